Context: an optimization exercise on an open-source flow, tuned for small area, a short achievable clock period and few clock cycles per item. The choices shown serve that exercise and are no tape-out recipe. At most, simulation tests tie the RTL to the original design; equivalence was not proved. Runs are listed by start time; runs that overlapped did not see each other's results, and the first one shown may already differ from the original design. Not every run is shown, and edits may drop behaviour that the tests do not exercise. Function not checked in runs 5, 7 to 11, 17, 20 to 22 and 27: the RTL went through the layout flow alone.

$ cat flow/design.v
`timescale 1ns / 1ps
module BlockA(
	input a,
	input b,
	input c_in,
	output s,
	output g,
	output p
	);
assign s = a ^ b ^ c_in;
assign g = a & b;
assign p = a | b;
endmodule
module BlockB(
	input c_in,
	input G_ij,
	input G_jk,
	input P_ij,
	input P_jk,
	output c_pass,
	output c_out,
	output G_out,
	output P_out
	);
assign G_out = G_jk | (P_jk & G_ij);
assign P_out = P_jk & P_ij;
assign c_pass = c_in;
assign c_out = G_ij | (P_ij & c_in);
endmodule
`timescale 1ns / 1ps
module EightBitAdder(
    input [7:0] a,
    input [7:0] b,
	 input carry_in,
    output [7:0] s,
    output carry_out
    );
		wire c [0:14];
		wire g [0:14];
		wire p [0:14];
		assign c[14] = carry_in;
		assign carry_out = g[14]|(p[14]&carry_in);
		generate
		genvar i;
			for(i = 0; i<8; i = i+1)
			begin: Block_Generator
				BlockA A(
					.a(a[i]),
					.b(b[i]),
					.s(s[i]),
					.g(g[i]),
					.p(p[i]),
					.c_in(c[i])
					);
				if	(i < 7)
					BlockB B(
						.c_in(c[i+8]),
						.c_pass(c[2*i]),
						.c_out(c[2*i+1]),
						.G_ij(g[2*i]),
						.G_jk(g[2*i+1]),
						.G_out(g[i+8]),
						.P_ij(p[2*i]),
						.P_jk(p[2*i+1]),
						.P_out(p[i+8])
						);
			end
		endgenerate
endmodule
`timescale 1ns / 1ps
module AddSubCLA129Bits(
		input [128:0] a,
		input [128:0] b,
		input add_sub,
		output [128:0] s,
		output carry_out
		);
		wire c [0:254];
		wire g [0:254];
		wire p [0:254];
		wire b_add_sub [128:0];
		wire [1:0] g_con, p_con;
		wire c_con;
		assign carry_out = (g_con[1]|(p_con[1]&add_sub))^add_sub;
		generate
		genvar i;
			for(i = 0; i<129; i = i+1)
			begin: Block_Generator
				if (i < 128)
					BlockA A(
						.a(a[i]),
						.b(b_add_sub[i]),
						.s(s[i]),
						.g(g[i]),
						.p(p[i]),
						.c_in(c[i])
						);
				if	(i < 127)
					BlockB B(
						.c_in(c[i+128]),
						.c_pass(c[2*i]),
						.c_out(c[2*i+1]),
						.G_ij(g[2*i]),
						.G_jk(g[2*i+1]),
						.G_out(g[i+128]),
						.P_ij(p[2*i]),
						.P_jk(p[2*i+1]),
						.P_out(p[i+128])
						);
				assign b_add_sub[i] = b[i]^add_sub;
			end
		endgenerate
		BlockA LastBit_A(
			.a(a[128]),
			.b(b_add_sub[128]),
			.s(s[128]),
			.g(g_con[0]),
			.p(p_con[0]),
			.c_in(c_con)
			);
		BlockB B_08(
			.c_in(add_sub),
			.c_pass(c[254]),
			.c_out(c_con),
			.G_ij(g[254]),
			.G_jk(g_con[0]),
			.G_out(g_con[1]),
			.P_ij(p[254]),
			.P_jk(p_con[0]),
			.P_out(p_con[1])
			);
endmodule
`timescale 1ns / 1ps
module SequentialNonrestoringDivider128Bit(
    input [127:0] dividend_q,
    input [127:0] divisor_m,
    input clk,
	 input reset_n,
    output [127:0] quotient,
	 output [127:0] remainder,
	 output done
    );
	parameter [2:0] 	START = 3'b000,
							SHIFT = 3'b001,
							ACCUM = 3'b010,
							FIX_REMAINDER = 3'b011,
							DONE = 3'b100;
	reg [2:0] state;
	reg [7:0] count;
	reg [127:0] q_shift;
	reg [129:0] a_shift;
	reg add_sub_control;
	wire [129:0] add_sub_out;
	wire [7:0] count_plusone;
	EightBitAdder count_inc (
		.a(count),
		.b(8'b0),
		.carry_in(1'b1),
		.s(count_plusone),
		.carry_out()
		);
	wire add_sub_carry;
	AddSubCLA129Bits add_sub (
		.a(a_shift[128:0]), 
		.b({1'b0, divisor_m}), 
		.add_sub(add_sub_control), 
		.s(add_sub_out[128:0]), 
		.carry_out(add_sub_carry)
		);
	assign add_sub_out[129] = a_shift[129] ^ add_sub_carry;
	always @(posedge clk or negedge reset_n)
	begin
		if (!reset_n) 
			state <= START;
		else
		begin
			case (state)
				START: 			begin
									q_shift <= dividend_q;
									a_shift <= 130'h0;
									add_sub_control <= 1;
									count <= 8'h00;
									state <= SHIFT;
									end
				SHIFT: 			begin
									count <= count + 1;
									{a_shift, q_shift} <= {a_shift[128:0], q_shift, 1'b0};
									state <= ACCUM;
									end
				ACCUM:			begin
									a_shift <= add_sub_out[129:0];
									if (add_sub_out[129])
										begin
										add_sub_control <= 0;
										q_shift[0] <= 0;
										end
									else
										begin
										add_sub_control <= 1;
										q_shift[0] <= 1;
										end
									state <= (count == 8'b10000000)? FIX_REMAINDER : SHIFT;
									end
				FIX_REMAINDER:	begin
									if (a_shift[129])
										begin
										add_sub_control <= 0;
										a_shift <= add_sub_out[129:0];
										state <= FIX_REMAINDER;
										end
									else
										begin
										state <= DONE;
										end
									end
				DONE:				begin
									state <= DONE;
									end
			endcase
		end
	end
	assign done = state[2];
	assign quotient = q_shift;
	assign remainder = a_shift[127:0];
endmodule
$ cat flow/run.sh
#!/bin/bash
# synth_recipe.tcl (not shown) runs the flow's synth.tcl, then flattens the netlist and writes it again
# the make line also repeats each setting of config.mk as NAME=value (left out here)
make -C /OpenROAD-flow-scripts/flow DESIGN_CONFIG=/design/flow/config.mk WORK_HOME=/design/flow/orfs CLKGATE_MAP_FILE= SYNTH_SCRIPT=/design/flow/synth_recipe.tcl finish
$ cat flow/config.mk
export PLATFORM = sky130hd
export DESIGN_NAME = SequentialNonrestoringDivider128Bit
export DESIGN_NICKNAME = SequentialNonrestoringDivider128Bit
export VERILOG_FILES = /design/flow/design.v
export SDC_FILE = /design/flow/constraint.sdc
export NUM_CORES = 4
export LEC_CHECK = 0
export CAP_MARGIN = 20
export CORE_MARGIN = 2
export CORE_UTILIZATION = 40
export SLEW_MARGIN = 20
$ cat flow/constraint.sdc
create_clock -name core_clock -period 5.5 [get_ports {clk}]
set_input_delay 1.1000 -clock core_clock [delete_from_list [all_inputs] [get_ports {clk}]]
set_output_delay 1.1000 -clock core_clock [all_outputs]
set_load 0.01 [all_outputs]
==> results.txt, run 1 <==
Synth Flop Type=edfxtp_1; DRC=0; global-route wire length before repair=96900 µm; Die H=235 µm; fillers=4765; Final setup viols=0; Critical Path Start Type=input pin; FF-to-FF End=a_shift[127]; clk_skew=22.8 ps; Via density=4.80; min Tclk post-route=5180 ps; Max stage delay on crit path=500 ps; met1 Track Usage GR=0.268; worst path required time=5750 ps; asr flop ratio synth=0.0111; largest net degree at the start of global routing=128; Post-synth EDFFs=267; Min-Delay Path Class=reg -> reg; fmax=0.193 GHz; H-Tree Depth=2; gr usage total=0.222; clock latency (worst-skew pair)=550 ps; WHS Path Cells=2; Routed WL=62400 µm; Hold Fails Final Rpt=0; Initial DRT Pass Iterations=6; Die Area=0.0553 mm²; # nets final=3265; # hold bufs at CTS=0; Die Span X=235 µm; Reg area=0.00809 mm²; grt met3 use=0.0660; Mapped Nets=2832; Yosys warning count=3; input/output buffers=514; TritonCTS clock tree=done; clk sinks=270; Min-Delay Endpoint=q_shift[123]; status=timing/DRC/antenna clean; DPL Wire Length=46700 µm; Worst path slowest cell=clkdlybuf4s50_1; MaxCap Viol Count=0; Crit Path Max Fanout=4; initial drt markers=715; critical path cell sequence=clkdlybuf4s50_1, xor2_2, inv_1, ha_1, nor4_4, nand3_1, a21oi_2, nor4_2, buf_4, nor3_2, o211a_1, o211ai_2, o31a_1, o41ai_4, buf_4, o21a_1, nor2_1, fa_1, xor2_1, o22ai_1; CP top delay family=compound AO/OA/AOI/OAI gates; Core Region=0.0527 mm²; Post-Syn Area=0.0214 mm²; crit share post-route=0.941; CTS buffer count=36; post-synthesis sequential area ratio=0.379; worst r2r src=add_sub_control; area delta synth->final=31.0%; crit path capture type=register; Unique masters post-synth=59; Starting Density=0.406; max_slew headroom=0.281; # IOs=515; vias post-DR=16300; transition time of the tightest slew-check pin=1080 ps; CTS clk-pin slew, worst paths=60 ps; Final Wtd Congestion=0.879; vias in the first global route=17100; fin. max-slew vios=0; Cells after DPL=3333; Worst Setup Path Type=in -> reg; Synth Instances=2250; HP Start=q_shift[122]; CTS max path bufs=3; syn avg cell area=9.49 µm²; initial antenna violation count=4; Routed WL per cell=18.3 µm; worst reg2reg path depth=18; row cnt=84; most used routing layer=met2; CP most frequent cell=buf_4; WP depth=20; grt total ovfl=0; Reg2Reg Setup Slack=500 ps; Multi-input gate area=0.0108 mm²; RSZ-0062 raised after global routing=no; final non-filler cell total=3399; GR met2 Demand/Resource=0.383; crit path buf inv count=4; Yosys reg bits=270; layout cells sized above 1=0.0561; worst endpoint data arrival time=5430 ps; post-route ant nets=0; Root Buffer=clkbuf_16
## worst max-delay path by stage
stage | startpoint | end | slack (ps)
after detailed placement | divisor_m[10] | a_shift[127] | -300
after CTS | divisor_m[10] | a_shift[127] | 270
after global placement | divisor_m[10] | a_shift[127] | -240
final | divisor_m[10] | a_shift[127] | 320
after global routing | divisor_m[6] | a_shift[129] | 2
after floorplan | reset_n | count[0] | 310
## routing by layer
metal | routed length [µm] | up-vias
met1 | 25400 | 7782
met2 | 30700 | 431
met5 | 41 | -
li1 | - | 8036
met3 | 4900 | 74
met4 | 1330 | 6
## flip-flops by register name, summed over array words and instances (netlist names)
register         cells
a_shift            130
q_shift            128
count                8
state                3
add_sub_control      1
## kinds of logic (layout without fill, tap and decap cells)
logic type / Yosys count / in the layout / synth area share
mux: 4 / 4 / 0.00187
xor+xnor: 199 / 199 / 0.0816
compound gates: 304 / 304 / 0.0900
flops: 270 / 270 / 0.379
other cells: 0 / 3 / 0
buf+inv: 543 / 1001 / 0.118
fa+ha+maj: 324 / 324 / 0.212
simple gates: 606 / 606 / 0.118
## cell usage in the layout, fill, tap and decap left out, drive strengths merged, types with 5 or more instances in the layout
cell	Yosys	layout
a21boi	8	8
a21o	14	14
a21oi	72	72
a221oi	8	8
buf	144	84
clkbuf	59	46
clkdlybuf4s50	0	514
clkinv	1	15
edfxtp	267	267
fa	63	63
ha	261	261
inv	339	340
nand2	440	440
nand3	13	13
nor2	89	89
nor2b	7	7
nor3	6	6
nor4	25	25
o21a	5	5
o21ai	51	51
o21bai	20	20
o22ai	94	94
o31ai	13	13
or4	6	6
xnor2	47	47
xor2	152	152
## cells in the mapped netlist, drive strengths merged, types with 2 or more instances
library cell / instances / area (µm²)
a21boi: 8 / 60.1
a21o: 14 / 105
a21oi: 72 / 364
a221o: 3 / 30.0
a221oi: 8 / 70.1
and2: 4 / 25.0
and3: 2 / 12.5
buf: 144 / 1020
clkbuf: 59 / 221
dfrtp: 3 / 75.1
edfxtp: 267 / 8020
fa: 63 / 1260
ha: 261 / 3270
inv: 339 / 1270
mux2i: 4 / 40.0
nand2: 440 / 1650
nand2b: 4 / 25.0
nand3: 13 / 65.1
nor2: 89 / 334
nor2b: 7 / 43.8
nor3: 6 / 35.0
nor4: 25 / 205
o21a: 5 / 37.5
o21ai: 51 / 255
o21bai: 20 / 150
o221ai: 2 / 17.5
o22ai: 94 / 588
o31a: 3 / 26.3
o31ai: 13 / 97.6
or2: 4 / 25.0
or3: 2 / 12.5
or4: 6 / 45.0
xnor2: 47 / 412
xor2: 152 / 1330
## area by class of cell
class	count	share of cell area
clock inverter	17	0.00510
tap	688	0.0308
sequential	270	0.289
timing repair buffer	598	0.210
multi-input combinational	1437	0.386
clock buffer	46	0.0335
antenna	3	0.000268
inverter	340	0.0456
## per-stage QoR
stage,hold WS (ps),setup TNS [ps],setup WS (ps),area [µm²],util
finish,535,0,323,28000,0.531
global route,557,0,2.43,28000,0.531
CTS,539,0,271,28000,0.531
detailed placement,525,-1740,-303,26900,0.510
global placement,518,-1230,-240,26900,0.510
floorplan,570,0,309,21400,-
## timing repair
| action | 4_1_cts | 5_1_grt |
|---|---|---|
| gates resized for setup | 0 | 1 |
| setup buffers | 0 | 0 |
| endpoints found under the setup margin | 0 | 3 |
## worst reg2reg max path, stage by stage (launching register included)
cell and delay (ps):
edfxtp_1 450, buf_12 330, xor2_1 310, inv_1 120, ha_1 220, nor4_1 410
and2_1 230, nand3_1 140, nor2_1 250, o211a_1 240, o211ai_2 190, o31a_1 440
o41ai_4 400, buf_4 170, o21a_1 100, nor2_1 50, fa_1 400, xor2_1 180
o22ai_1 90
Testbench counts, summed over its fixed seeds: cycles 99,650, items 384.
Power of run 1 is not shown: the default activity estimate is doubtful for this run.
==> inputs of run 2 (changes only) <==
==> flow/design.v (replaced) <==
`timescale 1ns / 1ps
module SequentialNonrestoringDivider128Bit(
    input  [127:0] dividend_q,
    input  [127:0] divisor_m,
    input          clk,
    input          reset_n,
    output [127:0] quotient,
    output [127:0] remainder,
    output         done
    );
    reg [127:0] r;       
    reg [127:0] q;       
    reg [7:0]   cnt;     
    reg         skip;    
    wire [15:0] nz;
    wire [15:0] hi;
    genvar k;
    generate
        for (k = 0; k < 16; k = k + 1) begin : g_nz
            assign nz[k] = |divisor_m[8*k+7:8*k];
        end
        for (k = 0; k < 16; k = k + 1) begin : g_hi
            if (k == 15) begin : g_top
                assign hi[k] = 1'b0;
            end else begin : g_or
                assign hi[k] = |nz[15:k+1];
            end
        end
    endgenerate
    wire [128:0] diff = {r, q[127]} - {1'b0, divisor_m};
    wire         qbit = ~diff[128];
    always @(posedge clk or negedge reset_n) begin
        if (!reset_n)
            cnt <= 8'd0;
        else if (!cnt[7])
            cnt <= skip ? cnt + 8'd8 : cnt + 8'd1;
    end
    always @(posedge clk) begin
        if (!reset_n) begin
            r    <= 128'd0;
            q    <= dividend_q;
            skip <= hi[0];
        end else if (!cnt[7]) begin
            if (skip) begin
                {r, q} <= {r[119:0], q, 8'd0};
                skip   <= hi[cnt[6:3] + 4'd1];
            end else begin
                r    <= qbit ? diff[127:0] : {r[126:0], q[127]};
                q    <= {q[126:0], qbit};
                skip <= 1'b0;
            end
        end
    end
    assign done      = cnt[7];
    assign quotient  = q;
    assign remainder = r;
endmodule
==> run 2 against run 1 <==
First-iteration DRC count increased to 2.8 times the previous value. Register-to-register slack improved by 530 ps. Clock skew decreased by 6.4 ps. Still clean on timing, DRC and antenna. Area after synthesis increased by 7.3%.
==> results.txt, run 2 <==
row cnt=87 (+3.6%); Root Buffer=clkbuf_16; grt met3 use=0.0711 (+0.00503); Worst Setup Path Type=in -> reg; fin. max-slew vios=0 (unchanged); # nets final=3849 (+18%); GR met2 Demand/Resource=0.585 (+0.202); Unique masters post-synth=88 (+49%); transition time of the tightest slew-check pin=1140 ps (+59.1 ps); H-Tree Depth=2 (unchanged); max_slew headroom=0.241 (-0.0394); Synth Instances=3021 (+34%); Die H=243 µm (+3.5%); syn avg cell area=7.58 µm² (-20%); crit path capture type=register; CTS clk-pin slew, worst paths=60 ps (about the same); post-route ant nets=0 (unchanged); Min-Delay Endpoint=cnt[0]; area delta synth->final=31.6%; most frequent cell after synthesis=a21oi_1; CTS buffer count=35 (-2.8%); met1 Track Usage GR=0.415 (+0.147); grt total ovfl=0 (unchanged); worst r2r src=q[127]; # IOs=515 (unchanged); Starting Density=0.406 (about the same); Reg2Reg Setup Slack=1030 ps (+530 ps); vias in the first global route=24900 (+46%); post-CTS setup buffers=0 (unchanged); top cells by area, synth=edfxtp_1 17%, dfxtp_1 11%, a21oi_1 9.6%; worst endpoint data arrival time=5610 ps (+180 ps); Yosys warning count=1 (-2); clk_skew=16.4 ps (-6.41 ps); FF-to-FF End=r[9]; commonest cells in the netlist=440 x a21oi_1, 357 x nand2_1, 337 x nor2_1; Critical Path Start Type=input pin; Final Wtd Congestion=0.978 (+11%); Hold Fails Final Rpt=0 (unchanged); Mapped Nets=3410 (+20%); Largest regs=q x128, r x128, cnt x6; initial antenna violation count=4 (unchanged); Die Span X=243 µm (+3.5%); TritonCTS clock tree=done; Final setup viols=0 (unchanged); share of the synthesized area in the top cell type=0.169 (-0.206); gr usage total=0.342 (+0.120); Core Region=0.0565 mm² (+7.3%); RSZ-0062 raised after global routing=no; Hold Slack=510 ps (-25.0 ps); # hold bufs at CTS=0 (unchanged); initial drt markers=1983 (+180%); Post-synth EDFFs=129 (-52%); MaxCap Viol Count=0 (unchanged); clk sinks=265 (-1.9%); Initial DRT Pass Iterations=5 (-1); Routed WL=105000 µm (+69%); status=timing/DRC/antenna clean; crit share post-route=0.932 (-0.00952); CTS max path bufs=3 (unchanged); DRC=0 (unchanged); DPL Wire Length=82000 µm (+76%); post_cts resized=0 (unchanged); most common cell after layout, fill and taps aside=clkdlybuf4s50_1; commonest cells after routing, fill and taps aside=513 x clkdlybuf4s50_1, 440 x a21oi_1, 357 x nand2_1, 336 x nor2_1, 210 x o21ai_0; vias post-DR=25200 (+54%); area leader, netlist=edfxtp_1; HP Start=cnt[0]; fmax=0.195 GHz (+1.0%); min Tclk post-route=5120 ps (-52.4 ps); Post-Syn Area=0.0229 mm² (+7.3%); largest net degree at the start of global routing=102 (-20%); Via density=5.93 (+23%); Routed WL per cell=24.8 µm (+35%); Die Area=0.0592 mm² (+7.2%); Crit Path Max Fanout=15 (+11); input/output buffers=514 (unchanged); WHS Path Cells=1 (-1); worst reg2reg path depth=18 (unchanged); Yosys reg bits=265 (-1.9%); most used routing layer=met2; Synth Flop Type=edfxtp_1; worst path required time=5990 ps (+240 ps); post-synthesis sequential area ratio=0.290 (-0.0893); layout cells sized above 1=0.0577 (+0.00153); fillers=5470 (+15%); Min-Delay Path Class=reg -> reg; asr flop ratio synth=0.0302 (+0.0191); global-route wire length before repair=156000 µm (+61%); clock latency (worst-skew pair)=580 ps (+30 ps)
-- run 2: layout make-up --
| cell class | count | area (µm²) | area share |
|---|---|---|---|
| antenna | 3 | 7.51 | 0.000249 |
| clock inverter | 13 | 195 | 0.00647 |
| clock buffer | 50 | 1020 | 0.0339 |
| tap | 756 | 946 | 0.0314 |
| multi-input combinational | 2391 | 14800 | 0.492 |
| timing repair buffer | 599 | 5870 | 0.195 |
| sequential | 265 | 6640 | 0.220 |
| inverter | 168 | 633 | 0.0210 |
-- run 2: per-stage QoR --
| step | setup slack, ps | cell area (µm²) | setup TNS [ps] | utilization | instances |
|---|---|---|---|---|---|
| detailed placement | -123 | 28900 | -123 | 0.512 | 4179 |
| global route | 177 | 30200 | 0 | 0.534 | 4242 |
| CTS | 438 | 30200 | 0 | 0.534 | 4242 |
| global placement | -88.8 | 28900 | -88.8 | 0.512 | 4179 |
| finish | 376 | 30200 | 0 | 0.534 | 4245 |
| floorplan | 851 | 22900 | 0 | - | 3021 |
-- run 2: worst max-delay path, cell delays in order --
cell and delay, ps:
clkdlybuf4s50_1 520, inv_1 60, ha_1 430, a21oi_1 270
o21ai_1 170, a221oi_2 290, a21oi_1 130, or4_1 470
a21oi_1 250, nor3_1 110, buf_4 150, o31ai_4 350
buf_4 320, a21oi_1 90, o21ai_0 440, buf_4 200
nand2_1 50, a21oi_1 190
-- run 2: cell families (layout without fill, tap and decap cells) --
| family | Yosys count | in the layout | synth area share |
|---|---|---|---|
| adder cells (fa/ha/maj) | 131 | 131 | 0.0719 |
| XOR/XNOR | 124 | 124 | 0.0474 |
| flip-flops | 265 | 265 | 0.290 |
| buffers and inverters | 365 | 830 | 0.0630 |
| AND/OR/NAND/NOR | 961 | 961 | 0.185 |
| AO/OA/AOI/OAI | 999 | 999 | 0.266 |
| multiplexers | 176 | 176 | 0.0769 |
| other | 0 | 3 | 0 |
-- run 2: how the worst max path moves through the flow --
stage / start / endpoint / slack, ps / depth (start not counted)
global route: divisor_m[33] / r[9] / 180 / 18
detailed placement: divisor_m[33] / r[9] / -120 / 18
global placement: divisor_m[35] / r[9] / -90 / 18
floorplan: reset_n / q[0] / 850 / 5
finish: divisor_m[33] / r[9] / 380 / 18
CTS: divisor_m[33] / r[9] / 440 / 18
-- run 2: metal layers --
layer | vias to the layer above | share of wire
li1 | 11800 | -
met1 | 12000 | 0.40
met2 | 1144 | 0.48
met3 | 250 | 0.080
met4 | 8 | 0.047
met5 | - | 0.00042
Testbench counts for the RTL of run 2, summed over its fixed seeds: cycles 29,684, items 384.
Power of run 2 is not shown: the default activity estimate is doubtful for this run.
==> inputs of run 3 (changes only) <==
--- a/flow/config.mk
+++ b/flow/config.mk
@@ -5,7 +5,9 @@
 export SDC_FILE = /design/flow/constraint.sdc
 export NUM_CORES = 4
 export LEC_CHECK = 0
+export ABC_CLOCK_PERIOD_IN_PS = 2500
 export CAP_MARGIN = 20
 export CORE_MARGIN = 2
-export CORE_UTILIZATION = 40
+export CORE_UTILIZATION = 60
+export SETUP_SLACK_MARGIN = 2.5
 export SLEW_MARGIN = 20
==> run 3 against run 2 <==
Synthesized cell count did not move. Area after synthesis did not move. The run now fails in global routing (5_1_grt).
==> results.txt, run 3 <==
row cnt=71 (-18%); Post-Syn Area=0.0229 mm² (unchanged); clk sinks=265 (unchanged); Synth Instances=3021 (unchanged); CTS max path bufs=3 (unchanged); DPL Wire Length=74900 µm (-8.7%); share of the synthesized area in the top cell type=0.169 (unchanged); top cells by area, synth=edfxtp_1 17%, dfxtp_1 11%, a21oi_1 9.6%; post-synthesis sequential area ratio=0.290 (unchanged); H-Tree Depth=1 (-1); # hold bufs at CTS=0 (unchanged); input/output buffers=514 (unchanged); last step reached=global routing (5_1_grt); gr usage total=0.775; global-route wire length before repair=229000 µm; syn avg cell area=7.58 µm² (unchanged); Yosys reg bits=265 (unchanged); asr flop ratio synth=0.0302 (unchanged); Starting Density=0.608 (+0.203); Final Wtd Congestion=1.09 (+12%); Cells after DPL=3880 (-7.2%); area leader, netlist=edfxtp_1; most frequent cell after synthesis=a21oi_1; Post-synth EDFFs=129 (unchanged); Unique masters post-synth=88 (unchanged); # IOs=515 (unchanged); First Err=[ERROR GRT-0116] Global routing finished with congestion. Check the congestion regions in the DRC Viewer.; largest net degree at the start of global routing=231; Root Buffer=clkbuf_16; status=stopped before the end; vias in the first global route=35300; commonest cells in the netlist=440 x a21oi_1, 357 x nand2_1, 337 x nor2_1; Yosys warning count=1 (unchanged); CTS buffer count=31 (-11%); grt total ovfl=171; Mapped Nets=3410 (unchanged); Synth Flop Type=edfxtp_1; Die Span X=199 µm (-18%); Die H=199 µm (-18%)
## run 3: cell counts after synthesis
Identical to the previous run, type by type.
## run 3: per-layer routing
layer  GRT usage  overflow
met2       0.940        93
met5       0.439         1
met1       0.782         2
met3       0.637         5
met4       0.706        70
## run 3: how the worst max path moves through the flow
stage | start | endpoint | slack [ps] | cells past startpoint
global placement | divisor_m[42] | r[114] | 160 | 14
detailed placement | divisor_m[32] | r[114] | 250 | 16
CTS | divisor_m[0] | r[61] | 1690 | 17
floorplan | divisor_m[0] | r[112] | 1520 | 16
## run 3: cell families after synthesis
logic type	after synthesis	synth area share
xor gates and xnor gates	124	0.0474
muxes	176	0.0769
buffers and inverters	365	0.0630
adders and majority gates	131	0.0719
and+or+nand+nor	961	0.185
AOI/OAI and AO/OA	999	0.266
DFF	265	0.290
## run 3: stage by stage
stage	hold WS, ps	cell area, µm²	setup slack (ps)	utilization
CTS	433	35000	1690	0.928
detailed placement	510	28900	250	0.766
global placement	486	28900	156	0.766
floorplan	469	23800	1520	-
## run 3: repair_timing
action | in CTS
resized for setup | 776
cloned | 12
endpoints found under the setup margin | 243
pin swaps | 251
setup buffers | 253
hold endpoints to repair | 0
==> inputs of run 4 (changes only) <==
--- a/flow/config.mk
+++ b/flow/config.mk
@@ -9,5 +9,4 @@
 export CAP_MARGIN = 20
 export CORE_MARGIN = 2
 export CORE_UTILIZATION = 60
-export SETUP_SLACK_MARGIN = 2.5
 export SLEW_MARGIN = 20
==> run 4 against run 3 <==
Now clean on timing, DRC and antenna. Synthesized cell count unchanged. Area after synthesis unchanged.
==> results.txt, run 4 <==
status=timing/DRC/antenna clean; Min-Delay Path Class=reg -> reg; most used routing layer=met2; grt total ovfl=0; initial drt markers=3835; Yosys warning count=1 (unchanged); # hold bufs at CTS=0 (unchanged); Critical Path Start Type=input pin; WHS Path Cells=1; post-CTS setup buffers=0 (-100%); CTS buffer count=30 (-3.2%); DPL Wire Length=74500 µm (-0.57%); # nets final=3832; clk_skew=55.3 ps; crit path capture type=register; CTS clk-pin slew, worst paths=70 ps; mux cell area share after synthesis=0.0769 (unchanged); Die Span X=199 µm (unchanged); MaxCap Viol Count=0; area delta synth->final=29.0%; min Tclk post-route=5080 ps; Post-Syn Area=0.0229 mm² (unchanged); Core Region=0.0377 mm²; # IOs=515 (unchanged); area share of fa/ha/maj cells after synthesis=0.0719 (unchanged); commonest cells after routing, fill and taps aside=513 x clkdlybuf4s50_1, 440 x a21oi_1, 357 x nand2_1, 336 x nor2_1, 210 x o21ai_0; DRC=0; fin. max-slew vios=0; Die H=199 µm (unchanged); Largest regs=q x128, r x128, cnt x6; area leader, netlist=edfxtp_1; most frequent cell after synthesis=a21oi_1; post_cts resized=0 (-100%); TritonCTS clock tree=done; Crit Path Max Fanout=7; Routed WL=102000 µm; initial antenna violation count=10; Starting Density=0.608 (unchanged); most common cell after layout, fill and taps aside=clkdlybuf4s50_1; transition time of the tightest slew-check pin=1080 ps; Via density=6.81; met1 Track Usage GR=0.561; Hold Fails Final Rpt=0; share of the synthesized area in the top cell type=0.169 (unchanged); worst r2r src=r[5]; post-synthesis sequential area ratio=0.290 (unchanged); GR met2 Demand/Resource=0.771; max_slew headroom=0.282; layout cells sized above 1=0.0511; post-synthesis xor/xnor area fraction=0.0474 (unchanged); Post-synth EDFFs=129 (unchanged); clk sinks=265 (unchanged); pre-CTS setup slack=-27.3 ps (-277 ps); largest net degree at the start of global routing=171; gr usage total=0.492; HP Start=cnt[6]; Unique masters post-synth=88 (unchanged); H-Tree Depth=1 (unchanged); input/output buffers=514 (unchanged); commonest cells in the netlist=440 x a21oi_1, 357 x nand2_1, 337 x nor2_1; fin worst setup slack=416 ps; grt met3 use=0.144; crit share post-route=0.924; Root Buffer=clkbuf_16; syn avg cell area=7.58 µm² (unchanged); Routed WL per cell=25.6 µm; Initial DRT Pass Iterations=10; Worst Setup Path Type=in -> reg; row cnt=71 (unchanged); Yosys reg bits=265 (unchanged); fin util=0.785; post-route ant nets=0; vias post-DR=27100; Die Area=0.0398 mm²; vias in the first global route=26300; Final Wtd Congestion=1.11 (+1.4%); worst endpoint data arrival time=5590 ps; Mapped Nets=3410 (unchanged); CTS max path bufs=3 (unchanged); global-route wire length before repair=150000 µm; worst path required time=6010 ps; asr flop ratio synth=0.0302 (unchanged); Synth Flop Type=edfxtp_1; largest family of logic cells by synthesized area=compound AO/OA/AOI/OAI gates; Simple-Gate Fraction of Synth Area=0.185 (unchanged); fmax=0.197 GHz; RSZ-0062 raised after global routing=no; Synth Area in Compound Gates=0.266 (unchanged); clock latency (worst-skew pair)=630 ps; crit path launch=divisor_m[71]; worst reg2reg path depth=14; top cells by area, synth=edfxtp_1 17%, dfxtp_1 11%, a21oi_1 9.6%; Synth Instances=3021 (unchanged); Final setup viols=0
## run 4: cell counts after synthesis
No cell type changed its count.
## run 4: worst paths after layout
path                            slack, ps     end
worst max-delay path                  420  r[124]
worst min-delay path                  520  cnt[6]
worst max register to register       1080  r[121]
worst min register to register        520  cnt[6]
min in group asynchronous             580  cnt[6]
max in group asynchronous            4360  cnt[7]
## run 4: cell families (layout without fill, tap and decap cells)
logic type	Yosys count	in the layout
adder cells (fa/ha/maj)	131	131
flip-flops	265	265
XOR/XNOR	124	124
AO/OA/AOI/OAI	999	999
other	0	6
buffers and inverters	365	811
multiplexers	176	176
AND/OR/NAND/NOR	961	961
## run 4: critical path: stages
cell	delay (ps)
clkdlybuf4s50_1	480
inv_1	60
ha_1	410
nand4_1	190
nor4_1	580
buf_4	230
nand2_1	50
nor4_1	490
a21o_2	350
a21oi_2	150
o31a_1	370
o31ai_4	370
a21oi_2	150
o31ai_4	230
xor2_1	110
a22o_1	250
## run 4: layout make-up
cell class                      count  area (µm²)
Clock buffer                       51         910
Inverter                          168         633
Timing Repair Buffer              587        5780
Tap cell                          511         639
Antenna cell                        6        15.0
Fill cell                        2498        8110
Sequential cell                   265        6640
Clock inverter                      5        97.6
Multi-Input combinational cell   2391       14800
## run 4: per-stage QoR
step / hold slack (ps) / cells / setup TNS [ps] / area (µm²)
floorplan: 469 / 3021 / 0 / 22900
CTS: 521 / 3978 / 0 / 29500
detailed placement: 508 / 3922 / -27.3 / 28500
global route: 537 / 3979 / 0 / 29500
global placement: 485 / 3922 / -45.4 / 28500
finish: 519 / 3984 / 0 / 29600
## run 4: per-layer routing
layer | vias to the layer above | share of wire
met5 | - | 0.00068
met1 | 12400 | 0.34
li1 | 11700 | -
met3 | 732 | 0.12
met4 | 10 | 0.10
met2 | 2257 | 0.44
Power of run 4 is not shown: the default activity estimate is doubtful for this run.
==> inputs of run 5 (changes only) <==
--- a/flow/design.v
+++ b/flow/design.v
@@ -12,12 +12,13 @@
     reg [127:0] q;       
     reg [7:0]   cnt;     
     reg         skip;    
+    reg [127:0] d;       
     wire [15:0] nz;
     wire [15:0] hi;
     genvar k;
     generate
         for (k = 0; k < 16; k = k + 1) begin : g_nz
-            assign nz[k] = |divisor_m[8*k+7:8*k];
+            assign nz[k] = |d[8*k+7:8*k];
         end
         for (k = 0; k < 16; k = k + 1) begin : g_hi
             if (k == 15) begin : g_top
@@ -27,7 +28,7 @@
             end
         end
     endgenerate
-    wire [128:0] diff = {r, q[127]} - {1'b0, divisor_m};
+    wire [128:0] diff = {r, q[127]} - {1'b0, d};
     wire         qbit = ~diff[128];
     always @(posedge clk or negedge reset_n) begin
         if (!reset_n)
@@ -35,11 +36,13 @@
         else if (!cnt[7])
             cnt <= skip ? cnt + 8'd8 : cnt + 8'd1;
     end
+    always @(posedge clk)
+        d <= divisor_m;
     always @(posedge clk) begin
         if (!reset_n) begin
             r    <= 128'd0;
             q    <= dividend_q;
-            skip <= hi[0];
+            skip <= |divisor_m[127:8];
         end else if (!cnt[7]) begin
             if (skip) begin
                 {r, q} <= {r[119:0], q, 8'd0};
--- a/flow/config.mk
+++ b/flow/config.mk
@@ -8,5 +8,6 @@
 export ABC_CLOCK_PERIOD_IN_PS = 2500
 export CAP_MARGIN = 20
 export CORE_MARGIN = 2
-export CORE_UTILIZATION = 60
+export CORE_UTILIZATION = 40
+export SETUP_SLACK_MARGIN = 2.0
 export SLEW_MARGIN = 20
==> run 5 against run 4 <==
Design area is 20% higher. Count of clock-buffer cells in the layout increased by 23. Critical endpoint is now r[47]. Wire length grew 14%. Largest cell class unchanged. Setup slack better by 950 ps.
==> results.txt, run 5 <==
CTS clk-pin slew, worst paths=70 ps (about the same); Critical Path Start Type=register; crit share post-route=0.752 (-0.172); Routed WL=117000 µm (+14%); # nets final=3991 (+4.1%); worst r2r src=r[122]; most common cell after layout, fill and taps aside=clkdlybuf4s50_1; CTS max path bufs=3 (unchanged); TNS Setup=0 ps (unchanged); Post-Syn Area=0.0256 mm² (+12%); Yosys warning count=1 (unchanged); post-synthesis sequential area ratio=0.359 (+0.0693); global-route wire length before repair=169000 µm (+12%); # IOs=515 (unchanged); Routed WL per cell=26.0 µm (+1.4%); most frequent cell after synthesis=a21oi_1; Synth Instances=3113 (+3.0%); gr usage total=0.334 (-0.158); worst path required time=5980 ps (-30 ps); Final setup viols=0 (unchanged); HP Start=cnt[0]; RSZ-0062 raised after global routing=yes; crit path capture type=register; Worst Setup Path Type=reg -> reg; initial drt markers=2285 (-40%); post-route ant nets=0 (unchanged); commonest cells after routing, fill and taps aside=513 x clkdlybuf4s50_1, 361 x a21oi_1, 273 x nor2_1, 269 x nand2_1, 241 x dfxtp_1; row cnt=92 (+30%); fin. max-slew vios=0 (unchanged); initial antenna violation count=6 (-4); DRC=0 (unchanged); Die Span X=257 µm (+29%); Min-Delay Path Class=reg -> reg; fillers=5794 (+130%); WHS Path Cells=1 (unchanged); H-Tree Depth=2 (+1); Synth Flop Type=dfxtp_1; Reg2Reg Setup Slack=1360 ps (+280 ps); min Tclk post-route=4140 ps (-948 ps); Core Region=0.0632 mm² (+68%); Crit Path Max Fanout=6 (-1); input/output buffers=514 (unchanged); MaxCap Viol Count=0 (unchanged); asr flop ratio synth=0.0204 (-0.00983); Min-Delay Endpoint=cnt[0]; Initial DRT Pass Iterations=5 (-5); Root Buffer=clkbuf_16; DPL Wire Length=85000 µm (+14%); clk sinks=393 (+48%); Die H=257 µm (+29%); Final Wtd Congestion=1.03 (-7.3%); status=timing/DRC/antenna clean; worst reg2reg path depth=14 (unchanged); transition time of the tightest slew-check pin=1130 ps (+55.5 ps); Via density=5.93 (-13%); Multi-input gate area=0.0163 mm² (+10%); syn avg cell area=8.23 µm² (+8.5%); Hold Fails Final Rpt=0 (unchanged); vias in the first global route=26500 (+0.53%); fmax=0.242 GHz (+23%); layout cells sized above 1=0.125 (+0.0737); top cells by area, synth=dfxtp_1 20%, edfxtp_1 15%, a21oi_1 7.6%; Unique masters post-synth=77 (-13%); Yosys reg bits=393 (+48%); worst endpoint data arrival time=4620 ps (-970 ps); Largest regs=d x128, q x128, r x128; commonest cells in the netlist=389 x a21oi_1, 292 x nor2_1, 288 x nand2_1; Starting Density=0.406 (-0.203); Die Area=0.0661 mm² (+66%); FF-to-FF End=r[47]; CTS buffer count=45 (+50%); clock latency (worst-skew pair)=620 ps (about the same); max_slew headroom=0.245 (-0.0370); TritonCTS clock tree=done; area leader, netlist=dfxtp_1; clk_skew=26.0 ps (-29.3 ps); Reg area=0.00922 mm² (+39%); Mapped Nets=3502 (+2.7%); largest net degree at the start of global routing=238 (+39%); vias post-DR=26600 (-2.0%); area delta synth->final=38.9%; grt total ovfl=0 (unchanged); share of the synthesized area in the top cell type=0.200 (+0.0309); Post-synth EDFFs=129 (unchanged)
[run 5: cell families (layout without fill, tap and decap cells)]
kind of cell / after synthesis / after routing / synth area share
AOI/OAI and AO/OA: 947 / 947 / 0.227
xor gates and xnor gates: 124 / 124 / 0.0427
adders and majority gates: 131 / 131 / 0.0642
buffers and inverters: 378 / 903 / 0.0564
DFF: 393 / 393 / 0.359
muxes: 216 / 216 / 0.0864
other: 0 / 3 / 0
and+or+nand+nor: 924 / 924 / 0.165
[run 5: timing repair]
item                       4_1_cts  5_1_grt
gates cloned                    14        4
resized for setup              174      151
setup endpoints to repair      130      130
hold buffers                     0        0
pin swaps                       52       77
setup buffers                   34       19
[run 5: worst max-delay path, stage by stage (launching register included)]
cell	delay (ps)
dfxtp_1	410
ha_4	370
nand2_1	110
or3_4	400
or4_4	530
or4_4	460
o41ai_4	350
buf_4	190
xor2_4	180
buf_12	160
buf_12	130
clkbuf_16	160
mux2_4	300
mux2i_1	130
o21ai_1	90
[run 5: final cells by class]
class	count	area share
diodes	3	0.000211
clock buffers	74	0.0384
clock inverters	9	0.00281
inverters	175	0.0194
multi-input cells	2342	0.459
flip-flops and latches	393	0.259
well taps	846	0.0297
repair buffers	645	0.192
[run 5: how the worst max path moves through the flow]
stage | from | end | slack (ps) | depth (start not counted)
after floorplan | q[127] | r[51] | 1700 | 17
after global placement | r[26] | r[110] | 590 | 15
after detailed placement | r[0] | r[85] | 670 | 15
after CTS | q[127] | r[105] | 1240 | 19
after global routing | q[127] | r[17] | 1210 | 20
final | r[122] | r[47] | 1360 | 14
[run 5: routing by layer]
metal	part of all wire	vias up	GRT usage
met5	0.00010	-	0
met3	0.072	270	0.0652
met1	0.39	12800	0.392
li1	-	12300	-
met4	0.054	2	0.159
met2	0.49	1187	0.584
[run 5: through the flow]
stage                     utilization  instances  hold WS, ps  area (µm²)  setup slack [ps]
final                           0.563       4487          499       35600              1360
after global routing            0.563       4487          535       35600              1210
after CTS                       0.548       4461          502       34600              1240
after detailed placement        0.504       4330          490       31800               670
after global placement          0.504       4330          485       31800               592
after floorplan                     -       3113          469       26000              1700
Power of run 5 is not shown: the default activity estimate is doubtful for this run.
==> inputs of run 6 (changes only) <==
--- a/flow/design.v
+++ b/flow/design.v
@@ -12,13 +12,12 @@
     reg [127:0] q;       
     reg [7:0]   cnt;     
     reg         skip;    
-    reg [127:0] d;       
     wire [15:0] nz;
     wire [15:0] hi;
     genvar k;
     generate
         for (k = 0; k < 16; k = k + 1) begin : g_nz
-            assign nz[k] = |d[8*k+7:8*k];
+            assign nz[k] = |divisor_m[8*k+7:8*k];
         end
         for (k = 0; k < 16; k = k + 1) begin : g_hi
             if (k == 15) begin : g_top
@@ -28,7 +27,7 @@
             end
         end
     endgenerate
-    wire [128:0] diff = {r, q[127]} - {1'b0, d};
+    wire [128:0] diff = {r, q[127]} - {1'b0, divisor_m};
     wire         qbit = ~diff[128];
     always @(posedge clk or negedge reset_n) begin
         if (!reset_n)
@@ -36,13 +35,11 @@
         else if (!cnt[7])
             cnt <= skip ? cnt + 8'd8 : cnt + 8'd1;
     end
-    always @(posedge clk)
-        d <= divisor_m;
     always @(posedge clk) begin
         if (!reset_n) begin
             r    <= 128'd0;
             q    <= dividend_q;
-            skip <= |divisor_m[127:8];
+            skip <= hi[0];
         end else if (!cnt[7]) begin
             if (skip) begin
                 {r, q} <= {r[119:0], q, 8'd0};
==> run 6 against run 5 <==
Setup slack gained 62 ps. Global-route usage rose by 3.6 points. Wire length grew 0.24%. Via count up 4.1%. First-iteration DRC count grew 8.5%. Die area down 10%. Design area rose by 6.7%.
==> results.txt, run 6 <==
status=timing/DRC/antenna clean; max_slew headroom=0.265 (+0.0196); largest net degree at the start of global routing=113 (-53%); wire length on met2=55600 µm (-1.7%); Unique masters post-synth=88 (+14%); Top Layer Used=met5; Cells after DPL=4240 (-2.1%); layout cells sized above 1=0.325 (+0.201); Metal-1 WL=44500 µm (-1.7%); Routed WL per cell=25.4 µm (-2.1%); CP top delay family=compound AO/OA/AOI/OAI gates; most frequent cell after synthesis=a21oi_1; critical path cell sequence=buf_8, ha_4, fa_2, nand2b_4, a21o_1, a31oi_2, o41a_1, a21o_2, buf_6, a21o_4, a221oi_4, buf_4, o31ai_4, buf_6, buf_12, buf_12, buf_16, nand2_1, a21oi_1, a21oi_1, o21ai_0; # hold bufs at CTS=0 (unchanged); crit path buf inv count=7 (+3); global-route wire length before repair=170000 µm (+0.76%); Synth Flop Type=edfxtp_1; Via density=6.02 (+1.6%); CTS clk-pin slew, worst paths=60 ps (about the same); grt total ovfl=0 (unchanged); TNS Setup=0 ps (unchanged); vias in the first global route=27700 (+4.8%); Largest regs=q x128, r x128, cnt x6; fin. max-slew vios=0 (unchanged); MaxCap Viol Count=0 (unchanged); WHS Path Cells=1 (unchanged); Initial DRT Pass Iterations=6 (+1); clk_skew=24.7 ps (-1.21 ps); HP Start=cnt[0]; Mapped Nets=3410 (-2.6%); clock latency (worst-skew pair)=580 ps (-40 ps); fmax=0.245 GHz (+1.5%); worst path required time=5950 ps (-30 ps); crit path capture type=register; share of the synthesized area in the top cell type=0.169 (-0.0309); row cnt=87 (-5.4%); commonest cells in the netlist=440 x a21oi_1, 357 x nand2_1, 337 x nor2_1; FF-to-FF End=r[43]; fillers=4593 (-21%); input/output buffers=514 (unchanged); H-Tree Depth=2 (unchanged); Final Wtd Congestion=1.00 (-2.2%); commonest cells after routing, fill and taps aside=385 x clkdlybuf4s50_1, 322 x buf_4, 294 x a21oi_1, 279 x nor2_1, 279 x nand2_1; Multi-input gate area=0.0192 mm² (+18%); Min-Delay Path Class=reg -> reg; Min-Delay Endpoint=cnt[0]; post-route ant nets=0 (unchanged); Core Region=0.0565 mm² (-11%); Die H=243 µm (-5.4%); transition time of the tightest slew-check pin=1100 ps (-29.4 ps); most common cell after layout, fill and taps aside=clkdlybuf4s50_1; crit share post-route=0.741 (-0.0112); gr usage total=0.371 (+0.0362); CTS max path bufs=3 (unchanged); area delta synth->final=65.8%; Root Buffer=clkbuf_16; Post-Syn Area=0.0229 mm² (-11%); CTS buffer count=36 (-20%); min Tclk post-route=4070 ps (-61.5 ps); post-synthesis sequential area ratio=0.290 (-0.0693); Starting Density=0.406 (about the same); Worst path slowest cell=o41a_1; Max stage delay on crit path=440 ps (-90 ps); final non-filler cell total=4595 (+2.4%); RSZ-0062 raised after global routing=yes; Synth Instances=3021 (-3.0%); Die Span X=243 µm (-5.4%); Hold Fails Final Rpt=0 (unchanged); vias post-DR=27700 (+4.1%); syn avg cell area=7.58 µm² (-7.9%); Die Area=0.0592 mm² (-10%); Crit Path Max Fanout=8 (+2); # IOs=515 (unchanged); Worst Setup Path Type=in -> reg; Critical Path Start Type=input pin; clk sinks=265 (-33%); Post-synth EDFFs=129 (unchanged); Yosys warning count=1 (unchanged); DRC=0 (unchanged); Reg2Reg Setup Slack=1450 ps (+90 ps); top cells by area, synth=edfxtp_1 17%, dfxtp_1 11%, a21oi_1 9.6%; met3 routed WL=9650 µm (+15%); TritonCTS clock tree=done; Reg area=0.00664 mm² (-28%); DPL Wire Length=81800 µm (-3.8%); worst reg2reg path depth=21 (+7); asr flop ratio synth=0.0302 (+0.00983); Final setup viols=0 (unchanged); worst r2r src=q[127]; area leader, netlist=edfxtp_1; worst endpoint data arrival time=4530 ps (-90 ps); Yosys reg bits=265 (-33%); initial drt markers=2480 (+8.5%); # nets final=4199 (+5.2%); initial antenna violation count=9 (+3); Routed WL=117000 µm (+0.24%)
## run 6: cell type report
| type | count | share of cell area |
|---|---|---|
| Antenna cell | 3 | 0.000198 |
| Sequential cell | 265 | 0.175 |
| Clock inverter | 17 | 0.00583 |
| Clock buffer | 47 | 0.0259 |
| Multi-Input combinational cell | 2392 | 0.505 |
| Inverter | 168 | 0.0174 |
| Timing Repair Buffer | 947 | 0.246 |
| Tap cell | 756 | 0.0249 |
## run 6: worst max-delay path by stage
stage,start,to,slack (ps),depth (start not counted)
6_report,divisor_m[0],r[43],1430,21
5_1_grt,q[127],r[44],1350,20
4_1_cts,divisor_m[0],r[59],1490,21
3_5_place_dp,divisor_m[8],r[97],100,16
3_3_place_gp,divisor_m[8],r[97],90,16
2_1_floorplan,divisor_m[0],r[112],1520,16
## run 6: per-stage QoR
| step | hold slack (ps) | instance area (µm²) | utilization | setup WS, ps |
|---|---|---|---|---|
| 2_1_floorplan | 469 | 23800 | - | 1520 |
| 3_3_place_gp | 486 | 30000 | 0.532 | 88.8 |
| 3_5_place_dp | 490 | 30000 | 0.532 | 97.3 |
| 4_1_cts | 501 | 36300 | 0.642 | 1490 |
| 5_1_grt | 523 | 38000 | 0.672 | 1350 |
| 6_report | 500 | 38000 | 0.672 | 1430 |
## run 6: per-layer routing
layer | GRT usage | vias up
li1 | - | 12500
met1 | 0.434 | 13300
met2 | 0.632 | 1473
met3 | 0.0843 | 426
met4 | 0.193 | 10
met5 | 0 | -
## run 6: what timing repair did
action,4_1_cts,5_1_grt
gates resized for setup,846,310
pin swaps,232,208
gates cloned,20,2
setup endpoints to repair,130,130
setup buffers,202,63
## run 6: kinds of logic after synthesis
logic type	after synthesis	synth area share
AO/OA/AOI/OAI	999	0.266
XOR/XNOR	124	0.0474
adder cells (fa/ha/maj)	131	0.0719
buffers and inverters	365	0.0630
flip-flops	265	0.290
multiplexers	176	0.0769
AND/OR/NAND/NOR	961	0.185
Testbench counts for the RTL of run 6, summed over its fixed seeds: cycles 29,684, items 384.
Power of run 6 is not shown: the default activity estimate is doubtful for this run.
==> inputs of run 7 (changes only) <==
--- a/flow/design.v
+++ b/flow/design.v
@@ -12,12 +12,13 @@
     reg [127:0] q;       
     reg [7:0]   cnt;     
     reg         skip;    
+    reg [127:0] d;       
     wire [15:0] nz;
     wire [15:0] hi;
     genvar k;
     generate
         for (k = 0; k < 16; k = k + 1) begin : g_nz
-            assign nz[k] = |divisor_m[8*k+7:8*k];
+            assign nz[k] = |d[8*k+7:8*k];
         end
         for (k = 0; k < 16; k = k + 1) begin : g_hi
             if (k == 15) begin : g_top
@@ -27,25 +28,49 @@
             end
         end
     endgenerate
-    wire [128:0] diff = {r, q[127]} - {1'b0, divisor_m};
-    wire         qbit = ~diff[128];
+    wire [127:0] a  = {r[126:0], q[127]};
+    wire [127:0] g0 = a & ~d;
+    wire [127:0] p0 = a | ~d;
+    wire [127:0] x0 = a ^ ~d;
+    wire [127:0] gl [0:7];
+    wire [127:0] pl [0:7];
+    assign gl[0] = {g0[127:1], g0[0] | p0[0]};   
+    assign pl[0] = p0;
+    genvar l, i;
+    generate
+        for (l = 0; l < 7; l = l + 1) begin : g_lvl
+            for (i = 0; i < 128; i = i + 1) begin : g_bit
+                if ((i >> l) & 1) begin : g_node
+                    assign gl[l+1][i] = gl[l][i] | (pl[l][i] & gl[l][((i >> l) << l) - 1]);
+                    assign pl[l+1][i] = pl[l][i] & pl[l][((i >> l) << l) - 1];
+                end else begin : g_pass
+                    assign gl[l+1][i] = gl[l][i];
+                    assign pl[l+1][i] = pl[l][i];
+                end
+            end
+        end
+    endgenerate
+    wire [127:0] diff = x0 ^ {gl[7][126:0], 1'b1};
+    wire         qbit = r[127] | gl[7][127];
     always @(posedge clk or negedge reset_n) begin
         if (!reset_n)
             cnt <= 8'd0;
         else if (!cnt[7])
             cnt <= skip ? cnt + 8'd8 : cnt + 8'd1;
     end
+    always @(posedge clk)
+        d <= divisor_m;
     always @(posedge clk) begin
         if (!reset_n) begin
             r    <= 128'd0;
             q    <= dividend_q;
-            skip <= hi[0];
+            skip <= |divisor_m[127:8];
         end else if (!cnt[7]) begin
             if (skip) begin
                 {r, q} <= {r[119:0], q, 8'd0};
                 skip   <= hi[cnt[6:3] + 4'd1];
             end else begin
-                r    <= qbit ? diff[127:0] : {r[126:0], q[127]};
+                r    <= qbit ? diff : {r[126:0], q[127]};
                 q    <= {q[126:0], qbit};
                 skip <= 1'b0;
             end
==> run 7 against run 6 <==
Still clean on timing, DRC and antenna. Count of clock-buffer cells in the layout rose by 15. Fmax grew 4.8%. Worst hold slack lost 170 ps. Sequential share of layout area rose by 8.7 points. Utilization decreased by 9.6 points. First-iteration DRC count down 27%. Die area up 8.8%. Register-to-register slack improved by 160 ps. Flip-flop and latch count up 128. Critical path depth shrank 3. Critical path type is now reg -> reg. Critical endpoint is now r[71]. Highest routed layer unchanged.
==> results.txt, run 7 <==
most common cell after layout, fill and taps aside=clkdlybuf4s50_1; met1 Track Usage GR=0.397 (-0.0368); MaxCap Viol Count=0 (unchanged); CTS buffer count=49 (+36%); share of the synthesized area in the top cell type=0.205 (+0.0362); CTS clk-pin slew, worst paths=60 ps (about the same); FF-to-FF End=r[71]; Final Wtd Congestion=0.924 (-7.9%); # hold bufs at CTS=0 (unchanged); Root Buffer=clkbuf_16; Final setup viols=0 (unchanged); Min-Delay Path Class=in -> async; gr usage total=0.321 (-0.0495); Die Area=0.0644 mm² (+8.8%); syn avg cell area=8.97 µm² (+18%); initial antenna violation count=12 (+3); worst r2r src=q[127]; crit share post-route=0.707 (-0.0340); Die H=254 µm (+4.3%); clk_skew=27.2 ps (+2.50 ps); worst endpoint data arrival time=4330 ps (-200 ps); vias post-DR=24900 (-10%); vias in the first global route=24800 (-10%); DRC=0 (unchanged); clk sinks=393 (+48%); TNS Setup=0 ps (unchanged); crit path launch=q[127]; Unique masters post-synth=86 (-2.3%); H-Tree Depth=2 (unchanged); transition time of the tightest slew-check pin=1120 ps (+12.3 ps); global-route wire length before repair=157000 µm (-7.9%); crit path capture type=register; post-route ant nets=0 (unchanged); Starting Density=0.405 (-0.000968); row cnt=91 (+4.6%); clock latency (worst-skew pair)=610 ps (+30 ps); Yosys warning count=1 (unchanged); area leader, netlist=dfxtp_1; Worst Setup Path Type=reg -> reg; Crit Path Max Fanout=7 (-1); Largest regs=d x128, q x128, r x128; Initial DRT Pass Iterations=5 (-1); initial drt markers=1802 (-27%); Reg2Reg Setup Slack=1610 ps (+160 ps); DPL Wire Length=74600 µm (-8.8%); grt met3 use=0.0690 (-0.0152); commonest cells in the netlist=335 x inv_1, 307 x a21oi_1, 256 x dfxtp_1; asr flop ratio synth=0.0204 (-0.00983); max_slew headroom=0.256 (-0.00820); Routed WL=108000 µm (-7.2%); layout cells sized above 1=0.145 (-0.181); Hold Fails Final Rpt=0 (unchanged); worst reg2reg path depth=18 (-14%); CTS max path bufs=3 (unchanged); RSZ-0062 raised after global routing=yes; Post-Syn Area=0.0250 mm² (+9.0%); area delta synth->final=42.6%; Core Region=0.0617 mm² (+9.2%); min Tclk post-route=3890 ps (-187 ps); Routed WL per cell=25.5 µm (+0.28%); top cells by area, synth=dfxtp_1 21%, edfxtp_1 16%, ha_1 13%; # IOs=515 (unchanged); Worst Setup EP=r[71]; Via density=5.86 (-2.8%); worst path required time=5940 ps (about the same); grt total ovfl=0 (unchanged); TritonCTS clock tree=done; Yosys reg bits=393 (+48%); fin. max-slew vios=0 (unchanged); input/output buffers=514 (unchanged); GR met2 Demand/Resource=0.541 (-0.0907); most frequent cell after synthesis=inv_1; Synth Flop Type=dfxtp_1; Synth Instances=2784 (-7.8%); post-synthesis sequential area ratio=0.368 (+0.0788); status=timing/DRC/antenna clean; commonest cells after routing, fill and taps aside=513 x clkdlybuf4s50_1, 327 x inv_1, 288 x a21oi_1, 237 x ha_1, 208 x nor2_1; fmax=0.257 GHz (+4.8%); largest net degree at the start of global routing=157 (+39%); Mapped Nets=3304 (-3.1%); # nets final=3891 (-7.3%); Die Span X=254 µm (+4.3%); most used routing layer=met2; Post-synth EDFFs=129 (unchanged); Critical Path Start Type=register
## run 7: stage by stage
step	cell area (µm²)	util	worst slack [ps]	hold WS (ps)	cells
after floorplan	25000	-	1950	462	2784
after global placement	31100	0.503	924	479	4038
after detailed placement	31100	0.503	851	480	4039
after CTS	34400	0.557	1590	285	4198
after global routing	35600	0.577	1480	306	4251
final	35600	0.577	1610	327	4252
## run 7: final cells by class
class                      count  area [µm²]
tap                          837        1050
clock buffer                  62        1320
antenna                        4        10.0
inverter                     339        1280
clock inverter                29         298
fill                        5501       26100
sequential                   393        9310
multi-input combinational   1913       15200
timing repair buffer         675        7150
## run 7: cells by family after synthesis
logic type	share of synthesized area
AND/OR/NAND/NOR	0.116
XOR/XNOR	0.0368
multiplexers	0.0563
AO/OA/AOI/OAI	0.217
adder cells (fa/ha/maj)	0.133
flip-flops	0.368
buffers and inverters	0.0730
## run 7: worst min path at each step
| stage | from | endpoint | slack, ps | cells past startpoint |
|---|---|---|---|---|
| floorplan | cnt[0] | cnt[0] | 460 | 1 |
| global placement | cnt[0] | cnt[0] | 480 | 1 |
| detailed placement | cnt[0] | cnt[0] | 480 | 1 |
| CTS | reset_n | async pin | 290 | 1 |
| global route | reset_n | async pin | 310 | 1 |
| finish | reset_n | async pin | 330 | 1 |
## run 7: layer usage
metal / share of wire / wire length (µm)
met4: 0.047 / 5100
met1: 0.40 / 42800
met2: 0.47 / 51000
met5: 0.00086 / 93
met3: 0.086 / 9380
## run 7: repair_timing
action / CTS / global route
pin swaps: 77 / 102
cloned: 9 / 7
setup endpoints to repair: 130 / 130
resized for setup: 223 / 166
buffers inserted: 59 / 43
## run 7: critical path, cell delays in order, from the launching register on
cell,delay [ps]
edfxtp_1,460
inv_2,120
ha_4,130
fa_2,230
nor2_4,50
o21ai_4,150
o2111ai_4,170
a2111oi_4,410
buf_6,200
o22ai_4,80
o21a_1,200
or3_4,460
a21boi_4,170
buf_12,160
nor2_4,90
buf_12,200
buf_16,130
a211oi_2,170
o22ai_1,130
Power of run 7 is not shown: the default activity estimate is doubtful for this run.
==> inputs of run 8 (changes only) <==
--- a/flow/design.v
+++ b/flow/design.v
@@ -28,30 +28,8 @@
             end
         end
     endgenerate
-    wire [127:0] a  = {r[126:0], q[127]};
-    wire [127:0] g0 = a & ~d;
-    wire [127:0] p0 = a | ~d;
-    wire [127:0] x0 = a ^ ~d;
-    wire [127:0] gl [0:7];
-    wire [127:0] pl [0:7];
-    assign gl[0] = {g0[127:1], g0[0] | p0[0]};   
-    assign pl[0] = p0;
-    genvar l, i;
-    generate
-        for (l = 0; l < 7; l = l + 1) begin : g_lvl
-            for (i = 0; i < 128; i = i + 1) begin : g_bit
-                if ((i >> l) & 1) begin : g_node
-                    assign gl[l+1][i] = gl[l][i] | (pl[l][i] & gl[l][((i >> l) << l) - 1]);
-                    assign pl[l+1][i] = pl[l][i] & pl[l][((i >> l) << l) - 1];
-                end else begin : g_pass
-                    assign gl[l+1][i] = gl[l][i];
-                    assign pl[l+1][i] = pl[l][i];
-                end
-            end
-        end
-    endgenerate
-    wire [127:0] diff = x0 ^ {gl[7][126:0], 1'b1};
-    wire         qbit = r[127] | gl[7][127];
+    wire [128:0] diff = {r, q[127]} - {1'b0, d};
+    wire         qbit = ~diff[128];
     always @(posedge clk or negedge reset_n) begin
         if (!reset_n)
             cnt <= 8'd0;
@@ -70,7 +48,7 @@
                 {r, q} <= {r[119:0], q, 8'd0};
                 skip   <= hi[cnt[6:3] + 4'd1];
             end else begin
-                r    <= qbit ? diff : {r[126:0], q[127]};
+                r    <= qbit ? diff[127:0] : {r[126:0], q[127]};
                 q    <= {q[126:0], qbit};
                 skip <= 1'b0;
             end
==> flow/flow/run.sh (new file) <==
#!/bin/bash
# The standard layout, except that the input and output ports are buffered with
# buf_1 cells (resizable later) instead of the delay buffer buffer_ports picks.
set -euo pipefail
export BUFFER_PORTS_ARGS="-buffer_cell sky130_fd_sc_hd__buf_1"
bash standard.sh > standard_flow.log 2>&1
==> flow/standard.sh (new file) <==
#!/bin/bash
# synth_recipe.tcl (not shown) runs the flow's synth.tcl, then flattens the netlist and writes it again
# the make line also repeats each setting of config.mk as NAME=value (left out here)
make -C /OpenROAD-flow-scripts/flow DESIGN_CONFIG=/design/flow/config.mk WORK_HOME=/design/flow/orfs CLKGATE_MAP_FILE= SYNTH_SCRIPT=/design/flow/synth_recipe.tcl "${@:-finish}"
removed: flow/run.sh
==> run 8 against run 7 <==
Worst hold slack better by 180 ps. Global-route usage is 1.7 points lower. Count of clock-buffer cells in the layout is 4 higher. Area after synthesis is 2.6% higher. Critical path type unchanged. Cell count is 4.9% higher.
==> results.txt, run 8 <==
clk_skew=27.7 ps (+0.501 ps); vias post-DR=26100 (+4.7%); Die Span X=257 µm (+1.3%); largest net degree at the start of global routing=194 (+24%); grt total ovfl=0 (unchanged); largest family of logic cells by synthesized area=compound AO/OA/AOI/OAI gates; CTS max path bufs=3 (unchanged); input/output buffers=514 (unchanged); area delta synth->final=23.3%; Worst Setup Path Type=reg -> reg; most common cell after layout, fill and taps aside=buf_1; Yosys warning count=1 (unchanged); Hold Fails Final Rpt=0 (unchanged); initial drt markers=2123 (+18%); Starting Density=0.406 (+0.000954); asr flop ratio synth=0.0204 (unchanged); layout cells sized above 1=0.107 (-0.0380); clock latency (worst-skew pair)=600 ps (about the same); Post-Syn Area=0.0256 mm² (+2.6%); TritonCTS clock tree=done; worst path required time=5940 ps (about the same); Critical Path Start Type=register; Die Area=0.0661 mm² (+2.6%); commonest cells after routing, fill and taps aside=513 x buf_1, 370 x a21oi_1, 281 x nor2_1, 268 x nand2_1, 248 x dfxtp_1; Root Buffer=clkbuf_16; crit path capture type=register; Simple-Gate Fraction of Synth Area=0.165 (+0.0491); fin. max-slew vios=0 (unchanged); area leader, netlist=dfxtp_1; min Tclk post-route=4190 ps (+306 ps); Min-Delay Path Class=reg -> reg; Mapped Nets=3502 (+6.0%); Synth Flop Type=dfxtp_1; share of the synthesized area in the top cell type=0.200 (-0.00529); Reg2Reg Setup Slack=1310 ps (-310 ps); most frequent cell after synthesis=a21oi_1; worst r2r src=r[122]; Via density=5.84 (-0.19%); Core Region=0.0632 mm² (+2.4%); Synth Area in Compound Gates=0.227 (+0.0102); vias in the first global route=25000 (+0.66%); status=timing/DRC/antenna clean; CTS clk-pin slew, worst paths=60 ps (about the same); # IOs=515 (unchanged); post-synthesis xor/xnor area fraction=0.0427 (+0.00584); Final Wtd Congestion=0.957 (+3.6%); mux cell area share after synthesis=0.0864 (+0.0300); Yosys reg bits=393 (unchanged); gr usage total=0.304 (-0.0174); Initial DRT Pass Iterations=6 (+1); worst reg2reg path depth=13 (-5); WHS Path Cells=1; RSZ-0062 raised after global routing=yes; syn avg cell area=8.23 µm² (-8.2%); worst endpoint data arrival time=4630 ps (+300 ps); Routed WL=106000 µm (-2.1%); FF-to-FF End=r[76]; global-route wire length before repair=155000 µm (-1.4%); post-route ant nets=0 (unchanged); Die H=257 µm (+1.3%); Post-synth EDFFs=129 (unchanged); Synth Instances=3113 (+12%); Final setup viols=0 (unchanged); crit share post-route=0.762 (+0.0556); post-synthesis sequential area ratio=0.359 (-0.00950); commonest cells in the netlist=389 x a21oi_1, 292 x nor2_1, 288 x nand2_1; fmax=0.238 GHz (-7.3%); MaxCap Viol Count=0 (unchanged); clk sinks=393 (unchanged); Largest regs=d x128, q x128, r x128; row cnt=92 (+1.1%); fillers=6280 (+14%); Routed WL per cell=23.8 µm (-6.7%); max_slew headroom=0.113 (-0.143); # hold bufs at CTS=0 (unchanged); TNS Setup=0 ps (unchanged); H-Tree Depth=2 (unchanged); crit path launch=r[122]; initial antenna violation count=3 (-9); Unique masters post-synth=77 (-10%); fin util=0.500 (-0.0770); # nets final=3968 (+2.0%); Crit Path Max Fanout=12 (+5); DPL Wire Length=78400 µm (+5.0%); HP Start=cnt[0]; transition time of the tightest slew-check pin=1330 ps (+215 ps); area share of fa/ha/maj cells after synthesis=0.0642 (-0.0692); Min-Delay Endpoint=cnt[0]; DRC=0 (unchanged); CTS buffer count=45 (-8.2%); top cells by area, synth=dfxtp_1 20%, edfxtp_1 15%, a21oi_1 7.6%
==> run 8: cell count changes after synthesis, moves of 24 or more <==
cell and change:
a21o_1 +56, a21oi_1 +82, a22o_1 -24, clkbuf_1 +53, ha_1 -125, inv_1 -162, mux2_2 +37, mux2i_1 +39
nand2_1 +215, nand4_1 +62, nor2_1 +78, o211ai_1 -51, o21ai_0 +80
==> run 8: per-layer routing <==
layer | track usage | up-vias | wire, µm
li1 | - | 12300 | -
met1 | 0.377 | 12400 | 42800
met2 | 0.522 | 1160 | 50800
met3 | 0.0450 | 243 | 7480
met4 | 0.131 | 2 | 4990
met5 | 0 | - | 13
==> run 8: cell families (layout without fill, tap and decap cells) <==
kind of cell	Yosys count	in the layout
AOI/OAI and AO/OA	947	947
DFF	393	393
other	0	1
buffers and inverters	378	878
xor gates and xnor gates	124	124
adders and majority gates	131	131
and+or+nand+nor	924	925
muxes	216	216
==> run 8: through the flow <==
step,cell area [µm²],std cells,worst slack (ps),hold slack (ps)
after floorplan,26000,3113,1700,469
after global placement,28500,4313,772,491
after detailed placement,28500,4313,721,493
after CTS,30900,4437,1240,506
after global routing,31600,4461,1140,539
final,31600,4461,1310,511
==> run 8: worst max-delay path, cell delays in order, from the launching register on <==
cell and delay (ps):
dfxtp_1 360, ha_1 460, nand2_1 140, or3_1 410, or4_4 520, or4_4 460, o41ai_4 360, buf_4 190
xor2_4 200, buf_6 150, buf_12 150, mux2_4 320, mux2i_2 190, o21ai_1 90
==> run 8: worst max path at each step <==
stage	depth (start not counted)	to	slack, ps
2_1_floorplan	17	r[51]	1700
3_3_place_gp	14	r[114]	770
3_5_place_dp	17	r[121]	720
4_1_cts	19	r[27]	1240
5_1_grt	19	r[26]	1140
6_report	13	r[76]	1310
==> run 8: final cells by class <==
| type | instances | area [µm²] | share of cell area |
|---|---|---|---|
| inverters | 175 | 689 | 0.0218 |
| repair buffers | 621 | 3270 | 0.103 |
| multi-input cells | 2343 | 15900 | 0.504 |
| clock buffers | 66 | 1330 | 0.0421 |
| clock inverters | 16 | 119 | 0.00376 |
| diodes | 1 | 2.50 | 0.0000792 |
| flip-flops and latches | 393 | 9210 | 0.292 |
| well taps | 846 | 1060 | 0.0335 |
==> run 8: timing repair <==
item | CTS | global route
resized for setup | 121 | 107
endpoints found under the setup margin | 129 | 129
buffers inserted | 32 | 17
pin swaps | 53 | 53
gates cloned | 10 | 6
Power of run 8 is not shown: the default activity estimate is doubtful for this run.
==> inputs of run 9 (changes only) <==
--- a/flow/design.v
+++ b/flow/design.v
@@ -28,8 +28,30 @@
             end
         end
     endgenerate
-    wire [128:0] diff = {r, q[127]} - {1'b0, d};
-    wire         qbit = ~diff[128];
+    wire [127:0] a  = {r[126:0], q[127]};
+    wire [127:0] g0 = a & ~d;
+    wire [127:0] p0 = a | ~d;
+    wire [127:0] x0 = a ^ ~d;
+    wire [127:0] gl [0:7];
+    wire [127:0] pl [0:7];
+    assign gl[0] = {g0[127:1], g0[0] | p0[0]};   
+    assign pl[0] = p0;
+    genvar l, i;
+    generate
+        for (l = 0; l < 7; l = l + 1) begin : g_lvl
+            for (i = 0; i < 128; i = i + 1) begin : g_bit
+                if ((i >> l) & 1) begin : g_node
+                    assign gl[l+1][i] = gl[l][i] | (pl[l][i] & gl[l][((i >> l) << l) - 1]);
+                    assign pl[l+1][i] = pl[l][i] & pl[l][((i >> l) << l) - 1];
+                end else begin : g_pass
+                    assign gl[l+1][i] = gl[l][i];
+                    assign pl[l+1][i] = pl[l][i];
+                end
+            end
+        end
+    endgenerate
+    wire [127:0] diff = x0 ^ {gl[7][126:0], 1'b1};
+    wire         qbit = r[127] | gl[7][127];
     always @(posedge clk or negedge reset_n) begin
         if (!reset_n)
             cnt <= 8'd0;
@@ -48,7 +70,7 @@
                 {r, q} <= {r[119:0], q, 8'd0};
                 skip   <= hi[cnt[6:3] + 4'd1];
             end else begin
-                r    <= qbit ? diff[127:0] : {r[126:0], q[127]};
+                r    <= qbit ? diff : {r[126:0], q[127]};
                 q    <= {q[126:0], qbit};
                 skip <= 1'b0;
             end
==> run 9 against run 8 <==
Die area down 2.5%. Critical path depth up 3. Flip-flop and latch count unchanged. Via count down 5.6%. First-iteration DRC count up 2.7%. Sequential share of layout area down 0.51 points. Non-clock buffer count up 60. Cell count down 4.6%. Wire length down 4.3%. Clock skew about the same. Highest routed layer unchanged. Largest cell class unchanged. Register-to-register slack better by 440 ps.
==> results.txt, run 9 <==
FF-to-FF End=r[46]; vias post-DR=24600 (-5.6%); Final setup viols=0 (unchanged); Max stage delay on crit path=430 ps (-90 ps); fillers=5800 (-7.6%); post-synthesis sequential area ratio=0.368 (+0.00950); layout cells sized above 1=0.160 (+0.0534); H-Tree Depth=2 (unchanged); Yosys warning count=1 (unchanged); Routed WL per cell=23.9 µm (+0.32%); max_slew headroom=0.232 (+0.119); worst path required time=6010 ps (+70 ps); post-route ant nets=0 (unchanged); CP most frequent cell=inv_1; fin. max-slew vios=0 (unchanged); TNS Setup=0 ps (unchanged); most frequent cell after synthesis=inv_1; Worst path slowest cell=o31ai_1; Die H=254 µm (-1.3%); Yosys reg bits=393 (unchanged); most used routing layer=met2; Synth Flop Type=dfxtp_1; global-route wire length before repair=146000 µm (-5.5%); CTS max path bufs=3 (unchanged); worst reg2reg path depth=16 (+3); crit share post-route=0.683 (-0.0795); crit path capture type=register; Placed Area=0.0278 mm² (-2.4%); clk_skew=28.2 ps (+0.445 ps); Post-Syn Area=0.0250 mm² (-2.6%); met1 Track Usage GR=0.371 (-0.00562); transition time of the tightest slew-check pin=1150 ps (-182 ps); Worst Setup Path Type=reg -> reg; WHS Path Cells=1 (unchanged); Synth Instances=2784 (-11%); Die Area=0.0644 mm² (-2.5%); CTS buffer count=48 (+6.7%); RSZ-0062 raised after global routing=yes; Final Wtd Congestion=0.941 (-1.6%); # nets final=3897 (-1.8%); clock latency (worst-skew pair)=600 ps (about the same); worst r2r src=r[80]; area delta synth->final=30.6%; commonest cells after routing, fill and taps aside=513 x buf_1, 318 x inv_1, 290 x a21oi_1, 215 x ha_1, 210 x nor2_1; vias in the first global route=23500 (-5.9%); initial drt markers=2180 (+2.7%); critical path cell sequence=inv_1, ha_1, inv_1, a21oi_1, o31ai_1, a221oi_2, o221ai_1, o21a_1, buf_6, nor3_4, o21ai_4, nand2_8, buf_12, buf_16, a221o_1, o22ai_1; commonest cells in the netlist=335 x inv_1, 307 x a21oi_1, 256 x dfxtp_1; Initial DRT Pass Iterations=6 (unchanged); Starting Density=0.405 (-0.000954); Crit Path Max Fanout=6 (-6); Mapped Nets=3304 (-5.7%); Routed WL=102000 µm (-4.3%); grt met3 use=0.0666 (+0.0216); Root Buffer=clkbuf_16; DRC=0 (unchanged); Via density=5.78 (-1.1%); # IOs=515 (unchanged); MaxCap Viol Count=0 (unchanged); Die Span X=254 µm (-1.3%); Reg2Reg Setup Slack=1740 ps (+440 ps); gr usage total=0.300 (-0.00415); Unique masters post-synth=86 (+12%); CTS clk-pin slew, worst paths=60 ps (about the same); min Tclk post-route=3760 ps (-437 ps); asr flop ratio synth=0.0204 (unchanged); status=timing/DRC/antenna clean; Post-synth EDFFs=129 (unchanged); grt total ovfl=0 (unchanged); HP Start=cnt[0]; Hold Slack=501 ps (-9.82 ps); fmax=0.266 GHz (+12%); most common cell after layout, fill and taps aside=buf_1; Min-Delay Endpoint=cnt[0]; share of the synthesized area in the top cell type=0.205 (+0.00529); initial antenna violation count=8 (+5); area leader, netlist=dfxtp_1; GR met2 Demand/Resource=0.499 (-0.0230); Critical Path Start Type=register; worst endpoint data arrival time=4270 ps (-360 ps); row cnt=91 (-1.1%); DPL Wire Length=69200 µm (-12%); clk sinks=393 (unchanged); final instance area=0.0326 mm² (+3.2%); Min-Delay Path Class=reg -> reg; TritonCTS clock tree=done; input/output buffers=514 (unchanged); largest net degree at the start of global routing=160 (-18%); top cells by area, synth=dfxtp_1 21%, edfxtp_1 16%, ha_1 13%; Largest regs=d x128, q x128, r x128; syn avg cell area=8.97 µm² (+8.9%); Hold Fails Final Rpt=0 (unchanged); Core Region=0.0617 mm² (-2.3%)
## run 9: cell count changes after synthesis, sizes merged, moves of 62 or more
cell   change
nand2    -214
a21oi     -82
inv      +165
nor2      -77
ha       +125
o21ai     -94
nand4     -62
## run 9: worst max-delay path, delay by kind of cell (launching register included)
family / cells / cell delay (ps)
buf+inv: 5 / 670
compound gates: 8 / 2130
flops: 1 / 360
fa+ha+maj: 1 / 260
simple gates: 2 / 240
## run 9: worst max-delay path by stage
stage / startpoint / end / slack (ps) / cells past startpoint
2_1_floorplan: q[127] / r[87] / 1950 / 17
3_3_place_gp: r[63] / r[31] / 930 / 15
3_5_place_dp: r[63] / r[31] / 770 / 15
4_1_cts: q[127] / r[61] / 1810 / 16
5_1_grt: q[127] / r[65] / 1620 / 17
6_report: r[80] / r[46] / 1740 / 16
## run 9: cell type report
| cell class | instances | area [µm²] | share of cell area |
|---|---|---|---|
| inverters | 339 | 1280 | 0.0393 |
| well taps | 837 | 1050 | 0.0321 |
| repair buffers | 681 | 3810 | 0.117 |
| clock inverters | 32 | 467 | 0.0143 |
| diodes | 3 | 7.51 | 0.000230 |
| flip-flops and latches | 393 | 9340 | 0.286 |
| clock buffers | 56 | 1270 | 0.0390 |
| multi-input cells | 1914 | 15400 | 0.472 |
## run 9: per-layer routing
layer / routed length [µm] / part of all wire
met1: 39400 / 0.39
met2: 47500 / 0.47
met3: 9480 / 0.093
met5: 55 / 0.00054
met4: 5130 / 0.051
## run 9: through the flow
| stage | cells | utilization | setup WS [ps] |
|---|---|---|---|
| floorplan | 2784 | - | 1950 |
| global placement | 4033 | 0.451 | 934 |
| detailed placement | 4033 | 0.451 | 768 |
| CTS | 4208 | 0.511 | 1810 |
| global route | 4253 | 0.528 | 1620 |
| finish | 4255 | 0.529 | 1740 |
## run 9: cells by family (layout without fill, tap and decap cells)
logic type	count (synthesis)	in the layout	share of synthesized area
AO/OA/AOI/OAI	820	820	0.217
XOR/XNOR	105	105	0.0368
adder cells (fa/ha/maj)	262	262	0.133
buffers and inverters	478	1108	0.0730
flip-flops	393	393	0.368
multiplexers	140	140	0.0563
other	0	3	0
AND/OR/NAND/NOR	586	587	0.116
## run 9: timing repair
action	CTS	global route
hold buffers	0	0
gates cloned	12	2
setup endpoints to repair	129	131
gates resized for setup	262	200
pin swaps	79	103
setup buffers	75	42
endpoints found under the hold margin	0	0
Power of run 9 is not shown: the default activity estimate is doubtful for this run.
==> inputs of run 10 (changes only) <==
--- a/flow/config.mk
+++ b/flow/config.mk
@@ -5,9 +5,9 @@
 export SDC_FILE = /design/flow/constraint.sdc
 export NUM_CORES = 4
 export LEC_CHECK = 0
-export ABC_CLOCK_PERIOD_IN_PS = 2500
+export ABC_CLOCK_PERIOD_IN_PS = 2000
 export CAP_MARGIN = 20
 export CORE_MARGIN = 2
 export CORE_UTILIZATION = 40
-export SETUP_SLACK_MARGIN = 2.0
+export SETUP_SLACK_MARGIN = 3.0
 export SLEW_MARGIN = 20
==> run 10 against run 9 <==
Critical path type unchanged. Still clean. Worst hold slack got worse by 11 ps. Global-route usage about the same. Non-clock buffer count up 28. Flip-flop and latch count stayed put. Clock skew decreased by 5.3 ps. Design area increased by 2.0%. Synthesized cell count did not move. First-iteration DRC count fell by 1.3%. Area after synthesis unchanged.
==> results.txt, run 10 <==
Initial DRT Pass Iterations=6 (unchanged); clk_skew=22.8 ps (-5.34 ps); RSZ-0062 raised after global routing=yes; CTS buffer count=48 (unchanged); commonest cells after routing, fill and taps aside=504 x buf_1, 319 x inv_1, 289 x a21oi_1, 211 x ha_1, 208 x nor2_1; MaxCap Viol Count=0 (unchanged); row cnt=91 (unchanged); vias post-DR=24800 (+0.78%); TritonCTS clock tree=done; Die Area=0.0644 mm² (unchanged); global-route wire length before repair=146000 µm (-0.16%); share of the synthesized area in the top cell type=0.205 (unchanged); Starting Density=0.405 (unchanged); input/output buffers=514 (unchanged); crit path capture type=register; syn avg cell area=8.97 µm² (unchanged); Mapped Nets=3304 (unchanged); Crit Path Max Fanout=6 (unchanged); Largest regs=d x128, q x128, r x128; largest net degree at the start of global routing=139 (-13%); DRC=0 (unchanged); post-synthesis sequential area ratio=0.368 (unchanged); gr usage total=0.299 (-0.000405); Post-synth EDFFs=129 (unchanged); H-Tree Depth=2 (unchanged); TNS Setup=0 ps (unchanged); crit path buf inv count=5 (unchanged); worst endpoint data arrival time=4270 ps (about the same); Die Span X=254 µm (unchanged); Yosys warning count=1 (unchanged); Root Buffer=clkbuf_16; DPL Wire Length=69000 µm (-0.41%); Critical Path Start Type=register; most frequent cell after synthesis=inv_1; CP most frequent cell=buf_12; most common cell after layout, fill and taps aside=buf_1; Worst path slowest cell=or3_4; transition time of the tightest slew-check pin=1170 ps (+20.7 ps); initial antenna violation count=7 (-1); grt total ovfl=0 (unchanged); layout cells sized above 1=0.181 (+0.0216); Hold Fails Final Rpt=0 (unchanged); Final setup viols=0 (unchanged); fmax=0.265 GHz (-0.59%); CTS clk-pin slew, worst paths=60 ps (about the same); clock latency (worst-skew pair)=610 ps (about the same); fin util=0.539 (+0.0106); CP top delay family=compound AO/OA/AOI/OAI gates; Routed WL=102000 µm (+0.52%); Unique masters post-synth=86 (unchanged); status=timing/DRC/antenna clean; area leader, netlist=dfxtp_1; Synth Instances=2784 (unchanged); vias in the first global route=23300 (-0.83%); CTS max path bufs=3 (unchanged); post-route ant nets=0 (unchanged); Via density=5.79 (+0.13%); asr flop ratio synth=0.0204 (unchanged); Yosys reg bits=393 (unchanged); worst path required time=5990 ps (-20 ps); # IOs=515 (unchanged); max_slew headroom=0.218 (-0.0139); Synth Flop Type=dfxtp_1; commonest cells in the netlist=335 x inv_1, 307 x a21oi_1, 256 x dfxtp_1; # nets final=3925 (+0.72%); Core Region=0.0617 mm² (unchanged); Routed WL per cell=23.8 µm (-0.14%); top cells by area, synth=dfxtp_1 21%, edfxtp_1 16%, ha_1 13%; crit share post-route=0.687 (+0.00406); Max stage delay on crit path=430 ps (about the same); critical path cell sequence=inv_2, ha_4, fa_2, nor2_4, o21ai_4, o2111ai_4, a2111oi_4, buf_4, o22ai_4, o21a_1, or3_4, a21boi_4, buf_12, buf_16, buf_12, nor3_4, a221o_1; min Tclk post-route=3780 ps (+22.3 ps); Die H=254 µm (unchanged); initial drt markers=2152 (-1.3%); clk sinks=393 (unchanged); Worst Setup Path Type=reg -> reg; Final Wtd Congestion=0.929 (-1.4%); fin. max-slew vios=0 (unchanged); Min-Delay Path Class=reg -> reg; area delta synth->final=33.3%; Post-Syn Area=0.0250 mm² (unchanged)
[run 10: changes by cell type in the layout (fill, tap and decap cells not counted), sizes merged]
cell      delta
buf         +23
bufbuf       +1
bufinv       -5
clkbuf      +14
clkinv       -2
clkinvlp     -1
diode        -1
inv          -1
[run 10: final timing paths]
path | from | endpoint | slack (ps) | depth (start not counted)
worst max-delay path | q[127] | r[99] | 1720 | 17
worst min-delay path | cnt[0] | cnt[0] | 490 | 1
worst max register to register | q[127] | r[99] | 1720 | 17
worst min register to register | cnt[0] | cnt[0] | 490 | 1
max in group asynchronous | reset_n | cnt[7] | 4500 | 1
min in group asynchronous | reset_n | cnt[7] | 540 | 1
[run 10: cells by family (layout without fill, tap and decap cells)]
group | after synthesis | count (layout) | synth area share
other | 0 | 2 | 0
and+or+nand+nor | 586 | 587 | 0.116
xor gates and xnor gates | 105 | 105 | 0.0368
buffers and inverters | 478 | 1137 | 0.0730
DFF | 393 | 393 | 0.368
AOI/OAI and AO/OA | 820 | 820 | 0.217
muxes | 140 | 140 | 0.0563
adders and majority gates | 262 | 262 | 0.133
[run 10: worst register-to-register path: cells and delay by family, from the launching register on]
family          cells  cell delay [ps]
compound gates      7             1580
flops               1              400
buf+inv             5              780
fa+ha+maj           2              360
simple gates        3              540
[run 10: final cells by class]
| type | count | area [µm²] |
|---|---|---|
| fill | 5726 | 28400 |
| multi-input combinational | 1914 | 15600 |
| sequential | 393 | 9380 |
| timing repair buffer | 709 | 4290 |
| clock buffer | 66 | 1400 |
| inverter | 339 | 1290 |
| tap | 837 | 1050 |
| clock inverter | 23 | 293 |
| antenna | 2 | 5.00 |
[run 10: stage by stage]
stage	instances	area, µm²	worst slack, ps	hold slack, ps
detailed placement	4030	27900	789	481
floorplan	2784	25200	1910	462
global placement	4030	27900	860	482
CTS	4215	31700	1840	493
finish	4283	33300	1720	490
global route	4282	33300	1590	534
[run 10: layer usage]
| metal | track usage | wire length [µm] | vias to the layer above | part of all wire |
|---|---|---|---|---|
| li1 | - | - | 11300 | - |
| met1 | 0.371 | 40000 | 11900 | 0.39 |
| met2 | 0.502 | 48000 | 1250 | 0.47 |
| met3 | 0.0577 | 9000 | 271 | 0.088 |
| met4 | 0.135 | 4930 | 10 | 0.048 |
| met5 | 0 | 67 | - | 0.00066 |
[run 10: what timing repair did]
item,CTS,global route
pin swaps,79,133
endpoints found under the hold margin,0,0
cloned,11,5
endpoints found under the setup margin,338,254
gates resized for setup,269,244
buffers inserted,85,61
hold buffers,0,0
Power of run 10 is not shown: the default activity estimate is doubtful for this run.
==> inputs of run 11 (changes only) <==
--- a/flow/design.v
+++ b/flow/design.v
@@ -60,17 +60,23 @@
     end
     always @(posedge clk)
         d <= divisor_m;
+    wire         step  = reset_n & ~cnt[7] & ~skip;
+    wire         take  = step & qbit;
+    wire [127:0] r_alt = step      ? {r[126:0], q[127]} :
+                         ~reset_n  ? 128'd0 :
+                         cnt[7]    ? r : {r[119:0], q[127:120]};
+    wire [127:0] r_nxt = take ? diff : r_alt;
+    always @(posedge clk)
+        r <= r_nxt;
     always @(posedge clk) begin
         if (!reset_n) begin
-            r    <= 128'd0;
             q    <= dividend_q;
             skip <= |divisor_m[127:8];
         end else if (!cnt[7]) begin
             if (skip) begin
-                {r, q} <= {r[119:0], q, 8'd0};
-                skip   <= hi[cnt[6:3] + 4'd1];
+                q    <= {q[119:0], 8'd0};
+                skip <= hi[cnt[6:3] + 4'd1];
             end else begin
-                r    <= qbit ? diff : {r[126:0], q[127]};
                 q    <= {q[126:0], qbit};
                 skip <= 1'b0;
             end
--- a/flow/config.mk
+++ b/flow/config.mk
@@ -5,9 +5,9 @@
 export SDC_FILE = /design/flow/constraint.sdc
 export NUM_CORES = 4
 export LEC_CHECK = 0
-export ABC_CLOCK_PERIOD_IN_PS = 2000
+export ABC_CLOCK_PERIOD_IN_PS = 2500
 export CAP_MARGIN = 20
 export CORE_MARGIN = 2
 export CORE_UTILIZATION = 40
-export SETUP_SLACK_MARGIN = 3.0
+export SETUP_SLACK_MARGIN = 2.0
 export SLEW_MARGIN = 20
==> run 11 against run 10 <==
Clock skew down 1.6 ps. Critical endpoint is now r[7]. Worst hold slack improved by 22 ps. Cell count shrank 5.7%. Register-to-register slack lost 240 ps. Area after synthesis decreased by 1.7%. Critical path type unchanged. Flip-flop and latch count unchanged. Highest routed layer unchanged. Still clean. Utilization rose by 0.55 points.
==> results.txt, run 11 <==
H-Tree Depth=2 (unchanged); clock latency (worst-skew pair)=590 ps (-20 ps); DPL Wire Length=64400 µm (-6.6%); crit path capture type=register; Post-synth EDFFs=257 (+99%); Hold Fails Final Rpt=0 (unchanged); worst path required time=5890 ps (-100 ps); CTS max path bufs=3 (unchanged); most common cell after layout, fill and taps aside=buf_1; Worst path slowest cell=fa_2; critical path cell sequence=inv_2, ha_4, fa_2, nor2_4, o211a_1, o211a_4, a2111oi_4, buf_4, o211ai_4, nand4_1, nand3_4, nand3_4, buf_6, and2_4, buf_6, buf_6, buf_16, nor2_4, a211oi_2, a211oi_1; Routed WL=97300 µm (-4.6%); asr flop ratio synth=0.0204 (unchanged); TritonCTS clock tree=done; Die Area=0.0634 mm² (-1.7%); clk_skew=21.2 ps (-1.62 ps); row cnt=90 (-1.1%); transition time of the tightest slew-check pin=1150 ps (-17.1 ps); fillers=5323 (-7.0%); Synth Flop Type=edfxtp_1; global-route wire length before repair=140000 µm (-4.4%); min Tclk post-route=4020 ps (+242 ps); Mapped Nets=3085 (-6.6%); Placed Area=0.0274 mm² (-2.0%); max_slew headroom=0.232 (+0.0143); final instance area=0.0329 mm² (-1.0%); fin. max-slew vios=0 (unchanged); Synth Instances=2565 (-7.9%); Root Buffer=clkbuf_16; Yosys reg bits=393 (unchanged); commonest cells after routing, fill and taps aside=513 x buf_1, 326 x inv_1, 257 x edfxtp_1, 243 x ha_1, 232 x a21oi_1; CTS clk-pin slew, worst paths=60 ps (about the same); Core Region=0.0605 mm² (-2.0%); worst endpoint data arrival time=4410 ps (+140 ps); share of the synthesized area in the top cell type=0.314 (+0.109); CP top delay family=compound AO/OA/AOI/OAI gates; vias in the first global route=22700 (-2.7%); post-route ant nets=0 (unchanged); CP most frequent cell=buf_6; Starting Density=0.406 (+0.00125); Initial DRT Pass Iterations=6 (unchanged); crit path buf inv count=6 (+1); fmax=0.249 GHz (-6.0%); # IOs=515 (unchanged); Worst Setup Path Type=reg -> reg; grt total ovfl=0 (unchanged); layout cells sized above 1=0.172 (-0.00954); final non-filler cell total=4041 (-5.7%); top cells by area, synth=edfxtp_1 31%, ha_1 13%, dfxtp_1 10%; syn avg cell area=9.57 µm² (+6.7%); # nets final=3737 (-4.8%); clk sinks=393 (unchanged); TNS Setup=0 ps (unchanged); post-synthesis sequential area ratio=0.427 (+0.0586); most frequent cell after synthesis=inv_1; area leader, netlist=edfxtp_1; Die Span X=252 µm (-0.85%); vias post-DR=23100 (-6.7%); CTS buffer count=48 (unchanged); Final setup viols=0 (unchanged); RSZ-0062 raised after global routing=yes; initial drt markers=1714 (-20%); Hold Slack=513 ps (+22.5 ps); Die H=252 µm (-0.85%); crit share post-route=0.731 (+0.0440); Cells after DPL=3767 (-6.5%); Largest regs=d x128, q x128, r x128; gr usage total=0.290 (-0.00941); area delta synth->final=34.2%; largest net degree at the start of global routing=211 (+52%); initial antenna violation count=4 (-3); MaxCap Viol Count=0 (unchanged); Critical Path Start Type=register; input/output buffers=514 (unchanged); Final Wtd Congestion=0.958 (+3.1%); Routed WL per cell=24.1 µm (+1.1%); Post-Syn Area=0.0245 mm² (-1.7%); Max stage delay on crit path=390 ps (-40 ps); # hold bufs at CTS=0 (unchanged); commonest cells in the netlist=330 x inv_1, 279 x a21oi_1, 257 x edfxtp_1; Min-Delay Path Class=reg -> reg; Yosys warning count=1 (unchanged); Crit Path Max Fanout=7 (+1); Unique masters post-synth=76 (-12%); status=timing/DRC/antenna clean; Via density=5.73 (-1.1%); DRC=0 (unchanged)
## run 11: per-layer routing
layer / track usage / share of wire / vias up
met2: 0.480 / 0.47 / 1148
met1: 0.360 / 0.39 / 11300
met5: 0 / 0.00021 / -
li1: - / - / 10500
met4: 0.138 / 0.054 / 4
met3: 0.0613 / 0.088 / 251
## run 11: worst reg2reg max path: cells and delay by family (launching register included)
family / cells / cell delay, ps
AO/OA/AOI/OAI: 6 / 1090
adder cells (fa/ha/maj): 2 / 550
buffers and inverters: 6 / 770
flip-flops: 1 / 370
AND/OR/NAND/NOR: 6 / 1040
## run 11: what timing repair did
item | CTS | global route
pin swaps | 155 | 92
gates resized for setup | 265 | 140
gates cloned | 32 | 3
endpoints found under the setup margin | 129 | 129
endpoints found under the hold margin | 0 | 0
setup buffers | 98 | 48
## run 11: worst paths after layout
| check | end | cells past startpoint | from | slack [ps] |
|---|---|---|---|---|
| hold / removal | cnt[0] | 1 | cnt[0] | 510 |
| setup reg to reg | r[7] | 20 | q[127] | 1480 |
| hold reg to reg | cnt[0] | 1 | cnt[0] | 510 |
| min in group asynchronous | cnt[6] | 2 | reset_n | 1080 |
| max in group asynchronous | cnt[0] | 2 | reset_n | 3960 |
| setup / recovery | r[7] | 20 | q[127] | 1480 |
## run 11: layout make-up
class	count	area, µm²	share of cell area
Antenna cell	2	5.00	0.000152
Clock buffer	69	1550	0.0471
Clock inverter	21	139	0.00422
Inverter	331	1250	0.0378
Multi-Input combinational cell	1731	14000	0.424
Sequential cell	393	10500	0.318
Tap cell	782	978	0.0297
Timing Repair Buffer	712	4560	0.138
## run 11: cells by family (layout without fill, tap and decap cells)
logic type               count (synthesis)  after routing  share of synthesized area
XOR/XNOR                               115            115                     0.0410
buffers and inverters                  447           1133                     0.0688
multiplexers                           126            126                     0.0514
other                                    0              2                          0
adder cells (fa/ha/maj)                262            262                      0.136
AO/OA/AOI/OAI                          604            604                      0.159
AND/OR/NAND/NOR                        618            624                      0.117
flip-flops                             393            393                      0.427
## run 11: per-stage QoR
step	setup WS, ps	util
3_3_place_gp	1140	0.453
6_report	1480	0.545
3_5_place_dp	1060	0.453
5_1_grt	1330	0.545
4_1_cts	1640	0.526
2_1_floorplan	1570	-
Power of run 11 is not shown: the default activity estimate is doubtful for this run.
==> inputs of run 12 (changes only) <==
--- a/flow/design.v
+++ b/flow/design.v
@@ -12,13 +12,12 @@
     reg [127:0] q;       
     reg [7:0]   cnt;     
     reg         skip;    
-    reg [127:0] d;       
     wire [15:0] nz;
     wire [15:0] hi;
     genvar k;
     generate
         for (k = 0; k < 16; k = k + 1) begin : g_nz
-            assign nz[k] = |d[8*k+7:8*k];
+            assign nz[k] = |divisor_m[8*k+7:8*k];
         end
         for (k = 0; k < 16; k = k + 1) begin : g_hi
             if (k == 15) begin : g_top
@@ -29,9 +28,9 @@
         end
     endgenerate
     wire [127:0] a  = {r[126:0], q[127]};
-    wire [127:0] g0 = a & ~d;
-    wire [127:0] p0 = a | ~d;
-    wire [127:0] x0 = a ^ ~d;
+    wire [127:0] g0 = a & ~divisor_m;
+    wire [127:0] p0 = a | ~divisor_m;
+    wire [127:0] x0 = a ^ ~divisor_m;
     wire [127:0] gl [0:7];
     wire [127:0] pl [0:7];
     assign gl[0] = {g0[127:1], g0[0] | p0[0]};   
@@ -58,8 +57,6 @@
         else if (!cnt[7])
             cnt <= skip ? cnt + 8'd8 : cnt + 8'd1;
     end
-    always @(posedge clk)
-        d <= divisor_m;
     wire         step  = reset_n & ~cnt[7] & ~skip;
     wire         take  = step & qbit;
     wire [127:0] r_alt = step      ? {r[126:0], q[127]} :
==> run 12 against run 11 <==
Count of clock-buffer cells in the layout is 23 lower. Critical path type is now in -> reg. Non-clock buffer count fell by 112. Still clean on timing, DRC and antenna. Critical endpoint is now r[93]. Cell count down 9.0%. Fmax shrank 8.4%.
==> results.txt, run 12 <==
max_slew headroom=0.106 (-0.126); Worst path slowest cell=or3_4; Crit Path Max Fanout=7 (unchanged); crit share post-route=0.798 (+0.0672); row cnt=85 (-5.6%); Hold Fails Final Rpt=0 (unchanged); top cells by area, synth=edfxtp_1 35%, ha_1 15%, inv_1 5.9%; initial antenna violation count=2 (-2); grt total ovfl=0 (unchanged); share of the synthesized area in the top cell type=0.354 (+0.0400); Routed WL per cell=22.8 µm (-5.5%); Die H=237 µm (-5.7%); area delta synth->final=26.7%; Final setup viols=0 (unchanged); fin. max-slew vios=0 (unchanged); CTS clk-pin slew, worst paths=60 ps (about the same); Post-Syn Area=0.0218 mm² (-11%); clk_skew=13.1 ps (-8.14 ps); post-synthesis sequential area ratio=0.364 (-0.0634); RSZ-0062 raised after global routing=yes; largest net degree at the start of global routing=214 (+1.4%); input/output buffers=514 (unchanged); Die Area=0.0563 mm² (-11%); DRC=0 (unchanged); # nets final=3476 (-7.0%); Starting Density=0.405 (-0.00123); vias post-DR=20700 (-11%); WP depth=19 (-5.0%); Yosys warning count=1 (unchanged); clk sinks=265 (-33%); DPL Wire Length=57900 µm (-10%); CTS buffer count=35 (-27%); Unique masters post-synth=69 (-9.2%); TNS Setup=0 ps (unchanged); layout cells sized above 1=0.0969 (-0.0750); CTS max path bufs=3 (unchanged); Synth Flop Type=edfxtp_1; Max stage delay on crit path=400 ps (about the same); worst endpoint data arrival time=4810 ps (+400 ps); Routed WL=83700 µm (-14%); worst reg2reg path depth=18 (-10%); Hold Slack=509 ps (-3.54 ps); WHS Path Cells=2 (+1); Largest regs=q x128, r x128, cnt x6; most frequent cell after synthesis=inv_1; H-Tree Depth=2 (unchanged); asr flop ratio synth=0.0302 (+0.00983); Placed Area=0.0245 mm² (-10%); Post-synth EDFFs=257 (unchanged); worst path required time=5920 ps (+30 ps); status=timing/DRC/antenna clean; transition time of the tightest slew-check pin=1330 ps (+176 ps); # IOs=515 (unchanged); critical path cell sequence=buf_1, ha_2, fa_2, nor2_4, o311ai_4, a311oi_2, a211oi_2, o21a_1, or3_4, a21oi_4, o211ai_4, o21ai_2, buf_4, buf_6, a21o_4, nand3_4, buf_6, clkbuf_16, o21ai_2; Mapped Nets=2952 (-4.3%); crit path capture type=register; Worst Setup Path Type=in -> reg; # hold bufs at CTS=0 (unchanged); Critical Path Start Type=input pin; Synth Instances=2432 (-5.2%); MaxCap Viol Count=0 (unchanged); Via density=5.62 (-1.9%); fmax=0.228 GHz (-8.4%); syn avg cell area=8.95 µm² (-6.4%); clock latency (worst-skew pair)=570 ps (-20 ps); most common cell after layout, fill and taps aside=buf_1; final instance area=0.0276 mm² (-16%); commonest cells in the netlist=345 x inv_1, 257 x edfxtp_1, 255 x ha_1; Final Wtd Congestion=0.949 (-0.96%); crit path buf inv count=5 (-1); vias in the first global route=20300 (-11%); Min-Delay Path Class=reg -> reg; TritonCTS clock tree=done; gr usage total=0.283 (-0.00678); post-route ant nets=0 (unchanged); Yosys reg bits=265 (-33%); Root Buffer=clkbuf_16; global-route wire length before repair=122000 µm (-12%); commonest cells after routing, fill and taps aside=513 x buf_1, 345 x inv_1, 257 x edfxtp_1, 251 x ha_1; Core Region=0.0538 mm² (-11%); initial drt markers=1433 (-16%); Initial DRT Pass Iterations=7 (+1); Die Span X=237 µm (-5.7%); min Tclk post-route=4390 ps (+370 ps); area leader, netlist=edfxtp_1; CP top delay family=compound AO/OA/AOI/OAI gates
run 12: cells by family (layout without fill, tap and decap cells):
family,after synthesis,in the layout,synth area share
flip-flops,265,265,0.364
AO/OA/AOI/OAI,681,683,0.188
AND/OR/NAND/NOR,518,520,0.108
other,0,2,0
buffers and inverters,462,1007,0.0809
adder cells (fa/ha/maj),262,262,0.153
XOR/XNOR,117,117,0.0471
multiplexers,127,127,0.0590
run 12: worst register-to-register path, stage by stage (launching register included):
cell and delay, ps:
edfxtp_1 480, inv_1 120, ha_4 170, or4_4 530
or4b_4 520, nor2_4 150, nand2b_4 60, o221a_1 250
o211a_4 190, a21oi_4 240, o211ai_4 120, o21ai_2 190
buf_4 140, buf_6 80, a21o_4 160, nand3_4 220
buf_6 250, clkbuf_16 160, o21ai_2 120
run 12: per-stage QoR:
stage | cells | worst slack, ps | util
finish | 3679 | 1110 | 0.513
global route | 3677 | 1010 | 0.513
CTS | 3657 | 1220 | 0.498
detailed placement | 3549 | 247 | 0.455
global placement | 3548 | 274 | 0.455
floorplan | 2432 | 1030 | -
run 12: cell type report:
type | count | area (µm²)
inverters | 345 | 1290
repair buffers | 600 | 3370
clock inverters | 16 | 160
fillers | 5069 | 26200
clock buffers | 46 | 957
well taps | 696 | 871
diodes | 2 | 5.00
flip-flops and latches | 265 | 7920
multi-input cells | 1709 | 13000
run 12: final timing paths:
check | startpoint | endpoint | slack [ps]
max in group asynchronous | reset_n | cnt[6] | 4500
worst max register to register | r[35] | r[93] | 1190
worst max-delay path | divisor_m[0] | r[93] | 1110
min in group asynchronous | reset_n | async pin | 590
worst min-delay path | register | register | 510
worst min register to register | register | register | 510
run 12: what timing repair did:
action / 4_1_cts / 5_1_grt
setup buffers: 27 / 12
pin swaps: 64 / 86
cloned: 19 / 7
setup endpoints to repair: 129 / 130
resized for setup: 107 / 123
run 12: layer usage:
layer  routed length, µm  up-vias  global-route usage  part of all wire
met4                4190        2               0.128             0.050
met5                  16        -                   0           0.00019
li1                    -     9664                   -                 -
met3                5980      214              0.0498             0.071
met2               41000      875               0.494              0.49
met1               32600     9924               0.340              0.39
Testbench counts for the RTL of run 12, summed over its fixed seeds: cycles 29,684, items 384.
Power of run 12 is not shown: the default activity estimate is doubtful for this run.
==> inputs of run 13 (changes only) <==
--- a/flow/config.mk
+++ b/flow/config.mk
@@ -5,9 +5,7 @@
 export SDC_FILE = /design/flow/constraint.sdc
 export NUM_CORES = 4
 export LEC_CHECK = 0
-export ABC_CLOCK_PERIOD_IN_PS = 2500
 export CAP_MARGIN = 20
 export CORE_MARGIN = 2
 export CORE_UTILIZATION = 40
-export SETUP_SLACK_MARGIN = 2.0
 export SLEW_MARGIN = 20
==> run 13 against run 12 <==
Sequential share of layout area up 2.2 points. Count of clock-buffer cells in the layout up 4. Wire length decreased by 9.0%. Cell count is 1.4% lower. Area after synthesis is the same. Largest cell class unchanged. Die area unchanged. Register-to-register slack got worse by 520 ps. Utilization down 3.7 points. Global-route usage fell by 2.1 points. Critical path depth fell by 2. Worst hold slack worse by 12 ps. Via count decreased by 3.6%.
==> results.txt, run 13 <==
fin. max-slew vios=0 (unchanged); fin worst setup slack=637 ps (-473 ps); Mapped Nets=2952 (unchanged); share of the synthesized area in the top cell type=0.354 (unchanged); HP Start=cnt[0]; clock latency (worst-skew pair)=550 ps (-20 ps); DPL Wire Length=57100 µm (-1.5%); Die Span X=237 µm (unchanged); Reg area=0.00792 mm² (unchanged); post-route ant nets=0 (unchanged); Reg2Reg Setup Slack=670 ps (-520 ps); largest net degree at the start of global routing=238 (+11%); Synth Flop Type=edfxtp_1; crit path launch=divisor_m[0]; FF-to-FF End=r[25]; Root Buffer=clkbuf_16; H-Tree Depth=2 (unchanged); worst reg2reg path depth=17 (-1); DRC=0 (unchanged); Largest regs=q x128, r x128, cnt x6; Min-Delay Path Class=reg -> reg; CTS clk-pin slew, worst paths=60 ps (about the same); Via density=5.50 (-2.2%); Post-synth EDFFs=257 (unchanged); input/output buffers=514 (unchanged); clk sinks=265 (unchanged); crit share post-route=0.884 (+0.0859); Hold Slack=497 ps (-11.9 ps); worst endpoint data arrival time=5220 ps (+410 ps); Crit Path Max Fanout=24 (+17); grt total ovfl=0 (unchanged); top cells by area, synth=edfxtp_1 35%, ha_1 15%, inv_1 5.9%; Top Layer Used=met5; Unique masters post-synth=69 (unchanged); max_slew headroom=0.312 (+0.206); pre-CTS setup slack=54.8 ps (-192 ps); worst path required time=5850 ps (-70 ps); Post-Syn Area=0.0218 mm² (unchanged); TritonCTS clock tree=done; post_cts resized=0 (-100%); CTS max path bufs=3 (unchanged); vias post-DR=19900 (-3.6%); Routed WL=76200 µm (-9.0%); worst r2r src=q[127]; Synth Instances=2432 (unchanged); Placed Area=0.0245 mm² (about the same); asr flop ratio synth=0.0302 (unchanged); Yosys reg bits=265 (unchanged); most frequent cell after synthesis=inv_1; global-route wire length before repair=114000 µm (-6.6%); Multi-input gate area=0.0121 mm² (-6.7%); initial antenna violation count=3 (+1); commonest cells in the netlist=345 x inv_1, 257 x edfxtp_1, 255 x ha_1; fmax=0.206 GHz (-9.7%); Initial DRT Pass Iterations=5 (-2); area leader, netlist=edfxtp_1; Final setup viols=0 (unchanged); post-synthesis sequential area ratio=0.364 (unchanged); Starting Density=0.405 (unchanged); crit path capture type=register; Core Region=0.0538 mm² (unchanged); row cnt=85 (unchanged); # IOs=515 (unchanged); area delta synth->final=17.7%; vias in the first global route=19500 (-3.7%); fillers=5264 (+3.8%); layout cells sized above 1=0.0348 (-0.0621); post-CTS setup buffers=0 (-100%); # nets final=3423 (-1.5%); final instance area=0.0256 mm² (-7.1%); most common cell after layout, fill and taps aside=buf_1; TNS Setup=0 ps (unchanged); Routed WL per cell=21.0 µm (-7.7%); gr usage total=0.262 (-0.0210); CTS buffer count=37 (+5.7%); commonest cells after routing, fill and taps aside=513 x buf_1, 345 x inv_1, 257 x edfxtp_1, 255 x ha_1, 214 x a21oi_1; clk_skew=19.0 ps (+5.95 ps); MaxCap Viol Count=0 (unchanged); Min-Delay Endpoint=cnt[0]; Die Area=0.0563 mm² (unchanged); met3 routed WL=5940 µm (-0.54%); Metal-1 WL=29700 µm (-8.7%); wire length on met2=37000 µm (-9.8%); syn avg cell area=8.95 µm² (unchanged); Critical Path Start Type=input pin; Die H=237 µm (unchanged); Yosys warning count=1 (unchanged); RSZ-0062 raised after global routing=no; Hold Fails Final Rpt=0 (unchanged); Worst Setup Path Type=in -> reg; transition time of the tightest slew-check pin=1030 ps (-296 ps); Final Wtd Congestion=0.922 (-2.8%); initial drt markers=1419 (-0.98%); status=timing/DRC/antenna clean; # hold bufs at CTS=0 (unchanged); WHS Path Cells=1 (-1); min Tclk post-route=4860 ps (+473 ps)
run 13: cells by family after synthesis:
| family | Yosys count | synth area share |
|---|---|---|
| adders and majority gates | 262 | 0.153 |
| AOI/OAI and AO/OA | 681 | 0.188 |
| and+or+nand+nor | 518 | 0.108 |
| muxes | 127 | 0.0590 |
| xor gates and xnor gates | 117 | 0.0471 |
| buffers and inverters | 462 | 0.0809 |
| DFF | 265 | 0.364 |
run 13: routing by layer:
metal	GRT usage	vias up
li1	-	9540
met1	0.313	9444
met2	0.454	791
met3	0.0528	159
met4	0.119	4
met5	0	-
run 13: worst max-delay path by stage:
stage               endpoint  slack [ps]
global placement       r[13]          90
CTS                    r[25]         600
floorplan               q[0]         320
finish                 r[25]         640
global route           r[25]         330
detailed placement     r[25]          50
run 13: layout make-up:
class / instances / area share
antenna: 1 / 0.0000977
clock buffer: 50 / 0.0384
clock inverter: 17 / 0.00342
inverter: 345 / 0.0505
multi-input combinational: 1705 / 0.474
sequential: 265 / 0.309
tap: 696 / 0.0340
timing repair buffer: 549 / 0.0908
run 13: worst max-delay path: stages:
cell and delay (ps):
buf_1 80, ha_1 150, fa_1 210, nor2_1 60, o311ai_1 450, a311oi_1 220, a211oi_1 550, o21a_1 250
or3_1 220, a21oi_4 90, o211ai_2 220, o21ai_2 80, buf_4 180, a21oi_4 510, buf_4 440, o31ai_1 140
a211oi_1 260
run 13: metrics by stage:
stage / std cells / utilization
after floorplan: 2432 / -
after global placement: 3558 / 0.455
after detailed placement: 3559 / 0.456
after CTS: 3626 / 0.476
after global routing: 3627 / 0.476
final: 3628 / 0.476
Power of run 13 is not shown: the default activity estimate is doubtful for this run.
==> inputs of run 14 (changes only) <==
--- a/flow/config.mk
+++ b/flow/config.mk
@@ -8,4 +8,6 @@
 export CAP_MARGIN = 20
 export CORE_MARGIN = 2
 export CORE_UTILIZATION = 40
+export CTS_BUF_LIST = sky130_fd_sc_hd__clkbuf_8
+export SETUP_SLACK_MARGIN = 2.0
 export SLEW_MARGIN = 20
==> run 14 against run 13 <==
Global-route usage increased by 2.4 points. Area after synthesis unchanged. First-iteration DRC count increased by 9.2%. Critical path depth unchanged. Highest routed layer unchanged. Non-clock buffer count increased by 62. Clock skew increased by 24 ps. Flip-flop and latch count unchanged. Fmax increased by 15%. Synthesized cell count unchanged. Utilization increased by 3.3 points. Sequential share of layout area decreased by 2.0 points.
==> results.txt, run 14 <==
Mapped Nets=2952 (unchanged); DRC=0 (unchanged); Reg area=0.00792 mm² (unchanged); crit share post-route=0.772 (-0.112); Multi-input gate area=0.0129 mm² (+6.3%); pre-CTS setup slack=247 ps (+192 ps); commonest cells in the netlist=345 x inv_1, 257 x edfxtp_1, 255 x ha_1; Routed WL per cell=22.4 µm (+6.6%); Final Wtd Congestion=0.949 (+2.9%); Unique masters post-synth=69 (unchanged); TritonCTS clock tree=done; worst endpoint data arrival time=4620 ps (-600 ps); Final setup viols=0 (unchanged); Worst Setup Path Type=in -> reg; Post-synth EDFFs=257 (unchanged); min Tclk post-route=4240 ps (-618 ps); post-route ant nets=0 (unchanged); Cells after DPL=3549 (-0.28%); Yosys warning count=1 (unchanged); largest net degree at the start of global routing=214 (-10%); DPL Wire Length=57900 µm (+1.5%); fin util=0.509 (+0.0328); Initial DRT Pass Iterations=5 (unchanged); global-route wire length before repair=123000 µm (+7.9%); Die H=237 µm (unchanged); Yosys reg bits=265 (unchanged); input/output buffers=514 (unchanged); worst path required time=5870 ps (+20 ps); commonest cells after routing, fill and taps aside=511 x buf_1, 360 x inv_1, 257 x edfxtp_1, 249 x ha_1, 211 x nor2_1; gr usage total=0.286 (+0.0238); area leader, netlist=edfxtp_1; CTS clk-pin slew, worst paths=60 ps (about the same); vias post-DR=20800 (+4.1%); Crit Path Max Fanout=6 (-75%); asr flop ratio synth=0.0302 (unchanged); Critical Path Start Type=input pin; Starting Density=0.405 (unchanged); clk sinks=265 (unchanged); critical path cell sequence=buf_1, ha_1, nor4_1, nand3_2, nand2b_4, o221a_1, o211a_4, a21oi_4, o211ai_4, o21ai_2, buf_6, a21oi_4, buf_12, buf_12, buf_12, o211ai_1, o21ai_1; syn avg cell area=8.95 µm² (unchanged); grt total ovfl=0 (unchanged); TNS Setup=0 ps (unchanged); MaxCap Viol Count=0 (unchanged); # IOs=515 (unchanged); Post-Syn Area=0.0218 mm² (unchanged); Largest regs=q x128, r x128, cnt x6; max_slew headroom=0.130 (-0.183); clk_skew=43.0 ps (+24.0 ps); fin worst setup slack=1260 ps (+618 ps); share of the synthesized area in the top cell type=0.354 (unchanged); row cnt=85 (unchanged); CP most frequent cell=buf_12; Core Region=0.0538 mm² (unchanged); transition time of the tightest slew-check pin=1290 ps (+263 ps); crit path buf inv count=5 (+2); Die Area=0.0563 mm² (unchanged); status=timing/DRC/antenna clean; Via density=5.57 (+1.4%); initial antenna violation count=4 (+1); # nets final=3506 (+2.4%); Max stage delay on crit path=680 ps (+130 ps); CTS max path bufs=3 (unchanged); Synth Instances=2432 (unchanged); RSZ-0062 raised after global routing=yes; # hold bufs at CTS=0 (unchanged); H-Tree Depth=2 (unchanged); vias in the first global route=20500 (+5.0%); area delta synth->final=25.8%; Root Buffer=clkbuf_8; Routed WL=83500 µm (+9.5%); most frequent cell after synthesis=inv_1; post-synthesis sequential area ratio=0.364 (unchanged); Synth Flop Type=edfxtp_1; CP top delay family=compound AO/OA/AOI/OAI gates; Worst path slowest cell=nor4_1; fin. max-slew vios=0 (unchanged); Min-Delay Path Class=reg -> reg; fillers=5132 (-2.5%); clock latency (worst-skew pair)=660 ps (+110 ps); Die Span X=237 µm (unchanged); top cells by area, synth=edfxtp_1 35%, ha_1 15%, inv_1 5.9%; final non-filler cell total=3726 (+2.7%); Hold Fails Final Rpt=0 (unchanged); fmax=0.236 GHz (+15%); crit path capture type=register; CTS buffer count=53 (+43%); most common cell after layout, fill and taps aside=buf_1; layout cells sized above 1=0.0964 (+0.0616); initial drt markers=1550 (+9.2%)
run 14: per-stage QoR:
stage	cell area [µm²]	hold slack, ps
finish	27400	513
global route	27400	495
CTS	26900	464
detailed placement	24500	505
global placement	24500	494
floorplan	21900	473
run 14: final timing paths:
| kind | startpoint | end | slack, ps | cells after the start |
|---|---|---|---|---|
| min in group asynchronous | reset_n | async pin | 520 | 1 |
| max reg2reg | r[62] | r[39] | 1330 | 17 |
| max | divisor_m[63] | r[39] | 1260 | 17 |
| max in group asynchronous | reset_n | cnt[6] | 4540 | 1 |
| min reg2reg | cnt[0] | cnt[0] | 510 | 1 |
| min | cnt[0] | cnt[0] | 510 | 1 |
run 14: kinds of logic (layout without fill, tap and decap cells):
| logic type | count (synthesis) | count (layout) | share of synthesized area |
|---|---|---|---|
| XOR/XNOR | 117 | 117 | 0.0471 |
| AO/OA/AOI/OAI | 681 | 684 | 0.188 |
| multiplexers | 127 | 127 | 0.0590 |
| adder cells (fa/ha/maj) | 262 | 262 | 0.153 |
| AND/OR/NAND/NOR | 518 | 520 | 0.108 |
| flip-flops | 265 | 265 | 0.364 |
| buffers and inverters | 462 | 1053 | 0.0809 |
| other | 0 | 2 | 0 |
run 14: per-layer routing:
metal / up-vias / GRT usage / part of all wire
li1: 9729 / - / -
met1: 9945 / 0.336 / 0.39
met2: 895 / 0.501 / 0.50
met3: 190 / 0.0552 / 0.072
met4: 4 / 0.136 / 0.047
met5: - / 0 / 0.00040
run 14: final cells by class:
type                    instances  share of cell area
flip-flops and latches        265               0.289
diodes                          2            0.000183
repair buffers                611               0.125
clock buffers                  53              0.0266
inverters                     345              0.0473
well taps                     696              0.0318
clock inverters                44             0.00882
multi-input cells            1710               0.471
run 14: timing repair:
item | in CTS | in global routing
endpoints found under the setup margin | 129 | 129
pin swaps | 89 | 66
gates resized for setup | 137 | 61
cloned | 22 | 1
buffers inserted | 37 | 17
Power of run 14 is not shown: the default activity estimate is doubtful for this run.
==> inputs of run 15 (changes only) <==
--- a/flow/config.mk
+++ b/flow/config.mk
@@ -8,6 +8,6 @@
 export CAP_MARGIN = 20
 export CORE_MARGIN = 2
 export CORE_UTILIZATION = 40
-export CTS_BUF_LIST = sky130_fd_sc_hd__clkbuf_8
+export CTS_BUF_LIST = sky130_fd_sc_hd__clkbuf_4
 export SETUP_SLACK_MARGIN = 2.0
 export SLEW_MARGIN = 20
==> run 15 against run 14 <==
Utilization increased by 1.3 points. Largest cell class unchanged. Setup slack lost 140 ps. Via count up 2.6%. Count of clock-buffer cells in the layout rose by 74. Fmax is 3.1% lower. First-iteration DRC count is 2.3% lower. Global-route usage is 0.14 points higher. Synthesized cell count unchanged. Area after synthesis unchanged. Wire length is 2.5% higher.
==> results.txt, run 15 <==
Worst path slowest cell=edfxtp_1; grt total ovfl=0 (unchanged); CTS buffer count=84 (+58%); Mapped Nets=2952 (unchanged); Routed WL per cell=22.4 µm (+0.18%); clock latency (worst-skew pair)=800 ps (+140 ps); final non-filler cell total=3812 (+2.3%); Die Span X=237 µm (unchanged); Cells after DPL=3549 (unchanged); initial antenna violation count=2 (-2); Min-Delay Path Class=in -> async; post-synthesis sequential area ratio=0.364 (unchanged); row cnt=85 (unchanged); Die Area=0.0563 mm² (unchanged); Yosys warning count=1 (unchanged); asr flop ratio synth=0.0302 (unchanged); crit share post-route=0.797 (+0.0248); post-route ant nets=0 (unchanged); CTS max path bufs=3 (unchanged); global-route wire length before repair=124000 µm (+0.71%); RSZ-0062 raised after global routing=yes; Root Buffer=clkbuf_4; commonest cells after routing, fill and taps aside=513 x buf_1, 343 x inv_1, 257 x edfxtp_1, 250 x ha_1; max_slew headroom=0.114 (-0.0159); min Tclk post-route=4380 ps (+136 ps); gr usage total=0.287 (+0.00141); area delta synth->final=29.1%; Core Region=0.0538 mm² (unchanged); Hold Fails Final Rpt=0 (unchanged); Die H=237 µm (unchanged); TNS Setup=0 ps (unchanged); Post-Syn Area=0.0218 mm² (unchanged); fillers=5042 (-1.8%); Reg area=0.00792 mm² (unchanged); vias in the first global route=20900 (+2.0%); largest net degree at the start of global routing=214 (unchanged); worst reg2reg path depth=35 (+18); Synth Flop Type=edfxtp_1; # IOs=515 (unchanged); Synth Instances=2432 (unchanged); area leader, netlist=edfxtp_1; Crit Path Max Fanout=2 (-4); Critical Path Start Type=register; initial drt markers=1515 (-2.3%); Multi-input gate area=0.0130 mm² (+1.0%); share of the synthesized area in the top cell type=0.354 (unchanged); MaxCap Viol Count=0 (unchanged); crit path capture type=register; Final Wtd Congestion=0.949 (unchanged); Initial DRT Pass Iterations=8 (+3); Via density=5.59 (+0.26%); transition time of the tightest slew-check pin=1320 ps (+20.7 ps); commonest cells in the netlist=345 x inv_1, 257 x edfxtp_1, 255 x ha_1; CP most frequent cell=buf_6; DPL Wire Length=57900 µm (unchanged); most frequent cell after synthesis=inv_1; Final setup viols=0 (unchanged); Starting Density=0.405 (unchanged); clk sinks=265 (unchanged); fin. max-slew vios=0 (unchanged); status=timing/DRC/antenna clean; vias post-DR=21300 (+2.6%); top cells by area, synth=edfxtp_1 35%, ha_1 15%, inv_1 5.9%; Post-synth EDFFs=257 (unchanged); # nets final=3576 (+2.0%); worst path required time=6120 ps (+250 ps); most common cell after layout, fill and taps aside=buf_1; Yosys reg bits=265 (unchanged); fmax=0.228 GHz (-3.1%); DRC=0 (unchanged); layout cells sized above 1=0.133 (+0.0368); input/output buffers=514 (unchanged); fin util=0.522 (+0.0135); clk_skew=33.2 ps (-9.84 ps); Max stage delay on crit path=410 ps (-270 ps); Routed WL=85500 µm (+2.5%); worst endpoint data arrival time=5000 ps (+380 ps); Unique masters post-synth=69 (unchanged); CTS clk-pin slew, worst paths=70 ps (about the same); Worst Setup Path Type=reg -> reg; Largest regs=q x128, r x128, cnt x6; syn avg cell area=8.95 µm² (unchanged); H-Tree Depth=3 (+1); TritonCTS clock tree=done
-- run 15: repair_timing --
item | CTS | global route
setup endpoints to repair | 129 | 129
endpoints found under the hold margin | 0 | 0
hold buffers | 0 | 0
gates resized for setup | 135 | 139
setup buffers | 60 | 31
cloned | 15 | 10
pin swaps | 49 | 91
-- run 15: critical path: cells and delay by family (launching register included) --
| family | cells | cell delay, ps |
|---|---|---|
| buf+inv | 34 | 3550 |
| flops | 1 | 410 |
| compound gates | 1 | 220 |
-- run 15: area by class of cell --
type	count	area share
flip-flops and latches	265	0.282
diodes	2	0.000178
repair buffers	651	0.139
inverters	345	0.0461
clock buffers	127	0.0339
well taps	696	0.0310
clock inverters	17	0.00418
multi-input cells	1709	0.464
-- run 15: worst paths after layout --
check,to,slack [ps],start
worst max-delay path,r[0],1120,q[127]
worst min-delay path,async pin,380,reset_n
worst max register to register,r[0],1120,q[127]
worst min register to register,register,510,register
max in group asynchronous,cnt[6],4670,reset_n
min in group core_clock,register,510,register
-- run 15: cells by family after synthesis --
| group | after synthesis | synth area share |
|---|---|---|
| AO/OA/AOI/OAI | 681 | 0.188 |
| AND/OR/NAND/NOR | 518 | 0.108 |
| buffers and inverters | 462 | 0.0809 |
| flip-flops | 265 | 0.364 |
| adder cells (fa/ha/maj) | 262 | 0.153 |
| multiplexers | 127 | 0.0590 |
| XOR/XNOR | 117 | 0.0471 |
-- run 15: through the flow --
stage / setup WS, ps / cell area (µm²) / hold slack, ps
floorplan: 1030 / 21900 / 473
global placement: 274 / 24500 / 494
detailed placement: 247 / 24500 / 505
CTS: 1360 / 27000 / 290
global route: 1090 / 28100 / 341
finish: 1120 / 28100 / 383
-- run 15: metal layers --
| layer | vias to the layer above | wire [µm] | track usage |
|---|---|---|---|
| met2 | 946 | 42000 | 0.503 |
| li1 | 9916 | - | - |
| met4 | 2 | 4110 | 0.134 |
| met3 | 229 | 6520 | 0.0605 |
| met1 | 10200 | 32900 | 0.336 |
| met5 | - | 16 | 0 |
Power of run 15 is not shown: the default activity estimate is doubtful for this run.
==> inputs of run 16 (changes only) <==
--- a/flow/config.mk
+++ b/flow/config.mk
@@ -7,7 +7,7 @@
 export LEC_CHECK = 0
 export CAP_MARGIN = 20
 export CORE_MARGIN = 2
-export CORE_UTILIZATION = 40
-export CTS_BUF_LIST = sky130_fd_sc_hd__clkbuf_4
+export CORE_UTILIZATION = 50
+export CTS_BUF_LIST = sky130_fd_sc_hd__clkbuf_8
 export SETUP_SLACK_MARGIN = 2.0
 export SLEW_MARGIN = 20
==> run 16 against run 15 <==
Still clean on timing, DRC and antenna. Cell count decreased by 5.0%. Global-route usage increased by 5.7 points. Count of clock-buffer cells in the layout shrank 74. Clock skew hardly changed. Synthesized cell count stayed put. Area after synthesis did not move. Setup slack improved by 170 ps. Sequential share of layout area rose by 0.82 points. First-iteration DRC count grew 9.0%. Register-to-register slack improved by 210 ps. Design area is 2.8% lower. Critical path depth shrank 16. Critical endpoint is now r[94].
==> results.txt, run 16 <==
status=timing/DRC/antenna clean; Metal-1 WL=32000 µm (-2.6%); Die Area=0.0452 mm² (-20%); wire length on met2=39200 µm (-6.6%); crit share post-route=0.766 (-0.0306); Reg2Reg Setup Slack=1330 ps (+210 ps); Die Span X=213 µm (-10%); HP Start=cnt[6]; Synth Instances=2432 (unchanged); clk_skew=32.7 ps (-0.418 ps); FF-to-FF End=r[94]; Largest regs=q x128, r x128, cnt x6; worst reg2reg path depth=19 (-46%); global-route wire length before repair=118000 µm (-4.9%); Unique masters post-synth=69 (unchanged); row cnt=76 (-11%); Top Layer Used=met5; crit path capture type=register; Root Buffer=clkbuf_8; post-synthesis sequential area ratio=0.364 (unchanged); final non-filler cell total=3620 (-5.0%); Core Region=0.0431 mm² (-20%); fmax=0.237 GHz (+4.0%); layout cells sized above 1=0.0973 (-0.0359); most common cell after layout, fill and taps aside=buf_1; post-synthesis xor/xnor area fraction=0.0471 (unchanged); syn avg cell area=8.95 µm² (unchanged); largest family of logic cells by synthesized area=compound AO/OA/AOI/OAI gates; fin. max-slew vios=0 (unchanged); worst r2r src=q[127]; Via density=5.73 (+2.6%); TritonCTS clock tree=done; Crit Path Max Fanout=5 (+3); Min-Delay Endpoint=cnt[6]; commonest cells in the netlist=345 x inv_1, 257 x edfxtp_1, 255 x ha_1; largest net degree at the start of global routing=252 (+18%); DPL Wire Length=57600 µm (-0.65%); fin util=0.634 (+0.112); met3 routed WL=6020 µm (-7.6%); area share of fa/ha/maj cells after synthesis=0.153 (unchanged); Cells after DPL=3443 (-3.0%); input/output buffers=514 (unchanged); asr flop ratio synth=0.0302 (unchanged); Starting Density=0.505 (+0.101); H-Tree Depth=2 (-1); MaxCap Viol Count=0 (unchanged); Critical Path Start Type=input pin; vias post-DR=20800 (-2.5%); Post-synth EDFFs=257 (unchanged); Post-Syn Area=0.0218 mm² (unchanged); Final setup viols=0 (unchanged); initial drt markers=1652 (+9.0%); DRC=0 (unchanged); gr usage total=0.344 (+0.0573); Die H=213 µm (-10%); Placed Area=0.0244 mm² (-0.41%); mux cell area share after synthesis=0.0590 (unchanged); Min-Delay Path Class=reg -> reg; TNS Setup=0 ps (unchanged); Yosys reg bits=265 (unchanged); CTS max path bufs=3 (unchanged); post-route ant nets=0 (unchanged); area leader, netlist=edfxtp_1; transition time of the tightest slew-check pin=1160 ps (-156 ps); final instance area=0.0273 mm² (-2.8%); RSZ-0062 raised after global routing=yes; Hold Fails Final Rpt=0 (unchanged); initial antenna violation count=12 (+10); Mapped Nets=2952 (unchanged); commonest cells after routing, fill and taps aside=512 x buf_1, 361 x inv_1, 257 x edfxtp_1, 250 x ha_1, 211 x nor2_1; Final Wtd Congestion=0.920 (-3.0%); top cells by area, synth=edfxtp_1 35%, ha_1 15%, inv_1 5.9%; grt total ovfl=0 (unchanged); # IOs=515 (unchanged); # nets final=3510 (-1.8%); worst endpoint data arrival time=4700 ps (-300 ps); Synth Flop Type=edfxtp_1; Routed WL=81100 µm (-5.2%); most frequent cell after synthesis=inv_1; clock latency (worst-skew pair)=660 ps (-140 ps); Initial DRT Pass Iterations=5 (-3); WHS Path Cells=1; share of the synthesized area in the top cell type=0.354 (unchanged); clk sinks=265 (unchanged); Routed WL per cell=22.4 µm (-0.16%); area delta synth->final=25.5%; min Tclk post-route=4210 ps (-168 ps); CTS clk-pin slew, worst paths=60 ps (about the same); Simple-Gate Fraction of Synth Area=0.108 (unchanged); vias in the first global route=20000 (-4.3%); Worst Setup Path Type=in -> reg; worst path required time=5990 ps (-130 ps); Synth Area in Compound Gates=0.188 (unchanged); CTS buffer count=52 (-38%); max_slew headroom=0.219 (+0.105); Yosys warning count=1 (unchanged)
-- run 16: cell counts after synthesis --
No cell type changed its count.
-- run 16: cell type report --
type                            instances  area, µm²
Tap cell                              585        732
Inverter                              345       1290
Clock inverter                         42        273
Timing Repair Buffer                  617       3490
Multi-Input combinational cell       1709      12900
Antenna cell                            4       10.0
Fill cell                            3759      15800
Sequential cell                       265       7920
Clock buffer                           53        729
-- run 16: per-stage QoR --
stage	hold WS (ps)	worst slack (ps)
after detailed placement	502	269
after CTS	517	1380
final	518	1290
after global routing	541	1220
after global placement	492	284
after floorplan	473	1030
-- run 16: cell families after synthesis --
kind of cell	count (synthesis)
buffers and inverters	462
multiplexers	127
AO/OA/AOI/OAI	681
XOR/XNOR	117
flip-flops	265
adder cells (fa/ha/maj)	262
AND/OR/NAND/NOR	518
-- run 16: worst max path at each step --
stage                  startpoint  cells past startpoint  slack (ps)  endpoint
finish               divisor_m[0]                     19        1290     r[94]
global route         divisor_m[0]                     19        1220     r[94]
CTS                  divisor_m[0]                     17        1380    r[109]
detailed placement   divisor_m[0]                     16         270    r[114]
global placement    divisor_m[64]                     14         280     r[10]
floorplan           divisor_m[36]                     15        1030    r[118]
-- run 16: repair_timing --
action,4_1_cts,5_1_grt
pin swaps,87,47
setup endpoints to repair,129,129
cloned,17,4
hold buffers,0,0
setup buffers,42,13
gates resized for setup,153,52
-- run 16: per-layer routing --
layer	GRT usage	vias to the layer above
met5	0	-
met4	0.163	16
met1	0.429	9890
li1	-	9730
met3	0.0635	190
met2	0.579	934
-- run 16: worst max-delay path: stages --
cell and delay, ps:
buf_1 80, ha_2 190, fa_2 380, nor2_4 160, o311ai_4 100, a311oi_2 330, a211oi_2 150, o21a_1 240
or3_4 390, a21oi_4 220, o211ai_4 120, o21ai_4 210, buf_4 140, a21o_4 160, nand3_4 110, buf_12 200
buf_12 120, buf_16 130, o21ai_2 150
Power of run 16 is not shown: the default activity estimate is doubtful for this run.
==> inputs of run 17 (changes only) <==
==> flow/design.v (replaced) <==
`timescale 1ns / 1ps
module SequentialNonrestoringDivider128Bit(
    input  [127:0] dividend_q,
    input  [127:0] divisor_m,
    input          clk,
    input          reset_n,
    output [127:0] quotient,
    output [127:0] remainder,
    output         done
    );
    reg [128:0] r;       
    reg [127:0] q;       
    reg [7:0]   cnt;     
    reg         skip;    
    wire [15:0] nz;
    wire [15:0] hi;
    genvar k;
    generate
        for (k = 0; k < 16; k = k + 1) begin : g_nz
            assign nz[k] = |divisor_m[8*k+7:8*k];
        end
        for (k = 0; k < 16; k = k + 1) begin : g_hi
            if (k == 15) begin : g_top
                assign hi[k] = 1'b0;
            end else begin : g_or
                assign hi[k] = |nz[15:k+1];
            end
        end
    endgenerate
    wire fix = cnt[7];       
    wire sub = ~r[128];      
    wire [128:0] a  = fix ? r : {r[127:0], q[127]};
    wire [128:0] b  = {sub, divisor_m ^ {128{sub}}};
    wire [128:0] g0 = a & b;
    wire [128:0] p0 = a | b;
    wire [128:0] x0 = a ^ b;
    wire [127:0] gl [0:7];
    wire [127:0] pl [0:7];
    assign gl[0] = {g0[127:1], g0[0] | (p0[0] & sub)};   
    assign pl[0] = p0[127:0];
    genvar l, i;
    generate
        for (l = 0; l < 7; l = l + 1) begin : g_lvl
            for (i = 0; i < 128; i = i + 1) begin : g_bit
                if ((i >> l) & 1) begin : g_node
                    assign gl[l+1][i] = gl[l][i] | (pl[l][i] & gl[l][((i >> l) << l) - 1]);
                    assign pl[l+1][i] = pl[l][i] & pl[l][((i >> l) << l) - 1];
                end else begin : g_pass
                    assign gl[l+1][i] = gl[l][i];
                    assign pl[l+1][i] = pl[l][i];
                end
            end
        end
    endgenerate
    wire [128:0] sum = x0 ^ {gl[7], sub};
    always @(posedge clk or negedge reset_n) begin
        if (!reset_n)
            cnt <= 8'd0;
        else if (!cnt[7])
            cnt <= skip ? cnt + 8'd8 : cnt + 8'd1;
    end
    always @(posedge clk) begin
        if (!reset_n) begin
            r    <= 129'd0;
            q    <= dividend_q;
            skip <= |divisor_m[127:8];
        end else if (!cnt[7]) begin
            if (skip) begin
                {r, q} <= {r[120:0], q, 8'd0};
                skip   <= hi[cnt[6:3] + 4'd1];
            end else begin
                r    <= sum;
                q    <= {q[126:0], ~sum[128]};
                skip <= 1'b0;
            end
        end else if (r[128]) begin
            r <= sum;
        end
    end
    assign done      = cnt[7] & ~r[128];
    assign quotient  = q;
    assign remainder = r[127:0];
endmodule
==> run 17 against run 16 <==
Count of clock-buffer cells in the layout is 6 higher. Setup slack better by 4.1 ps. Area after synthesis is 9.5% higher. Critical path type is now reg -> reg. Highest routed layer unchanged.
==> results.txt, run 17 <==
Synth Flop Type=edfxtp_1; grt total ovfl=0 (unchanged); Final Wtd Congestion=0.913 (-0.73%); crit path buf inv count=5 (unchanged); TNS Setup=0 ps (unchanged); critical path cell sequence=buf_12, buf_4, mux2i_2, ha_2, nor2_1, a221o_1, a221o_1, a311oi_2, o211a_1, o21ai_4, buf_12, buf_8, buf_6, a21oi_4, o21bai_4, a221oi_2, xor2_1, o22ai_1; gr usage total=0.324 (-0.0206); DPL Wire Length=59400 µm (+3.2%); final non-filler cell total=3864 (+6.7%); fin worst setup slack=1290 ps (+4.08 ps); Metal-1 WL=34400 µm (+7.3%); FF-to-FF End=r[71]; most common cell after layout, fill and taps aside=buf_1; # IOs=515 (unchanged); Post-synth EDFFs=129 (-50%); fin. max-slew vios=0 (unchanged); transition time of the tightest slew-check pin=1070 ps (-85.3 ps); worst r2r src=cnt[7]; Max stage delay on crit path=500 ps (+110 ps); Crit Path Max Fanout=9 (+4); worst endpoint data arrival time=4720 ps (+20 ps); clk_skew=37.5 ps (+4.75 ps); Cells after DPL=3666 (+6.5%); post-route ant nets=0 (unchanged); vias post-DR=22300 (+7.4%); vias in the first global route=21800 (+9.0%); Synth Instances=2773 (+14%); Initial DRT Pass Iterations=7 (+2); Post-Syn Area=0.0238 mm² (+9.5%); H-Tree Depth=2 (unchanged); area leader, netlist=edfxtp_1; layout cells sized above 1=0.129 (+0.0314); crit path launch=cnt[7]; # nets final=3717 (+5.9%); Die Area=0.0494 mm² (+9.3%); CTS max path bufs=3 (unchanged); Yosys reg bits=266 (+0.38%); commonest cells after routing, fill and taps aside=513 x buf_1, 357 x inv_1, 261 x a21oi_1, 243 x ha_1, 233 x mux2i_1; Unique masters post-synth=78 (+13%); input/output buffers=514 (unchanged); CTS clk-pin slew, worst paths=70 ps (about the same); pre-CTS setup slack=475 ps (+206 ps); crit share post-route=0.765 (about the same); Top Layer Used=met5; Core Region=0.0473 mm² (+9.9%); clock latency (worst-skew pair)=660 ps (about the same); worst reg2reg path depth=18 (-1); Reg2Reg Setup Slack=1290 ps (-40 ps); CP top delay family=compound AO/OA/AOI/OAI gates; Via density=5.77 (+0.59%); MaxCap Viol Count=0 (unchanged); Hold Fails Final Rpt=0 (unchanged); wire length on met2=39500 µm (+0.86%); min Tclk post-route=4210 ps (-4.08 ps); Min-Delay Path Class=reg -> reg; Hold Slack=508 ps (-10.4 ps); row cnt=80 (+5.3%); fmax=0.238 GHz (about the same); Most flops, register=r; asr flop ratio synth=0.0301 (-0.000113); Die H=222 µm (+4.5%); Routed WL per cell=21.7 µm (-3.1%); max_slew headroom=0.284 (+0.0651); CTS buffer count=54 (+3.8%); met3 routed WL=6130 µm (+1.9%); status=timing/DRC/antenna clean; crit path capture type=register; DRC=0 (unchanged); Mapped Nets=3293 (+12%); Die Span X=222 µm (+4.5%); Min-Delay Endpoint=cnt[0]; RSZ-0062 raised after global routing=yes; commonest cells in the netlist=338 x inv_1, 313 x a21oi_1, 257 x mux2i_1; share of the synthesized area in the top cell type=0.163 (-0.192); global-route wire length before repair=126000 µm (+6.7%); Routed WL=83900 µm (+3.5%); most frequent cell after synthesis=inv_1; worst path required time=6010 ps (+20 ps); WHS Path Cells=1 (unchanged); Largest register FFs=129; initial drt markers=1557 (-5.8%); Largest regs=r x129, q x128, cnt x6; post-synthesis sequential area ratio=0.279 (-0.0844); Critical Path Start Type=register; clk sinks=266 (+0.38%); initial antenna violation count=11 (-1); Final setup viols=0 (unchanged); Worst path slowest cell=dfrtp_4; Root Buffer=clkbuf_8; Yosys warning count=1 (unchanged); largest net degree at the start of global routing=241 (-4.4%); top cells by area, synth=edfxtp_1 16%, ha_1 13%, dfxtp_1 11%; Starting Density=0.503 (-0.00205); HP Start=cnt[0]; syn avg cell area=8.60 µm² (-4.0%); area delta synth->final=21.2%; Worst Setup Path Type=reg -> reg; TritonCTS clock tree=done
## run 17: changes by cell type in the layout (fill, tap and decap cells not counted), moves of 56 or more
cell and change:
dfxtp_1 +128, o211ai_1 -65, o21ai_1 -56, o21ai_0 -131, edfxtp_1 -128, mux2i_1 +107, a22oi_1 +87
## run 17: worst max path at each step
stage | to | cells past startpoint
2_1_floorplan | r[95] | 13
4_1_cts | q[0] | 18
3_5_place_dp | q[0] | 16
5_1_grt | q[0] | 17
3_3_place_gp | q[0] | 16
6_report | r[71] | 18
## run 17: repair_timing
| action | CTS | global route |
|---|---|---|
| pin swaps | 75 | 90 |
| endpoints found under the setup margin | 119 | 117 |
| gates resized for setup | 117 | 159 |
| buffers inserted | 52 | 35 |
| hold buffers | 0 | 0 |
| gates cloned | 1 | 2 |
## run 17: final cells by class
| cell class | count | area [µm²] |
|---|---|---|
| Antenna cell | 9 | 22.5 |
| Clock buffer | 59 | 812 |
| Multi-Input combinational cell | 1903 | 15800 |
| Fill cell | 4302 | 18400 |
| Sequential cell | 266 | 6660 |
| Inverter | 340 | 1290 |
| Tap cell | 615 | 769 |
| Clock inverter | 40 | 263 |
| Timing Repair Buffer | 632 | 3250 |
## run 17: stage by stage
step	utilization	instance area, µm²
floorplan	-	24100
global placement	0.541	25600
detailed placement	0.541	25600
CTS	0.587	27800
global route	0.610	28900
finish	0.610	28900
## run 17: kinds of logic after synthesis
| family | after synthesis | synth area share |
|---|---|---|
| flops | 266 | 0.279 |
| xor+xnor | 241 | 0.0886 |
| fa+ha+maj | 262 | 0.140 |
| simple gates | 498 | 0.0967 |
| compound gates | 643 | 0.171 |
| mux | 259 | 0.109 |
| buf+inv | 604 | 0.115 |
## run 17: worst reg2reg max path, cell delays in order (launching register included)
cell	delay (ps)
dfrtp_4	500
buf_12	150
buf_4	200
mux2i_2	220
ha_2	250
nor2_1	70
a221o_1	350
a221o_1	380
a311oi_2	260
o211a_1	210
o21ai_4	70
buf_12	150
buf_8	130
buf_6	110
a21oi_4	300
o21bai_4	130
a221oi_2	270
xor2_1	180
o22ai_1	130
## run 17: routing by layer
metal  GRT usage  up-vias
li1            -    10400
met1       0.409    10800
met2       0.530      878
met3      0.0656      197
met4       0.157        4
met5           0        -
Power of run 17 is not shown: the default activity estimate is doubtful for this run.
==> inputs of run 18 (changes only) <==
==> flow/design.v: back to that of run 12 <==
--- a/flow/config.mk
+++ b/flow/config.mk
@@ -5,9 +5,9 @@
 export SDC_FILE = /design/flow/constraint.sdc
 export NUM_CORES = 4
 export LEC_CHECK = 0
-export CAP_MARGIN = 20
+export CAP_MARGIN = 0
 export CORE_MARGIN = 2
-export CORE_UTILIZATION = 50
+export CORE_UTILIZATION = 60
 export CTS_BUF_LIST = sky130_fd_sc_hd__clkbuf_8
 export SETUP_SLACK_MARGIN = 2.0
-export SLEW_MARGIN = 20
+export SLEW_MARGIN = 0
==> run 18 against run 17 <==
Fmax decreased by 1.3%. Flip-flop and latch count decreased by 1. Count of clock-buffer cells in the layout shrank 10. Setup slack worse by 54 ps. Critical path depth is 1 higher. Utilization is 13 points higher. Global-route usage is 7.2 points higher. Via count is 4.8% lower. Register-to-register slack is essentially flat. Worst hold slack better by 13 ps. Synthesized cell count fell by 12%. Area after synthesis fell by 8.6%. Critical path type is now in -> reg. Critical endpoint is now r[21]. Highest routed layer unchanged.
==> results.txt, run 18 <==
status=timing/DRC/antenna clean; Hold Fails Final Rpt=0 (unchanged); fin util=0.742 (+0.132); post-route ant nets=0 (unchanged); asr flop ratio synth=0.0302 (+0.000113); mux cell area share after synthesis=0.0590 (-0.0499); Yosys reg bits=265 (-0.38%); H-Tree Depth=2 (unchanged); pre-CTS setup slack=70.3 ps (-405 ps); Largest regs=q x128, r x128, cnt x6; Critical Path Start Type=input pin; Synth Area in Compound Gates=0.188 (+0.0168); top cells by area, synth=edfxtp_1 35%, ha_1 15%, inv_1 5.9%; Unique masters post-synth=69 (-12%); # IOs=515 (unchanged); fin. max-slew vios=0 (unchanged); post-synthesis xor/xnor area fraction=0.0471 (-0.0415); TNS Setup=0 ps (unchanged); Initial DRT Pass Iterations=6 (-1); DPL Wire Length=55400 µm (-6.8%); TritonCTS clock tree=done; Crit Path Max Fanout=6 (-3); syn avg cell area=8.95 µm² (+4.2%); clock latency (worst-skew pair)=670 ps (about the same); # nets final=3484 (-6.3%); row cnt=69 (-14%); Mapped Nets=2952 (-10%); Routed WL per cell=22.8 µm (+4.9%); gr usage total=0.395 (+0.0715); largest net degree at the start of global routing=130 (-46%); Final Wtd Congestion=1.00 (+9.8%); layout cells sized above 1=0.0831 (-0.0456); Min-Delay Path Class=reg -> reg; commonest cells after routing, fill and taps aside=511 x buf_1, 359 x inv_1, 257 x edfxtp_1, 251 x ha_1, 212 x nor2_1; initial antenna violation count=10 (-1); largest family of logic cells by synthesized area=compound AO/OA/AOI/OAI gates; Via density=6.13 (+6.2%); DRC=0 (unchanged); share of the synthesized area in the top cell type=0.354 (+0.192); Root Buffer=clkbuf_8; initial drt markers=2103 (+35%); Routed WL=78800 µm (-6.0%); vias post-DR=21200 (-4.8%); Post-Syn Area=0.0218 mm² (-8.6%); area share of fa/ha/maj cells after synthesis=0.153 (+0.0132); CTS buffer count=49 (-9.3%); CTS clk-pin slew, worst paths=60 ps (about the same); Synth Instances=2432 (-12%); MaxCap Viol Count=0 (unchanged); global-route wire length before repair=116000 µm (-8.0%); min Tclk post-route=4260 ps (+54.3 ps); vias in the first global route=20400 (-6.2%); worst path required time=5900 ps (-110 ps); crit path capture type=register; Starting Density=0.611 (+0.107); max_slew headroom=0.282 (-0.00254); Die Area=0.0378 mm² (-23%); grt total ovfl=0 (unchanged); RSZ-0062 raised after global routing=yes; Hold Slack=520 ps (+12.9 ps); Synth Flop Type=edfxtp_1; Simple-Gate Fraction of Synth Area=0.108 (+0.0116); Die H=194 µm (-13%); commonest cells in the netlist=345 x inv_1, 257 x edfxtp_1, 255 x ha_1; transition time of the tightest slew-check pin=1070 ps (-7.46 ps); Post-synth EDFFs=257 (+99%); Core Region=0.0357 mm² (-25%); CTS max path bufs=3 (unchanged); most frequent cell after synthesis=inv_1; worst endpoint data arrival time=4670 ps (-50 ps); clk_skew=32.1 ps (-5.39 ps); area leader, netlist=edfxtp_1; Final setup viols=0 (unchanged); most common cell after layout, fill and taps aside=buf_1; fin worst setup slack=1240 ps (-54.3 ps); clk sinks=265 (-0.38%); area delta synth->final=21.5%; post-synthesis sequential area ratio=0.364 (+0.0844); input/output buffers=514 (unchanged); crit share post-route=0.775 (+0.00988); Die Span X=194 µm (-13%); fillers=2760 (-36%); Worst Setup Path Type=in -> reg; # hold bufs at CTS=0 (unchanged); fmax=0.235 GHz (-1.3%); Yosys warning count=1 (unchanged)
## run 18: cell types whose count changed after synthesis, moves of 65 or more
| cell | change |
|---|---|
| dfxtp_1 | -129 |
| buf_4 | -126 |
| mux2i_1 | -131 |
| o21ai_0 | +159 |
| a22oi_1 | -87 |
| a21oi_1 | -99 |
| edfxtp_1 | +128 |
| o211ai_1 | +65 |
| xnor2_1 | -67 |
## run 18: layout make-up
cell class / instances / area (µm²) / share of cell area
clock buffers: 49 / 674 / 0.0255
inverters: 345 / 1290 / 0.0489
well taps: 461 / 577 / 0.0218
flip-flops and latches: 265 / 7920 / 0.299
multi-input cells: 1711 / 12800 / 0.482
repair buffers: 592 / 2980 / 0.113
diodes: 6 / 15.0 / 0.000567
clock inverters: 33 / 235 / 0.00889
## run 18: metrics by stage
stage	cell area, µm²	instances
after floorplan	21900	2432
after global placement	24200	3317
after detailed placement	24200	3317
after CTS	25900	3437
after global routing	26500	3462
final	26500	3462
## run 18: final timing paths
check	startpoint	end	slack [ps]	cells after the start
max in group asynchronous	reset_n	cnt[6]	3700	2
max reg2reg	q[127]	r[21]	1290	19
min in group asynchronous	reset_n	cnt[4]	540	1
max	divisor_m[0]	r[21]	1240	19
min reg2reg	cnt[0]	cnt[0]	520	1
min	cnt[0]	cnt[0]	520	1
## run 18: layer usage
metal | share of wire | GRT usage | vias to the layer above | routed length (µm)
li1 | - | - | 9670 | -
met1 | 0.35 | 0.465 | 10000 | 28000
met2 | 0.47 | 0.651 | 1196 | 37100
met3 | 0.099 | 0.0925 | 314 | 7770
met4 | 0.076 | 0.256 | 4 | 5990
met5 | 0.00036 | 0 | - | 28
## run 18: critical path: stages
cell,delay (ps)
buf_1,90
ha_2,180
fa_2,370
nor2_4,170
o311ai_4,110
a311oi_2,360
a211oi_2,150
o21a_2,270
or3_4,390
a21oi_4,230
o211ai_4,150
o21ai_4,230
a21oi_4,140
nor2_4,170
buf_6,120
buf_12,130
buf_12,120
clkbuf_16,130
a221oi_2,50
## run 18: timing repair
action | in CTS | in global routing
endpoints found under the setup margin | 129 | 129
resized for setup | 84 | 80
gates cloned | 12 | 5
buffers inserted | 26 | 14
pin swaps | 31 | 50
## run 18: cells by family (layout without fill, tap and decap cells)
family                     count (synthesis)  in the layout
and+or+nand+nor                          518            523
adders and majority gates                262            262
muxes                                    127            127
buffers and inverters                    462           1019
xor gates and xnor gates                 117            117
other                                      0              6
AOI/OAI and AO/OA                        681            682
DFF                                      265            265
Testbench counts for the RTL of run 18, summed over its fixed seeds: cycles 29,684, items 384.
Power of run 18 is not shown: the default activity estimate is doubtful for this run.
==> inputs of run 19 (changes only) <==
--- a/flow/config.mk
+++ b/flow/config.mk
@@ -5,9 +5,9 @@
 export SDC_FILE = /design/flow/constraint.sdc
 export NUM_CORES = 4
 export LEC_CHECK = 0
-export CAP_MARGIN = 0
+export CAP_MARGIN = 20
 export CORE_MARGIN = 2
 export CORE_UTILIZATION = 60
 export CTS_BUF_LIST = sky130_fd_sc_hd__clkbuf_8
-export SETUP_SLACK_MARGIN = 2.0
-export SLEW_MARGIN = 0
+export SETUP_SLACK_MARGIN = 1.0
+export SLEW_MARGIN = 20
==> run 19 against run 18 <==
Cell count is 1.1% lower. Setup slack worse by 140 ps. Sequential share of layout area is 1.3 points higher. Area after synthesis stayed put. Worst hold slack worse by 18 ps. Register-to-register slack worse by 160 ps. Clock skew is 8.6 ps higher. Critical endpoint is now r[0]. Largest cell class unchanged.
==> results.txt, run 19 <==
status=timing/DRC/antenna clean; input/output buffers=514 (unchanged); Min-Delay Path Class=reg -> reg; most used routing layer=met2; syn avg cell area=8.95 µm² (unchanged); grt met3 use=0.0734 (-0.0191); crit path capture type=register; Final Wtd Congestion=1.02 (+1.4%); TNS Setup=0 ps (unchanged); FF-to-FF End=r[0]; Core Region=0.0357 mm² (unchanged); area delta synth->final=16.4%; clk_skew=40.7 ps (+8.59 ps); Die Area=0.0378 mm² (unchanged); vias post-DR=20500 (-3.3%); Root Buffer=clkbuf_8; Yosys reg bits=265 (unchanged); worst path required time=5850 ps (-50 ps); share of the synthesized area in the top cell type=0.354 (unchanged); GR met2 Demand/Resource=0.649 (-0.00212); Routed WL per cell=21.8 µm (-4.5%); Final setup viols=0 (unchanged); worst endpoint data arrival time=4760 ps (+90 ps); Yosys warning count=1 (unchanged); # nets final=3444 (-1.1%); worst r2r src=r[35]; fin. max-slew vios=0 (unchanged); min Tclk post-route=4400 ps (+142 ps); DRC=0 (unchanged); Routed WL=74500 µm (-5.5%); most frequent cell after synthesis=inv_1; Die Span X=194 µm (unchanged); Min-Delay Endpoint=cnt[0]; initial drt markers=1658 (-21%); CTS buffer count=48 (-2.0%); row cnt=69 (unchanged); crit share post-route=0.801 (+0.0258); Crit Path Max Fanout=35 (+29); Post-Syn Area=0.0218 mm² (unchanged); # IOs=515 (unchanged); RSZ-0062 raised after global routing=yes; Post-synth EDFFs=257 (unchanged); Initial DRT Pass Iterations=8 (+2); HP Start=cnt[0]; met1 Track Usage GR=0.453 (-0.0118); Largest regs=q x128, r x128, cnt x6; Hold Fails Final Rpt=0 (unchanged); worst reg2reg path depth=16 (-3); Synth Instances=2432 (unchanged); largest net degree at the start of global routing=193 (+48%); WHS Path Cells=1 (unchanged); clock latency (worst-skew pair)=610 ps (-60 ps); Reg2Reg Setup Slack=1130 ps (-160 ps); top cells by area, synth=edfxtp_1 35%, ha_1 15%, inv_1 5.9%; Worst Setup Path Type=in -> reg; Starting Density=0.611 (unchanged); grt total ovfl=0 (unchanged); CTS clk-pin slew, worst paths=60 ps (about the same); DPL Wire Length=55200 µm (-0.44%); asr flop ratio synth=0.0302 (unchanged); H-Tree Depth=2 (unchanged); TritonCTS clock tree=done; max_slew headroom=0.241 (-0.0401); CTS max path bufs=3 (unchanged); most common cell after layout, fill and taps aside=buf_1; fillers=2930 (+6.2%); gr usage total=0.379 (-0.0165); Critical Path Start Type=input pin; Unique masters post-synth=69 (unchanged); Mapped Nets=2952 (unchanged); fmax=0.227 GHz (-3.2%); transition time of the tightest slew-check pin=1130 ps (+59.5 ps); Via density=5.99 (-2.3%); initial antenna violation count=5 (-5); post-route ant nets=0 (unchanged); area leader, netlist=edfxtp_1; Synth Flop Type=edfxtp_1; commonest cells after routing, fill and taps aside=513 x buf_1, 367 x inv_1, 257 x edfxtp_1, 253 x ha_1, 213 x a21oi_1; vias in the first global route=19800 (-3.2%); layout cells sized above 1=0.0456 (-0.0375); commonest cells in the netlist=345 x inv_1, 257 x edfxtp_1, 255 x ha_1; Die H=194 µm (unchanged); # hold bufs at CTS=0 (unchanged); clk sinks=265 (unchanged); post-synthesis sequential area ratio=0.364 (unchanged); global-route wire length before repair=112000 µm (-3.6%); MaxCap Viol Count=0 (unchanged)
run 19: cell counts after synthesis:
Identical to the previous run, type by type.
run 19: critical path: stages:
cell and delay [ps]:
buf_1 110, ha_1 240, or4_4 500, or4b_4 570, nor2_4 140, nand2b_1 100, o221a_1 250, o211a_2 190
a21oi_4 250, o211ai_4 140, o21ai_4 260, a21oi_4 150, buf_4 220, nor2_4 130, buf_12 250, a221oi_1 130
run 19: area by class of cell:
class / count / area (µm²) / area share
multi-input combinational: 1706 / 12300 / 0.484
sequential: 265 / 7920 / 0.312
timing repair buffer: 558 / 2430 / 0.0961
inverter: 345 / 1290 / 0.0511
clock buffer: 48 / 661 / 0.0261
tap: 461 / 577 / 0.0228
clock inverter: 38 / 190 / 0.00751
antenna: 4 / 10.0 / 0.000395
run 19: how the worst max path moves through the flow:
| stage | startpoint | endpoint |
|---|---|---|
| global placement | divisor_m[38] | r[114] |
| finish | divisor_m[38] | r[0] |
| floorplan | reset_n | q[0] |
| CTS | divisor_m[36] | r[78] |
| detailed placement | divisor_m[36] | r[114] |
| global route | divisor_m[64] | r[21] |
run 19: through the flow:
step / hold slack, ps / worst slack (ps) / std cells / area (µm²) / util
2_1_floorplan: 473 / 322 / 2432 / 21800 / -
3_3_place_gp: 488 / 238 / 3316 / 24200 / 0.678
3_5_place_dp: 496 / 122 / 3317 / 24200 / 0.679
4_1_cts: 503 / 1000 / 3406 / 25100 / 0.704
5_1_grt: 531 / 943 / 3423 / 25300 / 0.710
6_report: 503 / 1100 / 3425 / 25300 / 0.711
run 19: logic make-up (layout without fill, tap and decap cells):
family	after synthesis	after routing	share of synthesized area
adders and majority gates	262	262	0.153
and+or+nand+nor	518	518	0.108
buffers and inverters	462	989	0.0809
DFF	265	265	0.364
xor gates and xnor gates	117	117	0.0471
muxes	127	127	0.0590
AOI/OAI and AO/OA	681	682	0.188
other	0	4	0
run 19: layer usage:
metal,wire [µm],up-vias,part of all wire
met1,27400,9649,0.37
met4,4310,2,0.058
met2,36100,1042,0.48
met5,13,-,0.00017
li1,-,9585,-
met3,6670,224,0.090
run 19: what timing repair did:
item,4_1_cts,5_1_grt
cloned,1,3
pin swaps,2,6
setup endpoints to repair,124,115
resized for setup,4,12
hold endpoints to repair,0,0
setup buffers,2,11
Power of run 19 is not shown: the default activity estimate is doubtful for this run.
==> inputs of run 20 (changes only) <==
--- a/flow/design.v
+++ b/flow/design.v
@@ -12,12 +12,13 @@
     reg [127:0] q;       
     reg [7:0]   cnt;     
     reg         skip;    
+    reg [127:0] d;       
     wire [15:0] nz;
     wire [15:0] hi;
     genvar k;
     generate
         for (k = 0; k < 16; k = k + 1) begin : g_nz
-            assign nz[k] = |divisor_m[8*k+7:8*k];
+            assign nz[k] = |d[8*k+7:8*k];
         end
         for (k = 0; k < 16; k = k + 1) begin : g_hi
             if (k == 15) begin : g_top
@@ -28,9 +29,9 @@
         end
     endgenerate
     wire [127:0] a  = {r[126:0], q[127]};
-    wire [127:0] g0 = a & ~divisor_m;
-    wire [127:0] p0 = a | ~divisor_m;
-    wire [127:0] x0 = a ^ ~divisor_m;
+    wire [127:0] g0 = a & ~d;
+    wire [127:0] p0 = a | ~d;
+    wire [127:0] x0 = a ^ ~d;
     wire [127:0] gl [0:7];
     wire [127:0] pl [0:7];
     assign gl[0] = {g0[127:1], g0[0] | p0[0]};   
@@ -57,6 +58,8 @@
         else if (!cnt[7])
             cnt <= skip ? cnt + 8'd8 : cnt + 8'd1;
     end
+    always @(posedge clk)
+        d <= divisor_m;
     wire         step  = reset_n & ~cnt[7] & ~skip;
     wire         take  = step & qbit;
     wire [127:0] r_alt = step      ? {r[126:0], q[127]} :
--- a/flow/config.mk
+++ b/flow/config.mk
@@ -9,5 +9,5 @@
 export CORE_MARGIN = 2
 export CORE_UTILIZATION = 60
 export CTS_BUF_LIST = sky130_fd_sc_hd__clkbuf_8
-export SETUP_SLACK_MARGIN = 1.0
+export SETUP_SLACK_MARGIN = 2.0
 export SLEW_MARGIN = 20
==> run 20 against run 19 <==
Wire length rose by 27%. First-iteration DRC count rose by 58%. Sequential share of layout area up 0.42 points. Fmax up 7.7%. Highest routed layer unchanged. Area after synthesis grew 13%. Critical path depth up 4. Die area up 12%. Still clean. Largest cell class unchanged. Critical path type is now reg -> reg. Count of clock-buffer cells in the layout up 33.
==> results.txt, run 20 <==
Die Area=0.0425 mm² (+12%); Critical Path Start Type=register; DRC=0 (unchanged); CTS max path bufs=3 (unchanged); Die H=206 µm (+6.0%); fmax=0.244 GHz (+7.7%); H-Tree Depth=3 (+1); Min-Delay Path Class=in -> async; crit path capture type=register; worst endpoint data arrival time=4600 ps (-160 ps); Hold Fails Final Rpt=0 (unchanged); initial drt markers=2613 (+58%); Final setup viols=0 (unchanged); Max stage delay on crit path=500 ps (-70 ps); Final Wtd Congestion=0.941 (-7.5%); Hold Slack=489 ps (-14.0 ps); vias post-DR=24100 (+18%); post-route ant nets=0 (unchanged); global-route wire length before repair=130000 µm (+16%); most common cell after layout, fill and taps aside=buf_1; pre-CTS setup slack=955 ps (+833 ps); Post-synth EDFFs=257 (unchanged); status=timing/DRC/antenna clean; Worst Setup Path Type=reg -> reg; initial antenna violation count=3 (-2); Crit Path Max Fanout=7 (-80%); layout cells sized above 1=0.207 (+0.161); MaxCap Viol Count=0 (unchanged); # nets final=3773 (+9.6%); Die Span X=206 µm (+6.0%); transition time of the tightest slew-check pin=1110 ps (-14.0 ps); RSZ-0062 raised after global routing=yes; Synth Instances=2565 (+5.5%); final non-filler cell total=3843 (+12%); Cells after DPL=3516 (+6.0%); min Tclk post-route=4090 ps (-314 ps); Routed WL=94400 µm (+27%); Starting Density=0.604 (-0.00689); row cnt=74 (+7.2%); most used routing layer=met2; area delta synth->final=34.9%; Via density=6.28 (+4.9%); fillers=2462 (-16%); asr flop ratio synth=0.0204 (-0.00983); max_slew headroom=0.259 (+0.0173); Synth Flop Type=edfxtp_1; DPL Wire Length=58900 µm (+6.8%); Mapped Nets=3085 (+4.5%); CP most frequent cell=buf_12; Core Region=0.0406 mm² (+14%); # hold bufs at CTS=0 (unchanged); Initial DRT Pass Iterations=8 (unchanged); fin. max-slew vios=0 (unchanged); area leader, netlist=edfxtp_1; commonest cells after routing, fill and taps aside=513 x buf_1, 348 x inv_1, 257 x edfxtp_1, 239 x ha_1; Worst path slowest cell=a221oi_1; worst path required time=6010 ps (+160 ps); Largest regs=d x128, q x128, r x128; CTS buffer count=70 (+46%); syn avg cell area=9.57 µm² (+6.9%); critical path cell sequence=inv_1, ha_2, nor2_1, a221oi_1, nor2_1, a211oi_4, o21ai_0, o21ai_2, nand3_4, nand3_4, buf_12, buf_12, nand2_8, buf_6, buf_6, buf_8, buf_12, nor3_4, a21oi_2, o22ai_1; share of the synthesized area in the top cell type=0.314 (-0.0400); clk sinks=393 (+48%); clk_skew=38.0 ps (-2.69 ps); Post-Syn Area=0.0245 mm² (+13%); CTS clk-pin slew, worst paths=70 ps (about the same); grt total ovfl=0 (unchanged); post-synthesis sequential area ratio=0.427 (+0.0634); GR met2 Demand/Resource=0.658 (+0.00908); # IOs=515 (unchanged); Root Buffer=clkbuf_8; met1 Track Usage GR=0.488 (+0.0348); crit share post-route=0.744 (-0.0572); most frequent cell after synthesis=inv_1; TNS Setup=0 ps (unchanged); commonest cells in the netlist=330 x inv_1, 279 x a21oi_1, 257 x edfxtp_1; input/output buffers=514 (unchanged); Yosys warning count=1 (unchanged); top cells by area, synth=edfxtp_1 31%, ha_1 13%, dfxtp_1 10%; Routed WL per cell=24.6 µm (+13%); gr usage total=0.405 (+0.0265); Unique masters post-synth=76 (+10%); clock latency (worst-skew pair)=680 ps (+70 ps); grt met3 use=0.0908 (+0.0174); TritonCTS clock tree=done; fin worst setup slack=1410 ps (+314 ps); Yosys reg bits=393 (+48%); largest net degree at the start of global routing=240 (+24%); vias in the first global route=22500 (+13%)
## run 20: kinds of logic (layout without fill, tap and decap cells)
kind of cell | Yosys count | after routing | share of synthesized area
AO/OA/AOI/OAI | 604 | 604 | 0.159
XOR/XNOR | 115 | 115 | 0.0410
adder cells (fa/ha/maj) | 262 | 262 | 0.136
buffers and inverters | 447 | 1181 | 0.0688
flip-flops | 393 | 393 | 0.427
multiplexers | 126 | 126 | 0.0514
other | 0 | 2 | 0
AND/OR/NAND/NOR | 618 | 628 | 0.117
## run 20: repair_timing
item	in CTS	in global routing
setup endpoints to repair	129	129
gates resized for setup	346	218
gates cloned	28	3
pin swaps	187	128
buffers inserted	95	70
## run 20: final cells by class
| type | count | area, µm² | share of cell area |
|---|---|---|---|
| multi-input cells | 1735 | 14800 | 0.448 |
| flip-flops and latches | 393 | 10500 | 0.317 |
| repair buffers | 722 | 4530 | 0.137 |
| inverters | 331 | 1240 | 0.0376 |
| clock buffers | 81 | 1110 | 0.0337 |
| well taps | 532 | 666 | 0.0201 |
| clock inverters | 47 | 235 | 0.00711 |
| diodes | 2 | 5.00 | 0.000151 |
## run 20: path summary, 6_finish.rpt
check                         from     end  slack [ps]  cells after the start
setup / recovery             r[53]  r[103]        1410                     20
min in group core_clock     cnt[0]  cnt[0]         500                      1
max in group asynchronous  reset_n  cnt[5]        4590                      1
hold reg to reg             cnt[0]  cnt[0]         500                      1
hold / removal             reset_n  cnt[4]         490                      1
setup reg to reg             r[53]  r[103]        1410                     20
## run 20: through the flow
stage / utilization / area (µm²)
after floorplan: - / 24600
after global placement: 0.665 / 27000
after detailed placement: 0.665 / 27000
after CTS: 0.770 / 31300
after global routing: 0.814 / 33100
final: 0.814 / 33100
## run 20: metal layers
| metal | part of all wire | vias up |
|---|---|---|
| met5 | 0.00030 | - |
| li1 | - | 10600 |
| met4 | 0.085 | 4 |
| met3 | 0.10 | 485 |
| met2 | 0.46 | 1693 |
| met1 | 0.35 | 11400 |
## run 20: worst max-delay path: cells and delay by family (launching register included)
family	cells	cell delay [ps]
compound gates	6	1530
fa+ha+maj	1	280
buf+inv	7	870
flops	1	480
simple gates	6	770
Power of run 20 is not shown: the default activity estimate is doubtful for this run.
==> inputs of run 21 (changes only) <==
==> flow/design.v (replaced) <==
`timescale 1ns / 1ps
module SequentialNonrestoringDivider128Bit(
    input  [127:0] dividend_q,
    input  [127:0] divisor_m,
    input          clk,
    input          reset_n,
    output [127:0] quotient,
    output [127:0] remainder,
    output         done
    );
    reg [127:0] r;       
    reg [127:0] q;       
    reg [7:0]   cnt;     
    reg         s16;     
    reg         s4;      
    wire [39:0] h4;
    genvar k;
    generate
        for (k = 0; k < 40; k = k + 1) begin : g_h4
            if (k >= 32) begin : g_top
                assign h4[k] = 1'b0;
            end else begin : g_or
                assign h4[k] = |divisor_m[127:4*k];
            end
        end
    endgenerate
    wire [4:0] t_nxt = cnt[6:2] + (s16 ? 5'd4 : 5'd1);
    wire [127:0] a  = {r[126:0], q[127]};
    wire [127:0] g0 = a & ~divisor_m;
    wire [127:0] p0 = a | ~divisor_m;
    wire [127:0] x0 = a ^ ~divisor_m;
    wire [127:0] gl [0:7];
    wire [127:0] pl [0:7];
    assign gl[0] = {g0[127:1], g0[0] | p0[0]};   
    assign pl[0] = p0;
    genvar l, i;
    generate
        for (l = 0; l < 7; l = l + 1) begin : g_lvl
            for (i = 0; i < 128; i = i + 1) begin : g_bit
                if ((i >> l) & 1) begin : g_node
                    assign gl[l+1][i] = gl[l][i] | (pl[l][i] & gl[l][((i >> l) << l) - 1]);
                    assign pl[l+1][i] = pl[l][i] & pl[l][((i >> l) << l) - 1];
                end else begin : g_pass
                    assign gl[l+1][i] = gl[l][i];
                    assign pl[l+1][i] = pl[l][i];
                end
            end
        end
    endgenerate
    wire [127:0] diff = x0 ^ {gl[7][126:0], 1'b1};
    wire         qbit = r[127] | gl[7][127];
    always @(posedge clk or negedge reset_n) begin
        if (!reset_n)
            cnt <= 8'd0;
        else if (!cnt[7])
            cnt <= s16 ? cnt + 8'd16 : s4 ? cnt + 8'd4 : cnt + 8'd1;
    end
    wire         step  = reset_n & ~cnt[7] & ~s16 & ~s4;
    wire         take  = step & qbit;
    wire [127:0] r_alt = step      ? {r[126:0], q[127]} :
                         ~reset_n  ? 128'd0 :
                         cnt[7]    ? r :
                         s16       ? {r[111:0], q[127:112]} : {r[123:0], q[127:124]};
    wire [127:0] r_nxt = take ? diff : r_alt;
    always @(posedge clk)
        r <= r_nxt;
    always @(posedge clk) begin
        if (!reset_n) begin
            q   <= dividend_q;
            s16 <= |divisor_m[127:16];
            s4  <= |divisor_m[127:4];
        end else if (!cnt[7]) begin
            if (s16 | s4) begin
                q   <= s16 ? {q[111:0], 16'd0} : {q[123:0], 4'd0};
                s16 <= h4[t_nxt + 6'd4];
                s4  <= h4[t_nxt + 6'd1];
            end else begin
                q   <= {q[126:0], qbit};
                s16 <= 1'b0;
                s4  <= 1'b0;
            end
        end
    end
    assign done      = cnt[7];
    assign quotient  = q;
    assign remainder = r;
endmodule
==> run 21 against run 20 <==
Cell count grew 6.5%. Setup slack better by 49 ps. Critical path type unchanged. Critical endpoint is now r[74]. Worst hold slack improved by 43 ps. Fmax is 1.2% higher. Via count up 10%. Utilization is 2.5 points lower. Still clean.
==> results.txt, run 21 <==
Synth Instances=2848 (+11%); crit share post-route=0.735 (-0.00889); Yosys warning count=1 (unchanged); # hold bufs at CTS=0 (unchanged); Hold Slack=531 ps (+42.7 ps); Post-Syn Area=0.0252 mm² (+2.9%); share of the synthesized area in the top cell type=0.307 (-0.00760); vias in the first global route=25200 (+12%); H-Tree Depth=2 (-1); most common cell after layout, fill and taps aside=buf_1; Final setup viols=0 (unchanged); Worst path slowest cell=edfxtp_1; asr flop ratio synth=0.0301 (+0.00972); max_slew headroom=0.149 (-0.110); grt total ovfl=0 (unchanged); Worst Setup Path Type=reg -> reg; pre-CTS setup slack=524 ps (-431 ps); crit path launch=r[39]; TritonCTS clock tree=done; final instance area=0.0330 mm² (-0.40%); top cells by area, synth=edfxtp_1 31%, ha_1 13%, mux2i_1 7.4%; Die H=209 µm (+1.4%); Die Span X=209 µm (+1.4%); fin. max-slew vios=0 (unchanged); Unique masters post-synth=85 (+12%); worst path required time=6050 ps (+40 ps); RSZ-0062 raised after global routing=yes; commonest cells in the netlist=331 x inv_1, 330 x nand2_1, 263 x o21ai_0; input/output buffers=514 (unchanged); worst endpoint data arrival time=4590 ps (about the same); Yosys reg bits=266 (-32%); area delta synth->final=30.6%; row cnt=75 (+1.4%); syn avg cell area=8.86 µm² (-7.3%); # nets final=4027 (+6.7%); crit path capture type=register; Starting Density=0.605 (+0.000816); Hold Fails Final Rpt=0 (unchanged); clk sinks=266 (-32%); Mapped Nets=3372 (+9.3%); Routed WL per cell=25.1 µm (+2.0%); Min-Delay Path Class=reg -> reg; largest net degree at the start of global routing=131 (-45%); MaxCap Viol Count=0 (unchanged); # IOs=515 (unchanged); critical path cell sequence=inv_1, ha_1, nor4_2, nor3b_1, inv_1, nor2_2, o211ai_1, and3_4, o21ai_4, buf_12, nand2_8, buf_16, or4_1, nand3_1; TNS Setup=0 ps (unchanged); fmax=0.247 GHz (+1.2%); vias post-DR=26600 (+10%); Placed Area=0.0283 mm² (+4.7%); transition time of the tightest slew-check pin=1270 ps (+154 ps); min Tclk post-route=4040 ps (-48.9 ps); gr usage total=0.428 (+0.0228); initial drt markers=2899 (+11%); post-route ant nets=0 (unchanged); post-synthesis sequential area ratio=0.315 (-0.112); Post-synth EDFFs=258 (+0.39%); status=timing/DRC/antenna clean; CTS buffer count=52 (-26%); fin worst setup slack=1460 ps (+48.9 ps); Via density=6.50 (+3.5%); DRC=0 (unchanged); most frequent cell after synthesis=inv_1; commonest cells after routing, fill and taps aside=496 x buf_1, 337 x inv_1, 273 x nand2_1, 258 x edfxtp_1, 236 x ha_1; Root Buffer=clkbuf_8; DPL Wire Length=66500 µm (+13%); CTS clk-pin slew, worst paths=60 ps (about the same); clk_skew=41.2 ps (+3.22 ps); Synth Flop Type=edfxtp_1; Crit Path Max Fanout=5 (-2); Initial DRT Pass Iterations=6 (-2); CTS max path bufs=3 (unchanged); layout cells sized above 1=0.217 (+0.0105); initial antenna violation count=15 (+12); Routed WL=103000 µm (+8.7%); CP most frequent cell=inv_1; global-route wire length before repair=144000 µm (+11%); Largest regs=q x128, r x128, cnt x4; Die Area=0.0437 mm² (+2.8%); Max stage delay on crit path=570 ps (+70 ps); Critical Path Start Type=register; clock latency (worst-skew pair)=710 ps (+30 ps); worst r2r src=r[39]; Final Wtd Congestion=0.974 (+3.5%); area leader, netlist=edfxtp_1; Core Region=0.0418 mm² (+2.7%)
[run 21: worst paths after layout]
| kind | end | slack (ps) | depth (start not counted) |
|---|---|---|---|
| hold / removal | register | 530 | 1 |
| setup / recovery | r[74] | 1460 | 14 |
| hold reg to reg | register | 530 | 1 |
| max in group asynchronous | cnt[6] | 3980 | 2 |
| min in group asynchronous | cnt[7] | 1120 | 2 |
| setup reg to reg | r[74] | 1460 | 14 |
[run 21: final cells by class]
cell class                 count  area (µm²)
tap                          539         674
antenna                       14        35.0
clock inverter                40         233
clock buffer                  52         716
timing repair buffer         744        4700
fill                        2709        8790
multi-input combinational   2108       17400
inverter                     331        1260
sequential                   266        7950
[run 21: critical path, delay by kind of cell (launching register included)]
kind	cells	cell delay, ps
simple gates	7	1930
buf+inv	4	720
fa+ha+maj	1	240
flops	1	570
compound gates	2	430
[run 21: stage by stage]
stage,util,instances
floorplan,-,2848
global placement,0.677,3794
detailed placement,0.677,3794
CTS,0.742,3986
global route,0.789,4092
finish,0.789,4094
[run 21: cells by family after synthesis]
family | after synthesis | share of synthesized area
multiplexers | 305 | 0.127
AO/OA/AOI/OAI | 742 | 0.188
XOR/XNOR | 116 | 0.0402
adder cells (fa/ha/maj) | 266 | 0.134
buffers and inverters | 476 | 0.0730
AND/OR/NAND/NOR | 677 | 0.123
flip-flops | 266 | 0.315
[run 21: layer usage]
layer	wire length [µm]	track usage	part of all wire	vias up
met1	35100	0.502	0.34	12600
met4	8540	0.305	0.083	4
li1	-	-	-	11600
met5	27	0	0.00026	-
met3	11400	0.0932	0.11	559
met2	47600	0.699	0.46	1884
[run 21: repair_timing]
item / 4_1_cts / 5_1_grt
endpoints found under the setup margin: 132 / 131
setup buffers: 85 / 84
pin swaps: 64 / 105
cloned: 15 / 9
resized for setup: 140 / 235
Power of run 21 is not shown: the default activity estimate is doubtful for this run.
==> inputs of run 22 (changes only) <==
--- a/flow/design.v
+++ b/flow/design.v
@@ -11,20 +11,22 @@
     reg [127:0] r;       
     reg [127:0] q;       
     reg [7:0]   cnt;     
-    reg         s16;     
-    reg         s4;      
-    wire [39:0] h4;
+    reg         skip;    
+    wire [15:0] nz;
+    wire [15:0] hi;
     genvar k;
     generate
-        for (k = 0; k < 40; k = k + 1) begin : g_h4
-            if (k >= 32) begin : g_top
-                assign h4[k] = 1'b0;
+        for (k = 0; k < 16; k = k + 1) begin : g_nz
+            assign nz[k] = |divisor_m[8*k+7:8*k];
+        end
+        for (k = 0; k < 16; k = k + 1) begin : g_hi
+            if (k == 15) begin : g_top
+                assign hi[k] = 1'b0;
             end else begin : g_or
-                assign h4[k] = |divisor_m[127:4*k];
+                assign hi[k] = |nz[15:k+1];
             end
         end
     endgenerate
-    wire [4:0] t_nxt = cnt[6:2] + (s16 ? 5'd4 : 5'd1);
     wire [127:0] a  = {r[126:0], q[127]};
     wire [127:0] g0 = a & ~divisor_m;
     wire [127:0] p0 = a | ~divisor_m;
@@ -53,31 +55,29 @@
         if (!reset_n)
             cnt <= 8'd0;
         else if (!cnt[7])
-            cnt <= s16 ? cnt + 8'd16 : s4 ? cnt + 8'd4 : cnt + 8'd1;
+            cnt <= skip ? cnt + 8'd8 : cnt + 8'd1;
     end
-    wire         step  = reset_n & ~cnt[7] & ~s16 & ~s4;
+    wire         step  = reset_n & ~cnt[7] & ~skip;
+    wire         shift = reset_n & ~cnt[7] & skip;
+    wire         hold  = reset_n & cnt[7];
     wire         take  = step & qbit;
-    wire [127:0] r_alt = step      ? {r[126:0], q[127]} :
-                         ~reset_n  ? 128'd0 :
-                         cnt[7]    ? r :
-                         s16       ? {r[111:0], q[127:112]} : {r[123:0], q[127:124]};
+    wire [127:0] r_alt = ({128{step}}  & {r[126:0], q[127]}) |
+                         ({128{shift}} & {r[119:0], q[127:120]}) |
+                         ({128{hold}}  & r);
     wire [127:0] r_nxt = take ? diff : r_alt;
     always @(posedge clk)
         r <= r_nxt;
     always @(posedge clk) begin
         if (!reset_n) begin
-            q   <= dividend_q;
-            s16 <= |divisor_m[127:16];
-            s4  <= |divisor_m[127:4];
+            q    <= dividend_q;
+            skip <= |divisor_m[127:8];
         end else if (!cnt[7]) begin
-            if (s16 | s4) begin
-                q   <= s16 ? {q[111:0], 16'd0} : {q[123:0], 4'd0};
-                s16 <= h4[t_nxt + 6'd4];
-                s4  <= h4[t_nxt + 6'd1];
+            if (skip) begin
+                q    <= {q[119:0], 8'd0};
+                skip <= hi[cnt[6:3] + 4'd1];
             end else begin
-                q   <= {q[126:0], qbit};
-                s16 <= 1'b0;
-                s4  <= 1'b0;
+                q    <= {q[126:0], qbit};
+                skip <= 1'b0;
             end
         end
     end
==> run 22 against run 21 <==
Still clean on timing, DRC and antenna. Synthesized cell count is 5.6% lower. Cell count down 9.0%. Design area fell by 17%. Largest cell class unchanged. Highest routed layer unchanged.
==> results.txt, run 22 <==
status=timing/DRC/antenna clean; Hold Fails Final Rpt=0 (unchanged); MaxCap Viol Count=0 (unchanged); row cnt=70 (-6.7%); CTS max path bufs=3 (unchanged); post-route ant nets=0 (unchanged); Yosys reg bits=265 (-0.38%); clk_skew=37.3 ps (-3.97 ps); commonest cells after routing, fill and taps aside=511 x buf_1, 361 x inv_1, 277 x nor2_1, 263 x a21oi_1, 254 x ha_1; Final setup viols=0 (unchanged); CTS clk-pin slew, worst paths=60 ps (about the same); max_slew headroom=0.261 (+0.112); share of the synthesized area in the top cell type=0.172 (-0.135); Routed WL=78900 µm (-23%); crit share post-route=0.765 (+0.0303); Synth Instances=2689 (-5.6%); Die Area=0.0390 mm² (-11%); Worst Setup Path Type=in -> reg; Mapped Nets=3209 (-4.8%); vias in the first global route=21500 (-15%); Root Buffer=clkbuf_8; fillers=2950 (+8.9%); grt total ovfl=0 (unchanged); TritonCTS clock tree=done; Synth Flop Type=edfxtp_1; Via density=6.05 (-6.9%); CTS buffer count=48 (-7.7%); crit path capture type=register; Reg area=0.00664 mm² (-16%); DPL Wire Length=54900 µm (-17%); HP Start=cnt[0]; Yosys warning count=1 (unchanged); gr usage total=0.383 (-0.0449); global-route wire length before repair=118000 µm (-18%); area leader, netlist=edfxtp_1; critical path cell sequence=buf_6, ha_4, fa_2, o21ba_4, or4_4, o2111ai_2, nand4b_1, a2111oi_4, buf_4, o21ai_4, buf_6, a21o_4, o31a_1, o31ai_4, nand3_1, a41o_1; Reg2Reg Setup Slack=1400 ps (-60 ps); Critical Path Start Type=input pin; initial drt markers=1832 (-37%); worst endpoint data arrival time=4700 ps (+110 ps); Multi-input gate area=0.0145 mm² (-16%); Final Wtd Congestion=0.969 (-0.46%); commonest cells in the netlist=343 x inv_1, 277 x nor2_1, 265 x a21oi_1; Starting Density=0.611 (+0.00637); clk sinks=265 (-0.38%); asr flop ratio synth=0.0302 (+0.000113); most frequent cell after synthesis=inv_1; CP most frequent cell=buf_6; WHS Path Cells=1 (unchanged); most common cell after layout, fill and taps aside=buf_1; Crit Path Max Fanout=4 (-1); transition time of the tightest slew-check pin=1110 ps (-156 ps); RSZ-0062 raised after global routing=yes; clock latency (worst-skew pair)=630 ps (-80 ps); # nets final=3729 (-7.4%); worst r2r src=q[127]; Post-synth EDFFs=129 (-50%); vias post-DR=22500 (-15%); area delta synth->final=21.6%; crit path launch=divisor_m[0]; crit path buf inv count=3 (-1); H-Tree Depth=2 (unchanged); Post-Syn Area=0.0225 mm² (-11%); Die H=198 µm (-5.5%); layout cells sized above 1=0.0795 (-0.138); fin. max-slew vios=0 (unchanged); TNS Setup=0 ps (unchanged); # IOs=515 (unchanged); FF-to-FF End=r[71]; syn avg cell area=8.36 µm² (-5.7%); worst path required time=6000 ps (-50 ps); CP top delay family=compound AO/OA/AOI/OAI gates; Min-Delay Path Class=reg -> reg; Max stage delay on crit path=430 ps (-140 ps); # hold bufs at CTS=0 (unchanged); Largest regs=q x128, r x128, cnt x6; DRC=0 (unchanged); Min-Delay Endpoint=cnt[0]; Initial DRT Pass Iterations=7 (+1); min Tclk post-route=4210 ps (+166 ps); worst reg2reg path depth=16 (+2); largest net degree at the start of global routing=148 (+13%); Die Span X=198 µm (-5.5%); top cells by area, synth=edfxtp_1 17%, ha_1 14%, dfxtp_1 11%; fmax=0.238 GHz (-4.0%); Unique masters post-synth=83 (-2.4%); Routed WL per cell=21.2 µm (-15%); input/output buffers=514 (unchanged); initial antenna violation count=11 (-4); post-synthesis sequential area ratio=0.295 (-0.0195); Worst path slowest cell=or4_4; Core Region=0.0368 mm² (-12%)
==> run 22: changes by cell type after synthesis, sizes merged, moves of 53 or more <==
cell	delta
nand2	-181
nor2	+151
mux2i	+53
edfxtp	-129
a21oi	+99
dfxtp	+128
o21ai	-126
o31ai	+63
mux2	-118
==> run 22: cell type report <==
cell class                 instances  share of cell area
inverter                         344              0.0473
multi-input combinational       1952               0.532
antenna                           12             0.00110
clock buffer                      53              0.0267
sequential                       265               0.243
tap                              468              0.0214
timing repair buffer             598               0.119
clock inverter                    34             0.00911
==> run 22: worst max-delay path by stage <==
stage	endpoint	slack [ps]	cells after the start
6_report	r[71]	1290	16
3_3_place_gp	r[70]	420	15
5_1_grt	r[72]	1210	19
2_1_floorplan	r[112]	1150	16
3_5_place_dp	r[70]	320	15
4_1_cts	r[117]	1280	17
==> run 22: stage by stage <==
stage,instances,hold WS [ps],worst slack (ps),area [µm²],utilization
after global placement,3562,484,418,24900,0.676
after global routing,3722,529,1210,27300,0.743
after detailed placement,3562,489,324,24900,0.676
after floorplan,2689,469,1150,22700,-
final,3726,500,1290,27300,0.743
after CTS,3696,501,1280,26900,0.731
==> run 22: per-layer routing <==
metal	GRT usage	routed length (µm)	vias up	part of all wire
met2	0.654	37900	1081	0.48
met4	0.205	4430	4	0.056
met3	0.0751	6940	271	0.088
met5	0	27	-	0.00034
met1	0.456	29700	10600	0.38
li1	-	-	10600	-
==> run 22: what timing repair did <==
item                                   4_1_cts  5_1_grt
endpoints found under the hold margin        0        0
pin swaps                                   28       10
gates cloned                                16        9
setup endpoints to repair                  130      130
setup buffers                               31        8
resized for setup                           75       35
==> run 22: worst reg2reg max path: cells and delay by family (launching register included) <==
family,cells,cell delay [ps]
DFF,1,390
and+or+nand+nor,3,800
buffers and inverters,3,440
adders and majority gates,2,500
AOI/OAI and AO/OA,8,1880
==> run 22: cell families after synthesis <==
family / count (synthesis) / synth area share
compound gates: 678 / 0.190
xor+xnor: 100 / 0.0390
fa+ha+maj: 262 / 0.148
buf+inv: 476 / 0.0835
flops: 265 / 0.295
mux: 240 / 0.107
simple gates: 668 / 0.137
Power of run 22 is not shown: the default activity estimate is doubtful for this run.
==> inputs of run 23 (changes only) <==
--- a/flow/design.v
+++ b/flow/design.v
@@ -58,12 +58,10 @@
             cnt <= skip ? cnt + 8'd8 : cnt + 8'd1;
     end
     wire         step  = reset_n & ~cnt[7] & ~skip;
-    wire         shift = reset_n & ~cnt[7] & skip;
-    wire         hold  = reset_n & cnt[7];
     wire         take  = step & qbit;
-    wire [127:0] r_alt = ({128{step}}  & {r[126:0], q[127]}) |
-                         ({128{shift}} & {r[119:0], q[127:120]}) |
-                         ({128{hold}}  & r);
+    wire [127:0] r_alt = step      ? {r[126:0], q[127]} :
+                         ~reset_n  ? 128'd0 :
+                         cnt[7]    ? r : {r[119:0], q[127:120]};
     wire [127:0] r_nxt = take ? diff : r_alt;
     always @(posedge clk)
         r <= r_nxt;
==> run 23 against run 22 <==
Count of clock-buffer cells in the layout down 4. Wire length is 0.27% lower. Cell count fell by 7.2%. Synthesized cell count is 9.6% lower. First-iteration DRC count grew 14%. Flip-flop and latch count stayed put. Critical path depth rose by 3. Clock skew shrank 1.0 ps. Critical path type unchanged.
==> results.txt, run 23 <==
status=timing/DRC/antenna clean; area delta synth->final=21.6% (about the same); Min-Delay Path Class=reg -> reg; Synth Flop Type=edfxtp_1; gr usage total=0.395 (+0.0121); FF-to-FF End=r[21]; Largest regs=q x128, r x128, cnt x6; Final Wtd Congestion=1.00 (+3.5%); Crit Path Max Fanout=5 (+1); # nets final=3481 (-6.7%); Yosys warning count=1 (unchanged); Final setup viols=0 (unchanged); share of the synthesized area in the top cell type=0.354 (+0.182); Min-Delay Endpoint=cnt[0]; Via density=6.14 (+1.5%); Yosys reg bits=265 (unchanged); WP depth=19 (+3); post-synthesis sequential area ratio=0.364 (+0.0683); transition time of the tightest slew-check pin=1040 ps (-69.9 ps); Synth Instances=2432 (-9.6%); Unique masters post-synth=69 (-17%); asr flop ratio synth=0.0302 (unchanged); TritonCTS clock tree=done; commonest cells after routing, fill and taps aside=510 x buf_1, 359 x inv_1, 257 x edfxtp_1, 249 x ha_1, 212 x nor2_1; CTS buffer count=49 (+2.1%); initial antenna violation count=10 (-1); Post-Syn Area=0.0218 mm² (-3.1%); area leader, netlist=edfxtp_1; # IOs=515 (unchanged); Placed Area=0.0242 mm² (-2.8%); Worst path slowest cell=or3_4; clk sinks=265 (unchanged); Core Region=0.0357 mm² (-3.1%); grt total ovfl=0 (unchanged); DRC=0 (unchanged); crit path buf inv count=5 (+2); # hold bufs at CTS=0 (unchanged); vias post-DR=21200 (-5.8%); Die Area=0.0378 mm² (-3.1%); most frequent cell after synthesis=inv_1; largest net degree at the start of global routing=130 (-12%); RSZ-0062 raised after global routing=yes; clock latency (worst-skew pair)=670 ps (+40 ps); CTS max path bufs=3 (unchanged); worst path required time=5900 ps (-100 ps); DPL Wire Length=55400 µm (+0.84%); vias in the first global route=20400 (-5.1%); fin util=0.743 (about the same); worst reg2reg path depth=19 (+3); fmax=0.235 GHz (-1.1%); CP top delay family=compound AO/OA/AOI/OAI gates; global-route wire length before repair=116000 µm (-1.5%); Die Span X=194 µm (-1.5%); Post-synth EDFFs=257 (+99%); CTS clk-pin slew, worst paths=60 ps (about the same); worst r2r src=q[127]; MaxCap Viol Count=0 (unchanged); syn avg cell area=8.95 µm² (+7.1%); Worst Setup Path Type=in -> reg; Hold Fails Final Rpt=0 (unchanged); input/output buffers=514 (unchanged); Root Buffer=clkbuf_8; Routed WL=78700 µm (-0.27%); crit path capture type=register; clk_skew=36.2 ps (-1.02 ps); Initial DRT Pass Iterations=8 (+1); post-route ant nets=0 (unchanged); row cnt=69 (-1.4%); critical path cell sequence=buf_1, ha_2, fa_2, nor2_4, o311ai_4, a311oi_2, a211oi_2, o21a_2, or3_4, a21oi_4, o211ai_4, o21ai_4, a21oi_4, nor2_4, buf_6, buf_12, buf_12, clkbuf_16, a221oi_2; commonest cells in the netlist=345 x inv_1, 257 x edfxtp_1, 255 x ha_1; final instance area=0.0265 mm² (-3.1%); H-Tree Depth=2 (unchanged); TNS Setup=0 ps (unchanged); min Tclk post-route=4250 ps (+46.2 ps); crit share post-route=0.773 (+0.00841); Die H=194 µm (-1.5%); Critical Path Start Type=input pin; Routed WL per cell=22.8 µm (+7.4%); layout cells sized above 1=0.0869 (+0.00742); HP Start=cnt[0]; top cells by area, synth=edfxtp_1 35%, ha_1 15%, inv_1 5.9%; WHS Path Cells=1 (unchanged); most common cell after layout, fill and taps aside=buf_1; Starting Density=0.611 (about the same); fin. max-slew vios=0 (unchanged); Reg2Reg Setup Slack=1300 ps (-100 ps); max_slew headroom=0.300 (+0.0393); initial drt markers=2082 (+14%); Mapped Nets=2952 (-8.0%); worst endpoint data arrival time=4660 ps (-40 ps); Max stage delay on crit path=390 ps (-40 ps)
-- run 23: changes by cell type in the layout (fill, tap and decap cells not counted), sizes merged, moves of 17 or more --
cell	change
xor2	+34
o211ai	+68
nor2	-56
o31ai	-66
xnor2	-17
mux2i	-113
nand3	-61
dfxtp	-128
edfxtp	+128
a21oi	-49
a2111oi	-22
a221oi	+28
o21ai	+87
-- run 23: cell type report --
type / count / area (µm²)
inverters: 345 / 1290
well taps: 461 / 577
repair buffers: 588 / 2940
flip-flops and latches: 265 / 7920
clock buffers: 49 / 674
fillers: 2749 / 9170
diodes: 6 / 15.0
multi-input cells: 1712 / 12800
clock inverters: 33 / 235
-- run 23: cell families (layout without fill, tap and decap cells) --
group,after synthesis,count (layout),share of synthesized area
AOI/OAI and AO/OA,681,682,0.188
and+or+nand+nor,518,524,0.108
buffers and inverters,462,1015,0.0809
DFF,265,265,0.364
adders and majority gates,262,262,0.153
muxes,127,127,0.0590
xor gates and xnor gates,117,117,0.0471
other,0,6,0
-- run 23: worst max path at each step --
stage / from / endpoint
2_1_floorplan: divisor_m[36] / r[118]
5_1_grt: divisor_m[80] / r[3]
6_report: divisor_m[0] / r[21]
3_3_place_gp: divisor_m[64] / r[7]
4_1_cts: divisor_m[0] / r[14]
3_5_place_dp: divisor_m[64] / r[7]
-- run 23: per-stage QoR --
step	hold slack, ps	worst slack (ps)	instances
floorplan	473	1030	2432
global placement	490	279	3317
detailed placement	509	70.3	3317
CTS	522	1390	3437
global route	535	1180	3459
finish	522	1250	3459
-- run 23: layer usage --
layer / vias up / track usage / share of wire
li1: 9685 / - / -
met1: 10000 / 0.465 / 0.36
met2: 1219 / 0.651 / 0.47
met3: 304 / 0.0925 / 0.10
met4: 4 / 0.256 / 0.075
met5: - / 0 / 0.00036
-- run 23: what timing repair did --
| item | in CTS | in global routing |
|---|---|---|
| endpoints found under the setup margin | 129 | 129 |
| gates cloned | 12 | 5 |
| pin swaps | 31 | 46 |
| setup buffers | 26 | 10 |
| gates resized for setup | 84 | 95 |
-- run 23: worst register-to-register path, cell delays in order (launching register included) --
cell and delay (ps):
edfxtp_1 390, inv_1 80, ha_2 170, fa_2 370, nor2_4 170, o311ai_4 110
a311oi_2 360, a211oi_2 150, o21a_2 280, or3_4 390, a21oi_4 230, o211ai_4 130
o21ai_4 230, a21oi_4 140, nor2_4 170, buf_6 120, buf_12 130, buf_12 130
clkbuf_16 130, a221oi_2 50
Testbench counts for the RTL of run 23, summed over its fixed seeds: cycles 29,684, items 384.
Power of run 23 is not shown: the default activity estimate is doubtful for this run.
==> inputs of run 24 (changes only) <==
--- a/flow/design.v
+++ b/flow/design.v
@@ -33,7 +33,7 @@
     wire [127:0] x0 = a ^ ~divisor_m;
     wire [127:0] gl [0:7];
     wire [127:0] pl [0:7];
-    assign gl[0] = {g0[127:1], g0[0] | p0[0]};   
+    assign gl[0] = {g0[127:1], a[0] | ~divisor_m[0]};      
     assign pl[0] = p0;
     genvar l, i;
     generate
@@ -49,7 +49,7 @@
             end
         end
     endgenerate
-    wire [127:0] diff = x0 ^ {gl[7][126:0], 1'b1};
+    wire [127:0] diff = {x0[127:1] ^ gl[7][126:0], a[0] ^ divisor_m[0]};
     wire         qbit = r[127] | gl[7][127];
     always @(posedge clk or negedge reset_n) begin
         if (!reset_n)
@@ -58,10 +58,12 @@
             cnt <= skip ? cnt + 8'd8 : cnt + 8'd1;
     end
     wire         step  = reset_n & ~cnt[7] & ~skip;
+    wire         shift = reset_n & ~cnt[7] & skip;
+    wire         hold  = reset_n & cnt[7];
     wire         take  = step & qbit;
-    wire [127:0] r_alt = step      ? {r[126:0], q[127]} :
-                         ~reset_n  ? 128'd0 :
-                         cnt[7]    ? r : {r[119:0], q[127:120]};
+    wire [127:0] r_alt = ({128{step}}  & {r[126:0], q[127]}) |
+                         ({128{shift}} & {r[119:0], q[127:120]}) |
+                         ({128{hold}}  & r);
     wire [127:0] r_nxt = take ? diff : r_alt;
     always @(posedge clk)
         r <= r_nxt;
--- a/flow/config.mk
+++ b/flow/config.mk
@@ -9,5 +9,5 @@
 export CORE_MARGIN = 2
 export CORE_UTILIZATION = 60
 export CTS_BUF_LIST = sky130_fd_sc_hd__clkbuf_8
-export SETUP_SLACK_MARGIN = 2.0
+export SETUP_SLACK_MARGIN = 3.0
 export SLEW_MARGIN = 20
==> run 24 against run 23 <==
Via count is 0.69% lower. Fmax is 9.4% higher. Setup slack better by 360 ps. Critical endpoint is now r[17]. Still clean. Area after synthesis is 3.2% higher. First-iteration DRC count is 28% lower. Flip-flop and latch count stayed put.
==> results.txt, run 24 <==
# nets final=3656 (+5.0%); crit path launch=r[20]; layout cells sized above 1=0.102 (+0.0151); area delta synth->final=21.4%; pre-CTS setup slack=469 ps (+398 ps); most frequent cell after synthesis=mux2i_1; row cnt=70 (+1.4%); mux cell area share after synthesis=0.168 (+0.109); Post-synth EDFFs=129 (-50%); Via density=5.77 (-6.0%); input/output buffers=514 (unchanged); CTS max path bufs=3 (unchanged); top cells by area, synth=edfxtp_1 17%, mux2i_1 17%, ha_1 14%; MaxCap Viol Count=0 (unchanged); clk_skew=34.0 ps (-2.28 ps); initial antenna violation count=12 (+2); worst r2r src=r[20]; asr flop ratio synth=0.0302 (unchanged); crit path capture type=register; vias in the first global route=20500 (+0.29%); post-synthesis xor/xnor area fraction=0.0468 (-0.000301); crit share post-route=0.707 (-0.0661); gr usage total=0.379 (-0.0164); commonest cells after routing, fill and taps aside=488 x buf_1, 371 x mux2i_1, 340 x inv_1, 276 x nand2_1, 249 x ha_1; Synth Area in Compound Gates=0.137 (-0.0511); post-synthesis sequential area ratio=0.295 (-0.0684); Synth Instances=2593 (+6.6%); Root Buffer=clkbuf_8; Simple-Gate Fraction of Synth Area=0.121 (+0.0125); initial drt markers=1502 (-28%); post-route ant nets=0 (unchanged); status=timing/DRC/antenna clean; Hold Fails Final Rpt=0 (unchanged); Yosys reg bits=265 (unchanged); clock latency (worst-skew pair)=650 ps (-20 ps); worst path required time=6050 ps (+150 ps); # hold bufs at CTS=0 (unchanged); wire length on met2=37100 µm (+0.83%); met3 routed WL=5650 µm (-28%); area share of fa/ha/maj cells after synthesis=0.148 (-0.00478); clk sinks=265 (unchanged); TritonCTS clock tree=done; most common cell after layout, fill and taps aside=buf_1; Top Layer Used=met5; Reg2Reg Setup Slack=1610 ps (+310 ps); RSZ-0062 raised after global routing=yes; TNS Setup=0 ps (unchanged); fin worst setup slack=1610 ps (+364 ps); largest family of logic cells by synthesized area=multiplexers; Routed WL=76900 µm (-2.3%); largest net degree at the start of global routing=177 (+36%); area leader, netlist=edfxtp_1; CTS buffer count=49 (unchanged); Die H=198 µm (+1.6%); Mapped Nets=3113 (+5.5%); worst endpoint data arrival time=4440 ps (-220 ps); # IOs=515 (unchanged); global-route wire length before repair=115000 µm (-0.56%); Worst Setup Path Type=reg -> reg; worst reg2reg path depth=17 (-2); FF-to-FF End=r[17]; share of the synthesized area in the top cell type=0.172 (-0.182); syn avg cell area=8.67 µm² (-3.2%); Crit Path Max Fanout=8 (+3); max_slew headroom=0.284 (-0.0161); CTS clk-pin slew, worst paths=60 ps (about the same); Min-Delay Path Class=in -> async; Final Wtd Congestion=0.973 (-3.0%); H-Tree Depth=2 (unchanged); Starting Density=0.611 (about the same); DRC=0 (unchanged); DPL Wire Length=54100 µm (-2.3%); Post-Syn Area=0.0225 mm² (+3.2%); Unique masters post-synth=93 (+35%); Die Area=0.0390 mm² (+3.2%); grt total ovfl=0 (unchanged); min Tclk post-route=3890 ps (-364 ps); Die Span X=198 µm (+1.6%); Routed WL per cell=21.0 µm (-7.5%); Yosys warning count=1 (unchanged); Metal-1 WL=30000 µm (+6.8%); vias post-DR=21100 (-0.69%); Initial DRT Pass Iterations=6 (-2); fmax=0.257 GHz (+9.4%); Largest regs=q x128, r x128, cnt x6; Final setup viols=0 (unchanged); transition time of the tightest slew-check pin=1070 ps (+35.1 ps); Core Region=0.0368 mm² (+3.2%); fin. max-slew vios=0 (unchanged); Synth Flop Type=edfxtp_1; Critical Path Start Type=register; commonest cells in the netlist=372 x mux2i_1, 327 x inv_1, 278 x nand2_1
run 24: layout make-up:
class | count | area (µm²)
clock buffer | 60 | 826
inverter | 333 | 1250
fill | 2823 | 9490
multi-input combinational | 1880 | 14400
timing repair buffer | 607 | 3300
antenna | 10 | 25.0
sequential | 265 | 6660
clock inverter | 32 | 238
tap | 468 | 586
run 24: through the flow:
step	area, µm²	utilization	std cells	hold slack [ps]
global placement	24600	0.670	3475	493
CTS	26900	0.731	3626	515
detailed placement	24600	0.670	3475	504
finish	27300	0.742	3655	458
global route	27300	0.742	3654	466
floorplan	22600	-	2593	469
run 24: logic make-up (layout without fill, tap and decap cells):
logic type	count (synthesis)	count (layout)
adders and majority gates	262	262
other	0	10
AOI/OAI and AO/OA	499	499
xor gates and xnor gates	120	120
muxes	376	376
DFF	265	265
buffers and inverters	448	1032
and+or+nand+nor	623	623
run 24: worst max path at each step:
stage,end,slack (ps)
detailed placement,r[17],470
CTS,r[59],1750
global placement,r[28],540
floorplan,r[112],1260
global route,r[33],1500
finish,r[17],1610
run 24: layer usage:
layer | up-vias | global-route usage
met5 | - | 0
met4 | 4 | 0.189
met2 | 865 | 0.643
li1 | 9991 | -
met1 | 10000 | 0.452
met3 | 222 | 0.0867
run 24: timing repair:
action	in CTS	in global routing
pin swaps	26	24
resized for setup	109	60
setup buffers	46	17
setup endpoints to repair	261	370
cloned	13	2
run 24: worst max-delay path: stages, from the launching register on:
cell	delay [ps]
dfxtp_1	540
inv_1	90
ha_1	230
or4_4	560
nor3_4	270
a211oi_1	140
o21ai_2	230
o21ai_4	120
o21ai_4	280
a21oi_4	110
o22ai_4	150
a31oi_4	130
a21boi_4	200
buf_6	120
buf_12	150
buf_12	120
buf_16	130
mux2i_1	230
Testbench counts for the RTL of run 24, summed over its fixed seeds: cycles 29,684, items 384.
Power of run 24 is not shown: the default activity estimate is doubtful for this run.
==> inputs of run 25 (changes only) <==
--- a/flow/config.mk
+++ b/flow/config.mk
@@ -9,5 +9,5 @@
 export CORE_MARGIN = 2
 export CORE_UTILIZATION = 60
 export CTS_BUF_LIST = sky130_fd_sc_hd__clkbuf_8
-export SETUP_SLACK_MARGIN = 3.0
+export SETUP_SLACK_MARGIN = 2.0
 export SLEW_MARGIN = 20
==> run 25 against run 24 <==
Count of clock-buffer cells in the layout is 4 lower. Via count is 0.26% higher. Flip-flop and latch count stayed put. Die area stayed put. Non-clock buffer count is 17 lower. Sequential share of layout area is 0.40 points higher. Still clean.
==> results.txt, run 25 <==
most frequent cell after synthesis=mux2i_1; Synth Flop Type=edfxtp_1; asr flop ratio synth=0.0302 (unchanged); Max stage delay on crit path=380 ps (-180 ps); Routed WL per cell=20.8 µm (-1.1%); RSZ-0062 raised after global routing=yes; WP depth=18 (+1); fin. max-slew vios=0 (unchanged); # IOs=515 (unchanged); CP top delay family=compound AO/OA/AOI/OAI gates; area delta synth->final=19.3%; vias post-DR=21100 (+0.26%); post-synthesis sequential area ratio=0.295 (unchanged); Core Region=0.0368 mm² (unchanged); worst reg2reg path depth=16 (-1); worst path required time=6050 ps (about the same); Root Buffer=clkbuf_8; Initial DRT Pass Iterations=5 (-1); Final setup viols=0 (unchanged); Yosys warning count=1 (unchanged); status=timing/DRC/antenna clean; input/output buffers=514 (unchanged); Synth Instances=2593 (unchanged); Final Wtd Congestion=0.976 (+0.29%); initial antenna violation count=11 (-1); min Tclk post-route=3880 ps (-10.1 ps); largest net degree at the start of global routing=190 (+7.3%); Yosys reg bits=265 (unchanged); # nets final=3640 (-0.44%); clock latency (worst-skew pair)=670 ps (+20 ps); commonest cells after routing, fill and taps aside=508 x buf_1, 371 x mux2i_1, 344 x inv_1, 276 x nand2_1, 251 x ha_1; Via density=5.82 (+0.81%); area leader, netlist=edfxtp_1; Starting Density=0.611 (unchanged); Hold Fails Final Rpt=0 (unchanged); Routed WL=75700 µm (-1.6%); row cnt=70 (unchanged); post-route ant nets=0 (unchanged); H-Tree Depth=2 (unchanged); Die H=198 µm (unchanged); clk_skew=39.0 ps (+5.01 ps); commonest cells in the netlist=372 x mux2i_1, 327 x inv_1, 278 x nand2_1; TNS Setup=0 ps (unchanged); clk sinks=265 (unchanged); Mapped Nets=3113 (unchanged); Min-Delay Path Class=in -> async; CP most frequent cell=o21ai_4; crit path capture type=register; Die Span X=198 µm (unchanged); Die Area=0.0390 mm² (unchanged); worst endpoint data arrival time=4430 ps (about the same); top cells by area, synth=edfxtp_1 17%, mux2i_1 17%, ha_1 14%; crit share post-route=0.705 (-0.00183); CTS max path bufs=3 (unchanged); most common cell after layout, fill and taps aside=buf_1; Worst Setup Path Type=in -> reg; CTS clk-pin slew, worst paths=60 ps (about the same); vias in the first global route=20300 (-1.1%); share of the synthesized area in the top cell type=0.172 (unchanged); Largest regs=q x128, r x128, cnt x6; initial drt markers=1385 (-7.8%); Crit Path Max Fanout=8 (unchanged); gr usage total=0.371 (-0.00825); syn avg cell area=8.67 µm² (unchanged); Post-Syn Area=0.0225 mm² (unchanged); global-route wire length before repair=113000 µm (-2.4%); DRC=0 (unchanged); Reg2Reg Setup Slack=1640 ps (+30 ps); TritonCTS clock tree=done; critical path cell sequence=buf_6, ha_4, fa_2, nor2_4, o21ai_4, a311oi_2, a2111o_1, and4_4, o21ai_4, o21ai_4, a21oi_4, o22ai_4, a31oi_4, a21boi_4, buf_12, buf_12, buf_16, mux2i_1; Worst path slowest cell=fa_2; worst r2r src=r[21]; MaxCap Viol Count=0 (unchanged); Post-synth EDFFs=129 (unchanged); fmax=0.258 GHz (+0.26%); FF-to-FF End=r[51]; Unique masters post-synth=93 (unchanged); Worst Setup EP=r[51]; Critical Path Start Type=input pin; crit path launch=divisor_m[0]; max_slew headroom=0.305 (+0.0212); CTS buffer count=50 (+2.0%); crit path buf inv count=4 (-1); layout cells sized above 1=0.0804 (-0.0216); fillers=3014 (+6.8%); transition time of the tightest slew-check pin=1040 ps (-31.8 ps); DPL Wire Length=53700 µm (-0.71%); grt total ovfl=0 (unchanged)
[run 25: cell types whose count changed in the layout (fill, tap and decap cells not counted), sizes merged]
cell and change:
clkinv -1, buf -14, bufbuf -1, inv +6, bufinv -2, diode -2
clkbuf -6
[run 25: timing repair]
action,CTS,global route
hold buffers,0,0
pin swaps,35,11
resized for setup,68,33
hold endpoints to repair,0,0
cloned,10,4
buffers inserted,38,12
setup endpoints to repair,129,129
[run 25: cell type report]
class	instances	area [µm²]	share of cell area
inverters	333	1250	0.0466
multi-input cells	1880	14300	0.534
clock inverters	35	200	0.00747
clock buffers	56	771	0.0288
flip-flops and latches	265	6640	0.248
well taps	468	586	0.0218
diodes	8	20.0	0.000747
repair buffers	590	3020	0.113
[run 25: how the worst min path moves through the flow]
stage,from,end,slack (ps),cells after the start
2_1_floorplan,cnt[0],cnt[0],470,1
4_1_cts,reset_n,cnt[0],490,1
6_report,reset_n,cnt[0],530,1
5_1_grt,reset_n,cnt[0],530,1
3_3_place_gp,cnt[0],cnt[0],490,1
3_5_place_dp,cnt[0],cnt[0],490,1
[run 25: per-layer routing]
metal  global-route usage  up-vias  wire length, µm
li1                     -     9952                -
met1                0.446    10100            29300
met2                0.628      888            36800
met3               0.0698      220             5550
met4                0.199        6             3960
met5                    0        -               44
[run 25: kinds of logic after synthesis]
| group | after synthesis | share of synthesized area |
|---|---|---|
| compound gates | 499 | 0.137 |
| xor+xnor | 120 | 0.0468 |
| fa+ha+maj | 262 | 0.148 |
| buf+inv | 448 | 0.0842 |
| flops | 265 | 0.295 |
| mux | 376 | 0.168 |
| simple gates | 623 | 0.121 |
[run 25: stage by stage]
stage | setup slack, ps | hold WS (ps) | util | cells | instance area [µm²]
after floorplan | 1260 | 469 | - | 2593 | 22500
after global placement | 465 | 487 | 0.668 | 3472 | 24600
after detailed placement | 390 | 492 | 0.668 | 3472 | 24600
after CTS | 1730 | 487 | 0.719 | 3611 | 26400
after global routing | 1470 | 532 | 0.729 | 3635 | 26800
final | 1620 | 526 | 0.729 | 3635 | 26800
Power of run 25 is not shown: the default activity estimate is doubtful for this run.
==> inputs of run 26 (changes only) <==
--- a/flow/config.mk
+++ b/flow/config.mk
@@ -7,7 +7,7 @@
 export LEC_CHECK = 0
 export CAP_MARGIN = 20
 export CORE_MARGIN = 2
-export CORE_UTILIZATION = 60
+export CORE_UTILIZATION = 70
 export CTS_BUF_LIST = sky130_fd_sc_hd__clkbuf_8
 export SETUP_SLACK_MARGIN = 2.0
 export SLEW_MARGIN = 20
==> run 26 against run 25 <==
Still clean. Cell count down 1.9%. Wire length rose by 0.50%. Non-clock buffer count is 2 lower. First-iteration DRC count increased by 37%. Critical path depth up 1. Critical path type unchanged. Largest cell class unchanged.
==> results.txt, run 26 <==
# hold bufs at CTS=0 (unchanged); Unique masters post-synth=93 (unchanged); fmax=0.248 GHz (-3.9%); largest net degree at the start of global routing=229 (+21%); clock latency (worst-skew pair)=610 ps (-60 ps); worst path required time=6000 ps (-50 ps); clk sinks=265 (unchanged); clk_skew=30.9 ps (-8.11 ps); fin util=0.843 (+0.114); Max stage delay on crit path=380 ps (about the same); commonest cells after routing, fill and taps aside=503 x buf_1, 372 x mux2i_1, 353 x inv_1, 276 x nand2_1, 242 x ha_1; post-synthesis sequential area ratio=0.295 (unchanged); RSZ-0062 raised after global routing=yes; Mapped Nets=3113 (unchanged); Die Area=0.0336 mm² (-14%); input/output buffers=514 (unchanged); status=timing/DRC/antenna clean; DPL Wire Length=53700 µm (-0.12%); fin. max-slew vios=0 (unchanged); Die Span X=183 µm (-7.3%); Crit Path Max Fanout=6 (-2); area delta synth->final=18.3%; area share of fa/ha/maj cells after synthesis=0.148 (unchanged); Post-Syn Area=0.0225 mm² (unchanged); worst endpoint data arrival time=4540 ps (+110 ps); worst r2r src=r[29]; worst reg2reg path depth=17 (+1); Core Region=0.0316 mm² (-14%); share of the synthesized area in the top cell type=0.172 (unchanged); Hold Fails Final Rpt=0 (unchanged); commonest cells in the netlist=372 x mux2i_1, 327 x inv_1, 278 x nand2_1; critical path cell sequence=buf_8, ha_4, fa_2, nor2_4, o21ai_2, a311oi_2, a2111o_1, and4_4, o21ai_4, o21ai_4, a21oi_4, o22ai_4, a31oi_4, a21boi_4, buf_6, buf_6, buf_16, buf_8, mux2i_1; FF-to-FF End=r[126]; Reg2Reg Setup Slack=1580 ps (-60 ps); crit share post-route=0.734 (+0.0284); crit path launch=divisor_m[0]; area leader, netlist=edfxtp_1; Simple-Gate Fraction of Synth Area=0.121 (unchanged); CTS buffer count=48 (-4.0%); most frequent cell after synthesis=mux2i_1; CTS max path bufs=3 (unchanged); Synth Area in Compound Gates=0.137 (unchanged); Final Wtd Congestion=1.03 (+5.7%); Initial DRT Pass Iterations=5 (unchanged); # nets final=3636 (-0.11%); gr usage total=0.425 (+0.0546); global-route wire length before repair=113000 µm (+0.33%); Post-synth EDFFs=129 (unchanged); Largest regs=q x128, r x128, cnt x6; H-Tree Depth=2 (unchanged); Root Buffer=clkbuf_8; post-route ant nets=0 (unchanged); mux cell area share after synthesis=0.168 (unchanged); grt total ovfl=0 (unchanged); crit path capture type=register; Die H=183 µm (-7.3%); Min-Delay Path Class=reg -> reg; initial antenna violation count=12 (+1); top cells by area, synth=edfxtp_1 17%, mux2i_1 17%, ha_1 14%; CTS clk-pin slew, worst paths=70 ps (about the same); most common cell after layout, fill and taps aside=buf_1; syn avg cell area=8.67 µm² (unchanged); initial drt markers=1902 (+37%); min Tclk post-route=4040 ps (+156 ps); WHS Path Cells=1; Min-Delay Endpoint=cnt[0]; Synth Instances=2593 (unchanged); Via density=6.12 (+5.3%); Worst Setup Path Type=in -> reg; Synth Flop Type=edfxtp_1; Critical Path Start Type=input pin; # IOs=515 (unchanged); vias in the first global route=21300 (+4.9%); asr flop ratio synth=0.0302 (unchanged); Yosys reg bits=265 (unchanged); row cnt=65 (-7.1%); Routed WL=76100 µm (+0.50%); Starting Density=0.712 (+0.101); TNS Setup=0 ps (unchanged); vias post-DR=21800 (+3.3%); DRC=0 (unchanged); max_slew headroom=0.244 (-0.0608); Final setup viols=0 (unchanged); fillers=1963 (-35%); layout cells sized above 1=0.0821 (+0.00174); HP Start=cnt[0]; transition time of the tightest slew-check pin=1130 ps (+91.2 ps); Worst path slowest cell=fa_2; Yosys warning count=1 (unchanged); post-synthesis xor/xnor area fraction=0.0468 (unchanged); Routed WL per cell=21.3 µm (+2.4%); largest family of logic cells by synthesized area=multiplexers; MaxCap Viol Count=0 (unchanged); TritonCTS clock tree=done
==> run 26: cell types whose count changed in the layout (fill, tap and decap cells not counted), sizes merged <==
cell	delta
diode	+4
bufinv	-1
clkinv	-10
clkinvlp	-1
buf	-4
inv	+10
==> run 26: kinds of logic after synthesis <==
group                      count (synthesis)
DFF                                      265
xor gates and xnor gates                 120
buffers and inverters                    448
muxes                                    376
and+or+nand+nor                          623
adders and majority gates                262
AOI/OAI and AO/OA                        499
==> run 26: area by class of cell <==
type | instances | area, µm² | area share
multi-input cells | 1880 | 14400 | 0.540
clock buffers | 54 | 743 | 0.0279
inverters | 333 | 1250 | 0.0470
flip-flops and latches | 265 | 6640 | 0.250
well taps | 402 | 503 | 0.0189
diodes | 12 | 30.0 | 0.00113
clock inverters | 33 | 164 | 0.00616
repair buffers | 588 | 2900 | 0.109
==> run 26: timing repair <==
action,CTS,global route
setup endpoints to repair,129,129
buffers inserted,41,11
cloned,7,0
endpoints found under the hold margin,0,0
resized for setup,61,61
pin swaps,30,21
==> run 26: how the worst max path moves through the flow <==
stage | endpoint | slack (ps) | cells after the start
4_1_cts | r[121] | 1620 | 17
3_3_place_gp | r[31] | 420 | 17
3_5_place_dp | r[24] | 290 | 17
6_report | r[126] | 1460 | 19
5_1_grt | r[126] | 1400 | 17
2_1_floorplan | r[112] | 1260 | 15
==> run 26: worst max-delay path: cells and delay by family <==
kind                       cells  cell delay (ps)
AOI/OAI and AO/OA              9             1620
adders and majority gates      2              530
buffers and inverters          5              620
muxes                          1              270
and+or+nand+nor                2              380
==> run 26: metrics by stage <==
step / worst slack, ps / hold slack, ps / cell area (µm²) / cells
finish: 1460 / 524 / 26600 / 3567
global route: 1400 / 538 / 26600 / 3566
CTS: 1620 / 526 / 26300 / 3544
detailed placement: 291 / 515 / 24500 / 3409
global placement: 422 / 492 / 24500 / 3409
floorplan: 1260 / 469 / 22500 / 2593
==> run 26: metal layers <==
metal,global-route usage,share of wire
met1,0.488,0.36
met2,0.707,0.47
met3,0.0923,0.094
met4,0.301,0.082
met5,0,0.00012
Power of run 26 is not shown: the default activity estimate is doubtful for this run.
==> inputs of run 27 (changes only) <==
--- a/flow/design.v
+++ b/flow/design.v
@@ -67,19 +67,17 @@
     wire [127:0] r_nxt = take ? diff : r_alt;
     always @(posedge clk)
         r <= r_nxt;
+    wire [127:0] q_nxt = ({128{~reset_n}} & dividend_q) |
+                         ({128{step}}     & {q[126:0], qbit}) |
+                         ({128{shift}}    & {q[119:0], 8'd0}) |
+                         ({128{hold}}     & q);
+    always @(posedge clk)
+        q <= q_nxt;
     always @(posedge clk) begin
-        if (!reset_n) begin
-            q    <= dividend_q;
+        if (!reset_n)
             skip <= |divisor_m[127:8];
-        end else if (!cnt[7]) begin
-            if (skip) begin
-                q    <= {q[119:0], 8'd0};
-                skip <= hi[cnt[6:3] + 4'd1];
-            end else begin
-                q    <= {q[126:0], qbit};
-                skip <= 1'b0;
-            end
-        end
+        else if (!cnt[7])
+            skip <= skip & hi[cnt[6:3] + 4'd1];
     end
     assign done      = cnt[7];
     assign quotient  = q;
--- a/flow/config.mk
+++ b/flow/config.mk
@@ -7,7 +7,7 @@
 export LEC_CHECK = 0
 export CAP_MARGIN = 20
 export CORE_MARGIN = 2
-export CORE_UTILIZATION = 70
+export CORE_UTILIZATION = 60
 export CTS_BUF_LIST = sky130_fd_sc_hd__clkbuf_8
 export SETUP_SLACK_MARGIN = 2.0
 export SLEW_MARGIN = 20
==> run 27 against run 26 <==
Still clean on timing, DRC and antenna. Count of clock-buffer cells in the layout up 9. Die area grew 15%. Utilization down 11 points. Design area up 0.51%. Global-route usage shrank 6.0 points. Cell count up 9.1%. Non-clock buffer count is 20 higher. Register-to-register slack lost 70 ps. Clock skew shrank 6.6 ps.
==> results.txt, run 27 <==
Final Wtd Congestion=0.969 (-6.0%); commonest cells after routing, fill and taps aside=536 x nand2_1, 507 x buf_1, 358 x inv_1, 306 x mux2i_1, 268 x o21ai_0; Hold Fails Final Rpt=0 (unchanged); clock latency (worst-skew pair)=620 ps (about the same); crit path capture type=register; Die H=196 µm (+7.2%); fmax=0.245 GHz (-1.0%); crit share post-route=0.741 (+0.00744); gr usage total=0.365 (-0.0604); vias post-DR=22300 (+2.1%); DPL Wire Length=54500 µm (+1.6%); row cnt=70 (+7.7%); Post-Syn Area=0.0222 mm² (-1.3%); area delta synth->final=20.5%; Min-Delay Path Class=reg -> reg; grt total ovfl=0 (unchanged); Unique masters post-synth=67 (-28%); Via density=5.73 (-6.4%); crit path buf inv count=5 (unchanged); Synth Flop Type=dfxtp_1; Worst Setup Path Type=in -> reg; CTS buffer count=49 (+2.1%); final instance area=0.0267 mm² (+0.51%); input/output buffers=514 (unchanged); most frequent cell after synthesis=nand2_1; # IOs=515 (unchanged); clk_skew=24.2 ps (-6.63 ps); asr flop ratio synth=0.0302 (unchanged); Synth Instances=2857 (+10%); MaxCap Viol Count=0 (unchanged); status=timing/DRC/antenna clean; area leader, netlist=dfxtp_1; min Tclk post-route=4080 ps (+40.9 ps); Routed WL per cell=19.8 µm (-7.4%); Largest regs=q x128, r x128, cnt x6; Crit Path Max Fanout=6 (unchanged); largest net degree at the start of global routing=216 (-5.7%); Placed Area=0.0244 mm² (-0.67%); TritonCTS clock tree=done; Final setup viols=0 (unchanged); initial drt markers=1498 (-21%); Die Span X=196 µm (+7.2%); worst path required time=6030 ps (+30 ps); Initial DRT Pass Iterations=5 (unchanged); critical path cell sequence=buf_1, ha_1, nor4_1, nand3_1, nor2_1, inv_1, o211ai_1, a31o_4, a21oi_4, nor4_4, nor2_4, o21ai_4, a21oi_4, buf_12, clkbuf_16, clkbuf_16, mux2i_1; Root Buffer=clkbuf_8; Max stage delay on crit path=610 ps (+230 ps); post-synthesis sequential area ratio=0.241 (-0.0540); layout cells sized above 1=0.0885 (+0.00634); Worst path slowest cell=nor4_1; RSZ-0062 raised after global routing=yes; Post-synth EDFFs=1 (-99%); H-Tree Depth=2 (unchanged); Yosys reg bits=265 (unchanged); transition time of the tightest slew-check pin=1050 ps (-85.1 ps); worst endpoint data arrival time=4610 ps (+70 ps); Yosys warning count=1 (unchanged); TNS Setup=0 ps (unchanged); CTS max path bufs=3 (unchanged); Core Region=0.0365 mm² (+16%); Starting Density=0.608 (-0.105); max_slew headroom=0.295 (+0.0503); Routed WL=76900 µm (+1.1%); CTS clk-pin slew, worst paths=60 ps (about the same); Die Area=0.0385 mm² (+15%); commonest cells in the netlist=538 x nand2_1, 338 x inv_1, 307 x mux2i_1; initial antenna violation count=10 (-2); DRC=0 (unchanged); vias in the first global route=21100 (-0.91%); global-route wire length before repair=113000 µm (about the same); CP top delay family=simple AND/OR/NAND/NOR gates; Critical Path Start Type=input pin; syn avg cell area=7.77 µm² (-10%); post-route ant nets=0 (unchanged); Mapped Nets=3377 (+8.5%); most common cell after layout, fill and taps aside=nand2_1; clk sinks=265 (unchanged); fin. max-slew vios=0 (unchanged); # nets final=3897 (+7.2%); top cells by area, synth=dfxtp_1 23%, ha_1 14%, mux2i_1 14%; share of the synthesized area in the top cell type=0.231 (+0.0586)
==> run 27: changes by cell type after synthesis, sizes merged, moves of 96 or more <==
cell	delta
nand2	+260
dfxtp	+128
edfxtp	-128
o21ai	+124
a21oi	-108
nor2	-96
==> run 27: cell type report <==
cell class | count | area, µm²
sequential | 265 | 5360
antenna | 12 | 30.0
fill | 3037 | 9790
clock buffer | 63 | 867
clock inverter | 24 | 124
multi-input combinational | 2115 | 15300
inverter | 338 | 1270
tap | 468 | 586
timing repair buffer | 608 | 3180
==> run 27: per-layer routing <==
metal / track usage / share of wire / up-vias
met5: 0 / 0.00047 / -
met4: 0.178 / 0.051 / 6
met3: 0.0703 / 0.077 / 242
met2: 0.627 / 0.48 / 933
met1: 0.437 / 0.39 / 10400
li1: - / - / 10700
==> run 27: logic make-up (layout without fill, tap and decap cells) <==
group | Yosys count | after routing | synth area share
compound gates | 570 | 571 | 0.156
xor+xnor | 120 | 120 | 0.0474
fa+ha+maj | 262 | 262 | 0.150
buf+inv | 478 | 1033 | 0.0856
flops | 265 | 265 | 0.241
mux | 363 | 363 | 0.167
other cells | 0 | 12 | 0
simple gates | 799 | 799 | 0.153
==> run 27: per-stage QoR <==
stage / utilization / hold slack [ps] / worst slack (ps) / std cells
floorplan: - / 469 / 1260 / 2857
global placement: 0.667 / 461 / 551 / 3718
detailed placement: 0.667 / 462 / 559 / 3718
CTS: 0.702 / 474 / 1540 / 3820
global route: 0.732 / 501 / 1310 / 3886
finish: 0.732 / 478 / 1420 / 3893
==> run 27: worst paths after layout <==
| check | startpoint | end | slack [ps] | cells after the start |
|---|---|---|---|---|
| min in group asynchronous | reset_n | cnt[5] | 1120 | 2 |
| hold / removal | q[85] | q[93] | 480 | 2 |
| setup / recovery | divisor_m[46] | r[25] | 1420 | 17 |
| hold reg to reg | q[85] | q[93] | 480 | 2 |
| max in group asynchronous | reset_n | cnt[7] | 3850 | 2 |
| setup reg to reg | r[45] | r[25] | 1510 | 17 |
==> run 27: repair_timing <==
| action | CTS | global route |
|---|---|---|
| cloned | 2 | 19 |
| pin swaps | 16 | 33 |
| hold buffers | 0 | 0 |
| setup buffers | 13 | 42 |
| setup endpoints to repair | 129 | 130 |
| gates resized for setup | 32 | 93 |
==> run 27: worst min-delay path, stage by stage, from the launching register on <==
cell and delay (ps):
dfxtp_1 330, nand2_1 60, nand2_1 40
Power of run 27 is not shown: the default activity estimate is doubtful for this run.
==> inputs of run 28 (changes only) <==
--- a/flow/design.v
+++ b/flow/design.v
@@ -29,12 +29,11 @@
     endgenerate
     wire [127:0] a  = {r[126:0], q[127]};
     wire [127:0] g0 = a & ~divisor_m;
-    wire [127:0] p0 = a | ~divisor_m;
     wire [127:0] x0 = a ^ ~divisor_m;
     wire [127:0] gl [0:7];
     wire [127:0] pl [0:7];
     assign gl[0] = {g0[127:1], a[0] | ~divisor_m[0]};      
-    assign pl[0] = p0;
+    assign pl[0] = x0;                            
     genvar l, i;
     generate
         for (l = 0; l < 7; l = l + 1) begin : g_lvl
==> run 28 against run 27 <==
Flip-flop and latch count stayed put. Sequential share of layout area is 2.0 points higher. Via count is 2.5% lower. Wire length is 2.8% lower. Global-route usage is 4.2 points higher. Critical endpoint is now r[87]. Highest routed layer unchanged.
==> results.txt, run 28 <==
status=timing/DRC/antenna clean; DRC=0 (unchanged); # nets final=3418 (-12%); Yosys warning count=1 (unchanged); TNS Setup=0 ps (unchanged); # hold bufs at CTS=0 (unchanged); GR met2 Demand/Resource=0.650 (+0.0229); Critical Path Start Type=input pin; area share of fa/ha/maj cells after synthesis=0.0900 (-0.0601); Synth Area in Compound Gates=0.219 (+0.0632); Starting Density=0.604 (-0.00379); Routed WL=74700 µm (-2.8%); crit share post-route=0.717 (-0.0242); Hold Fails Final Rpt=0 (unchanged); worst r2r src=q[127]; commonest cells in the netlist=429 x nand2_1, 313 x o21ai_0, 256 x dfxtp_1; Core Region=0.0323 mm² (-12%); Via density=6.21 (+8.4%); Min-Delay Endpoint=q[52]; post-synthesis sequential area ratio=0.275 (+0.0334); grt total ovfl=0 (unchanged); Die Area=0.0340 mm² (-12%); initial drt markers=1777 (+19%); share of the synthesized area in the top cell type=0.263 (+0.0319); most frequent cell after synthesis=nand2_1; Mapped Nets=2936 (-13%); critical path cell sequence=buf_2, inv_2, ha_4, and2_1, a221o_1, a221oi_2, o22ai_1, nor3_2, o2bb2ai_2, or2_4, o211ai_4, a21oi_4, o211ai_4, buf_12, buf_16, buf_16, nand3_1, o21ai_1; clk_skew=25.6 ps (+1.34 ps); vias in the first global route=20100 (-4.5%); FF-to-FF End=r[87]; Initial DRT Pass Iterations=6 (+1); min Tclk post-route=3940 ps (-133 ps); CTS max path bufs=3 (unchanged); Routed WL per cell=21.3 µm (+8.0%); fillers=2580 (-15%); WHS Path Cells=2 (unchanged); Synth Flop Type=dfxtp_1; RSZ-0062 raised after global routing=yes; largest family of logic cells by synthesized area=compound AO/OA/AOI/OAI gates; syn avg cell area=7.67 µm² (-1.3%); met1 Track Usage GR=0.482 (+0.0454); worst endpoint data arrival time=4430 ps (-180 ps); max_slew headroom=0.253 (-0.0413); crit path capture type=register; Crit Path Max Fanout=9 (+3); # IOs=515 (unchanged); transition time of the tightest slew-check pin=1120 ps (+71.6 ps); Simple-Gate Fraction of Synth Area=0.176 (+0.0236); most used routing layer=met2; top cells by area, synth=dfxtp_1 26%, mux2i_1 9.3%, ha_1 8.3%; commonest cells after routing, fill and taps aside=509 x buf_1, 428 x nand2_1, 275 x o21ai_0, 256 x dfxtp_1, 181 x mux2i_1; Yosys reg bits=265 (unchanged); worst path required time=5980 ps (-50 ps); Final Wtd Congestion=0.972 (+0.31%); Post-synth EDFFs=1 (unchanged); area leader, netlist=dfxtp_1; most common cell after layout, fill and taps aside=buf_1; asr flop ratio synth=0.0302 (unchanged); row cnt=66 (-5.7%); fmax=0.254 GHz (+3.4%); global-route wire length before repair=110000 µm (-3.0%); MaxCap Viol Count=0 (unchanged); post-synthesis xor/xnor area fraction=0.0485 (+0.00116); H-Tree Depth=2 (unchanged); gr usage total=0.407 (+0.0421); Synth Instances=2542 (-11%); TritonCTS clock tree=done; Root Buffer=clkbuf_8; DPL Wire Length=49500 µm (-9.2%); area delta synth->final=24.8%; mux cell area share after synthesis=0.125 (-0.0416); Die H=184 µm (-6.1%); clock latency (worst-skew pair)=590 ps (-30 ps); Post-Syn Area=0.0195 mm² (-12%); post-route ant nets=0 (unchanged); Final setup viols=0 (unchanged); CTS buffer count=48 (-2.0%); layout cells sized above 1=0.120 (+0.0311); input/output buffers=514 (unchanged); CTS clk-pin slew, worst paths=60 ps (about the same); fin. max-slew vios=0 (unchanged); Die Span X=184 µm (-6.1%); clk sinks=265 (unchanged); Min-Delay Path Class=reg -> reg; Largest regs=q x128, r x128, cnt x6; vias post-DR=21800 (-2.5%); Reg2Reg Setup Slack=1700 ps (+190 ps); grt met3 use=0.0984 (+0.0281); Worst Setup Path Type=in -> reg; initial antenna violation count=11 (+1); Worst path slowest cell=a221o_1; HP Start=q[44]; Unique masters post-synth=70 (+4.5%); worst reg2reg path depth=18 (+1); largest net degree at the start of global routing=157 (-27%); Max stage delay on crit path=350 ps (-260 ps)
## run 28: changes by cell type after synthesis, sizes merged, moves of 42 or more
cell,before,now
inv,338,158
nand3,12,154
ha,255,129
mux2i,307,181
o21ai,275,398
nand2,538,429
nor2,116,43
a21o,7,49
## run 28: critical path, delay by kind of cell
family	cells	cell delay (ps)
AOI/OAI and AO/OA	8	1650
and+or+nand+nor	4	720
adders and majority gates	1	240
buffers and inverters	5	680
## run 28: metal layers
metal / share of wire / vias to the layer above / routed length [µm]
li1: - / 10000 / -
met5: 0.0010 / - / 77
met3: 0.096 / 396 / 7210
met2: 0.45 / 1206 / 33700
met1: 0.37 / 10100 / 27700
met4: 0.081 / 12 / 6050
## run 28: cells by family (layout without fill, tap and decap cells)
kind of cell	after synthesis	count (layout)
AOI/OAI and AO/OA	720	720
xor gates and xnor gates	108	108
adders and majority gates	136	136
buffers and inverters	309	820
DFF	265	265
muxes	237	237
other	0	7
and+or+nand+nor	767	767
## run 28: cell type report
class | instances | area (µm²) | area share
antenna | 7 | 17.5 | 0.000720
clock buffer | 60 | 826 | 0.0339
clock inverter | 19 | 92.6 | 0.00380
inverter | 158 | 593 | 0.0244
multi-input combinational | 1968 | 13800 | 0.566
sequential | 265 | 5360 | 0.220
tap | 442 | 553 | 0.0227
timing repair buffer | 583 | 3130 | 0.129
## run 28: how the worst max path moves through the flow
stage | end | cells past startpoint | from | slack, ps
final | r[87] | 18 | divisor_m[45] | 1560
after global routing | r[110] | 16 | divisor_m[0] | 1520
after CTS | r[113] | 17 | divisor_m[0] | 1720
after detailed placement | r[25] | 16 | divisor_m[35] | 680
after global placement | r[62] | 16 | divisor_m[35] | 760
after floorplan | r[109] | 16 | divisor_m[0] | 1500
## run 28: timing repair
action | 4_1_cts | 5_1_grt
pin swaps | 16 | 14
gates cloned | 17 | 6
endpoints found under the setup margin | 129 | 129
buffers inserted | 20 | 9
resized for setup | 78 | 95
## run 28: stage by stage
stage | hold slack [ps] | std cells | setup WS (ps) | utilization | instance area, µm²
5_1_grt | 499 | 3500 | 1520 | 0.754 | 24300
4_1_cts | 472 | 3480 | 1720 | 0.734 | 23700
6_report | 473 | 3502 | 1560 | 0.754 | 24300
3_5_place_dp | 462 | 3364 | 680 | 0.677 | 21900
2_1_floorplan | 469 | 2542 | 1500 | - | 19800
3_3_place_gp | 460 | 3363 | 761 | 0.676 | 21800
Testbench counts for the RTL of run 28, summed over its fixed seeds: cycles 29,684, items 384.
Power of run 28 is not shown: the default activity estimate is doubtful for this run.
==> inputs of run 29 (changes only) <==
--- a/flow/config.mk
+++ b/flow/config.mk
@@ -9,5 +9,5 @@
 export CORE_MARGIN = 2
 export CORE_UTILIZATION = 60
 export CTS_BUF_LIST = sky130_fd_sc_hd__clkbuf_8
-export SETUP_SLACK_MARGIN = 2.0
+export SETUP_SLACK_MARGIN = 2.5
 export SLEW_MARGIN = 20
==> run 29 against run 28 <==
Sequential share of layout area fell by 0.12 points. Area after synthesis did not move. Synthesized cell count did not move. Utilization rose by 0.40 points. Critical path depth did not move. Non-clock buffer count rose by 3. Design area rose by 0.54%. Flip-flop and latch count did not move. Count of clock-buffer cells in the layout did not move. Worst hold slack barely moved. Global-route usage barely moved.
==> results.txt, run 29 <==
# IOs=515 (unchanged); crit share post-route=0.707 (-0.0106); WHS Path Cells=2 (unchanged); Hold Slack=473 ps (-0.181 ps); status=timing/DRC/antenna clean; fillers=2542 (-1.5%); CTS clk-pin slew, worst paths=70 ps (about the same); post-route ant nets=0 (unchanged); TritonCTS clock tree=done; transition time of the tightest slew-check pin=983 ps (-137 ps); worst r2r src=q[127]; Unique masters post-synth=70 (unchanged); grt total ovfl=0 (unchanged); Min-Delay Endpoint=q[52]; HP Start=q[44]; top cells by area, synth=dfxtp_1 26%, mux2i_1 9.3%, ha_1 8.3%; clk_skew=27.4 ps (+1.86 ps); fmax=0.257 GHz (+1.5%); input/output buffers=514 (unchanged); Yosys warning count=1 (unchanged); worst path required time=6020 ps (+40 ps); DRC=0 (unchanged); layout cells sized above 1=0.126 (+0.00675); most common cell after layout, fill and taps aside=buf_1; clk sinks=265 (unchanged); post-synthesis sequential area ratio=0.275 (unchanged); Largest regs=q x128, r x128, cnt x6; Final Wtd Congestion=0.972 (unchanged); Reg2Reg Setup Slack=1690 ps (about the same); FF-to-FF End=r[89]; max_slew headroom=0.344 (+0.0912); Crit Path Max Fanout=9 (unchanged); Hold Fails Final Rpt=0 (unchanged); most frequent cell after synthesis=nand2_1; Final setup viols=0 (unchanged); Root Buffer=clkbuf_8; CTS max path bufs=3 (unchanged); fin. max-slew vios=0 (unchanged); area delta synth->final=25.5%; Post-Syn Area=0.0195 mm² (unchanged); # hold bufs at CTS=0 (unchanged); Synth Flop Type=dfxtp_1; Synth Instances=2542 (unchanged); Routed WL=74700 µm (about the same); crit path capture type=register; vias post-DR=21700 (-0.15%); commonest cells after routing, fill and taps aside=507 x buf_1, 428 x nand2_1, 276 x o21ai_0, 256 x dfxtp_1, 181 x mux2i_1; DPL Wire Length=49500 µm (unchanged); clock latency (worst-skew pair)=590 ps (about the same); Post-synth EDFFs=1 (unchanged); TNS Setup=0 ps (unchanged); commonest cells in the netlist=429 x nand2_1, 313 x o21ai_0, 256 x dfxtp_1; worst endpoint data arrival time=4400 ps (-30 ps); worst reg2reg path depth=18 (unchanged); Yosys reg bits=265 (unchanged); H-Tree Depth=2 (unchanged); Min-Delay Path Class=reg -> reg; Mapped Nets=2936 (unchanged); initial drt markers=1775 (-0.11%); area leader, netlist=dfxtp_1; Starting Density=0.604 (unchanged); Die Span X=184 µm (unchanged); global-route wire length before repair=110000 µm (about the same); Via density=6.20 (-0.23%); Die H=184 µm (unchanged); share of the synthesized area in the top cell type=0.263 (unchanged); vias in the first global route=20100 (+0.070%); Core Region=0.0323 mm² (unchanged); gr usage total=0.407 (about the same); Critical Path Start Type=input pin; row cnt=66 (unchanged); RSZ-0062 raised after global routing=yes; Worst Setup Path Type=in -> reg; largest net degree at the start of global routing=157 (unchanged); initial antenna violation count=11 (unchanged); MaxCap Viol Count=0 (unchanged); syn avg cell area=7.67 µm² (unchanged); Initial DRT Pass Iterations=5 (-1); Routed WL per cell=21.3 µm (about the same); asr flop ratio synth=0.0302 (unchanged); min Tclk post-route=3890 ps (-58.4 ps); # nets final=3421 (+0.088%); CTS buffer count=48 (unchanged); Die Area=0.0340 mm² (unchanged)
## run 29: cell counts after synthesis
No cell type changed its count.
## run 29: critical path, cell delays in order
cell	delay [ps]
buf_2	110
inv_2	50
ha_4	250
and2_4	160
a221o_1	350
a221oi_2	310
o22ai_1	150
nor3_2	200
o2bb2ai_2	130
or2_4	260
o211ai_4	230
a21oi_4	110
o211ai_4	210
buf_12	180
buf_16	180
clkbuf_16	200
nand3_2	80
o21ai_1	130
## run 29: cells by family after synthesis
kind of cell,Yosys count,share of synthesized area
AO/OA/AOI/OAI,720,0.219
flip-flops,265,0.275
buffers and inverters,309,0.0661
adder cells (fa/ha/maj),136,0.0900
AND/OR/NAND/NOR,767,0.176
XOR/XNOR,108,0.0485
multiplexers,237,0.125
## run 29: area by class of cell
| cell class | count | area [µm²] | area share |
|---|---|---|---|
| Clock buffer | 60 | 826 | 0.0338 |
| Inverter | 158 | 593 | 0.0242 |
| Multi-Input combinational cell | 1968 | 13800 | 0.566 |
| Clock inverter | 19 | 92.6 | 0.00378 |
| Timing Repair Buffer | 586 | 3180 | 0.130 |
| Antenna cell | 7 | 17.5 | 0.000716 |
| Sequential cell | 265 | 5360 | 0.219 |
| Tap cell | 442 | 553 | 0.0226 |
## run 29: worst max path at each step
stage                         to  slack, ps          start  cells past startpoint
after CTS                 r[113]       1730   divisor_m[0]                     17
after detailed placement   r[25]        680  divisor_m[35]                     16
final                      r[76]       1610  divisor_m[45]                     18
after floorplan           r[109]       1500   divisor_m[0]                     16
after global routing      r[110]       1500   divisor_m[0]                     16
after global placement     r[62]        760  divisor_m[35]                     16
## run 29: what timing repair did
action | 4_1_cts | 5_1_grt
buffers inserted | 22 | 9
endpoints found under the setup margin | 129 | 157
cloned | 17 | 7
pin swaps | 17 | 18
resized for setup | 81 | 116
## run 29: layer usage
metal | GRT usage | part of all wire | wire length (µm) | vias up
met4 | 0.284 | 0.080 | 5950 | 12
li1 | - | - | - | 10000
met2 | 0.651 | 0.45 | 33800 | 1173
met3 | 0.0984 | 0.094 | 7040 | 378
met5 | 0 | 0.0010 | 77 | -
met1 | 0.482 | 0.37 | 27900 | 10100
## run 29: through the flow
stage               std cells  area (µm²)  worst slack (ps)   util
detailed placement       3364       21900               680  0.677
global placement         3363       21800               761  0.676
floorplan                2542       19800              1500      -
CTS                      3482       23700              1730  0.735
global route             3503       24500              1500  0.758
finish                   3505       24500              1610  0.758
Power of run 29 is not shown: the default activity estimate is doubtful for this run.
==> inputs of run 30 (changes only) <==
--- a/flow/design.v
+++ b/flow/design.v
@@ -11,22 +11,17 @@
     reg [127:0] r;       
     reg [127:0] q;       
     reg [7:0]   cnt;     
-    reg         skip;    
-    wire [15:0] nz;
-    wire [15:0] hi;
+    reg         s16;     
+    reg         s4;      
+    wire [39:0] h4;
+    assign h4[39:32] = 8'd0;
     genvar k;
     generate
-        for (k = 0; k < 16; k = k + 1) begin : g_nz
-            assign nz[k] = |divisor_m[8*k+7:8*k];
-        end
-        for (k = 0; k < 16; k = k + 1) begin : g_hi
-            if (k == 15) begin : g_top
-                assign hi[k] = 1'b0;
-            end else begin : g_or
-                assign hi[k] = |nz[15:k+1];
-            end
+        for (k = 31; k >= 0; k = k - 1) begin : g_h4
+            assign h4[k] = h4[k+1] | (|divisor_m[4*k+3:4*k]);
         end
     endgenerate
+    wire [4:0] t_nxt = cnt[6:2] + (s16 ? 5'd4 : 5'd1);
     wire [127:0] a  = {r[126:0], q[127]};
     wire [127:0] g0 = a & ~divisor_m;
     wire [127:0] x0 = a ^ ~divisor_m;
@@ -54,29 +49,36 @@
         if (!reset_n)
             cnt <= 8'd0;
         else if (!cnt[7])
-            cnt <= skip ? cnt + 8'd8 : cnt + 8'd1;
+            cnt <= s16 ? cnt + 8'd16 : s4 ? cnt + 8'd4 : cnt + 8'd1;
     end
-    wire         step  = reset_n & ~cnt[7] & ~skip;
-    wire         shift = reset_n & ~cnt[7] & skip;
+    wire         run   = reset_n & ~cnt[7];
+    wire         step  = run & ~s16 & ~s4;
+    wire         sh16  = run & s16;
+    wire         sh4   = run & ~s16 & s4;
     wire         hold  = reset_n & cnt[7];
     wire         take  = step & qbit;
-    wire [127:0] r_alt = ({128{step}}  & {r[126:0], q[127]}) |
-                         ({128{shift}} & {r[119:0], q[127:120]}) |
-                         ({128{hold}}  & r);
+    wire [127:0] r_alt = ({128{step}} & {r[126:0], q[127]}) |
+                         ({128{sh16}} & {r[111:0], q[127:112]}) |
+                         ({128{sh4}}  & {r[123:0], q[127:124]}) |
+                         ({128{hold}} & r);
     wire [127:0] r_nxt = take ? diff : r_alt;
     always @(posedge clk)
         r <= r_nxt;
     wire [127:0] q_nxt = ({128{~reset_n}} & dividend_q) |
                          ({128{step}}     & {q[126:0], qbit}) |
-                         ({128{shift}}    & {q[119:0], 8'd0}) |
+                         ({128{sh16}}     & {q[111:0], 16'd0}) |
+                         ({128{sh4}}      & {q[123:0], 4'd0}) |
                          ({128{hold}}     & q);
     always @(posedge clk)
         q <= q_nxt;
     always @(posedge clk) begin
-        if (!reset_n)
-            skip <= |divisor_m[127:8];
-        else if (!cnt[7])
-            skip <= skip & hi[cnt[6:3] + 4'd1];
+        if (!reset_n) begin
+            s16 <= |divisor_m[127:16];
+            s4  <= |divisor_m[127:4];
+        end else if (!cnt[7]) begin
+            s16 <= (s16 | s4) & h4[t_nxt + 6'd4];
+            s4  <= (s16 | s4) & h4[t_nxt + 6'd1];
+        end
     end
     assign done      = cnt[7];
     assign quotient  = q;
--- a/flow/config.mk
+++ b/flow/config.mk
@@ -9,5 +9,5 @@
 export CORE_MARGIN = 2
 export CORE_UTILIZATION = 60
 export CTS_BUF_LIST = sky130_fd_sc_hd__clkbuf_8
-export SETUP_SLACK_MARGIN = 2.5
+export SETUP_SLACK_MARGIN = 2.0
 export SLEW_MARGIN = 20
==> run 30 against run 29 <==
Register-to-register slack got worse by 110 ps. Synthesized cell count fell by 3.7%. Cell count fell by 2.1%. Clock skew rose by 9.8 ps. Flip-flop and latch count rose by 1. Wire length rose by 10%. Non-clock buffer count rose by 26. Highest routed layer unchanged.
==> results.txt, run 30 <==
Critical Path Start Type=input pin; status=timing/DRC/antenna clean; # nets final=3342 (-2.3%); post-synthesis sequential area ratio=0.267 (-0.00723); Synth Instances=2448 (-3.7%); top cells by area, synth=dfxtp_1 25%, a221oi_1 8.7%, ha_1 8.3%; gr usage total=0.432 (+0.0244); RSZ-0062 raised after global routing=yes; MaxCap Viol Count=0 (unchanged); area leader, netlist=dfxtp_1; CTS clk-pin slew, worst paths=60 ps (about the same); layout cells sized above 1=0.112 (-0.0142); Starting Density=0.605 (+0.00121); DPL Wire Length=54800 µm (+11%); Routed WL per cell=24.0 µm (+13%); vias post-DR=23900 (+10%); Initial DRT Pass Iterations=7 (+2); Root Buffer=clkbuf_8; Yosys reg bits=266 (+0.38%); Die Span X=187 µm (+1.6%); most frequent cell after synthesis=dfxtp_1; initial antenna violation count=10 (-1); Max stage delay on crit path=370 ps (+20 ps); crit path buf inv count=4 (-1); crit path capture type=register; grt total ovfl=0 (unchanged); wire length on met2=37300 µm (+10%); asr flop ratio synth=0.0301 (-0.000113); initial drt markers=3009 (+70%); global-route wire length before repair=122000 µm (+12%); clk_skew=37.2 ps (+9.79 ps); Via density=6.97 (+12%); commonest cells after routing, fill and taps aside=502 x buf_1, 255 x dfxtp_1, 201 x a22oi_1, 198 x inv_1, 198 x a221oi_1; Top Layer Used=met5; fmax=0.251 GHz (-2.6%); post-route ant nets=0 (unchanged); Hold Slack=517 ps (+44.3 ps); TritonCTS clock tree=done; Worst path slowest cell=fa_2; commonest cells in the netlist=256 x dfxtp_1, 201 x a22oi_1, 201 x nor2_1; Unique masters post-synth=89 (+27%); input/output buffers=514 (unchanged); largest net degree at the start of global routing=129 (-18%); syn avg cell area=8.23 µm² (+7.2%); max_slew headroom=0.150 (-0.195); Yosys warning count=1 (unchanged); DRC=0 (unchanged); Hold Fails Final Rpt=0 (unchanged); Routed WL=82400 µm (+10%); critical path cell sequence=buf_8, ha_4, fa_2, nor2b_4, o2111a_2, o21ai_4, a211oi_4, nor2_4, a211oi_4, o21ai_2, a21o_1, a211o_1, and2_4, buf_12, buf_12, clkbuf_16, a31oi_1; transition time of the tightest slew-check pin=1260 ps (+280 ps); CTS max path bufs=3 (unchanged); H-Tree Depth=2 (unchanged); Core Region=0.0333 mm² (+3.1%); area delta synth->final=24.8%; # IOs=515 (unchanged); # hold bufs at CTS=0 (unchanged); crit share post-route=0.725 (+0.0187); Die Area=0.0350 mm² (+3.2%); vias in the first global route=22100 (+9.8%); Final setup viols=0 (unchanged); clock latency (worst-skew pair)=620 ps (+30 ps); Crit Path Max Fanout=6 (-3); Metal-1 WL=29800 µm (+6.8%); Min-Delay Path Class=reg -> reg; Post-Syn Area=0.0201 mm² (+3.3%); Worst Setup Path Type=in -> reg; row cnt=67 (+1.5%); Largest regs=q x128, r x128, cnt x4; worst endpoint data arrival time=4510 ps (+110 ps); TNS Setup=0 ps (unchanged); CTS buffer count=47 (-2.1%); min Tclk post-route=3990 ps (+103 ps); CP top delay family=compound AO/OA/AOI/OAI gates; Final Wtd Congestion=0.992 (+2.0%); most common cell after layout, fill and taps aside=buf_1; Die H=187 µm (+1.6%); clk sinks=266 (+0.38%); worst path required time=6020 ps (about the same); met3 routed WL=9810 µm (+39%); share of the synthesized area in the top cell type=0.255 (-0.00835); fin. max-slew vios=0 (unchanged); Synth Flop Type=dfxtp_1; Post-synth EDFFs=2 (+1); Mapped Nets=2846 (-3.1%)
## run 30: cell count changes in the layout (fill, tap and decap cells not counted), moves of 32 or more
cell and delta:
nand2_1 -364, a221oi_1 +196, nor2_1 +152, a22oi_1 +124, o21ai_0 -121, a22o_1 +96, mux2i_1 -96, o21ai_1 -81
nand3_2 -79, mux2_2 -55, a21oi_1 +36, nand3_1 -35, inv_1 +32
## run 30: stage by stage
stage / cells / area (µm²) / utilization / worst slack [ps]
final: 3431 / 25100 / 0.755 / 1510
after global routing: 3429 / 25100 / 0.755 / 1540
after CTS: 3410 / 24300 / 0.731 / 1740
after detailed placement: 3271 / 22400 / 0.672 / 727
after global placement: 3271 / 22400 / 0.672 / 785
after floorplan: 2448 / 20200 / - / 1420
## run 30: final timing paths
path | slack [ps] | from | cells after the start | to
min in group asynchronous | 1420 | reset_n | 3 | cnt[7]
max in group asynchronous | 3580 | reset_n | 3 | cnt[7]
max | 1510 | divisor_m[0] | 17 | r[6]
min reg2reg | 520 | register | 1 | register
max reg2reg | 1580 | q[127] | 17 | r[6]
min | 520 | register | 1 | register
## run 30: metal layers
metal  vias up  global-route usage
li1      10500                   -
met1     11200               0.533
met2      1808               0.692
met3       423              0.0991
met4        14               0.247
met5         -                   0
## run 30: cells by family after synthesis
family,share of synthesized area
AOI/OAI and AO/OA,0.367
and+or+nand+nor,0.118
buffers and inverters,0.0679
DFF,0.267
adders and majority gates,0.0896
xor gates and xnor gates,0.0422
muxes,0.0483
## run 30: cell type report
| cell class | count | area (µm²) |
|---|---|---|
| Inverter | 184 | 692 |
| Clock buffer | 62 | 853 |
| Multi-Input combinational cell | 1833 | 14300 |
| Tap cell | 448 | 561 |
| Fill cell | 2580 | 8160 |
| Timing Repair Buffer | 612 | 3190 |
| Sequential cell | 266 | 5390 |
| Clock inverter | 23 | 109 |
| Antenna cell | 3 | 7.51 |
## run 30: timing repair
action                                  CTS  global route
pin swaps                                26            32
endpoints found under the setup margin  131           131
cloned                                    9             2
resized for setup                        95           106
setup buffers                            45            15
Testbench counts for the RTL of run 30, summed over its fixed seeds: cycles 27,948, items 384.
Power of run 30 is not shown: the default activity estimate is doubtful for this run.
==> inputs of run 31 (changes only) <==
--- a/flow/config.mk
+++ b/flow/config.mk
@@ -9,5 +9,5 @@
 export CORE_MARGIN = 2
 export CORE_UTILIZATION = 60
 export CTS_BUF_LIST = sky130_fd_sc_hd__clkbuf_8
-export SETUP_SLACK_MARGIN = 2.0
+export SETUP_SLACK_MARGIN = 2.5
 export SLEW_MARGIN = 20
==> run 31 against run 30 <==
Critical path depth stayed put. Register-to-register slack better by 70 ps. Non-clock buffer count is 1 higher. Count of clock-buffer cells in the layout stayed put. Clock skew is 3.6 ps higher. Die area stayed put. Global-route usage is 0.23 points higher. Synthesized cell count stayed put. Setup slack better by 77 ps. Cell count stayed put. Area after synthesis stayed put. First-iteration DRC count is 5.8% lower. Largest cell class unchanged. Highest routed layer unchanged.
==> results.txt, run 31 <==
area delta synth->final=24.7% (about the same); critical path cell sequence=buf_8, ha_4, fa_2, nor2b_4, o2111a_2, o21ai_4, a211oi_4, nor2_4, a211oi_4, o21ai_2, a21o_1, a211o_1, and2_4, buf_12, buf_12, clkbuf_16, a31oi_1; initial antenna violation count=10 (unchanged); vias post-DR=23900 (-0.075%); # IOs=515 (unchanged); Post-synth EDFFs=2 (unchanged); Final setup viols=0 (unchanged); Worst Setup Path Type=in -> reg; Post-Syn Area=0.0201 mm² (unchanged); fin worst setup slack=1590 ps (+77.3 ps); worst endpoint data arrival time=4430 ps (-80 ps); global-route wire length before repair=123000 µm (+0.55%); Routed WL per cell=23.9 µm (-0.28%); gr usage total=0.434 (+0.00230); TNS Setup=0 ps (unchanged); post-synthesis sequential area ratio=0.267 (unchanged); CTS buffer count=47 (unchanged); Yosys reg bits=266 (unchanged); Starting Density=0.605 (unchanged); Yosys warning count=1 (unchanged); fin. max-slew vios=0 (unchanged); input/output buffers=514 (unchanged); Synth Instances=2448 (unchanged); worst path required time=6020 ps (about the same); most common cell after layout, fill and taps aside=buf_1; initial drt markers=2833 (-5.8%); Die H=187 µm (unchanged); DRC=0 (unchanged); clk_skew=40.8 ps (+3.58 ps); asr flop ratio synth=0.0301 (unchanged); TritonCTS clock tree=done; largest net degree at the start of global routing=129 (unchanged); top cells by area, synth=dfxtp_1 25%, a221oi_1 8.7%, ha_1 8.3%; area leader, netlist=dfxtp_1; fillers=2584 (+0.16%); Die Span X=187 µm (unchanged); commonest cells after routing, fill and taps aside=502 x buf_1, 255 x dfxtp_1, 201 x a22oi_1, 198 x inv_1, 198 x a221oi_1; crit path capture type=register; commonest cells in the netlist=256 x dfxtp_1, 201 x a22oi_1, 201 x nor2_1; layout cells sized above 1=0.111 (-0.000709); clk sinks=266 (unchanged); Initial DRT Pass Iterations=8 (+1); most frequent cell after synthesis=dfxtp_1; Core Region=0.0333 mm² (unchanged); Die Area=0.0350 mm² (unchanged); vias in the first global route=22200 (+0.57%); post-route ant nets=0 (unchanged); H-Tree Depth=2 (unchanged); CP top delay family=compound AO/OA/AOI/OAI gates; Via density=6.97 (about the same); MaxCap Viol Count=0 (unchanged); Critical Path Start Type=input pin; pre-CTS setup slack=727 ps (unchanged); Max stage delay on crit path=370 ps (about the same); min Tclk post-route=3910 ps (-77.3 ps); Final Wtd Congestion=0.992 (unchanged); share of the synthesized area in the top cell type=0.255 (unchanged); CTS clk-pin slew, worst paths=60 ps (about the same); grt total ovfl=0 (unchanged); RSZ-0062 raised after global routing=yes; row cnt=67 (unchanged); crit share post-route=0.711 (-0.0141); # nets final=3343 (+0.030%); status=timing/DRC/antenna clean; max_slew headroom=0.174 (+0.0245); Largest regs=q x128, r x128, cnt x4; DPL Wire Length=54800 µm (unchanged); Min-Delay Path Class=reg -> reg; CTS max path bufs=3 (unchanged); Root Buffer=clkbuf_8; Routed WL=82200 µm (-0.28%); Synth Flop Type=dfxtp_1; Mapped Nets=2846 (unchanged); Unique masters post-synth=89 (unchanged); Worst path slowest cell=fa_2; Hold Fails Final Rpt=0 (unchanged); clock latency (worst-skew pair)=630 ps (about the same); syn avg cell area=8.23 µm² (unchanged); transition time of the tightest slew-check pin=1230 ps (-36.5 ps); crit path buf inv count=4 (unchanged); fmax=0.256 GHz (+2.0%); Crit Path Max Fanout=6 (unchanged)
[run 31: final timing paths]
path                                   start       end  slack (ps)  cells after the start
worst max-delay path            divisor_m[0]      r[6]        1590                     17
worst min-delay path                register  register         520                      1
worst max register to register        q[127]      r[6]        1650                     17
worst min register to register      register  register         520                      1
max in group asynchronous            reset_n    cnt[7]        3550                      3
min in group asynchronous            reset_n    cnt[6]        1430                      3
[run 31: routing by layer]
layer,wire length [µm],up-vias,track usage,part of all wire
met1,29900,11200,0.534,0.36
met3,9850,403,0.101,0.12
met2,37200,1808,0.699,0.45
met4,5170,16,0.246,0.063
met5,99,-,0,0.0012
li1,-,10500,-,-
[run 31: per-stage QoR]
| stage | cells | hold WS (ps) | instance area (µm²) | utilization |
|---|---|---|---|---|
| 6_report | 3431 | 517 | 25100 | 0.755 |
| 5_1_grt | 3430 | 546 | 25100 | 0.755 |
| 4_1_cts | 3412 | 521 | 24400 | 0.733 |
| 3_5_place_dp | 3271 | 509 | 22400 | 0.672 |
| 3_3_place_gp | 3271 | 511 | 22400 | 0.672 |
| 2_1_floorplan | 2448 | 485 | 20200 | - |
[run 31: logic make-up after synthesis]
kind of cell             Yosys count  share of synthesized area
buffers and inverters            351                     0.0679
adder cells (fa/ha/maj)          140                     0.0896
AO/OA/AOI/OAI                   1022                      0.367
multiplexers                      95                     0.0483
XOR/XNOR                          97                     0.0422
AND/OR/NAND/NOR                  477                      0.118
flip-flops                       266                      0.267
[run 31: final cells by class]
type	count	area, µm²	share of cell area
flip-flops and latches	266	5390	0.215
diodes	2	5.00	0.000199
well taps	448	561	0.0223
multi-input cells	1833	14300	0.568
clock buffers	62	853	0.0340
clock inverters	23	109	0.00433
inverters	184	692	0.0276
repair buffers	613	3230	0.129
[run 31: repair_timing]
item | 4_1_cts | 5_1_grt
hold buffers | 0 | 0
pin swaps | 27 | 30
setup endpoints to repair | 132 | 132
setup buffers | 47 | 14
gates cloned | 9 | 2
gates resized for setup | 100 | 101
Power of run 31 is not shown: the default activity estimate is doubtful for this run.
==> inputs of run 32 (changes only) <==
--- a/flow/config.mk
+++ b/flow/config.mk
@@ -7,7 +7,7 @@
 export LEC_CHECK = 0
 export CAP_MARGIN = 20
 export CORE_MARGIN = 2
-export CORE_UTILIZATION = 60
+export CORE_UTILIZATION = 65
 export CTS_BUF_LIST = sky130_fd_sc_hd__clkbuf_8
 export SETUP_SLACK_MARGIN = 2.5
 export SLEW_MARGIN = 20
==> run 32 against run 31 <==
Now fails the layout checks on capacitance limit, slew limit. Die area decreased by 7.5%. Sequential share of layout area decreased by 0.27 points. Synthesized cell count unchanged. Via count increased by 4.8%. Clock skew decreased by 12 ps. Design area increased by 1.2%. Area after synthesis unchanged. Critical path depth unchanged. Setup slack got worse by 360 ps. Largest cell class unchanged. Highest routed layer unchanged.
==> results.txt, run 32 <==
gr usage total=0.479 (+0.0449); worst path required time=5950 ps (-70 ps); layout cells sized above 1=0.121 (+0.00974); Worst Setup Path Type=in -> reg; MaxCap Viol Count=2 (+2); commonest cells in the netlist=256 x dfxtp_1, 201 x a22oi_1, 201 x nor2_1; CTS clk-pin slew, worst paths=60 ps (about the same); crit share post-route=0.777 (+0.0655); Starting Density=0.660 (+0.0550); Final setup viols=0 (unchanged); vias in the first global route=23200 (+4.3%); Initial DRT Pass Iterations=12 (+4); worst endpoint data arrival time=4720 ps (+290 ps); share of the synthesized area in the top cell type=0.255 (unchanged); most common cell after layout, fill and taps aside=buf_1; clock latency (worst-skew pair)=610 ps (-20 ps); clk sinks=266 (unchanged); Synth Flop Type=dfxtp_1; post-synthesis sequential area ratio=0.267 (unchanged); Die H=180 µm (-3.8%); Yosys reg bits=266 (unchanged); RSZ-0062 raised after global routing=yes; Post-synth EDFFs=2 (unchanged); fin. max-slew vios=7 (+7); area leader, netlist=dfxtp_1; CTS max path bufs=3 (unchanged); DRC=0 (unchanged); crit path launch=divisor_m[13]; syn avg cell area=8.23 µm² (unchanged); Via density=7.39 (+6.0%); max_slew headroom=-0.0853 (-0.260); vias post-DR=25000 (+4.8%); post-route ant nets=0 (unchanged); crit path capture type=register; Unique masters post-synth=89 (unchanged); input/output buffers=514 (unchanged); TNS Setup=0 ps (unchanged); transition time of the tightest slew-check pin=1610 ps (+386 ps); H-Tree Depth=2 (unchanged); initial drt markers=3989 (+41%); DPL Wire Length=55100 µm (+0.56%); SO Viols=capacitance limit, slew limit; Critical Path Start Type=input pin; CP most frequent cell=buf_4; Min-Delay Path Class=reg -> reg; # hold bufs at CTS=0 (unchanged); status=complete, but fails checks; CTS buffer count=48 (+2.1%); clk_skew=29.2 ps (-11.7 ps); global-route wire length before repair=126000 µm (+2.5%); critical path cell sequence=buf_1, inv_1, ha_1, and4_1, a21oi_1, o211ai_1, and2_4, nor2_4, buf_4, a2111oi_4, buf_4, o21ai_1, nand2_1, fa_1, xor2_1, a21oi_4, a31oi_2; Yosys warning count=1 (unchanged); top cells by area, synth=dfxtp_1 25%, a221oi_1 8.7%, ha_1 8.3%; Worst path slowest cell=a31oi_2; fmax=0.234 GHz (-8.4%); row cnt=64 (-4.5%); Crit Path Max Fanout=5 (-1); Synth Instances=2448 (unchanged); # nets final=3351 (+0.24%); area delta synth->final=26.2%; Largest regs=q x128, r x128, cnt x4; Root Buffer=clkbuf_8; # IOs=515 (unchanged); commonest cells after routing, fill and taps aside=507 x buf_1, 255 x dfxtp_1, 199 x a22oi_1, 198 x a221oi_1, 197 x inv_1; grt total ovfl=0 (unchanged); Final Wtd Congestion=1.03 (+4.2%); worst r2r src=r[14]; initial antenna violation count=7 (-3); Die Span X=180 µm (-3.8%); Die Area=0.0324 mm² (-7.5%); Mapped Nets=2846 (unchanged); asr flop ratio synth=0.0301 (unchanged); TritonCTS clock tree=done; Hold Fails Final Rpt=0 (unchanged); most frequent cell after synthesis=dfxtp_1; Max stage delay on crit path=420 ps (+50 ps); largest net degree at the start of global routing=113 (-12%); Routed WL=86900 µm (+5.8%); Routed WL per cell=25.6 µm (+7.1%); min Tclk post-route=4270 ps (+360 ps); Core Region=0.0305 mm² (-8.3%); Hold Slack=546 ps (+28.8 ps); Post-Syn Area=0.0201 mm² (unchanged)
run 32: cell families after synthesis:
group | after synthesis | share of synthesized area
DFF | 266 | 0.267
xor gates and xnor gates | 97 | 0.0422
adders and majority gates | 140 | 0.0896
AOI/OAI and AO/OA | 1022 | 0.367
buffers and inverters | 351 | 0.0679
muxes | 95 | 0.0483
and+or+nand+nor | 477 | 0.118
run 32: per-layer routing:
layer | GRT usage | wire, µm | up-vias
li1 | - | - | 10500
met1 | 0.562 | 28700 | 11500
met2 | 0.756 | 38100 | 2308
met3 | 0.121 | 12100 | 673
met4 | 0.358 | 8050 | 2
met5 | 0 | 10 | -
run 32: path summary, 6_finish.rpt:
check | slack, ps | depth (start not counted) | endpoint
max reg2reg | 1290 | 15 | r[65]
max in group asynchronous | 4380 | 2 | cnt[7]
min in group asynchronous | 650 | 2 | async pin
max | 1230 | 17 | r[65]
min | 550 | 1 | register
min reg2reg | 550 | 1 | register
run 32: layout make-up:
type	count	area, µm²
diodes	6	15.0
multi-input cells	1831	14500
inverters	184	692
clock buffers	63	867
fillers	1943	5090
well taps	396	495
flip-flops and latches	266	5390
clock inverters	23	135
repair buffers	622	3310
run 32: worst max-delay path: cells and delay by family:
family | cells | cell delay, ps
AOI/OAI and AO/OA | 6 | 1240
adders and majority gates | 2 | 780
buffers and inverters | 4 | 510
and+or+nand+nor | 4 | 790
xor gates and xnor gates | 1 | 290
run 32: stage by stage:
| step | instances | setup slack [ps] | utilization | instance area [µm²] |
|---|---|---|---|---|
| after detailed placement | 3222 | 618 | 0.731 | 22300 |
| after CTS | 3357 | 1720 | 0.803 | 24500 |
| after global placement | 3222 | 689 | 0.731 | 22300 |
| after floorplan | 2448 | 1420 | - | 20200 |
| final | 3391 | 1230 | 0.833 | 25400 |
| after global routing | 3389 | 1110 | 0.833 | 25400 |
run 32: what timing repair did:
item / in CTS / in global routing
pin swaps: 29 / 39
setup buffers: 39 / 24
gates resized for setup: 129 / 113
endpoints found under the setup margin: 132 / 228
gates cloned: 10 / 4
Power of run 32 is not shown: the default activity estimate is doubtful for this run.
==> inputs of run 33 (changes only) <==
--- a/flow/config.mk
+++ b/flow/config.mk
@@ -7,7 +7,7 @@
 export LEC_CHECK = 0
 export CAP_MARGIN = 20
 export CORE_MARGIN = 2
-export CORE_UTILIZATION = 65
+export CORE_UTILIZATION = 55
 export CTS_BUF_LIST = sky130_fd_sc_hd__clkbuf_8
 export SETUP_SLACK_MARGIN = 2.5
 export SLEW_MARGIN = 20
==> run 33 against run 32 <==
The run now finishes clean. Via count decreased by 4.6%. Non-clock buffer count increased by 15. Fmax increased by 12%. Count of clock-buffer cells in the layout decreased by 5. Largest cell class unchanged. Highest routed layer unchanged.
==> results.txt, run 33 <==
worst path required time=6010 ps (+60 ps); area delta synth->final=28.0%; post-route ant nets=0 (unchanged); layout cells sized above 1=0.132 (+0.0110); Routed WL per cell=24.5 µm (-4.4%); syn avg cell area=8.23 µm² (unchanged); Placed Area=0.0224 mm² (+0.26%); CTS clk-pin slew, worst paths=60 ps (about the same); Final setup viols=0 (unchanged); CTS buffer count=50 (+4.2%); Largest regs=q x128, r x128, cnt x4; most common cell after layout, fill and taps aside=buf_1; grt total ovfl=0 (unchanged); vias post-DR=23900 (-4.6%); TNS Setup=0 ps (unchanged); initial antenna violation count=8 (+1); Yosys reg bits=266 (unchanged); max_slew headroom=0.204 (+0.290); crit path capture type=register; gr usage total=0.417 (-0.0621); Routed WL=85300 µm (-1.9%); Post-Syn Area=0.0201 mm² (unchanged); largest net degree at the start of global routing=154 (+36%); Starting Density=0.554 (-0.106); area leader, netlist=dfxtp_1; commonest cells in the netlist=256 x dfxtp_1, 201 x a22oi_1, 201 x nor2_1; CTS max path bufs=3 (unchanged); fmax=0.262 GHz (+12%); Metal-1 WL=31200 µm (+8.7%); Die Area=0.0382 mm² (+18%); DPL Wire Length=56000 µm (+1.7%); worst endpoint data arrival time=4330 ps (-390 ps); row cnt=70 (+9.4%); MaxCap Viol Count=0 (-2); Hold Fails Final Rpt=0 (unchanged); Worst Setup Path Type=in -> reg; Synth Instances=2448 (unchanged); post-synthesis sequential area ratio=0.267 (unchanged); wire length on met2=39500 µm (+3.8%); RSZ-0062 raised after global routing=yes; Synth Flop Type=dfxtp_1; Root Buffer=clkbuf_8; fin. max-slew vios=0 (-7); Yosys warning count=1 (unchanged); status=timing/DRC/antenna clean; met3 routed WL=8940 µm (-26%); vias in the first global route=22200 (-4.2%); most frequent cell after synthesis=dfxtp_1; # hold bufs at CTS=0 (unchanged); transition time of the tightest slew-check pin=1180 ps (-431 ps); Multi-input gate area=0.0146 mm² (+0.55%); Crit Path Max Fanout=7 (+2); Via density=6.87 (-7.0%); pre-CTS setup slack=368 ps (-251 ps); Min-Delay Path Class=reg -> reg; fin worst setup slack=1680 ps (+452 ps); input/output buffers=514 (unchanged); Core Region=0.0363 mm² (+19%); DRC=0 (unchanged); asr flop ratio synth=0.0301 (unchanged); initial drt markers=2859 (-28%); crit share post-route=0.694 (-0.0823); H-Tree Depth=2 (unchanged); Die Span X=195 µm (+8.5%); Post-synth EDFFs=2 (unchanged); top cells by area, synth=dfxtp_1 25%, a221oi_1 8.7%, ha_1 8.3%; share of the synthesized area in the top cell type=0.255 (unchanged); Final Wtd Congestion=0.977 (-5.5%); Reg area=0.00540 mm² (about the same); global-route wire length before repair=126000 µm (-0.28%); Mapped Nets=2846 (unchanged); clk_skew=49.2 ps (+20.0 ps); clk sinks=266 (unchanged); Initial DRT Pass Iterations=7 (-5); fillers=3072 (+58%); # nets final=3371 (+0.60%); final instance area=0.0258 mm² (+1.4%); commonest cells after routing, fill and taps aside=503 x buf_1, 253 x dfxtp_1, 199 x a22oi_1, 197 x inv_1, 197 x a221oi_1; # IOs=515 (unchanged); Top Layer Used=met5; min Tclk post-route=3820 ps (-452 ps); TritonCTS clock tree=done; clock latency (worst-skew pair)=680 ps (+70 ps); Critical Path Start Type=input pin; Unique masters post-synth=89 (unchanged); Die H=195 µm (+8.5%)
## run 33: cell count changes in the layout (fill, tap and decap cells not counted), sizes merged
cell	before	now
bufinv	1	0
buf	615	629
clkinv	6	9
clkbuf	70	66
and2	9	12
inv	200	202
## run 33: kinds of logic after synthesis
kind of cell | count (synthesis) | synth area share
AOI/OAI and AO/OA | 1022 | 0.367
xor gates and xnor gates | 97 | 0.0422
adders and majority gates | 140 | 0.0896
buffers and inverters | 351 | 0.0679
DFF | 266 | 0.267
muxes | 95 | 0.0483
and+or+nand+nor | 477 | 0.118
## run 33: area by class of cell
class,instances,share of cell area
Timing Repair Buffer,637,0.138
Tap cell,468,0.0227
Inverter,184,0.0269
Clock inverter,27,0.00524
Multi-Input combinational cell,1834,0.566
Clock buffer,58,0.0310
Sequential cell,266,0.209
Antenna cell,6,0.000582
## run 33: repair_timing
| action | CTS | global route |
|---|---|---|
| setup buffers | 36 | 39 |
| setup endpoints to repair | 189 | 133 |
| gates resized for setup | 142 | 137 |
| endpoints found under the hold margin | 0 | 0 |
| gates cloned | 20 | 1 |
| pin swaps | 48 | 51 |
## run 33: worst paths after layout
kind | to | slack, ps | cells after the start | from
worst max-delay path | r[100] | 1680 | 17 | divisor_m[0]
worst min-delay path | register | 530 | 1 | register
worst max register to register | r[100] | 1740 | 17 | q[127]
worst min register to register | register | 530 | 1 | register
max in group asynchronous | cnt[7] | 4490 | 2 | reset_n
min in group asynchronous | async pin | 580 | 2 | reset_n
## run 33: worst max-delay path: stages
cell      delay [ps]
buf_6            100
ha_4             150
fa_2             380
nor2b_4          130
o2111a_2         240
o21ai_4           80
a211oi_4         310
nor2_4           110
a211oi_4         300
o21ai_2          120
a21o_1           220
a211o_1          310
buf_6            140
and2_4           230
buf_16           180
buf_12           130
mux2i_1          100
## run 33: stage by stage
stage / util / hold slack [ps] / cells
after CTS: 0.680 / 532 / 3434
after detailed placement: 0.615 / 520 / 3293
after global placement: 0.615 / 516 / 3293
after global routing: 0.709 / 556 / 3478
after floorplan: - / 485 / 2448
final: 0.709 / 530 / 3480
## run 33: routing by layer
layer / track usage / up-vias
met2: 0.680 / 1637
met3: 0.0959 / 380
met4: 0.244 / 4
li1: - / 10600
met1: 0.503 / 11300
met5: 0 / -
Power of run 33 is not shown: the default activity estimate is doubtful for this run.
==> inputs of run 34 (changes only) <==
--- a/flow/config.mk
+++ b/flow/config.mk
@@ -7,7 +7,7 @@
 export LEC_CHECK = 0
 export CAP_MARGIN = 20
 export CORE_MARGIN = 2
-export CORE_UTILIZATION = 55
+export CORE_UTILIZATION = 60
 export CTS_BUF_LIST = sky130_fd_sc_hd__clkbuf_8
-export SETUP_SLACK_MARGIN = 2.5
+export SETUP_SLACK_MARGIN = 3.0
 export SLEW_MARGIN = 20
==> run 34 against run 33 <==
Synthesized cell count stayed put. Design area is 4.2% lower. Still clean. Flip-flop and latch count stayed put. First-iteration DRC count decreased by 1.3%. Non-clock buffer count shrank 50. Cell count is 2.0% lower. Register-to-register slack lost 160 ps. Highest routed layer is now met4. Largest cell class unchanged. Count of clock-buffer cells in the layout grew 3. Sequential share of layout area up 0.90 points.
==> results.txt, run 34 <==
global-route wire length before repair=122000 µm (-3.2%); Final Wtd Congestion=1.01 (+3.0%); input/output buffers=514 (unchanged); transition time of the tightest slew-check pin=1100 ps (-81.9 ps); Yosys warning count=1 (unchanged); CTS clk-pin slew, worst paths=60 ps (about the same); Initial DRT Pass Iterations=6 (-1); worst path required time=5940 ps (-70 ps); Mapped Nets=2846 (unchanged); initial antenna violation count=2 (-6); Routed WL per cell=23.9 µm (-2.5%); clk sinks=266 (unchanged); grt total ovfl=0 (unchanged); crit share post-route=0.721 (+0.0267); Die Span X=187 µm (-4.2%); RSZ-0062 raised after global routing=yes; layout cells sized above 1=0.0976 (-0.0345); commonest cells after routing, fill and taps aside=504 x buf_1, 253 x dfxtp_1, 201 x inv_1, 201 x a22oi_1, 199 x a221oi_1; MaxCap Viol Count=0 (unchanged); row cnt=67 (-4.3%); DPL Wire Length=53700 µm (-4.2%); worst endpoint data arrival time=4410 ps (+80 ps); clock latency (worst-skew pair)=590 ps (-90 ps); post-route ant nets=0 (unchanged); min Tclk post-route=3970 ps (+147 ps); most frequent cell after synthesis=dfxtp_1; Die H=187 µm (-4.2%); vias in the first global route=21900 (-1.3%); clk_skew=25.8 ps (-23.4 ps); Root Buffer=clkbuf_8; Via density=6.91 (+0.60%); CTS max path bufs=3 (unchanged); fmax=0.252 GHz (-3.7%); area delta synth->final=22.7%; Max stage delay on crit path=400 ps (+20 ps); critical path cell sequence=buf_6, ha_4, fa_2, nor2b_2, o2111a_1, o21ai_4, a211oi_4, nor2_4, a211oi_4, o21ai_2, a21o_1, buf_6, a211o_4, clkbuf_16, a21oi_1, a31oi_1; Critical Path Start Type=input pin; Worst path slowest cell=a211o_4; syn avg cell area=8.23 µm² (unchanged); CP top delay family=compound AO/OA/AOI/OAI gates; Final setup viols=0 (unchanged); Synth Instances=2448 (unchanged); status=timing/DRC/antenna clean; Hold Fails Final Rpt=0 (unchanged); Min-Delay Path Class=reg -> reg; vias post-DR=23600 (-1.4%); most common cell after layout, fill and taps aside=buf_1; H-Tree Depth=2 (unchanged); Core Region=0.0333 mm² (-8.4%); Largest regs=q x128, r x128, cnt x4; Yosys reg bits=266 (unchanged); Crit Path Max Fanout=18 (+11); DRC=0 (unchanged); Die Area=0.0350 mm² (-8.2%); CTS buffer count=47 (-6.0%); # IOs=515 (unchanged); Post-synth EDFFs=2 (unchanged); # nets final=3324 (-1.4%); gr usage total=0.427 (+0.0102); top cells by area, synth=dfxtp_1 25%, a221oi_1 8.7%, ha_1 8.3%; share of the synthesized area in the top cell type=0.255 (unchanged); crit path buf inv count=3 (-1); initial drt markers=2823 (-1.3%); Worst Setup Path Type=in -> reg; TritonCTS clock tree=done; Post-Syn Area=0.0201 mm² (unchanged); fin. max-slew vios=0 (unchanged); TNS Setup=0 ps (unchanged); Starting Density=0.605 (+0.0510); max_slew headroom=0.260 (+0.0551); Routed WL=81500 µm (-4.4%); area leader, netlist=dfxtp_1; Unique masters post-synth=89 (unchanged); asr flop ratio synth=0.0301 (unchanged); Synth Flop Type=dfxtp_1; largest net degree at the start of global routing=125 (-19%); crit path capture type=register; post-synthesis sequential area ratio=0.267 (unchanged); commonest cells in the netlist=256 x dfxtp_1, 201 x a22oi_1, 201 x nor2_1
==> run 34: changes by cell type in the layout (fill, tap and decap cells not counted), moves of 6 or more <==
| cell | delta |
|---|---|
| a21oi_1 | +27 |
| a21oi_2 | -21 |
| a21oi_4 | -6 |
| and2_4 | +7 |
| buf_12 | -6 |
| buf_16 | -16 |
| buf_4 | -19 |
| buf_6 | -14 |
| clkinv_2 | -6 |
| ha_1 | +11 |
| ha_4 | -11 |
| nand3_1 | +6 |
| o2bb2a_1 | +6 |
| o2bb2a_4 | -6 |
==> run 34: kinds of logic after synthesis <==
| group | after synthesis | synth area share |
|---|---|---|
| AO/OA/AOI/OAI | 1022 | 0.367 |
| XOR/XNOR | 97 | 0.0422 |
| adder cells (fa/ha/maj) | 140 | 0.0896 |
| buffers and inverters | 351 | 0.0679 |
| flip-flops | 266 | 0.267 |
| multiplexers | 95 | 0.0483 |
| AND/OR/NAND/NOR | 477 | 0.118 |
==> run 34: final cells by class <==
cell class                      count  area (µm²)
Antenna cell                        1        2.50
Clock buffer                       61         840
Clock inverter                     24         138
Fill cell                        2713        8580
Inverter                          184         693
Multi-Input combinational cell   1840       14200
Sequential cell                   266        5390
Tap cell                          448         561
Timing Repair Buffer              587        2870
==> run 34: stage by stage <==
stage	std cells	hold WS (ps)	area [µm²]	utilization	setup slack [ps]
floorplan	2448	485	20300	-	1420
CTS	3390	522	24000	0.722	1720
global placement	3271	503	22300	0.671	406
finish	3411	524	24700	0.742	1530
global route	3411	547	24700	0.742	1460
detailed placement	3271	510	22300	0.671	283
==> run 34: final timing paths <==
check                        startpoint   endpoint  slack (ps)  depth (start not counted)
setup / recovery           divisor_m[0]      r[72]        1530                         16
hold / removal                 register   register         520                          1
setup reg to reg                 q[127]      r[72]        1580                         16
hold reg to reg                register   register         520                          1
max in group asynchronous       reset_n     cnt[7]        3900                          2
min in group asynchronous       reset_n  async pin        1000                          2
==> run 34: worst register-to-register path, cell delays in order, from the launching register on <==
cell	delay, ps
dfxtp_2	450
inv_1	100
ha_4	170
fa_2	360
nor2b_2	160
o2111a_1	270
o21ai_4	100
a211oi_4	280
nor2_4	100
a211oi_4	350
o21ai_2	130
a21o_1	240
buf_6	130
a211o_4	400
clkbuf_16	240
a21oi_1	200
a31oi_1	80
==> run 34: repair_timing <==
item                                    in CTS  in global routing
setup buffers                               24                 11
gates resized for setup                     94                 79
pin swaps                                   19                 26
cloned                                      10                  9
endpoints found under the setup margin     258                259
hold buffers                                 0                  0
==> run 34: per-layer routing <==
layer / GRT usage / vias to the layer above / part of all wire
met3: 0.0807 / 334 / 0.10
met5: 0 / - / 0
met1: 0.535 / 11100 / 0.37
met4: 0.249 / 0 / 0.063
li1: - / 10500 / -
met2: 0.687 / 1640 / 0.46
Power of run 34 is not shown: the default activity estimate is doubtful for this run.

static timing again, ports no longer ideal:
In the flow no input, the clock included, has a driving cell. The finished layouts below were timed again as built, in two steps.
Step 1 sets driving cells, clkbuf_16 on the clock port and buf_2 on the other inputs (assumed; they add their load-dependent delay and slew).
Step 2, shift: input delay + t, output delay - t, t = (earliest + latest rising clock arrival at the registers) / 2. This alone moves slack from input paths to output paths.
Slacks: ideal ports / drivers / drivers and shift; pairs: ideal ports / drivers.
| run | t (ns) | slack for setup (ns) | worst data-port slew with drivers (ns) |
|---|---|---|---|
| run 1 | 0.593 | 0.323 / 0.357 / -0.235 | 0.12 |
| run 2 | 0.631 | 0.376 / 0.413 / -0.218 | 0.16 |
| run 4 | 0.664 | 0.416 / 0.448 / -0.216 | 0.13 |
| run 5 | 0.681 | 1.364 / 1.364 / 1.364 | 0.12 |
| run 6 | 0.629 | 1.426 / 1.430 / 0.802 | 0.19 |
| run 7 | 0.658 | 1.612 / 1.612 / 1.435 | 0.12 |
| run 8 | 0.652 | 1.307 / 1.307 / 1.307 | 0.12 |
| run 9 | 0.650 | 1.744 / 1.744 / 1.450 | 0.14 |
| run 10 | 0.662 | 1.721 / 1.721 / 1.721 | 0.10 |
| run 11 | 0.645 | 1.479 / 1.479 / 1.479 | 0.19 |
| run 12 | 0.619 | 1.110 / 1.145 / 0.526 | 0.13 |
| run 13 | 0.595 | 0.637 / 0.670 / 0.074 | 0.11 |
| run 14 | 0.694 | 1.256 / 1.281 / 0.587 | 0.12 |
| run 15 | 0.839 | 1.119 / 1.119 / 0.508 | 0.14 |
| run 16 | 0.702 | 1.287 / 1.310 / 0.608 | 0.13 |
| run 17 | 0.697 | 1.291 / 1.291 / 0.844 | 0.12 |
| run 18 | 0.702 | 1.237 / 1.263 / 0.561 | 0.14 |
| run 19 | 0.644 | 1.095 / 1.121 / 0.477 | 0.13 |
| run 20 | 0.720 | 1.410 / 1.410 / 1.410 | 0.11 |
| run 21 | 0.740 | 1.459 / 1.459 / 0.832 | 0.14 |
| run 22 | 0.667 | 1.292 / 1.317 / 0.651 | 0.11 |
| run 23 | 0.702 | 1.246 / 1.271 / 0.569 | 0.13 |
| run 24 | 0.687 | 1.610 / 1.610 / 0.958 | 0.14 |
| run 25 | 0.702 | 1.620 / 1.608 / 0.906 | 0.12 |
| run 26 | 0.651 | 1.463 / 1.455 / 0.805 | 0.14 |
| run 27 | 0.659 | 1.423 / 1.451 / 0.792 | 0.14 |
| run 28 | 0.630 | 1.555 / 1.585 / 0.955 | 0.15 |
| run 29 | 0.631 | 1.614 / 1.641 / 1.010 | 0.15 |
| run 30 | 0.659 | 1.511 / 1.527 / 0.868 | 0.11 |
| run 31 | 0.661 | 1.588 / 1.603 / 0.942 | 0.12 |
| run 32 | 0.651 | 1.228 / 1.169 / 0.519 | 0.13 |
| run 33 | 0.718 | 1.681 / 1.706 / 0.988 | 0.10 |
| run 34 | 0.631 | 1.534 / 1.534 / 0.903 | 0.10 |
Met with ideal ports but missed after step 2: setup timing in run 1, run 2 and run 4. The setup slack of run 25, which loses most, moves by -0.012 ns with the drivers and by -0.714 ns with both steps.
